Background: an optimization exercise with open tools, aiming at small area, a short achievable clock period and few clock cycles. Do not read the settings as production practice. RTL that was checked went through simulation tests only; none was proved equivalent to the original. Runs are listed by start time; runs that overlapped did not see each other's results, and the first one shown may already differ from the original design. The series may have gaps, and a smaller design here may also do less where the tests do not look. No functional check of the RTL was part of runs 4 to 11 and 13. Power figures rest on the tool's default switching activity, not on a simulated workload.

===== flow/config.mk =====
export PLATFORM = sky130hd
export DESIGN_NAME = sap1
export DESIGN_NICKNAME = sap1
export VERILOG_FILES = /design/flow/design.v
export SDC_FILE = /design/flow/constraint.sdc
export NUM_CORES = 4
export LEC_CHECK = 0
export CAP_MARGIN = 20
export CORE_MARGIN = 2
export CORE_UTILIZATION = 40
export SLEW_MARGIN = 20

===== flow/design.v =====
module register (
    input           clk,
    input           rst,
    input           load,
    input   [7:0]   bus,
    output  [7:0]   out
);
    reg     [7:0]   register;
    always @(posedge clk or posedge rst) begin
        if (rst) register <= 8'b0; 
        else if (load) register <= bus;
    end
    assign out = register;
endmodule
module ir (
    input           clk,
    input           rst,
    input           load,
    input   [7:0]   bus,
    output  [3:0]   instr_out,
    output  [3:0]   addr_out
);
    reg     [7:0]   register;
    always @(posedge clk or posedge rst) begin
        if (rst) register <= 8'b0; 
        else if (load) register <= bus;
    end
    assign instr_out = register[7:4];
    assign addr_out = register[3:0];
endmodule
module flags(
    input           clk,
    input           rst,
    input           load,
    input           cf_in,
    input           zf_in,
    output          cf_out,
    output          zf_out
);
    reg     [1:0]   flags;
    always @(posedge clk or posedge rst) begin
        if (rst) flags <= 2'b0;
        else if (load) flags <= {cf_in, zf_in};
    end
    assign {cf_out, zf_out} = flags;
endmodule
module adder(
    input   [7:0]   a,
    input   [7:0]   b,
    input           sub,
    output  [7:0]   out,
    output          cf,
    output          zf
);
    assign {cf, out} = sub ? {1'b0, a} - {1'b0, b} : {1'b0, a} + {1'b0, b};
    assign zf = (out == 8'b0);
endmodule
module pc(
    input           clk,
    input           rst,
    input           inc,
    input           load,
    input   [7:0]   bus,
    output  [7:0]   out
);
    reg     [3:0]   counter;
    always @(posedge clk or posedge rst) begin
        if (rst) counter <= 4'b0; 
        else if (inc) counter <= counter + 1;
        else if (load) counter <= bus[3:0];
    end
    assign out = counter;
endmodule
module memory(
    input           clk,
    input           rst,
    input           load,
    input           store,
    input   [7:0]   bus,
    input           prog_we,
    input   [3:0]   prog_addr,
    input   [7:0]   prog_data,
    output  [7:0]   out,
    output  [7:0]   prog_out
);
    reg     [3:0]   mar;
    reg     [7:0]   ram [0:15];
    always @(posedge clk or posedge rst) begin
        if (rst) mar <= 4'b0;
        else if (load) mar <= bus[3:0];
    end
    always @(posedge clk) begin
        if (rst) begin
            if (prog_we) ram[prog_addr] <= prog_data;
        end
        else if (!load && store) ram[mar] <= bus;
    end
    assign out = ram[mar];
    assign prog_out = ram[prog_addr];
endmodule
module controller(
    input           clk,
    input           rst,
    input   [1:0]   flags,
    input   [3:0]   opcode,
    output  [15:0]  out
);
    localparam OP_NOP = 4'b0000;
    localparam OP_LDA = 4'b0001;
    localparam OP_ADD = 4'b0010;
    localparam OP_SUB = 4'b0011;
    localparam OP_STA = 4'b0100;
    localparam OP_LDI = 4'b0101;
    localparam OP_JMP = 4'b0110;
    localparam OP_JC  = 4'b0111;
    localparam OP_JZ  = 4'b1000;
    localparam OP_OUT = 4'b1110;
    localparam OP_HLT = 4'b1111;
    reg [2:0] stage;
    reg hlt, pc_inc, pc_load, pc_en, mar_load, mem_st, mem_en, ir_load, ir_en, 
        a_load, a_en, b_load, adder_sub, adder_en, flags_load, out_load;
    always @(posedge clk or posedge rst) begin
        if (rst)
            stage <= 3'b0;
        else if (!hlt) begin
            if (stage >= 5) 
                stage <= 0;
            else 
                stage <= stage + 1;
        end
    end
    always @(*) begin
        {hlt, pc_inc, pc_load, pc_en, mar_load, mem_st, mem_en, ir_load, ir_en, 
         a_load, a_en, b_load, adder_sub, adder_en, flags_load, out_load} = 15'b0;
        case (stage)
            0: begin
                pc_en = 1;
                mar_load = 1;
            end
            1: begin
                pc_inc = 1;
            end
            2: begin
                mem_en = 1;
                ir_load = 1;
            end
            3: begin
                case (opcode)
                    OP_LDA, OP_ADD, OP_SUB, OP_STA: begin
                        ir_en = 1;
                        mar_load = 1;
                    end
                    OP_LDI: begin
                        ir_en = 1;
                        a_load = 1;
                    end
                    OP_JMP: begin
                        ir_en = 1;
                        pc_load = 1;
                    end
                    OP_JC: begin
                        if (flags[1]) begin
                            ir_en = 1;
                            pc_load = 1;
                        end
                    end
                    OP_JZ: begin
                        if (flags[0]) begin
                            ir_en = 1;
                            pc_load = 1;
                        end
                    end
                    OP_OUT: begin
                        a_en = 1;
                        out_load = 1;
                    end
                    OP_HLT: begin
                        hlt = 1;
                    end
                endcase
            end
            4: begin
                case (opcode)
                    OP_LDA: begin
                        mem_en = 1;
                        a_load = 1;
                    end
                    OP_ADD, OP_SUB: begin
                        mem_en = 1;
                        b_load = 1;
                    end
                    OP_STA: begin
                        a_en = 1;
                        mem_st = 1;
                    end
                endcase
            end
            5: begin
                case (opcode)
                    OP_ADD: begin
                        adder_en = 1;
                        a_load = 1;
                        flags_load = 1;
                    end
                    OP_SUB: begin
                        adder_sub = 1;
                        adder_en = 1;
                        a_load = 1;
                        flags_load = 1;
                    end
                endcase
            end
        endcase
    end
    assign out = {
        hlt,
        pc_inc,
        pc_load,
        pc_en,
        mar_load,
        mem_st,
        mem_en,
        ir_load,
        ir_en,
        a_load,
        a_en,
        b_load,
        adder_sub,
        adder_en,
        flags_load,
        out_load
    };
endmodule
module sap1(
    input           clk,
    input           rst,
    input           mem_we,
    input   [3:0]   mem_addr,
    input   [7:0]   mem_wdata,
    output  [7:0]   mem_rdata,
    output  [7:0]   out,
    output          cf,
    output          zf,
    output          halted
);
    wire hlt;
    assign {cf, zf} = {flags_cf, flags_zf};
    assign halted = hlt;
    assign out = out_out;
    reg		[7:0]	bus;
    always @(*) begin
        if (ir_en) begin
            bus = {4'b0, ir_addr_out};
        end else if (adder_en) begin
            bus = adder_out;
        end else if (a_en) begin
            bus = a_out;
        end else if (mem_en) begin
            bus = mem_out;
        end else if (pc_en) begin
            bus = pc_out;
        end else begin
            bus = 8'b0;
        end
    end
    wire pc_inc;
    wire pc_load;
    wire pc_en;
    wire    [7:0]   pc_out;
    pc pc(
        .clk(clk),
        .rst(rst),
        .inc(pc_inc),
        .load(pc_load),
        .bus(bus),
        .out(pc_out)
    );
    wire mar_load;
    wire mem_st;
    wire mem_en;
    wire    [7:0]   mem_out;
    memory mem(
        .clk(clk),
        .rst(rst),
        .load(mar_load),
        .store(mem_st),
        .bus(bus),
        .prog_we(mem_we),
        .prog_addr(mem_addr),
        .prog_data(mem_wdata),
        .out(mem_out),
        .prog_out(mem_rdata)
    );
    wire a_load;
    wire a_en;
    wire    [7:0]   a_out;
    register reg_a(
        .clk(clk),
        .rst(rst),
        .load(a_load),
        .bus(bus),
        .out(a_out)
    );
    wire b_load;
    wire    [7:0]   b_out;
    register reg_b(
        .clk(clk),
        .rst(rst),
        .load(b_load),
        .bus(bus),
        .out(b_out)
    );
    wire adder_sub;
    wire adder_en;
    wire adder_cf;
    wire adder_zf;
    wire    [7:0]   adder_out;
    adder adder(
        .a(a_out),
        .b(b_out),
        .sub(adder_sub),
        .out(adder_out),
        .cf(adder_cf),
        .zf(adder_zf)
    );
    wire ir_load;
    wire ir_en;
    wire    [3:0]   ir_instr_out;
    wire    [3:0]   ir_addr_out;
    ir ir (
        .clk(clk),
        .rst(rst),
        .load(ir_load),
        .bus(bus),
        .instr_out(ir_instr_out),
        .addr_out(ir_addr_out)
    );
    wire out_load;
    wire    [7:0]   out_out;
    register out_reg(
        .clk(clk),
        .rst(rst),
        .load(out_load),
        .bus(bus),
        .out(out_out)
    );
    wire flags_load;
    wire flags_cf;
    wire flags_zf;
    flags flags(
        .clk(clk),
        .rst(rst),
        .load(flags_load),
        .cf_in(adder_cf),
        .zf_in(adder_zf),
        .cf_out(flags_cf),
        .zf_out(flags_zf)
    );
    controller controller(
        .clk(clk),
        .rst(rst),
        .flags({flags_cf, flags_zf}),
        .opcode(ir_instr_out),
        .out(
        {
            hlt,
            pc_inc,
            pc_load,
            pc_en,
            mar_load,
            mem_st,
            mem_en,
            ir_load,
            ir_en,
            a_load,
            a_en,
            b_load,
            adder_sub,
            adder_en,
            flags_load,
            out_load
        })
    );
endmodule

===== flow/constraint.sdc =====
create_clock -name core_clock -period 6.5 [get_ports {clk}]
set_input_delay 1.3000 -clock core_clock [delete_from_list [all_inputs] [get_ports {clk}]]
set_output_delay 1.3000 -clock core_clock [all_outputs]
set_load 0.01 [all_outputs]

===== flow/run.sh =====
#!/bin/bash
# synth_recipe.tcl (not shown) runs the flow's synth.tcl, then flattens the netlist and writes it again
# the make line also repeats each setting of config.mk as NAME=value (left out here)
make -C /OpenROAD-flow-scripts/flow DESIGN_CONFIG=/design/flow/config.mk WORK_HOME=/design/flow/orfs CLKGATE_MAP_FILE= SYNTH_SCRIPT=/design/flow/synth_recipe.tcl finish

==> impl_metrics.yaml, run 1 <==
synth:
  synth_area_sq_mm: 0.00889
  synth.largest_area_cell: "edfxtp_1"
  ys_ff_latch: 173
  synthTopCellsByArea: "edfxtp_1 (43%), mux4_2 (17%), dfrtp_1 (13%)"
  ys_async_sr_fraction_pct: 26.0
  synth.top_cell.area_share_pct: 43.2
  synth_edf_count: 128
  ys_seq_area_share_pct: 55.9
  syn_inst: 604
  ys.flop_type: "edfxtp_1"
  syn_nets: 635
  ys_warn_count: 7
  syn_area_per_cell_sq_um: 14.7
  synth_cell_types: 64
timing:
  setup_viol: 0
  holdWs_ns: 0.490
  slew_headroom_pct: 21.7
  tns_ns: 0
  max_freq_mhz: 193
  period_needed_ns: 5.17
  timing.final.crit_share_pct: 79.5
  tightest_slew_ns: 1.17
  rsz0062_at_grt: "false"
  final_hold_viol_count: 0
  report.final.slew_viol_count: 0
  clock_skew_ns: 0.0178
die:
  fp-row-count: 54
  dieArea_sq_mm: 0.0234
  start_util_pct: 40.8
  die_h_microns: 153
  coreArea_sq_mm: 0.0218
  boundaryPins: 34
  die_x_microns: 153
worst_setup_path:
  crit_family: "buffers and inverters"
  reg2regPathDepth: 8
  rrSetupSlack_ns: 1.74
  critPathBufInv: 3
  r2r-end: "mem.ram[15][4]"
  cp-start-kind: "primary input"
  reg2reg_from: "controller.stage[2]"
  end_kind: "output port"
  critPathArrivalTime_ns: 3.87
  criticalPathCategory: "in -> out"
  cp.depth: 5
  critPathMaxStageDelay_ns: 0.67
  crit_top_cell: "mux4_2"
  required_ns: 5.20
  path_cells: "buf_2 -> buf_4 -> mux4_2 -> mux4_2 -> clkdlybuf4s50_1"
  crit_slowest_cell: "buf_2"
  critPathMaxFanout: 26
routing:
  drt-wirelength-per-cell_microns: 24.4
  drt-vias-per-instance: 5.98
  dr.pass1.iters: 5
  wl_microns: 22700
  drc: 0
  drtIter0Drc: 613
  vias: 5572
  final_antenna_net_count: 0
clock_network:
  h-tree-depth: 4
  cts.sinks: 173
  cts_resized: 0
  cts_tree: "yes"
  clk_pin_slew_worst_paths_ns: 0.06
  cts_hold_buf: 0
  cts-root-buf: "clkbuf_16"
  clock_path_buffers: 2
  numCtsBuffers: 17
  post_cts_buffers: 0
  insertion_delay_ns: 0.43
layout:
  layout.nets: 668
  layout_commonest_cell: "edfxtp_1"
  layout_common_cells: "edfxtp_1 (128), mux4_2 (68), nand2_1 (62)"
  drive_above_1_share_pct: 23.2
  fillers: 1895
  syn2layout_area_growth_pct: 14.0
place:
  routabilityCongestion: 0.885
  io_buffers: 33
  dpl.hpwl_microns: 14700
run:
  maxCapViolations: 0
global_routing:
  grt_overflow_total: 0
  grt.met1_usage_pct: 26.1
  grt_antenna_before_repair: 1
  grt_use_met2_pct: 32.9
  track_usage_pct: 19.7
  grt_pass1_vias: 5665
  grt_first_pass_wirelength_microns: 34300
  busiest_layer: "met2"
  grt_max_degree: 46
  met3_usage_pct: 4.25
power_and_ir_drop:
  peakVddDrop_mv: 0.219
  leakage_uw: 0.00353
  p_per_area_mw_per_mm2: 380
run_status:
  status: "no timing/DRC/antenna violations"
worst_hold_path:
  hp-start: "out_reg.register[6]"
  min_to: "out_reg.register[6]"
  hold_path_class: "reg -> reg"
  whs_path_depth: 2
[synthesized netlist by cell type, types with 4 or more instances]
library cell / n
ha_1: 15
mux4_2: 68
edfxtp_1: 128
mux2_2: 14
a21oi_1: 15
nand2_1: 62
a31oi_1: 7
xor2_1: 6
clkbuf_1: 22
nor2_1: 47
nand3_1: 8
dfrtp_1: 45
nor3b_1: 4
o21ai_1: 5
o31ai_1: 10
o21ai_0: 29
xnor2_1: 4
nor3_1: 12
buf_2: 4
nor2b_1: 6
inv_1: 15
mux4_1: 11
nand2b_1: 9
buf_1: 5
[power breakdown]
part	total, uW	switching [uW]	internal [uW]
clock	1000	489	511
combinational	1430	795	639
sequential	1420	137	1280
total	3850	1420	2430
[metal layers]
layer / vias to the layer above / part of all wire, %
li1: 2455 / -
met1: 2858 / 40
met2: 234 / 51
met3: 25 / 7.6
met4: 0 / 1.1
met5: - / 0
[per-stage QoR]
| step | total power, uW | util (%) | setup WS, ns | cells | area [sq um] |
|---|---|---|---|---|---|
| finish | 3850 | 46.5 | 1.33 | 931 | 10100 |
| global route | 4060 | 46.4 | 1.16 | 930 | 10100 |
| CTS | 3850 | 46.3 | 1.26 | 927 | 10100 |
| detailed placement | 2850 | 43.6 | 1.26 | 895 | 9510 |
| global placement | 2820 | 43.5 | 1.28 | 894 | 9490 |
| floorplan | 2500 | - | 1.93 | 604 | 8890 |
[cells by family after synthesis]
kind of cell	after synthesis	share of synthesized area [%]
flip-flops	173	55.9
adder cells (fa/ha/maj)	16	2.34
multiplexers	96	22.6
AND/OR/NAND/NOR	165	8.53
buffers and inverters	50	2.48
XOR/XNOR	10	0.985
AO/OA/AOI/OAI	94	7.22
[worst max path at each step]
stage	start	endpoint	slack [ns]
6_report	mem_addr[0]	mem_rdata[2]	1.33
5_1_grt	mem_addr[0]	mem_rdata[2]	1.16
4_1_cts	mem_addr[0]	mem_rdata[2]	1.26
3_5_place_dp	mem_addr[0]	mem_rdata[2]	1.26
3_3_place_gp	mem_addr[0]	mem_rdata[2]	1.28
2_1_floorplan	mem_addr[0]	mem_rdata[7]	1.93
[sequential cells by signal, indices dropped and copies added (netlist names)]
register,cells
reg_a.register,8
pc.counter,4
mem.mar,4
mem.ram,128
controller.stage,3
out_reg.register,8
ir.register,8
reg_b.register,8
flags.flags,2
[worst register-to-register path: stages, from the launching register on]
cell and delay, ns:
dfrtp_1 0.56, inv_1 0.18, ha_1 0.29, nor4bb_1 0.15, a21oi_1 0.66, nand3_1 0.82, inv_1 0.53, a31oi_1 0.26
nor2_1 0.93
[final cells by class]
type	count	area [sq um]	share of cell area, %
Clock buffer	17	425	4.20
Clock inverter	15	158	1.55
Timing Repair Buffer	48	449	4.43
Inverter	16	60.1	0.592
Multi-Input combinational cell	381	3720	36.7
Sequential cell	173	4970	49.0
Tap cell	280	350	3.46
Antenna cell	1	2.50	0.0247
Testbench counts, summed over its fixed seeds: cycles 82,848.
==> run 2, diff against run 1 <==
==> flow/design.v (replaced) <==
module sap1(
    input           clk,
    input           rst,
    input           mem_we,
    input   [3:0]   mem_addr,
    input   [7:0]   mem_wdata,
    output  [7:0]   mem_rdata,
    output  [7:0]   out,
    output          cf,
    output          zf,
    output          halted
);
    reg     [3:0]   pc;
    reg     [7:0]   a;
    reg             c, z;
    reg     [7:0]   o;
    reg             h;
    reg     [7:0]   ram [0:15];
    assign out = o;
    assign cf = c;
    assign zf = z;
    assign halted = h;
    wire    [3:0]   raddr = (rst | h) ? mem_addr : pc;
    wire    [7:0]   ins = ram[raddr];
    assign mem_rdata = ins;
    wire    [3:0]   op = ins[7:4];
    wire    [3:0]   x = ins[3:0];
    wire    [7:0]   m = ram[x];
    wire            s = op[0];
    wire    [8:0]   t = {1'b0, a} + {1'b0, m ^ {8{s}}} + {8'b0, s};
    wire            jump = (op == 4'h6) | (op == 4'h7 & c) | (op == 4'h8 & z);
    always @(posedge clk or posedge rst) begin
        if (rst) begin
            pc <= 4'b0;
            a <= 8'b0;
            c <= 1'b0;
            z <= 1'b0;
            o <= 8'b0;
            h <= 1'b0;
        end else if (!h) begin
            pc <= jump ? x : pc + 4'b1;
            case (op)
                4'h1: a <= m;
                4'h2, 4'h3: begin
                    a <= t[7:0];
                    c <= t[8] ^ s;
                    z <= (t[7:0] == 8'b0);
                end
                4'h5: a <= {4'b0, x};
                4'he: o <= a;
                4'hf: h <= 1'b1;
                default: ;
            endcase
        end
    end
    wire            we = rst ? mem_we : (!h && op == 4'h4);
    wire    [3:0]   wa = rst ? mem_addr : x;
    wire    [7:0]   wd = rst ? mem_wdata : a;
    always @(posedge clk) begin
        if (we) ram[wa] <= wd;
    end
endmodule
==> run 2 against run 1 <==
- highest routed layer unchanged
- largest power group unchanged
- first-iteration DRC count down 23%
- non-clock buffer count grew 90
- largest cell class unchanged
- utilization rose by 3.1 points
- clock power barely moved
- cell area increased by 2.1%
- worst hold slack gained 0.00060 ns
- synthesized cell count rose by 18%
- global-route usage up 2.8 points
- critical endpoint is now z
- sequential cell count down 22
- still clean
- via count grew 14%
- power is 36% higher
- setup slack got worse by 0.91 ns
==> impl_metrics.yaml, run 2 <==
run_status:
  status: "no timing/DRC/antenna violations"
timing:
  clock_skew_ns: 0.0134
  report.final.slew_viol_count: 0
  timing.final.crit_share_pct: 93.6
  slew_headroom_pct: 40.6
  max_freq_mhz: 164
  final_hold_viol_count: 0
  tightest_slew_ns: 0.881
  setup_viol: 0
  rsz0062_at_grt: "false"
  tns_ns: 0
  period_needed_ns: 6.08
layout:
  largest_reg_flops: 128
  top_register: "ram"
  layout_commonest_cell: "edfxtp_1"
  antenna_cells: 0
  syn2layout_area_growth_pct: 22.3
  layout.nets: 849
  drive_above_1_share_pct: 26.4
  register_area_sq_mm: 0.00442
  fillers: 1831
  top_regs: "ram x128, a x8, o x8"
  multi_input_comb_area_sq_mm: 0.00376
  layout_common_cells: "edfxtp_1 (128), buf_4 (100), nand2_1 (69)"
synth:
  syn_nets: 740
  syn_inst: 715
  synth.largest_area_cell: "edfxtp_1"
  synth_area_sq_mm: 0.00846
  synth.most_common_cell: "edfxtp_1"
  ys_seq_area_share_pct: 52.2
  ys_warn_count: 1
  synth_top_family_by_area: "multiplexers"
  ys_async_sr_fraction_pct: 15.2
  synthTopCellsByArea: "edfxtp_1 (45%), dfrtp_1 (6.8%), mux2_2 (6.5%)"
  synthAdderAreaFrac_pct: 1.57
  synth.top_cell.area_share_pct: 45.4
  synth_edf_count: 128
  ys_ff_latch: 151
  ys.flop_type: "edfxtp_1"
  syn_area_per_cell_sq_um: 11.8
  synth_cell_types: 75
  synth_simple_gate_area_share_pct: 12.2
  synthMuxAreaShare_pct: 16.3
  synth_compound_area_share_pct: 12.3
  synth_common_cells: "edfxtp_1 (128), nand2_1 (69), mux2i_1 (54)"
  synth_xor_area_share_pct: 1.55
die:
  coreArea_sq_mm: 0.0209
  start_util_pct: 40.5
  die_x_microns: 149
  fp-row-count: 53
  dieArea_sq_mm: 0.0223
  boundaryPins: 34
  die_h_microns: 149
global_routing:
  grt_max_degree: 28
  grt_overflow_total: 0
  track_usage_pct: 22.4
  grt_antenna_before_repair: 0
  grt_first_pass_wirelength_microns: 37200
  grt_pass1_vias: 6401
clock_network:
  insertion_delay_ns: 0.43
  cts_resized: 0
  clk_pin_slew_worst_paths_ns: 0.07
  h-tree-depth: 4
  cts-root-buf: "clkbuf_16"
  clock_path_buffers: 2
  cts_tree: "yes"
  cts.sinks: 151
  cts_hold_buf: 0
  numCtsBuffers: 17
  post_cts_buffers: 0
power_and_ir_drop:
  leakage_uw: 0.00389
  p_total_uw: 5240
  p_per_area_mw_per_mm2: 507
  peakVddDrop_mv: 0.261
worst_setup_path:
  critPathBufInv: 3
  path_cells: "clkdlybuf4s50_1 -> o21ai_0 -> o21ai_0 -> buf_4 -> nand3_1 -> o32a_1 -> nand4_1 -> buf_4 -> mux2_2 -> nor2_1 -> a211oi_1 -> a211oi_1 -> a21oi_2 -> xnor2_1 -> fa_1 -> a21o_1 -> a21oi_1 -> o21ai_0 -> xor2_1 -> nor4b_1 -> o211ai_1 -> nor2_1 -> o311ai_1 -> o32ai_2"
  cp-start-kind: "primary input"
  crit_top_cell: "o21ai_0"
  crit_slowest_cell: "clkdlybuf4s50_1"
  required_ns: 6.85
  end_kind: "flip-flop"
  critPathMaxStageDelay_ns: 0.59
  criticalPathCategory: "in -> reg"
  critPathMaxFanout: 13
  critPathArrivalTime_ns: 6.43
  crit_family: "compound AO/OA/AOI/OAI gates"
routing:
  vias: 6340
  drtIter0Drc: 473
  drt-wirelength-per-cell_microns: 21.6
  drt-vias-per-instance: 5.70
  wl_microns: 24000
  dr.pass1.iters: 6
  drc: 0
  final_antenna_net_count: 0
place:
  dpl.hpwl_microns: 17900
  io_buffers: 33
  routabilityCongestion: 0.956
worst_hold_path:
  hold_path_class: "reg -> reg"
run:
  maxCapViolations: 0
-- run 2: cell types whose count changed in the layout (fill, tap and decap cells not counted), moves of 21 or more --
cell	change
a211oi_1	+22
a21oi_1	+31
buf_4	+88
dfrtp_1	-21
mux2_2	+35
mux2i_1	+50
mux4_2	-58
nand3_1	+27
-- run 2: area by class of cell --
class / count / area share (%)
tap: 275 / 3.33
sequential: 151 / 42.7
clock inverter: 14 / 1.57
clock buffer: 18 / 4.15
multi-input combinational: 502 / 36.3
timing repair buffer: 138 / 11.4
inverter: 14 / 0.508
-- run 2: stage by stage --
| stage | area, sq um | instances | hold slack, ns | util (%) | setup WS (ns) |
|---|---|---|---|---|---|
| floorplan | 8460 | 715 | 0.488 | - | 0.374 |
| global placement | 9750 | 1080 | 0.475 | 46.7 | -0.182 |
| detailed placement | 9750 | 1080 | 0.485 | 46.7 | -0.280 |
| CTS | 10300 | 1112 | 0.500 | 49.5 | 0.162 |
| global route | 10300 | 1112 | 0.515 | 49.5 | 0.152 |
| finish | 10300 | 1112 | 0.491 | 49.5 | 0.415 |
-- run 2: cells by family after synthesis --
family                     count (synthesis)
muxes                                    118
DFF                                      151
buffers and inverters                     62
xor gates and xnor gates                  15
and+or+nand+nor                          216
adders and majority gates                 10
AOI/OAI and AO/OA                        143
-- run 2: path summary, 6_finish.rpt --
| kind | cells past startpoint | slack (ns) | endpoint | startpoint |
|---|---|---|---|---|
| hold / removal | 1 | 0.49 | o[6] | o[6] |
| setup / recovery | 24 | 0.42 | z | mem_addr[3] |
| max in group asynchronous | 3 | 4.81 | a[1] | rst |
| setup reg to reg | 23 | 0.87 | z | h |
| min in group asynchronous | 3 | 1.31 | o[7] | rst |
| hold reg to reg | 1 | 0.49 | o[6] | o[6] |
-- run 2: power breakdown --
| group | internal (uW) | switching, uW |
|---|---|---|
| Combinational | 1390 | 1550 |
| Clock | 576 | 422 |
| Sequential | 1200 | 98.5 |
-- run 2: layer usage --
layer | routed length [microns] | track usage [%] | vias to the layer above
li1 | - | - | 2944
met1 | 10400 | 30.0 | 3134
met4 | 581 | 8.00 | 0
met2 | 11400 | 36.4 | 227
met5 | 0 | 0 | -
met3 | 1580 | 4.42 | 35
-- run 2: worst reg2reg max path: stages, from the launching register on --
cell and delay [ns]:
dfrtp_1 0.62, or3b_4 0.52, nand2_4 0.20, buf_4 0.19, nand2_1 0.05, a311o_1 0.36
nand4_1 0.13, buf_4 0.23, mux2_2 0.36, nor2_1 0.10, a211oi_1 0.06, a211oi_1 0.38
a21oi_2 0.11, xnor2_1 0.18, fa_1 0.43, a21o_1 0.18, a21oi_1 0.19, o21ai_0 0.16
xor2_1 0.18, nor4b_1 0.32, o211ai_1 0.13, nor2_1 0.10, o311ai_1 0.13, o32ai_2 0.25
Testbench counts for the RTL of run 2, summed over its fixed seeds: cycles 19,184.
==> run 3, diff against run 2 <==
--- a/flow/config.mk
+++ b/flow/config.mk
@@ -5,7 +5,9 @@
 export SDC_FILE = /design/flow/constraint.sdc
 export NUM_CORES = 4
 export LEC_CHECK = 0
+export ABC_CLOCK_PERIOD_IN_PS = 3500
 export CAP_MARGIN = 20
 export CORE_MARGIN = 2
 export CORE_UTILIZATION = 40
+export SETUP_SLACK_MARGIN = 2.5
 export SLEW_MARGIN = 20
==> run 3 against run 2 <==
- maximum frequency increased by 4.3%
- clock power about the same
- highest routed layer unchanged
- via count increased by 15%
- still clean on timing, DRC and antenna
- sequential share of layout area decreased by 7.6 points
- synthesized cell count unchanged
- sequential power about the same
- count of clock-buffer cells in the layout increased by 1
==> impl_metrics.yaml, run 3 <==
synth:
  synth.largest_area_cell: "edfxtp_1"
  syn_nets: 740
  ys_async_sr_fraction_pct: 15.2
  synth_cell_types: 75
  ys_ff_latch: 151
  syn_area_per_cell_sq_um: 11.8
  synth_area_sq_mm: 0.00846
  ys.flop_type: "edfxtp_1"
  synth_edf_count: 128
  synthTopCellsByArea: "edfxtp_1 (45%), dfrtp_1 (6.8%), mux2_2 (6.5%)"
  synth.most_common_cell: "edfxtp_1"
  synth.top_cell.area_share_pct: 45.4
  ys_warn_count: 1
  synth_common_cells: "edfxtp_1 (128), nand2_1 (69), mux2i_1 (54)"
  ys_seq_area_share_pct: 52.2
  syn_inst: 715
die:
  boundaryPins: 34
  fp-row-count: 53
  die_h_microns: 149
  start_util_pct: 40.5
  dieArea_sq_mm: 0.0223
  die_x_microns: 149
  coreArea_sq_mm: 0.0209
routing:
  dr.pass1.iters: 5
  drc: 0
  drt-wirelength-per-cell_microns: 24.4
  vias: 7272
  final_antenna_net_count: 0
  drtIter0Drc: 628
  wl_microns: 29700
  drt-vias-per-instance: 5.97
global_routing:
  grt_max_degree: 27
  grt_first_pass_wirelength_microns: 43900
  grt_overflow_total: 0
  track_usage_pct: 26.8
  grt_antenna_before_repair: 0
  grt_pass1_vias: 7265
power_and_ir_drop:
  switching_share_pct: 40.1
  power.switching_uw: 2790
  p_seq_share_pct: 18.6
  power.internal_uw: 4180
  p_comb_share_pct: 66.6
  p_per_area_mw_per_mm2: 553
  peakVddDrop_mv: 0.428
  clockPowerShare_pct: 14.7
  leakage_uw: 0.00485
  p_total_uw: 6970
worst_setup_path:
  crit_end: "z"
  crit_slowest_cell: "or3b_4"
  crit_family: "compound AO/OA/AOI/OAI gates"
  critPathBufInv: 7
  end_kind: "flip-flop"
  criticalPathCategory: "in -> reg"
  crit_start: "rst"
  cp-start-kind: "primary input"
  cp.depth: 27
  reg2reg_from: "h"
  critPathMaxStageDelay_ns: 0.49
  r2r-end: "z"
  rrSetupSlack_ns: 1.09
  critPathMaxFanout: 8
  required_ns: 6.84
  reg2regPathDepth: 26
  critPathArrivalTime_ns: 6.18
worst_hold_path:
  hold_path_class: "reg -> reg"
clock_network:
  clock_path_buffers: 2
  cts_tree: "yes"
  insertion_delay_ns: 0.44
  cts.sinks: 151
  clk_pin_slew_worst_paths_ns: 0.06
  numCtsBuffers: 17
  cts-root-buf: "clkbuf_16"
  h-tree-depth: 4
timing:
  timing.final.crit_share_pct: 89.8
  tightest_slew_ns: 1.21
  period_needed_ns: 5.83
  clock_skew_ns: 0.0113
  final_hold_viol_count: 0
  rsz0062_at_grt: "true"
  max_freq_mhz: 171
  setup_ws_ns: 0.666
  holdWs_ns: 0.489
  setup_viol: 0
  slew_headroom_pct: 19.0
  report.final.slew_viol_count: 0
layout:
  drive_above_1_share_pct: 49.1
  fillers: 1568
  register_area_sq_mm: 0.00442
  layout_commonest_cell: "edfxtp_1"
  antenna_cells: 0
  top_regs: "ram x128, a x8, o x8"
  layout_common_cells: "edfxtp_1 (128), buf_4 (118), buf_6 (61)"
  syn2layout_area_growth_pct: 48.9
  fin_util_pct: 60.3
  layout.nets: 955
  multi_input_comb_area_sq_mm: 0.00469
  postLayoutCellArea_sq_mm: 0.0126
  largest_reg_flops: 128
  top_register: "ram"
place:
  dpl.hpwl_microns: 18500
  routabilityCongestion: 0.897
  post_dp_cell_area_sq_mm: 0.00989
  io_buffers: 33
  dp_slack_ns: -0.229
run_status:
  status: "no timing/DRC/antenna violations"
run:
  maxCapViolations: 0
-- run 3: changes by cell type in the layout (fill, tap and decap cells not counted), moves of 12 or more --
cell	previous run	this run
a21oi_1	46	31
buf_12	5	20
buf_4	100	118
buf_6	0	61
clkdlybuf4s50_1	32	20
nand2_1	69	54
nand2_2	0	14
nand3_1	35	18
nand3_2	1	17
-- run 3: cell type report --
class | count | area share [%]
multi-input combinational | 506 | 37.2
inverter | 14 | 0.457
clock inverter | 13 | 1.34
tap | 275 | 2.73
sequential | 151 | 35.1
timing repair buffer | 240 | 19.8
clock buffer | 19 | 3.44
-- run 3: cell families (layout without fill, tap and decap cells) --
kind of cell | Yosys count | count (layout) | synth area share (%)
multiplexers | 118 | 119 | 16.3
AO/OA/AOI/OAI | 143 | 143 | 12.3
buffers and inverters | 62 | 286 | 3.84
AND/OR/NAND/NOR | 216 | 219 | 12.2
XOR/XNOR | 15 | 15 | 1.55
flip-flops | 151 | 151 | 52.2
adder cells (fa/ha/maj) | 10 | 10 | 1.57
-- run 3: stage by stage --
step                cells  TNS [ns]
global route         1218         0
finish               1218         0
detailed placement   1070    -0.547
floorplan             715         0
CTS                  1196         0
global placement     1070    -0.447
-- run 3: how the worst min path moves through the flow --
stage | startpoint | end | cells past startpoint
after floorplan | a[2] | a[2] | 2
after global placement | o[7] | o[7] | 1
after detailed placement | o[7] | o[7] | 1
after CTS | o[7] | o[7] | 1
after global routing | o[7] | o[7] | 1
final | o[7] | o[7] | 1
-- run 3: power groups by stage --
stage | Combinational [uW] | Sequential [uW] | Clock [uW]
2_1_floorplan | 2030 | 1280 | 0
3_3_place_gp | 3070 | 1300 | 0
3_5_place_dp | 3100 | 1310 | 0
4_1_cts | 4120 | 1290 | 1030
5_1_grt | 4900 | 1310 | 1080
6_report | 4640 | 1300 | 1030
-- run 3: repair_timing --
item,4_1_cts,5_1_grt
hold buffers,0,0
pin swaps,57,48
endpoints found under the setup margin,158,158
buffers inserted,86,21
hold endpoints to repair,0,0
gates cloned,8,1
gates resized for setup,186,84
-- run 3: per-layer routing --
layer / vias up / GRT usage (%) / share of wire [%]
li1: 3173 / - / -
met1: 3650 / 33.8 / 40
met2: 344 / 45.3 / 49
met3: 105 / 4.82 / 6.8
met4: 0 / 11.8 / 4.4
met5: - / 0 / 0
==> run 4, diff against run 3 <==
==> flow/design.v (replaced) <==
module sap1(
    input           clk,
    input           rst,
    input           mem_we,
    input   [3:0]   mem_addr,
    input   [7:0]   mem_wdata,
    output  [7:0]   mem_rdata,
    output  [7:0]   out,
    output          cf,
    output          zf,
    output          halted
);
    reg     [7:0]   ir;          
    reg     [3:0]   pc;          
    reg     [7:0]   a;
    reg             c, z;
    reg     [7:0]   o;
    reg             h;           
    reg     [7:0]   ram [0:15];
    wire    [3:0]   op = ir[7:4];
    wire    [3:0]   x = ir[3:0];
    wire            hlt = (op == 4'hf);
    assign out = o;
    assign cf = c;
    assign zf = z;
    assign halted = h | (!rst & hlt);
    wire    [7:0]   m = ram[x];
    wire            s = op[0];
    wire    [8:0]   t = {1'b0, a} + {1'b0, m ^ {8{s}}} + {8'b0, s};
    wire            jump = (op == 4'h6) | (op == 4'h7 & c) | (op == 4'h8 & z);
    wire    [3:0]   fa = jump ? x : pc;
    wire    [3:0]   raddr = (rst | h | hlt) ? mem_addr : fa;
    wire    [7:0]   rd = ram[raddr];
    assign mem_rdata = rd;
    wire            sta = (op == 4'h4);
    wire    [7:0]   nxt = (sta && x == fa) ? a : rd;
    wire            we = rst ? mem_we : (!h & sta);
    wire    [3:0]   wa = rst ? mem_addr : x;
    wire    [7:0]   wd = rst ? mem_wdata : a;
    always @(posedge clk) begin
        if (we) ram[wa] <= wd;
    end
    wire    [7:0]   ram0_next = (mem_we && mem_addr == 4'h0) ? mem_wdata : ram[0];
    always @(posedge clk) begin
        ir <= rst ? ram0_next : nxt;
    end
    always @(posedge clk or posedge rst) begin
        if (rst) begin
            pc <= 4'h1;
            a <= 8'b0;
            c <= 1'b0;
            z <= 1'b0;
            o <= 8'b0;
            h <= 1'b0;
        end else if (!h) begin
            pc <= fa + 4'h1;
            case (op)
                4'h1: a <= m;
                4'h2, 4'h3: begin
                    a <= t[7:0];
                    c <= t[8] ^ s;
                    z <= (t[7:0] == 8'b0);
                end
                4'h5: a <= {4'b0, x};
                4'he: o <= a;
                4'hf: h <= 1'b1;
                default: ;
            endcase
        end
    end
endmodule
==> run 4 against run 3 <==
- still clean on timing, DRC and antenna
- maximum frequency increased by 32%
- first-iteration DRC count up 28%
- clock skew up 0.0015 ns
- final cell count decreased by 10%
- setup slack better by 1.4 ns
- cell area is 12% lower
- count of clock-buffer cells in the layout shrank 1
- largest power group unchanged
==> impl_metrics.yaml, run 4 <==
timing:
  final_hold_viol_count: 0
  max_freq_mhz: 227
  timing.final.crit_share_pct: 67.8
  report.final.slew_viol_count: 0
  clock_skew_ns: 0.0128
  tightest_slew_ns: 1.23
  setup_viol: 0
  tns_ns: 0
  period_needed_ns: 4.41
  rsz0062_at_grt: "true"
  slew_headroom_pct: 17.7
  holdWs_ns: 0.490
worst_setup_path:
  reg2reg_from: "ir[4]"
  required_ns: 5.20
  criticalPathCategory: "in -> out"
  end_kind: "output port"
  crit_start: "rst"
  cp-start-kind: "primary input"
  critPathArrivalTime_ns: 3.11
  critPathMaxFanout: 8
layout:
  postLayoutCellArea_sq_mm: 0.0110
  layout_common_cells: "edfxtp_1 (128), buf_4 (52), nor2_1 (49)"
  fin_cells: 1094
  drive_above_1_share_pct: 28.8
  syn2layout_area_growth_pct: 27.8
  top_register: "ram"
  largest_reg_flops: 128
  antenna_cells: 0
  layout_commonest_cell: "edfxtp_1"
  layout.nets: 831
place:
  io_buffers: 33
  dpl.hpwl_microns: 17000
  dp.cells: 992
  routabilityCongestion: 0.880
  post_dp_cell_area_sq_mm: 0.00933
power_and_ir_drop:
  power.switching_uw: 1840
  p_comb_share_pct: 51.8
  peakVddDrop_mv: 0.222
  p_per_area_mw_per_mm2: 435
  clockPowerShare_pct: 19.7
  leakage_uw: 0.00409
  p_total_uw: 4810
  switching_share_pct: 38.2
  power.internal_uw: 2970
  p_seq_share_pct: 28.5
routing:
  wl_met1_microns: 11200
  final_antenna_net_count: 0
  vias: 7089
  wl_microns: 29400
  dr.pass1.iters: 5
  highest_layer: "met4"
  drc: 0
  drt-vias-per-instance: 6.48
  drtIter0Drc: 806
  dr_wl_met3_microns: 3470
  dr_wl_met2_microns: 13200
  drt-wirelength-per-cell_microns: 26.9
synth:
  ys.flop_type: "edfxtp_1"
  synth.largest_area_cell: "edfxtp_1"
  ys_warn_count: 1
  ys_ff_latch: 159
  synth_cell_types: 69
  synth_area_sq_mm: 0.00864
  syn_nets: 732
  synthTopCellsByArea: "edfxtp_1 (44%), mux4_2 (10%), dfrtp_1 (6.4%)"
  syn_area_per_cell_sq_um: 12.2
  synth.top_cell.area_share_pct: 44.5
  syn_inst: 708
  ys_async_sr_fraction_pct: 14.5
  synth.most_common_cell: "edfxtp_1"
  synth_edf_count: 128
  ys_seq_area_share_pct: 53.0
  synth_common_cells: "edfxtp_1 (128), nor2_1 (55), nand2_1 (49)"
die:
  start_util_pct: 41.0
  die_x_microns: 151
  coreArea_sq_mm: 0.0211
  dieArea_sq_mm: 0.0228
  fp-row-count: 53
  boundaryPins: 34
  die_h_microns: 151
clock_network:
  cts-root-buf: "clkbuf_16"
  h-tree-depth: 4
  cts_tree: "yes"
  insertion_delay_ns: 0.44
  cts.sinks: 159
  clock_path_buffers: 2
  numCtsBuffers: 17
  clk_pin_slew_worst_paths_ns: 0.06
run:
  maxCapViolations: 0
worst_hold_path:
  hold_path_class: "reg -> reg"
  hp-start: "o[1]"
global_routing:
  track_usage_pct: 26.0
  grt_overflow_total: 0
  grt_antenna_before_repair: 0
  grt_first_pass_wirelength_microns: 42600
  grt_max_degree: 41
  grt_pass1_vias: 6910
run_status:
  status: "no timing/DRC/antenna violations"
## run 4: metrics by stage
stage	worst slack [ns]	utilization, %
floorplan	2.48	-
global placement	0.685	44.3
detailed placement	0.611	44.3
CTS	2.16	50.9
global route	2.05	52.4
finish	2.09	52.4
## run 4: worst paths after layout
check,endpoint,slack (ns),cells past startpoint
worst max-delay path,mem_rdata[6],2.09,10
worst min-delay path,o[1],0.49,2
worst max register to register,ir[3],2.45,23
worst min register to register,o[1],0.49,2
max in group asynchronous,pc[0],5.11,4
min in group asynchronous,a[0],1.10,4
## run 4: final cells by class
class                           count  area, sq um
Timing Repair Buffer              129         1460
Sequential cell                   159         4600
Tap cell                          275          344
Multi-Input combinational cell    470         3970
Inverter                           30          119
Clock inverter                     13          115
Clock buffer                       18          429
Fill cell                        1731        10000
## run 4: logic make-up (layout without fill, tap and decap cells)
| kind of cell | Yosys count | count (layout) | share of synthesized area [%] |
|---|---|---|---|
| buf+inv | 79 | 190 | 3.69 |
| mux | 68 | 68 | 13.8 |
| compound gates | 203 | 203 | 16.8 |
| flops | 159 | 159 | 53.0 |
| simple gates | 175 | 175 | 9.75 |
| fa+ha+maj | 9 | 9 | 1.39 |
| xor+xnor | 15 | 15 | 1.52 |
## run 4: timing repair
action	in CTS	in global routing
hold buffers	0	0
resized for setup	125	36
gates cloned	7	1
endpoints found under the setup margin	15	11
pin swaps	24	22
buffers inserted	43	19
## run 4: metal layers
layer,vias to the layer above,GRT usage (%)
li1,2983,-
met1,3503,33.6
met2,494,40.0
met3,109,8.52
met4,0,11.9
met5,-,0
## run 4: power by group through the flow
stage	Sequential, uW	Combinational (uW)	Clock [uW]
after floorplan	1330	1360	0
after CTS	1380	2250	951
after global placement	1410	1830	0
final	1370	2490	947
after detailed placement	1410	1870	0
after global routing	1390	2640	994
## run 4: critical path: stages
cell and delay [ns]:
buf_12 0.12, nor2_4 0.21, o211ai_1 0.27, buf_4 0.22
o211ai_1 0.08, buf_4 0.26, a31oi_1 0.07, a22oi_1 0.19
o211ai_1 0.19, buf_2 0.19
==> run 5, diff against run 4 <==
--- a/flow/design.v
+++ b/flow/design.v
@@ -29,9 +29,8 @@
     wire    [8:0]   t = {1'b0, a} + {1'b0, m ^ {8{s}}} + {8'b0, s};
     wire            jump = (op == 4'h6) | (op == 4'h7 & c) | (op == 4'h8 & z);
     wire    [3:0]   fa = jump ? x : pc;
-    wire    [3:0]   raddr = (rst | h | hlt) ? mem_addr : fa;
-    wire    [7:0]   rd = ram[raddr];
-    assign mem_rdata = rd;
+    wire    [7:0]   rd = ram[fa];
+    assign mem_rdata = ram[mem_addr];
     wire            sta = (op == 4'h4);
     wire    [7:0]   nxt = (sta && x == fa) ? a : rd;
     wire            we = rst ? mem_we : (!h & sta);
==> flow/config.mk (replaced) <==
export PLATFORM = sky130hd
export DESIGN_NAME = sap1
export DESIGN_NICKNAME = sap1
export VERILOG_FILES = /design/flow/design.v
export SDC_FILE = /design/flow/constraint.sdc
export NUM_CORES = 4
export LEC_CHECK = 0
export CAP_MARGIN = 20
export CORE_MARGIN = 2
export CORE_UTILIZATION = 40
export SLEW_MARGIN = 20
==> run 5 against run 4 <==
- still clean
- critical path depth down 5
- register-to-register slack worse by 0.68 ns
- clock power increased by 4.9%
- setup slack got worse by 0.67 ns
- combinational power is 6% higher
- worst hold slack worse by 0.0083 ns
- final cell count fell by 6.4%
- global-route usage decreased by 3.8 points
- wire length shrank 11%
- count of clock-buffer cells in the layout fell by 1
- die area rose by 5.6%
- clock skew fell by 0.0011 ns
==> impl_metrics.yaml, run 5 <==
run_status:
  status: "no timing/DRC/antenna violations"
global_routing:
  grt_first_pass_wirelength_microns: 39300
  track_usage_pct: 22.3
  grt_max_degree: 55
  grt_overflow_total: 0
  grt_pass1_vias: 6409
  grt_antenna_before_repair: 0
layout:
  antenna_cells: 0
  layout.nets: 750
  layout_common_cells: "nand2_1 (130), edfxtp_1 (128), mux4_2 (80)"
  fillers: 1951
  drive_above_1_share_pct: 22.3
  syn2layout_area_growth_pct: 13.4
  top_register: "ram"
  layout_commonest_cell: "nand2_1"
  largest_reg_flops: 128
die:
  start_util_pct: 40.6
  boundaryPins: 34
  die_h_microns: 155
  coreArea_sq_mm: 0.0225
  die_x_microns: 155
  fp-row-count: 55
  dieArea_sq_mm: 0.0241
worst_setup_path:
  cp-start-kind: "primary input"
  reg2regPathDepth: 10
  r2r-end: "ir[2]"
  rrSetupSlack_ns: 1.77
  end_kind: "output port"
  critPathMaxFanout: 23
  required_ns: 5.20
  critPathArrivalTime_ns: 3.78
  criticalPathCategory: "in -> out"
  reg2reg_from: "ir[4]"
timing:
  setup_viol: 0
  tns_ns: 0
  report.final.slew_viol_count: 0
  slew_headroom_pct: 17.3
  tightest_slew_ns: 1.23
  clock_skew_ns: 0.0117
  final_hold_viol_count: 0
  max_freq_mhz: 197
  rsz0062_at_grt: "false"
  timing.final.crit_share_pct: 78.1
  period_needed_ns: 5.08
synth:
  syn_inst: 704
  ys_async_sr_fraction_pct: 14.5
  synthTopCellsByArea: "edfxtp_1 (42%), mux4_2 (20%), dfrtp_1 (6.0%)"
  synth_area_sq_mm: 0.00913
  ys_warn_count: 1
  syn_area_per_cell_sq_um: 13.0
  ys.flop_type: "edfxtp_1"
  syn_nets: 728
  synth.largest_area_cell: "edfxtp_1"
  synth_cell_types: 57
  ys_seq_area_share_pct: 50.2
  synth.top_cell.area_share_pct: 42.1
  synth_edf_count: 128
  synth.most_common_cell: "nand2_1"
  ys_ff_latch: 159
  synth_common_cells: "nand2_1 (130), edfxtp_1 (128), mux4_2 (80)"
power_and_ir_drop:
  leakage_uw: 0.00364
  p_total_uw: 5100
  peakVddDrop_mv: 0.287
  p_per_area_mw_per_mm2: 492
clock_network:
  cts-root-buf: "clkbuf_16"
  clock_path_buffers: 2
  cts.sinks: 159
  cts_tree: "yes"
  cts_resized: 0
  post_cts_buffers: 0
  insertion_delay_ns: 0.44
  numCtsBuffers: 17
  clk_pin_slew_worst_paths_ns: 0.07
  cts_hold_buf: 0
  h-tree-depth: 4
routing:
  drc: 0
  drt-vias-per-instance: 6.41
  drt-wirelength-per-cell_microns: 25.5
  drtIter0Drc: 754
  dr.pass1.iters: 6
  vias: 6566
  wl_microns: 26200
  final_antenna_net_count: 0
worst_hold_path:
  hp-start: "o[5]"
  whs_path_depth: 2
  min_to: "o[5]"
  hold_path_class: "reg -> reg"
place:
  routabilityCongestion: 0.942
  dpl.hpwl_microns: 17600
  io_buffers: 33
run:
  maxCapViolations: 0
run 5: cell types whose count changed in the layout (fill, tap and decap cells not counted), sizes merged, moves of 14 or more:
cell | previous run | this run
buf | 101 | 20
nand2 | 49 | 130
mux4 | 39 | 80
o21ai | 40 | 18
nor2 | 56 | 35
o211ai | 19 | 0
a21oi | 30 | 15
inv | 32 | 18
run 5: layer usage:
layer | global-route usage [%] | part of all wire (%) | vias to the layer above
li1 | - | - | 2800
met1 | 29.9 | 39 | 3247
met2 | 34.4 | 46 | 448
met3 | 6.49 | 12 | 71
met4 | 8.60 | 3.2 | 0
met5 | 0 | 0 | -
run 5: how the worst max path moves through the flow:
stage                     cells after the start   startpoint           end
final                                         5  mem_addr[0]  mem_rdata[1]
after global routing                          5  mem_addr[0]  mem_rdata[3]
after CTS                                     5  mem_addr[0]  mem_rdata[1]
after detailed placement                      5  mem_addr[0]  mem_rdata[1]
after global placement                        5  mem_addr[0]  mem_rdata[3]
after floorplan                               4  mem_addr[0]  mem_rdata[0]
run 5: stage by stage:
stage / cell area, sq um / util [%] / worst slack (ns) / cells / hold WS (ns)
final: 10400 / 46.0 / 1.42 / 1024 / 0.482
after global routing: 10400 / 46.0 / 1.25 / 1024 / 0.515
after CTS: 10400 / 46.0 / 1.37 / 1024 / 0.492
after detailed placement: 9770 / 43.4 / 1.38 / 992 / 0.476
after global placement: 9760 / 43.4 / 1.45 / 992 / 0.469
after floorplan: 9130 / - / 1.97 / 704 / 0.484
run 5: final cells by class:
type	count	area, sq um	area share [%]
inverters	15	58.8	0.568
multi-input cells	481	4310	41.6
clock buffers	17	425	4.11
repair buffers	52	468	4.52
clock inverters	15	158	1.52
flip-flops and latches	159	4580	44.2
well taps	285	357	3.44
run 5: critical path, stage by stage:
cell,delay [ns]
buf_2,0.39
buf_4,0.48
mux4_2,0.56
mux4_2,0.50
clkdlybuf4s50_1,0.50
run 5: report_power, final:
group          leakage, uW  internal, uW  total [uW]  switching, uW
Sequential         0.00151          1280        1480            199
Clock             0.000280           568         993            424
Combinational      0.00186          1100        2630           1530
Total              0.00364          2940        5100           2160
run 5: cell families after synthesis:
family	after synthesis	synth area share [%]
simple gates	229	11.2
flops	159	50.2
mux	129	25.4
compound gates	96	7.26
buf+inv	64	2.95
xor+xnor	18	1.73
fa+ha+maj	9	1.32
==> run 6, diff against run 5 <==
--- a/flow/config.mk
+++ b/flow/config.mk
@@ -5,7 +5,9 @@
 export SDC_FILE = /design/flow/constraint.sdc
 export NUM_CORES = 4
 export LEC_CHECK = 0
+export ABC_CLOCK_PERIOD_IN_PS = 3500
 export CAP_MARGIN = 20
 export CORE_MARGIN = 2
 export CORE_UTILIZATION = 40
+export SETUP_SLACK_MARGIN = 2.5
 export SLEW_MARGIN = 20
==> run 6 against run 5 <==
- synthesized cell count unchanged
- global-route usage increased by 1.0 points
- clock skew decreased by 0.0013 ns
- critical path depth increased by 1
- power increased by 3.4%
- via count increased by 2.2%
- final cell count increased by 1.6%
- maximum frequency increased by 24%
- sequential cell count unchanged
- largest power group unchanged
==> impl_metrics.yaml, run 6 <==
die:
  boundaryPins: 34
  start_util_pct: 40.6
  dieArea_sq_mm: 0.0241
  fp-row-count: 55
  coreArea_sq_mm: 0.0225
  die_h_microns: 155
  die_x_microns: 155
layout:
  layout.nets: 766
  postLayoutCellArea_sq_mm: 0.0108
  drive_above_1_share_pct: 25.6
  top_register: "ram"
  fillers: 1880
  fin_util_pct: 48.0
  largest_reg_flops: 128
  layout_commonest_cell: "nand2_1"
  syn2layout_area_growth_pct: 18.2
  antenna_cells: 0
  layout_common_cells: "nand2_1 (130), edfxtp_1 (128), mux4_2 (80)"
synth:
  syn_inst: 704
  synth_common_cells: "nand2_1 (130), edfxtp_1 (128), mux4_2 (80)"
  synth_area_sq_mm: 0.00913
  syn_nets: 728
  synth.largest_area_cell: "edfxtp_1"
  ys_warn_count: 1
  synth_xor_area_share_pct: 1.73
  ys_ff_latch: 159
  ys_seq_area_share_pct: 50.2
  synth.most_common_cell: "nand2_1"
  synth_cell_types: 57
  synthAdderAreaFrac_pct: 1.32
  synth_top_family_by_area: "multiplexers"
  synth.top_cell.area_share_pct: 42.1
  syn_area_per_cell_sq_um: 13.0
  ys_async_sr_fraction_pct: 14.5
  synthTopCellsByArea: "edfxtp_1 (42%), mux4_2 (20%), dfrtp_1 (6.0%)"
  synth_compound_area_share_pct: 7.26
  ys.flop_type: "edfxtp_1"
  synth_simple_gate_area_share_pct: 11.2
  synth_edf_count: 128
  synthMuxAreaShare_pct: 25.4
run:
  maxCapViolations: 0
place:
  io_buffers: 33
  dpl.hpwl_microns: 17600
  post_dp_cell_area_sq_mm: 0.00976
  routabilityCongestion: 0.926
  dp_slack_ns: 1.40
worst_setup_path:
  critPathMaxStageDelay_ns: 0.49
  criticalPathCategory: "in -> out"
  crit_end: "mem_rdata[6]"
  cp-start-kind: "primary input"
  r2r-end: "ir[5]"
  crit_slowest_cell: "mux4_2"
  reg2regPathDepth: 11
  required_ns: 5.20
  critPathArrivalTime_ns: 2.80
  end_kind: "output port"
  reg2reg_from: "ir[4]"
  path_cells: "buf_16 -> buf_12 -> clkbuf_16 -> mux4_2 -> mux4_2 -> buf_6"
  crit_top_cell: "mux4_2"
  critPathMaxFanout: 5
  crit_start: "mem_addr[0]"
  rrSetupSlack_ns: 2.65
clock_network:
  insertion_delay_ns: 0.44
  numCtsBuffers: 17
  clk_pin_slew_worst_paths_ns: 0.07
  h-tree-depth: 4
  cts-root-buf: "clkbuf_16"
  clock_path_buffers: 2
  cts_tree: "yes"
  cts_hold_buf: 0
  cts.sinks: 159
routing:
  final_antenna_net_count: 0
  vias: 6709
  dr.pass1.iters: 7
  drc: 0
  drt-vias-per-instance: 6.45
  wl_microns: 27400
  drt-wirelength-per-cell_microns: 26.3
  drtIter0Drc: 884
power_and_ir_drop:
  power.switching_uw: 2230
  leakage_uw: 0.00387
  p_comb_share_pct: 52.5
  p_per_area_mw_per_mm2: 489
  clockPowerShare_pct: 19.9
  peakVddDrop_mv: 0.262
  switching_share_pct: 42.3
  p_seq_share_pct: 27.6
  power.internal_uw: 3050
timing:
  period_needed_ns: 4.10
  setup_viol: 0
  max_freq_mhz: 244
  timing.final.crit_share_pct: 63.0
  holdWs_ns: 0.489
  tightest_slew_ns: 1.17
  final_hold_viol_count: 0
  tns_ns: 0
  rsz0062_at_grt: "true"
  setup_ws_ns: 2.40
  clock_skew_ns: 0.0104
  slew_headroom_pct: 21.2
  report.final.slew_viol_count: 0
global_routing:
  grt_first_pass_wirelength_microns: 41200
  track_usage_pct: 23.3
  grt_pass1_vias: 6724
  grt_overflow_total: 0
  grt_antenna_before_repair: 0
  grt_max_degree: 55
worst_hold_path:
  hold_path_class: "reg -> reg"
  hp-start: "o[5]"
run_status:
  status: "no timing/DRC/antenna violations"
run 6: cell counts after synthesis:
Identical to the previous run, type by type.
run 6: area by class of cell:
class / count / area, sq um / share of cell area (%)
Inverter: 15 / 58.8 / 0.545
Timing Repair Buffer: 68 / 870 / 8.06
Multi-Input combinational cell: 481 / 4300 / 39.9
Sequential cell: 159 / 4590 / 42.5
Tap cell: 285 / 357 / 3.30
Clock inverter: 15 / 191 / 1.77
Clock buffer: 17 / 425 / 3.94
run 6: repair_timing:
action,CTS,global route
buffers inserted,5,4
gates cloned,5,1
setup endpoints to repair,15,16
gates resized for setup,73,7
run 6: per-layer routing:
metal  global-route usage, %  routed length (microns)  vias to the layer above
met5                       0                        0                        -
li1                        -                        -                     2824
met4                    11.1                     1070                        0
met1                    29.9                    10700                     3402
met2                    37.4                    13100                      419
met3                    5.74                     2540                       64
run 6: worst min-delay path by stage:
stage               endpoint  slack, ns  cells after the start
floorplan              pc[0]       0.48                      2
global placement        o[5]       0.47                      2
detailed placement      o[5]       0.49                      2
CTS                     o[5]       0.50                      2
global route            o[7]       0.54                      1
finish                  o[5]       0.49                      2
run 6: logic make-up (layout without fill, tap and decap cells):
logic type,after synthesis,after routing
AND/OR/NAND/NOR,229,229
flip-flops,159,159
multiplexers,129,129
AO/OA/AOI/OAI,96,96
buffers and inverters,64,115
XOR/XNOR,18,18
adder cells (fa/ha/maj),9,9
run 6: critical path: cells and delay by family:
family | cells | cell delay (ns)
muxes | 2 | 0.97
buffers and inverters | 4 | 0.52
run 6: power groups by stage:
stage / Combinational, uW / Clock (uW) / Sequential [uW]
after global placement: 2510 / 0 / 1500
final: 2770 / 1050 / 1460
after detailed placement: 2560 / 0 / 1510
after global routing: 2970 / 1100 / 1480
after floorplan: 1960 / 0 / 1370
after CTS: 2630 / 1060 / 1470
run 6: per-stage QoR:
step / power (uW) / std cells
3_3_place_gp: 4010 / 992
5_1_grt: 5550 / 1040
6_report: 5280 / 1040
4_1_cts: 5160 / 1034
2_1_floorplan: 3330 / 704
3_5_place_dp: 4060 / 992
==> run 7, diff against run 6 <==
--- a/flow/design.v
+++ b/flow/design.v
@@ -28,20 +28,17 @@
     wire            s = op[0];
     wire    [8:0]   t = {1'b0, a} + {1'b0, m ^ {8{s}}} + {8'b0, s};
     wire            jump = (op == 4'h6) | (op == 4'h7 & c) | (op == 4'h8 & z);
-    wire    [3:0]   fa = jump ? x : pc;
+    wire    [3:0]   fa = rst ? 4'h0 : jump ? x : pc;
     wire    [7:0]   rd = ram[fa];
     assign mem_rdata = ram[mem_addr];
-    wire            sta = (op == 4'h4);
-    wire    [7:0]   nxt = (sta && x == fa) ? a : rd;
-    wire            we = rst ? mem_we : (!h & sta);
+    wire            we = rst ? mem_we : (!h & op == 4'h4);
     wire    [3:0]   wa = rst ? mem_addr : x;
     wire    [7:0]   wd = rst ? mem_wdata : a;
     always @(posedge clk) begin
         if (we) ram[wa] <= wd;
     end
-    wire    [7:0]   ram0_next = (mem_we && mem_addr == 4'h0) ? mem_wdata : ram[0];
     always @(posedge clk) begin
-        ir <= rst ? ram0_next : nxt;
+        ir <= (we && wa == fa) ? wd : rd;
     end
     always @(posedge clk or posedge rst) begin
         if (rst) begin
--- a/flow/config.mk
+++ b/flow/config.mk
@@ -5,7 +5,6 @@
 export SDC_FILE = /design/flow/constraint.sdc
 export NUM_CORES = 4
 export LEC_CHECK = 0
-export ABC_CLOCK_PERIOD_IN_PS = 3500
 export CAP_MARGIN = 20
 export CORE_MARGIN = 2
 export CORE_UTILIZATION = 40
==> run 7 against run 6 <==
- still clean
- clock power is 8% lower
- register-to-register slack worse by 0.68 ns
- sequential share of layout area is 2.0 points lower
- sequential cell count is 4 lower
- maximum frequency is 9.6% lower
- power is 17% higher
- worst hold slack better by 0.0076 ns
- critical endpoint is now c
==> impl_metrics.yaml, run 7 <==
routing:
  drt-wirelength-per-cell_microns: 27.3
  dr.pass1.iters: 7
  vias: 6386
  final_antenna_net_count: 0
  drt-vias-per-instance: 6.34
  drtIter0Drc: 682
  drc: 0
  wl_microns: 27500
power_and_ir_drop:
  peakVddDrop_mv: 0.396
  leakage_uw: 0.00388
  p_per_area_mw_per_mm2: 555
worst_setup_path:
  cp-start-kind: "flip-flop"
  rrSetupSlack_ns: 1.97
  required_ns: 6.82
  criticalPathCategory: "reg -> reg"
  crit_family: "multiplexers"
  reg2reg_from: "ram[10][1]"
  critPathBufInv: 1
  end_kind: "flip-flop"
  critPathArrivalTime_ns: 4.85
  critPathMaxStageDelay_ns: 0.73
  crit_slowest_cell: "mux4_4"
  path_cells: "mux4_2 -> mux4_4 -> and2b_1 -> a22oi_1 -> a31oi_1 -> or2_4 -> mux2_4 -> fa_2 -> a21oi_2 -> nor2_1 -> nor2_2 -> buf_4 -> o21bai_1 -> a21oi_2 -> o21ai_1 -> a21oi_1 -> xnor2_1 -> o21ai_1"
  crit_start: "ram[10][1]"
  critPathMaxFanout: 7
global_routing:
  grt_overflow_total: 0
  grt_antenna_before_repair: 0
  track_usage_pct: 23.5
  grt_pass1_vias: 6388
  grt_first_pass_wirelength_microns: 40700
  grt_max_degree: 33
timing:
  holdWs_ns: 0.496
  max_freq_mhz: 221
  report.final.slew_viol_count: 0
  final_hold_viol_count: 0
  clock_skew_ns: 0.0130
  setup_ws_ns: 1.97
  period_needed_ns: 4.53
  rsz0062_at_grt: "true"
  slew_headroom_pct: 43.9
  setup_viol: 0
  timing.final.crit_share_pct: 69.7
  tightest_slew_ns: 0.841
  tns_ns: 0
worst_hold_path:
  hold_path_class: "reg -> reg"
  hp-start: "pc[3]"
clock_network:
  clock_path_buffers: 2
  clk_pin_slew_worst_paths_ns: 0.07
  insertion_delay_ns: 0.43
  cts-root-buf: "clkbuf_16"
  numCtsBuffers: 17
  cts.sinks: 155
  h-tree-depth: 4
  cts_tree: "yes"
layout:
  layout_common_cells: "edfxtp_1 (128), mux4_2 (75), buf_4 (64)"
  drive_above_1_share_pct: 38.7
  layout_commonest_cell: "edfxtp_1"
  antenna_cells: 0
  top_register: "ram"
  fillers: 1801
  layout.nets: 738
  fin_cells: 1007
  top_regs: "ram x128, a x8, o x8"
  largest_reg_flops: 128
  syn2layout_area_growth_pct: 25.4
die:
  coreArea_sq_mm: 0.0218
  start_util_pct: 40.7
  dieArea_sq_mm: 0.0234
  fp-row-count: 54
  die_x_microns: 153
  boundaryPins: 34
  die_h_microns: 153
synth:
  synth_edf_count: 128
  synth_cell_types: 49
  synth.most_common_cell: "edfxtp_1"
  ys_ff_latch: 155
  synth_common_cells: "edfxtp_1 (128), mux4_2 (71), a211oi_1 (50)"
  ys_seq_area_share_pct: 50.6
  syn_inst: 620
  syn_nets: 644
  syn_area_per_cell_sq_um: 14.3
  synth_area_sq_mm: 0.00889
  synth.largest_area_cell: "edfxtp_1"
  ys.flop_type: "edfxtp_1"
  ys_warn_count: 1
  synthTopCellsByArea: "edfxtp_1 (43%), mux4_2 (18%), dfrtp_1 (6.2%)"
  ys_async_sr_fraction_pct: 14.8
  synth.top_cell.area_share_pct: 43.3
place:
  routabilityCongestion: 0.905
  dp.cells: 912
  dpl.hpwl_microns: 16400
  dp_slack_ns: 0.974
  io_buffers: 33
run_status:
  status: "no timing/DRC/antenna violations"
run:
  maxCapViolations: 0
-- run 7: path summary, 6_finish.rpt --
| check | end | depth (start not counted) |
|---|---|---|
| worst max-delay path | c | 18 |
| worst min-delay path | pc[3] | 2 |
| worst max register to register | c | 18 |
| worst min register to register | pc[3] | 2 |
| max in group asynchronous | a[1] | 3 |
| min in group asynchronous | pc[1] | 3 |
-- run 7: cells by family (layout without fill, tap and decap cells) --
| kind of cell | count (synthesis) | count (layout) | synth area share, % |
|---|---|---|---|
| buffers and inverters | 58 | 162 | 2.91 |
| adders and majority gates | 9 | 9 | 1.35 |
| AOI/OAI and AO/OA | 121 | 121 | 9.08 |
| muxes | 145 | 148 | 27.9 |
| DFF | 155 | 155 | 50.6 |
| xor gates and xnor gates | 18 | 18 | 1.77 |
| and+or+nand+nor | 114 | 114 | 6.35 |
-- run 7: stage by stage --
stage / power [uW] / area (sq um) / util (%)
detailed placement: 4340 / 9620 / 44.1
finish: 6180 / 11100 / 51.1
CTS: 6020 / 10900 / 50.0
global route: 6520 / 11100 / 51.1
global placement: 4250 / 9590 / 43.9
floorplan: 3670 / 9010 / -
-- run 7: worst reg2reg max path, stage by stage (launching register included) --
cell	delay, ns
edfxtp_1	0.45
mux4_2	0.56
mux4_4	0.73
and2b_1	0.29
a22oi_1	0.10
a31oi_1	0.21
or2_4	0.18
mux2_4	0.31
fa_2	0.41
a21oi_2	0.14
nor2_1	0.06
nor2_2	0.12
buf_4	0.12
o21bai_1	0.07
a21oi_2	0.21
o21ai_1	0.08
a21oi_1	0.17
xnor2_1	0.14
o21ai_1	0.07
-- run 7: per-layer routing --
| metal | up-vias | GRT usage [%] | wire length, microns |
|---|---|---|---|
| met5 | - | 0 | 0 |
| met4 | 0 | 9.57 | 1120 |
| met3 | 77 | 6.12 | 2430 |
| met2 | 361 | 37.5 | 13200 |
| met1 | 3240 | 30.8 | 10800 |
| li1 | 2708 | - | - |
-- run 7: power by group --
group	switching [uW]	internal, uW
clock network	431	537
registers	117	1260
logic	2060	1780
-- run 7: timing repair --
item / in CTS / in global routing
cloned: 8 / 0
hold buffers: 0 / 0
pin swaps: 32 / 17
setup endpoints to repair: 82 / 87
setup buffers: 37 / 18
resized for setup: 115 / 28
endpoints found under the hold margin: 0 / 0
-- run 7: cell type report --
type	count	area [sq um]	area share [%]
multi-input combinational	410	4460	40.0
sequential	155	4510	40.5
clock inverter	14	138	1.24
tap	280	350	3.14
clock buffer	18	429	3.85
inverter	12	48.8	0.438
timing repair buffer	118	1210	10.8
==> run 8, diff against run 7 <==
--- a/flow/config.mk
+++ b/flow/config.mk
@@ -7,6 +7,7 @@
 export LEC_CHECK = 0
 export CAP_MARGIN = 20
 export CORE_MARGIN = 2
-export CORE_UTILIZATION = 40
+export CORE_UTILIZATION = 65
+export CTS_BUF_LIST = sky130_fd_sc_hd__clkbuf_4 sky130_fd_sc_hd__clkbuf_8
 export SETUP_SLACK_MARGIN = 2.5
 export SLEW_MARGIN = 20
==> run 8 against run 7 <==
- first-iteration DRC count up 59%
- worst hold slack better by 0.0045 ns
- combinational power shrank 3%
- setup slack worse by 0.096 ns
- critical path type unchanged
- clock power shrank 23%
- cell area decreased by 2.5%
- area after synthesis is the same
- still clean
==> impl_metrics.yaml, run 8 <==
run_status:
  status: "no timing/DRC/antenna violations"
die:
  dieArea_sq_mm: 0.0146
  boundaryPins: 34
  die_h_microns: 121
  start_util_pct: 66.8
  coreArea_sq_mm: 0.0133
  die_x_microns: 121
  fp-row-count: 42
synth:
  synth_cell_types: 49
  synth.most_common_cell: "edfxtp_1"
  syn_nets: 644
  syn_inst: 620
  synth_common_cells: "edfxtp_1 (128), mux4_2 (71), a211oi_1 (50)"
  synth.largest_area_cell: "edfxtp_1"
  syn_area_per_cell_sq_um: 14.3
  ys_warn_count: 1
  synth_edf_count: 128
  synth.top_cell.area_share_pct: 43.3
  ys.flop_type: "edfxtp_1"
  synth_area_sq_mm: 0.00889
  ys_ff_latch: 155
  ys_seq_area_share_pct: 50.6
  synthTopCellsByArea: "edfxtp_1 (43%), mux4_2 (18%), dfrtp_1 (6.2%)"
  ys_async_sr_fraction_pct: 14.8
routing:
  drt-vias-per-instance: 7.47
  dr.pass1.iters: 6
  drtIter0Drc: 1081
  final_antenna_net_count: 0
  wl_microns: 27300
  vias: 6687
  drt-wirelength-per-cell_microns: 30.5
  drc: 0
clock_network:
  cts.sinks: 155
  insertion_delay_ns: 0.47
  clk_pin_slew_worst_paths_ns: 0.09
  cts_tree: "yes"
  clock_path_buffers: 2
  h-tree-depth: 4
  numCtsBuffers: 17
  cts-root-buf: "clkbuf_8"
run:
  maxCapViolations: 0
place:
  io_buffers: 33
  dpl.hpwl_microns: 15300
  routabilityCongestion: 0.951
worst_setup_path:
  criticalPathCategory: "reg -> reg"
  critPathBufInv: 2
  r2r-end: "z"
  reg2reg_from: "ram[10][1]"
  critPathMaxFanout: 30
  cp.depth: 17
  crit_slowest_cell: "mux4_4"
  reg2regPathDepth: 17
  critPathMaxStageDelay_ns: 0.73
  critPathArrivalTime_ns: 5.03
  crit_start: "ram[10][1]"
  path_cells: "mux4_2 -> mux4_4 -> buf_8 -> nor2b_1 -> a211oi_1 -> a211oi_1 -> a21oi_1 -> a21oi_2 -> xnor2_1 -> ha_1 -> inv_1 -> nor2_1 -> nor2_2 -> xnor2_1 -> or4_1 -> nor4_2 -> a41o_1"
  crit_end: "z"
  rrSetupSlack_ns: 1.87
  end_kind: "flip-flop"
  cp-start-kind: "flip-flop"
  crit_family: "multiplexers"
  required_ns: 6.91
timing:
  period_needed_ns: 4.63
  tightest_slew_ns: 0.922
  clock_skew_ns: 0.0137
  report.final.slew_viol_count: 0
  max_freq_mhz: 216
  rsz0062_at_grt: "true"
  tns_ns: 0
  timing.final.crit_share_pct: 71.2
  setup_viol: 0
  holdWs_ns: 0.501
  slew_headroom_pct: 37.3
  final_hold_viol_count: 0
global_routing:
  grt_overflow_total: 0
  grt_max_degree: 35
  grt_antenna_before_repair: 0
  grt_pass1_vias: 6525
  track_usage_pct: 38.2
  grt_first_pass_wirelength_microns: 39200
layout:
  top_regs: "ram x128, a x8, o x8"
  syn2layout_area_growth_pct: 22.2
  layout_commonest_cell: "edfxtp_1"
  largest_reg_flops: 128
  layout_common_cells: "edfxtp_1 (128), mux4_2 (79), buf_4 (46)"
  drive_above_1_share_pct: 38.2
  fin_util_pct: 81.7
  antenna_cells: 0
  top_register: "ram"
  layout.nets: 731
power_and_ir_drop:
  leakage_uw: 0.00376
  peakVddDrop_mv: 0.335
  p_per_area_mw_per_mm2: 538
  p_total_uw: 5840
worst_hold_path:
  hold_path_class: "reg -> reg"
[run 8: worst min-delay path by stage]
| stage | startpoint | endpoint | slack (ns) | depth (start not counted) |
|---|---|---|---|---|
| finish | pc[2] | pc[2] | 0.50 | 2 |
| global route | o[7] | o[7] | 0.54 | 1 |
| CTS | pc[2] | pc[2] | 0.51 | 2 |
| detailed placement | pc[2] | pc[2] | 0.49 | 2 |
| global placement | pc[2] | pc[2] | 0.48 | 2 |
| floorplan | pc[2] | pc[2] | 0.45 | 2 |
[run 8: worst min-delay path, cell delays in order, from the launching register on]
cell,delay (ns)
dfrtp_1,0.36
nand2_1,0.05
o21ai_0,0.06
[run 8: power breakdown]
group          total, uW  internal (uW)  switching (uW)
combinational       3740           1650            2090
clock                748            390             358
sequential          1360           1250             103
total               5840           3290            2550
[run 8: cells by family after synthesis]
logic type | Yosys count | synth area share, %
AND/OR/NAND/NOR | 114 | 6.35
buffers and inverters | 58 | 2.91
multiplexers | 145 | 27.9
AO/OA/AOI/OAI | 121 | 9.08
XOR/XNOR | 18 | 1.77
flip-flops | 155 | 50.6
adder cells (fa/ha/maj) | 9 | 1.35
[run 8: layout make-up]
cell class	count	area, sq um
clock inverters	11	146
inverters	12	48.8
clock buffers	20	256
repair buffers	109	1210
multi-input cells	412	4470
flip-flops and latches	155	4510
well taps	176	220
fillers	679	2430
[run 8: layer usage]
layer / up-vias / track usage, % / routed length [microns]
li1: 2689 / - / -
met5: - / 0 / 0
met4: 0 / 20.6 / 1590
met2: 573 / 57.2 / 12600
met1: 3273 / 50.1 / 9110
met3: 152 / 12.3 / 3940
[run 8: repair_timing]
action	4_1_cts	5_1_grt
setup endpoints to repair	132	84
pin swaps	11	4
cloned	8	0
resized for setup	116	35
hold buffers	0	0
buffers inserted	41	10
[run 8: per-stage QoR]
stage | instances | worst slack [ns] | area, sq um
floorplan | 620 | 2.08 | 9010
global placement | 805 | 1.30 | 9450
detailed placement | 805 | 1.12 | 9460
CTS | 885 | 2.03 | 10600
global route | 895 | 1.78 | 10900
finish | 895 | 1.87 | 10900
==> run 9, diff against run 8 <==
==> flow/design.v (replaced) <==
module adder(
    input   [7:0]   a,
    input   [7:0]   b,
    input           ci,
    output  [7:0]   s,
    output          co
);
    wire    [7:0]   g0 = a & b;
    wire    [7:0]   p0 = a ^ b;
    wire    [7:0]   g1, p1;
    wire    [7:0]   g2, p2;
    wire    [7:0]   g3, p3;
    genvar i;
    generate
        for (i = 0; i < 8; i = i + 1) begin : l1
            if (i % 2 == 1) begin : c
                assign g1[i] = g0[i] | (p0[i] & g0[i - 1]);
                assign p1[i] = p0[i] & p0[i - 1];
            end else begin : k
                assign g1[i] = g0[i];
                assign p1[i] = p0[i];
            end
        end
        for (i = 0; i < 8; i = i + 1) begin : l2
            if (i % 4 >= 2) begin : c
                assign g2[i] = g1[i] | (p1[i] & g1[i - (i % 4) + 1]);
                assign p2[i] = p1[i] & p1[i - (i % 4) + 1];
            end else begin : k
                assign g2[i] = g1[i];
                assign p2[i] = p1[i];
            end
        end
        for (i = 0; i < 8; i = i + 1) begin : l3
            if (i >= 4) begin : c
                assign g3[i] = g2[i] | (p2[i] & g2[3]);
                assign p3[i] = p2[i] & p2[3];
            end else begin : k
                assign g3[i] = g2[i];
                assign p3[i] = p2[i];
            end
        end
    endgenerate
    wire    [7:0]   c = g3 | (p3 & {8{ci}});
    assign s = p0 ^ {c[6:0], ci};
    assign co = c[7];
endmodule
module dec16(
    input   [3:0]   a,
    output  [15:0]  y
);
    wire    [3:0]   l, h;
    dec4n ul(.a(a[1:0]), .y(l));
    dec4n uh(.a(a[3:2]), .y(h));
    genvar i;
    generate
        for (i = 0; i < 16; i = i + 1) begin : g
            nor2m u(.a(l[i % 4]), .b(h[i / 4]), .y(y[i]));
        end
    endgenerate
endmodule
module dec4n(
    input   [1:0]   a,
    output  [3:0]   y
);
    assign y = ~{a[1] & a[0], a[1] & ~a[0], ~a[1] & a[0], ~a[1] & ~a[0]};
endmodule
module nor2m(
    input           a,
    input           b,
    output          y
);
    assign y = ~(a | b);
endmodule
module ao222n(
    input           a0, b0, a1, b1, a2, b2,
    output          y
);
    assign y = ~((a0 & b0) | (a1 & b1) | (a2 & b2));
endmodule
module ao22n(
    input           a0, b0, a1, b1,
    output          y
);
    assign y = ~((a0 & b0) | (a1 & b1));
endmodule
module nand6(
    input   [5:0]   a,
    output          y
);
    assign y = ~(&a);
endmodule
module rbit(
    input   [15:0]  d,
    input   [15:0]  e,
    output          y
);
    wire    [5:0]   n;
    ao222n u0(d[0], e[0], d[1], e[1], d[2], e[2], n[0]);
    ao222n u1(d[3], e[3], d[4], e[4], d[5], e[5], n[1]);
    ao222n u2(d[6], e[6], d[7], e[7], d[8], e[8], n[2]);
    ao222n u3(d[9], e[9], d[10], e[10], d[11], e[11], n[3]);
    ao22n  u4(d[12], e[12], d[13], e[13], n[4]);
    ao22n  u5(d[14], e[14], d[15], e[15], n[5]);
    nand6  u6(n, y);
endmodule
module rport(
    input   [127:0] q,
    input   [15:0]  e,
    output  [7:0]   y
);
    genvar b, i;
    generate
        for (b = 0; b < 8; b = b + 1) begin : gb
            wire    [15:0]  col;
            for (i = 0; i < 16; i = i + 1) begin : gi
                assign col[i] = q[8 * i + b];
            end
            rbit u(.d(col), .e(e), .y(y[b]));
        end
    endgenerate
endmodule
module sap1(
    input           clk,
    input           rst,
    input           mem_we,
    input   [3:0]   mem_addr,
    input   [7:0]   mem_wdata,
    output  [7:0]   mem_rdata,
    output  [7:0]   out,
    output          cf,
    output          zf,
    output          halted
);
    reg     [7:0]   ir;          
    reg     [3:0]   pc;          
    reg     [7:0]   a;
    reg             c, z;
    reg     [7:0]   o;
    reg             h;           
    reg             hs;          
    reg     [7:0]   ram [0:15];
    wire    [3:0]   op = ir[7:4];
    wire    [3:0]   x = ir[3:0];
    wire            hlt = (op == 4'hf);
    assign out = o;
    assign cf = c;
    assign zf = z;
    assign halted = h | (!rst & hlt);
    wire    [127:0] q;
    genvar i;
    generate
        for (i = 0; i < 16; i = i + 1) begin : gq
            assign q[8 * i + 7 : 8 * i] = ram[i];
        end
    endgenerate
    wire    [3:0]   ma = (rst | hs) ? mem_addr : x;
    wire    [15:0]  me;
    wire    [7:0]   m;
    dec16 u_mdec(.a(ma), .y(me));
    rport u_mport(.q(q), .e(me), .y(m));
    assign mem_rdata = m;
    wire            jump = (op == 4'h6) | (op == 4'h7 & c) | (op == 4'h8 & z);
    wire    [3:0]   fa = rst ? 4'h0 : jump ? x : pc;
    wire    [15:0]  fe;
    wire    [7:0]   rd;
    dec16 u_fdec(.a(fa), .y(fe));
    rport u_fport(.q(q), .e(fe), .y(rd));
    wire            we = rst ? mem_we : (!h & op == 4'h4);
    wire    [7:0]   wd = rst ? mem_wdata : a;
    generate
        for (i = 0; i < 16; i = i + 1) begin : gw
            always @(posedge clk) begin
                if (we & me[i]) ram[i] <= wd;
            end
        end
    endgenerate
    wire    [7:0]   nxt = (we && ma == fa) ? wd : rd;
    always @(posedge clk) begin
        ir <= nxt;
        hs <= (!rst & (h | hlt)) | (nxt[7:4] == 4'hf);
    end
    wire            s = op[0];
    wire    [7:0]   t;
    wire            co;
    adder u_add(.a(a), .b(m ^ {8{s}}), .ci(s), .s(t), .co(co));
    wire    [7:0]   za = s ? a : (~a + 8'd1);
    always @(posedge clk or posedge rst) begin
        if (rst) begin
            pc <= 4'h1;
            a <= 8'b0;
            c <= 1'b0;
            z <= 1'b0;
            o <= 8'b0;
            h <= 1'b0;
        end else if (!h) begin
            pc <= fa + 4'h1;
            case (op)
                4'h1: a <= m;
                4'h2, 4'h3: begin
                    a <= t;
                    c <= co ^ s;
                    z <= (m == za);
                end
                4'h5: a <= {4'b0, x};
                4'he: o <= a;
                4'hf: h <= 1'b1;
                default: ;
            endcase
        end
    end
endmodule
--- a/flow/config.mk
+++ b/flow/config.mk
@@ -7,7 +7,8 @@
 export LEC_CHECK = 0
 export CAP_MARGIN = 20
 export CORE_MARGIN = 2
-export CORE_UTILIZATION = 65
-export CTS_BUF_LIST = sky130_fd_sc_hd__clkbuf_4 sky130_fd_sc_hd__clkbuf_8
+export CORE_UTILIZATION = 55
+export CTS_BUF_LIST = sky130_fd_sc_hd__clkbuf_8
 export SETUP_SLACK_MARGIN = 2.5
 export SLEW_MARGIN = 20
+export SYNTH_HIERARCHICAL = 1
==> run 9 against run 8 <==
- critical path depth fell by 6
- wire length fell by 15%
- sequential cell count rose by 5
- utilization fell by 14 points
- clock skew fell by 0.0018 ns
- sequential share of layout area rose by 7.7 points
- still clean on timing, DRC and antenna
- largest cell class unchanged
==> impl_metrics.yaml, run 9 <==
clock_network:
  clk_pin_slew_worst_paths_ns: 0.09
  cts_hold_buf: 0
  insertion_delay_ns: 0.48
  numCtsBuffers: 17
  cts_tree: "yes"
  cts-root-buf: "clkbuf_8"
  h-tree-depth: 4
  cts.sinks: 160
  clock_path_buffers: 2
routing:
  wl_microns: 23200
  drt-wirelength-per-cell_microns: 27.6
  dr.pass1.iters: 11
  final_antenna_net_count: 0
  drtIter0Drc: 1147
  vias: 5893
  drt-vias-per-instance: 7.01
  drc: 0
global_routing:
  grt_pass1_vias: 5476
  grt_first_pass_wirelength_microns: 34900
  grt_max_degree: 27
  track_usage_pct: 32.5
  grt_antenna_before_repair: 0
  grt_overflow_total: 0
worst_setup_path:
  end_kind: "output port"
  reg2reg_from: "hs"
  rrSetupSlack_ns: 2.41
  cp-start-kind: "primary input"
  r2r-end: "c"
  reg2regPathDepth: 19
  criticalPathCategory: "in -> out"
  required_ns: 5.20
  critPathMaxFanout: 6
  critPathArrivalTime_ns: 3.41
synth:
  synth_common_cells: "edfxtp_1 (128), a222oi_1 (64), nor2_1 (47)"
  synth.largest_area_cell: "edfxtp_1"
  ys_async_sr_fraction_pct: 14.4
  syn_nets: 593
  synthTopCellsByArea: "edfxtp_1 (50%), a222oi_1 (8.3%), dfrtp_1 (7.1%)"
  synth.top_cell.area_share_pct: 49.8
  syn_area_per_cell_sq_um: 13.6
  ys.flop_type: "edfxtp_1"
  syn_inst: 567
  synth_edf_count: 128
  ys_ff_latch: 160
  synth_area_sq_mm: 0.00771
  synth.most_common_cell: "edfxtp_1"
  synth_cell_types: 46
  ys_warn_count: 8
  ys_seq_area_share_pct: 59.6
worst_hold_path:
  whs_path_depth: 2
  min_to: "o[1]"
  hp-start: "o[1]"
  hold_path_class: "reg -> reg"
timing:
  rsz0062_at_grt: "true"
  timing.final.crit_share_pct: 72.4
  setup_ws_ns: 1.79
  report.final.slew_viol_count: 0
  tns_ns: 0
  clock_skew_ns: 0.0119
  tightest_slew_ns: 1.04
  slew_headroom_pct: 30.7
  final_hold_viol_count: 0
  max_freq_mhz: 212
  setup_viol: 0
  period_needed_ns: 4.71
die:
  boundaryPins: 34
  fp-row-count: 43
  die_h_microns: 122
  dieArea_sq_mm: 0.0150
  coreArea_sq_mm: 0.0138
  die_x_microns: 122
  start_util_pct: 56.0
place:
  io_buffers: 33
  routabilityCongestion: 1.01
  dp.cells: 775
  dpl.hpwl_microns: 15700
  dp_slack_ns: 0.972
layout:
  layout_commonest_cell: "edfxtp_1"
  fillers: 991
  layout_common_cells: "edfxtp_1 (128), a222oi_1 (64), a22oi_2 (32)"
  top_register: "ram"
  largest_reg_flops: 128
  antenna_cells: 0
  register_area_sq_mm: 0.00460
  multi_input_comb_area_sq_mm: 0.00346
  fin_cells: 841
  drive_above_1_share_pct: 30.9
  layout.nets: 674
  syn2layout_area_growth_pct: 21.2
power_and_ir_drop:
  peakVddDrop_mv: 0.227
  p_total_uw: 4530
  leakage_uw: 0.00320
  p_per_area_mw_per_mm2: 484
run:
  maxCapViolations: 0
run_status:
  status: "no timing/DRC/antenna violations"
[run 9: cell families (layout without fill, tap and decap cells)]
kind of cell | Yosys count | in the layout | share of synthesized area (%)
adder cells (fa/ha/maj) | 11 | 11 | 1.88
AND/OR/NAND/NOR | 164 | 166 | 11.2
flip-flops | 160 | 160 | 59.6
multiplexers | 32 | 32 | 4.62
buffers and inverters | 19 | 111 | 0.924
AO/OA/AOI/OAI | 148 | 148 | 18.0
XOR/XNOR | 33 | 33 | 3.75
[run 9: worst max path at each step]
stage          startpoint      endpoint  slack (ns)  cells past startpoint
2_1_floorplan         rst             c        2.14                     16
3_3_place_gp          rst  mem_rdata[7]        0.95                      8
3_5_place_dp          rst  mem_rdata[7]        0.97                      8
4_1_cts               rst  mem_rdata[0]        1.87                      9
5_1_grt               rst  mem_rdata[0]        1.73                      9
6_report              rst  mem_rdata[3]        1.79                     11
[run 9: repair_timing]
item	CTS	global route
gates resized for setup	90	18
buffers inserted	21	10
pin swaps	36	12
endpoints found under the setup margin	28	25
cloned	2	0
[run 9: critical path, stage by stage]
cell and delay [ns]:
buf_8 0.10, nor2_4 0.16, mux2_4 0.37, nand2b_4 0.14
buf_4 0.13, buf_6 0.09, nor2_4 0.04, a222oi_1 0.46
and4_4 0.33, nand3_4 0.10, buf_6 0.16
[run 9: modules after synthesis, one instance, submodules excluded, excerpt]
| module | times used | area [sq um] | flip-flops and latches |
|---|---|---|---|
| sap1 | 1 | 5920 | 160 |
| dec4n | 4 | 22.5 | 0 |
| ao222n | 64 | 10.0 | 0 |
| nand6 | 16 | 13.8 | 0 |
| ao22n | 32 | 12.5 | 0 |
| adder | 1 | 320 | 0 |
| nor2m | 32 | 3.75 | 0 |
[run 9: area by class of cell]
type	instances	share of cell area [%]
sequential	160	49.2
multi-input combinational	390	37.0
timing repair buffer	68	6.81
clock buffer	17	2.50
tap	180	2.41
clock inverter	15	1.61
inverter	11	0.455
[run 9: layer usage]
metal	wire, microns	part of all wire, %	GRT usage [%]
met5	0	0	0
met4	704	3.0	11.8
met3	2500	11	7.06
met2	10200	44	47.3
met1	9830	42	48.0
[run 9: metrics by stage]
stage | utilization, % | instance area [sq um] | hold WS [ns]
3_3_place_gp | 61.4 | 8450 | 0.462
5_1_grt | 67.9 | 9350 | 0.505
2_1_floorplan | - | 7900 | 0.453
6_report | 67.9 | 9350 | 0.491
4_1_cts | 66.7 | 9180 | 0.496
3_5_place_dp | 61.4 | 8450 | 0.476
[run 9: report_power, final]
group / leakage, uW / switching (uW) / internal (uW)
clock: 0.000199 / 412 / 315
sequential: 0.00152 / 135 / 1290
combinational: 0.00148 / 1310 / 1060
total: 0.00320 / 1860 / 2670
==> run 10, diff against run 9 <==
--- a/flow/config.mk
+++ b/flow/config.mk
@@ -7,8 +7,7 @@
 export LEC_CHECK = 0
 export CAP_MARGIN = 20
 export CORE_MARGIN = 2
-export CORE_UTILIZATION = 55
-export CTS_BUF_LIST = sky130_fd_sc_hd__clkbuf_8
+export CORE_UTILIZATION = 40
 export SETUP_SLACK_MARGIN = 2.5
 export SLEW_MARGIN = 20
 export SYNTH_HIERARCHICAL = 1
==> run 10 against run 9 <==
- still clean
- synthesized cell count did not move
- sequential share of layout area fell by 2.2 points
- power rose by 8.9%
- utilization fell by 16 points
- largest cell class unchanged
- highest routed layer unchanged
==> impl_metrics.yaml, run 10 <==
layout:
  fin_util_pct: 51.9
  drive_above_1_share_pct: 31.4
  syn2layout_area_growth_pct: 26.7
  top_register: "ram"
  layout.nets: 682
  layout_commonest_cell: "edfxtp_1"
  fin_cells: 930
  fillers: 1580
  largest_reg_flops: 128
  layout_common_cells: "edfxtp_1 (128), a222oi_1 (64), buf_4 (35)"
timing:
  timing.final.crit_share_pct: 72.4
  setup_viol: 0
  slew_headroom_pct: 34.9
  rsz0062_at_grt: "true"
  final_hold_viol_count: 0
  max_freq_mhz: 213
  clock_skew_ns: 0.00883
  period_needed_ns: 4.71
  setup_ws_ns: 1.79
  report.final.slew_viol_count: 0
  tightest_slew_ns: 0.976
  tns_ns: 0
power_and_ir_drop:
  p_per_area_mw_per_mm2: 504
  peakVddDrop_mv: 0.212
  p_total_uw: 4930
  leakage_uw: 0.00337
worst_setup_path:
  critPathArrivalTime_ns: 3.41
  end_kind: "output port"
  critPathMaxFanout: 5
  cp-start-kind: "primary input"
  criticalPathCategory: "in -> out"
  r2r-end: "c"
  rrSetupSlack_ns: 2.51
  crit_slowest_cell: "a222oi_1"
  reg2regPathDepth: 17
  critPathMaxStageDelay_ns: 0.54
  required_ns: 5.20
  reg2reg_from: "hs"
  path_cells: "buf_8 -> nor2_4 -> mux2_4 -> nand2b_4 -> nor2_4 -> buf_6 -> a222oi_1 -> and4_4 -> nand3_4 -> buf_6"
worst_hold_path:
  hold_path_class: "reg -> reg"
  min_to: "pc[0]"
  whs_path_depth: 2
  hp-start: "pc[0]"
place:
  dp.cells: 855
  io_buffers: 33
  routabilityCongestion: 1.02
  dpl.hpwl_microns: 15400
  dp_slack_ns: 0.968
routing:
  drc: 0
  drtIter0Drc: 1068
  vias: 5802
  final_antenna_net_count: 0
  wl_microns: 22500
  dr.pass1.iters: 14
  drt-wirelength-per-cell_microns: 24.2
  drt-vias-per-instance: 6.24
synth:
  synth_cell_types: 46
  synth_common_cells: "edfxtp_1 (128), a222oi_1 (64), nor2_1 (47)"
  ys_warn_count: 8
  ys_async_sr_fraction_pct: 14.4
  synth.most_common_cell: "edfxtp_1"
  ys.flop_type: "edfxtp_1"
  synthTopCellsByArea: "edfxtp_1 (50%), a222oi_1 (8.3%), dfrtp_1 (7.1%)"
  ys_ff_latch: 160
  syn_inst: 567
  syn_area_per_cell_sq_um: 13.6
  synth_area_sq_mm: 0.00771
  synth_edf_count: 128
  ys_seq_area_share_pct: 59.6
  syn_nets: 593
  synth.largest_area_cell: "edfxtp_1"
  synth.top_cell.area_share_pct: 49.8
global_routing:
  grt_pass1_vias: 5562
  track_usage_pct: 22.8
  grt_overflow_total: 0
  grt_antenna_before_repair: 0
  grt_first_pass_wirelength_microns: 34000
  grt_max_degree: 27
die:
  die_x_microns: 143
  die_h_microns: 143
  fp-row-count: 50
  start_util_pct: 41.0
  boundaryPins: 34
  dieArea_sq_mm: 0.0204
  coreArea_sq_mm: 0.0188
clock_network:
  clk_pin_slew_worst_paths_ns: 0.07
  cts-root-buf: "clkbuf_16"
  numCtsBuffers: 17
  cts.sinks: 160
  cts_hold_buf: 0
  h-tree-depth: 4
  cts_tree: "yes"
  insertion_delay_ns: 0.43
  clock_path_buffers: 2
run:
  maxCapViolations: 0
run_status:
  status: "no timing/DRC/antenna violations"
==> run 10: worst max-delay path, delay by kind of cell <==
family                 cells  cell delay (ns)
buffers and inverters      3             0.38
AND/OR/NAND/NOR            5             0.81
multiplexers               1             0.36
AO/OA/AOI/OAI              1             0.54
==> run 10: what timing repair did <==
action	CTS	global route
setup endpoints to repair	28	21
buffers inserted	25	14
pin swaps	28	34
endpoints found under the hold margin	0	0
gates cloned	1	1
resized for setup	94	16
==> run 10: power by group <==
part / total (uW) / internal [uW] / switching (uW)
Combinational: 2410 / 1130 / 1280
Clock: 1100 / 687 / 413
Sequential: 1430 / 1290 / 132
==> run 10: worst max path at each step <==
stage / slack (ns) / start / endpoint / cells after the start
6_report: 1.79 / rst / mem_rdata[3] / 10
5_1_grt: 1.80 / rst / mem_rdata[7] / 10
4_1_cts: 1.87 / rst / mem_rdata[3] / 10
3_5_place_dp: 0.97 / rst / mem_rdata[0] / 8
3_3_place_gp: 0.98 / rst / mem_rdata[1] / 8
2_1_floorplan: 2.14 / rst / c / 16
==> run 10: metrics by stage <==
step	hold slack [ns]	area [sq um]
floorplan	0.453	7900
global placement	0.461	8550
detailed placement	0.479	8550
CTS	0.486	9600
global route	0.520	9780
finish	0.483	9780
==> run 10: routing by layer <==
layer | part of all wire [%] | track usage (%)
met1 | 42 | 31.9
met5 | 0 | 0
met2 | 46 | 35.0
met4 | 3.0 | 7.97
met3 | 9.4 | 5.40
==> run 10: Yosys stat by module, one instance, submodules excluded, excerpt <==
| module | times used | cell area [sq um] | cells inside |
|---|---|---|---|
| sap1 | 1 | 5920 | 351 |
| adder | 1 | 320 | 40 |
| dec4n | 4 | 22.5 | 4 |
| nand6 | 16 | 13.8 | 2 |
| ao22n | 32 | 12.5 | 1 |
| ao222n | 64 | 10.0 | 1 |
| nor2m | 32 | 3.75 | 1 |
==> run 10: logic make-up (layout without fill, tap and decap cells) <==
kind of cell / Yosys count / after routing / share of synthesized area [%]
fa+ha+maj: 11 / 11 / 1.88
other cells: 0 / 1 / 0
mux: 32 / 32 / 4.62
xor+xnor: 33 / 33 / 3.75
flops: 160 / 160 / 59.6
simple gates: 164 / 166 / 11.2
compound gates: 148 / 148 / 18.0
buf+inv: 19 / 119 / 0.924
==> run 10: cell type report <==
type | instances | area [sq um] | share of cell area (%)
Sequential cell | 160 | 4600 | 47.1
Multi-Input combinational cell | 390 | 3440 | 35.1
Timing Repair Buffer | 76 | 711 | 7.27
Clock buffer | 17 | 425 | 4.35
Tap cell | 260 | 325 | 3.33
Clock inverter | 15 | 231 | 2.37
Inverter | 11 | 46.3 | 0.473
Antenna cell | 1 | 2.50 | 0.0256
==> run 11, diff against run 10 <==
--- a/flow/design.v
+++ b/flow/design.v
@@ -99,8 +99,8 @@
     ao222n u1(d[3], e[3], d[4], e[4], d[5], e[5], n[1]);
     ao222n u2(d[6], e[6], d[7], e[7], d[8], e[8], n[2]);
     ao222n u3(d[9], e[9], d[10], e[10], d[11], e[11], n[3]);
-    ao22n  u4(d[12], e[12], d[13], e[13], n[4]);
-    ao22n  u5(d[14], e[14], d[15], e[15], n[5]);
+    ao222n u4(d[12], e[12], d[13], e[13], d[14], e[14], n[4]);
+    nand2m u5(.a(d[15]), .b(e[15]), .y(n[5]));
     nand6  u6(n, y);
 endmodule
 module rport(
@@ -118,6 +118,44 @@
             rbit u(.d(col), .e(e), .y(y[b]));
         end
     endgenerate
+endmodule
+module ao32n(
+    input           a1, a2, a3, b1, b2,
+    output          y
+);
+    assign y = ~((a1 & a2 & a3) | (b1 & b2));
+endmodule
+module seldec16(
+    input           sel,
+    input           en,
+    input   [3:0]   p,
+    input   [3:0]   xl,
+    input   [3:0]   xh,
+    output  [15:0]  y
+);
+    wire    [3:0]   ln, hn;
+    wire    [3:0]   pn = ~p;
+    ao32n l0(sel, pn[1], pn[0], en, xl[0], ln[0]);
+    ao32n l1(sel, pn[1], p[0],  en, xl[1], ln[1]);
+    ao32n l2(sel, p[1],  pn[0], en, xl[2], ln[2]);
+    ao32n l3(sel, p[1],  p[0],  en, xl[3], ln[3]);
+    ao32n h0(sel, pn[3], pn[2], en, xh[0], hn[0]);
+    ao32n h1(sel, pn[3], p[2],  en, xh[1], hn[1]);
+    ao32n h2(sel, p[3],  pn[2], en, xh[2], hn[2]);
+    ao32n h3(sel, p[3],  p[2],  en, xh[3], hn[3]);
+    genvar i;
+    generate
+        for (i = 0; i < 16; i = i + 1) begin : g
+            nor2m u(.a(ln[i % 4]), .b(hn[i / 4]), .y(y[i]));
+        end
+    endgenerate
+endmodule
+module nand2m(
+    input           a,
+    input           b,
+    output          y
+);
+    assign y = ~(a & b);
 endmodule
 module sap1(
     input           clk,
@@ -153,10 +191,12 @@
             assign q[8 * i + 7 : 8 * i] = ram[i];
         end
     endgenerate
-    wire    [3:0]   ma = (rst | hs) ? mem_addr : x;
     wire    [15:0]  me;
     wire    [7:0]   m;
-    dec16 u_mdec(.a(ma), .y(me));
+    wire    [3:0]   xl = {x[1:0] == 2'd3, x[1:0] == 2'd2, x[1:0] == 2'd1, x[1:0] == 2'd0};
+    wire    [3:0]   xh = {x[3:2] == 2'd3, x[3:2] == 2'd2, x[3:2] == 2'd1, x[3:2] == 2'd0};
+    seldec16 u_mdec(.sel(rst | hs), .en(!rst), .p(mem_addr),
+                    .xl(xl & {4{!hs}}), .xh(xh & {4{!hs}}), .y(me));
     rport u_mport(.q(q), .e(me), .y(m));
     assign mem_rdata = m;
     wire            jump = (op == 4'h6) | (op == 4'h7 & c) | (op == 4'h8 & z);
@@ -174,7 +214,8 @@
             end
         end
     endgenerate
-    wire    [7:0]   nxt = (we && ma == fa) ? wd : rd;
+    wire            fwd = rst ? mem_we & (mem_addr == 4'h0) : we & (x == fa);
+    wire    [7:0]   nxt = fwd ? wd : rd;
     always @(posedge clk) begin
         ir <= nxt;
         hs <= (!rst & (h | hlt)) | (nxt[7:4] == 4'hf);
--- a/flow/config.mk
+++ b/flow/config.mk
@@ -7,7 +7,8 @@
 export LEC_CHECK = 0
 export CAP_MARGIN = 20
 export CORE_MARGIN = 2
-export CORE_UTILIZATION = 40
+export CORE_UTILIZATION = 55
+export CTS_BUF_LIST = sky130_fd_sc_hd__clkbuf_8
 export SETUP_SLACK_MARGIN = 2.5
 export SLEW_MARGIN = 20
 export SYNTH_HIERARCHICAL = 1
==> run 11 against run 10 <==
- first-iteration DRC count is 36% higher
- non-clock buffer count is 8 lower
- combinational power is 5% lower
- power is 9.6% lower
- synthesized cell count is 3.0% higher
- critical path type unchanged
- largest cell class unchanged
==> impl_metrics.yaml, run 11 <==
layout:
  layout.nets: 686
  antenna_cells: 0
  syn2layout_area_growth_pct: 21.3
  layout_common_cells: "edfxtp_1 (128), a222oi_1 (80), nor2_1 (39)"
  drive_above_1_share_pct: 24.7
  fin_util_pct: 67.5
  layout_commonest_cell: "edfxtp_1"
  largest_reg_flops: 128
  top_register: "ram"
  fin_cells: 853
worst_setup_path:
  end_kind: "output port"
  criticalPathCategory: "in -> out"
  critPathMaxStageDelay_ns: 0.64
  crit_slowest_cell: "a222oi_1"
  rrSetupSlack_ns: 2.29
  path_cells: "buf_8 -> buf_4 -> clkinvlp_4 -> buf_4 -> a32oi_4 -> nor2_4 -> a222oi_1 -> and4_2 -> nand3_4 -> buf_6"
  cp-start-kind: "primary input"
  critPathMaxFanout: 9
  required_ns: 5.20
  critPathArrivalTime_ns: 3.48
  crit_top_cell: "buf_4"
synth:
  syn_area_per_cell_sq_um: 13.1
  synth_edf_count: 128
  ys.flop_type: "edfxtp_1"
  synthTopCellsByArea: "edfxtp_1 (50%), a222oi_1 (10%), dfrtp_1 (7.2%)"
  synth.most_common_cell: "edfxtp_1"
  ys_async_sr_fraction_pct: 14.4
  synth_common_cells: "edfxtp_1 (128), a222oi_1 (80), nor2_1 (51)"
  ys_warn_count: 8
  ys_ff_latch: 160
  syn_inst: 584
  ys_seq_area_share_pct: 60.3
  synth.largest_area_cell: "edfxtp_1"
  synth.top_cell.area_share_pct: 50.3
  syn_nets: 610
  synth_area_sq_mm: 0.00763
  synth_cell_types: 53
clock_network:
  h-tree-depth: 4
  clk_pin_slew_worst_paths_ns: 0.08
  cts_tree: "yes"
  cts-root-buf: "clkbuf_8"
  clock_path_buffers: 2
  cts.sinks: 160
  insertion_delay_ns: 0.48
  numCtsBuffers: 17
  cts_hold_buf: 0
timing:
  report.final.slew_viol_count: 0
  period_needed_ns: 4.78
  clock_skew_ns: 0.0186
  tightest_slew_ns: 1.17
  max_freq_mhz: 209
  final_hold_viol_count: 0
  tns_ns: 0
  holdWs_ns: 0.492
  setup_viol: 0
  slew_headroom_pct: 21.6
  rsz0062_at_grt: "true"
  timing.final.crit_share_pct: 73.6
global_routing:
  grt_max_degree: 26
  grt_first_pass_wirelength_microns: 33800
  grt_overflow_total: 0
  grt_antenna_before_repair: 0
  track_usage_pct: 31.7
  grt_pass1_vias: 5497
power_and_ir_drop:
  switching_share_pct: 41.7
  p_seq_share_pct: 32.3
  power.switching_uw: 1860
  peakVddDrop_mv: 0.208
  leakage_uw: 0.00318
  p_comb_share_pct: 51.5
  p_total_uw: 4460
  power.internal_uw: 2600
  p_per_area_mw_per_mm2: 482
  clockPowerShare_pct: 16.2
die:
  start_util_pct: 55.6
  boundaryPins: 34
  dieArea_sq_mm: 0.0148
  fp-row-count: 43
  die_h_microns: 122
  coreArea_sq_mm: 0.0137
  die_x_microns: 122
place:
  dp.cells: 790
  routabilityCongestion: 0.917
  io_buffers: 33
  dpl.hpwl_microns: 15300
run:
  maxCapViolations: 0
routing:
  drtIter0Drc: 1450
  vias: 6139
  final_antenna_net_count: 0
  drt-vias-per-instance: 7.20
  wl_microns: 23200
  drt-wirelength-per-cell_microns: 27.2
  drc: 0
  dr.pass1.iters: 10
run_status:
  status: "no timing/DRC/antenna violations"
worst_hold_path:
  hold_path_class: "reg -> reg"
-- run 11: per-layer routing --
metal	GRT usage, %	wire length [microns]
met1	47.5	9810
met2	44.7	10200
met3	9.36	2730
met4	9.99	514
met5	0	0
-- run 11: critical path, delay by kind of cell --
kind | cells | cell delay, ns
AND/OR/NAND/NOR | 3 | 0.64
AO/OA/AOI/OAI | 2 | 0.89
buffers and inverters | 5 | 0.65
-- run 11: layout make-up --
class / instances / area (sq um)
sequential: 160 / 4600
tap: 180 / 225
multi-input combinational: 394 / 3320
timing repair buffer: 68 / 641
clock inverter: 15 / 159
fill: 1004 / 4460
inverter: 19 / 75.1
clock buffer: 17 / 234
-- run 11: what timing repair did --
item / CTS / global route
pin swaps: 38 / 22
setup endpoints to repair: 19 / 19
resized for setup: 97 / 16
setup buffers: 26 / 5
-- run 11: per-module statistics from Yosys, one instance, submodules excluded, a selection --
module / cells / copies in the design / flops+latches
seldec16: 4 / 1 / 0
nand2m: 1 / 16 / 0
sap1: 364 / 1 / 160
nor2m: 1 / 32 / 0
ao32n: 1 / 8 / 0
dec4n: 4 / 2 / 0
ao222n: 1 / 80 / 0
adder: 40 / 1 / 0
nand6: 2 / 16 / 0
-- run 11: worst paths after layout --
| check | start | to | cells after the start |
|---|---|---|---|
| worst max-delay path | rst | mem_rdata[7] | 10 |
| worst min-delay path | o[1] | o[1] | 2 |
| worst max register to register | ir[2] | a[7] | 16 |
| worst min register to register | o[1] | o[1] | 2 |
| max in group asynchronous | rst | pc[0] | 5 |
| min in group asynchronous | rst | a[2] | 5 |
-- run 11: power by group through the flow --
stage / clock network, uW / registers, uW / logic (uW)
6_report: 721 / 1440 / 2300
5_1_grt: 769 / 1460 / 2450
4_1_cts: 726 / 1430 / 2140
3_5_place_dp: 0 / 1460 / 1910
3_3_place_gp: 0 / 1450 / 1860
2_1_floorplan: 0 / 1410 / 1380
-- run 11: through the flow --
stage	cell area, sq um	worst slack (ns)
2_1_floorplan	7880	1.66
6_report	9260	1.72
5_1_grt	9260	1.72
3_5_place_dp	8400	0.658
3_3_place_gp	8400	0.684
4_1_cts	9170	1.78
-- run 11: cells by family after synthesis --
| kind of cell | Yosys count | synth area share, % |
|---|---|---|
| adders and majority gates | 11 | 1.90 |
| DFF | 160 | 60.3 |
| AOI/OAI and AO/OA | 156 | 17.6 |
| muxes | 27 | 3.88 |
| and+or+nand+nor | 172 | 11.5 |
| buffers and inverters | 30 | 1.61 |
| xor gates and xnor gates | 28 | 3.21 |
==> run 12, diff against run 11 <==
--- a/flow/design.v
+++ b/flow/design.v
@@ -99,8 +99,8 @@
     ao222n u1(d[3], e[3], d[4], e[4], d[5], e[5], n[1]);
     ao222n u2(d[6], e[6], d[7], e[7], d[8], e[8], n[2]);
     ao222n u3(d[9], e[9], d[10], e[10], d[11], e[11], n[3]);
-    ao222n u4(d[12], e[12], d[13], e[13], d[14], e[14], n[4]);
-    nand2m u5(.a(d[15]), .b(e[15]), .y(n[5]));
+    ao22n  u4(d[12], e[12], d[13], e[13], n[4]);
+    ao22n  u5(d[14], e[14], d[15], e[15], n[5]);
     nand6  u6(n, y);
 endmodule
 module rport(
@@ -118,44 +118,6 @@
             rbit u(.d(col), .e(e), .y(y[b]));
         end
     endgenerate
-endmodule
-module ao32n(
-    input           a1, a2, a3, b1, b2,
-    output          y
-);
-    assign y = ~((a1 & a2 & a3) | (b1 & b2));
-endmodule
-module seldec16(
-    input           sel,
-    input           en,
-    input   [3:0]   p,
-    input   [3:0]   xl,
-    input   [3:0]   xh,
-    output  [15:0]  y
-);
-    wire    [3:0]   ln, hn;
-    wire    [3:0]   pn = ~p;
-    ao32n l0(sel, pn[1], pn[0], en, xl[0], ln[0]);
-    ao32n l1(sel, pn[1], p[0],  en, xl[1], ln[1]);
-    ao32n l2(sel, p[1],  pn[0], en, xl[2], ln[2]);
-    ao32n l3(sel, p[1],  p[0],  en, xl[3], ln[3]);
-    ao32n h0(sel, pn[3], pn[2], en, xh[0], hn[0]);
-    ao32n h1(sel, pn[3], p[2],  en, xh[1], hn[1]);
-    ao32n h2(sel, p[3],  pn[2], en, xh[2], hn[2]);
-    ao32n h3(sel, p[3],  p[2],  en, xh[3], hn[3]);
-    genvar i;
-    generate
-        for (i = 0; i < 16; i = i + 1) begin : g
-            nor2m u(.a(ln[i % 4]), .b(hn[i / 4]), .y(y[i]));
-        end
-    endgenerate
-endmodule
-module nand2m(
-    input           a,
-    input           b,
-    output          y
-);
-    assign y = ~(a & b);
 endmodule
 module sap1(
     input           clk,
@@ -175,7 +137,6 @@
     reg             c, z;
     reg     [7:0]   o;
     reg             h;           
-    reg             hs;          
     reg     [7:0]   ram [0:15];
     wire    [3:0]   op = ir[7:4];
     wire    [3:0]   x = ir[3:0];
@@ -193,37 +154,36 @@
     endgenerate
     wire    [15:0]  me;
     wire    [7:0]   m;
-    wire    [3:0]   xl = {x[1:0] == 2'd3, x[1:0] == 2'd2, x[1:0] == 2'd1, x[1:0] == 2'd0};
-    wire    [3:0]   xh = {x[3:2] == 2'd3, x[3:2] == 2'd2, x[3:2] == 2'd1, x[3:2] == 2'd0};
-    seldec16 u_mdec(.sel(rst | hs), .en(!rst), .p(mem_addr),
-                    .xl(xl & {4{!hs}}), .xh(xh & {4{!hs}}), .y(me));
+    dec16 u_mdec(.a(x), .y(me));
     rport u_mport(.q(q), .e(me), .y(m));
-    assign mem_rdata = m;
+    wire    [15:0]  pe;
+    dec16 u_pdec(.a(mem_addr), .y(pe));
+    rport u_pport(.q(q), .e(pe), .y(mem_rdata));
     wire            jump = (op == 4'h6) | (op == 4'h7 & c) | (op == 4'h8 & z);
     wire    [3:0]   fa = rst ? 4'h0 : jump ? x : pc;
     wire    [15:0]  fe;
     wire    [7:0]   rd;
     dec16 u_fdec(.a(fa), .y(fe));
     rport u_fport(.q(q), .e(fe), .y(rd));
-    wire            we = rst ? mem_we : (!h & op == 4'h4);
+    wire            sta = !h & (op == 4'h4);
     wire    [7:0]   wd = rst ? mem_wdata : a;
     generate
         for (i = 0; i < 16; i = i + 1) begin : gw
             always @(posedge clk) begin
-                if (we & me[i]) ram[i] <= wd;
-            end
-        end
-    endgenerate
-    wire            fwd = rst ? mem_we & (mem_addr == 4'h0) : we & (x == fa);
+                if (rst ? mem_we & pe[i] : sta & me[i]) ram[i] <= wd;
+            end
+        end
+    endgenerate
+    wire            fwd = rst ? mem_we & (mem_addr == 4'h0) : sta & (x == fa);
     wire    [7:0]   nxt = fwd ? wd : rd;
     always @(posedge clk) begin
         ir <= nxt;
-        hs <= (!rst & (h | hlt)) | (nxt[7:4] == 4'hf);
     end
     wire            s = op[0];
     wire    [7:0]   t;
     wire            co;
     adder u_add(.a(a), .b(m ^ {8{s}}), .ci(s), .s(t), .co(co));
+    wire    [7:0]   ca = s ? a : ~a;
     wire    [7:0]   za = s ? a : (~a + 8'd1);
     always @(posedge clk or posedge rst) begin
         if (rst) begin
@@ -239,7 +199,7 @@
                 4'h1: a <= m;
                 4'h2, 4'h3: begin
                     a <= t;
-                    c <= co ^ s;
+                    c <= (m > ca);
                     z <= (m == za);
                 end
                 4'h5: a <= {4'b0, x};
==> run 12 against run 11 <==
- count of clock-buffer cells in the layout is the same
- non-clock buffer count fell by 10
- cell area up 9.6%
- maximum frequency is 14% higher
- final cell count is 15% higher
- sequential power hardly changed
- critical path type unchanged
==> impl_metrics.yaml, run 12 <==
run_status:
  status: "no timing/DRC/antenna violations"
global_routing:
  grt_max_degree: 34
  grt_pass1_vias: 7019
  grt_overflow_total: 0
  grt_antenna_before_repair: 1
  grt_first_pass_wirelength_microns: 43900
  track_usage_pct: 36.2
die:
  boundaryPins: 34
  dieArea_sq_mm: 0.0170
  coreArea_sq_mm: 0.0157
  die_x_microns: 130
  fp-row-count: 46
  start_util_pct: 55.8
  die_h_microns: 130
routing:
  dr.pass1.iters: 15
  drtIter0Drc: 1880
  drc: 0
  drt-wirelength-per-cell_microns: 31.0
  vias: 7447
  final_antenna_net_count: 0
  wl_microns: 30500
  drt-vias-per-instance: 7.58
layout:
  largest_reg_flops: 128
  drive_above_1_share_pct: 25.6
  syn2layout_area_growth_pct: 15.8
  postLayoutCellArea_sq_mm: 0.0101
  fin_util_pct: 64.6
  layout.nets: 788
  fillers: 1176
  top_register: "ram"
  antenna_cells: 0
  layout_commonest_cell: "edfxtp_1"
  layout_common_cells: "edfxtp_1 (128), a222oi_1 (96), nor2_1 (49)"
clock_network:
  h-tree-depth: 4
  cts.sinks: 159
  insertion_delay_ns: 0.48
  clk_pin_slew_worst_paths_ns: 0.09
  cts_hold_buf: 0
  clock_path_buffers: 2
  numCtsBuffers: 17
  cts-root-buf: "clkbuf_8"
  cts_tree: "yes"
worst_setup_path:
  critPathMaxStageDelay_ns: 0.57
  crit_slowest_cell: "a222oi_1"
  criticalPathCategory: "in -> out"
  critPathMaxFanout: 4
  end_kind: "output port"
  required_ns: 5.20
  crit_family: "simple AND/OR/NAND/NOR gates"
  path_cells: "buf_8 -> nand2b_4 -> buf_6 -> nor2_4 -> a222oi_1 -> and4_1 -> nand3_1 -> buf_2"
  critPathBufInv: 3
  critPathArrivalTime_ns: 2.91
  cp-start-kind: "primary input"
timing:
  setup_ws_ns: 2.29
  report.final.slew_viol_count: 0
  slew_headroom_pct: 19.3
  max_freq_mhz: 238
  rsz0062_at_grt: "true"
  tightest_slew_ns: 1.21
  setup_viol: 0
  holdWs_ns: 0.521
  period_needed_ns: 4.21
  tns_ns: 0
  final_hold_viol_count: 0
  timing.final.crit_share_pct: 64.7
  clock_skew_ns: 0.0176
power_and_ir_drop:
  p_per_area_mw_per_mm2: 467
  leakage_uw: 0.00343
  peakVddDrop_mv: 0.330
place:
  post_dp_cell_area_sq_mm: 0.00932
  dp_slack_ns: 1.30
  routabilityCongestion: 1.02
  io_buffers: 33
  dpl.hpwl_microns: 21200
synth:
  syn_nets: 727
  synth_area_sq_mm: 0.00877
  syn_area_per_cell_sq_um: 12.6
  ys_warn_count: 8
  syn_inst: 693
run:
  maxCapViolations: 0
worst_hold_path:
  hold_path_class: "reg -> reg"
run 12: changes by cell type in the layout (fill, tap and decap cells not counted), sizes merged, moves of 9 or more:
cell / previous run / this run
a222oi: 80 / 96
and4: 16 / 25
a22o: 5 / 17
nand2b: 5 / 14
a22oi: 7 / 53
nand2: 32 / 22
nor2b: 17 / 2
nor2: 51 / 72
run 12: timing repair:
action                     4_1_cts  5_1_grt
cloned                           1        1
gates resized for setup        114       29
setup endpoints to repair       22       13
pin swaps                       23       18
buffers inserted                14        6
run 12: per-stage QoR:
stage                     cells  total power, uW
final                       983             4740
after global placement      929             3750
after detailed placement    929             3850
after CTS                   976             4620
after floorplan             693             3150
after global routing        983             4990
run 12: worst paths after layout:
kind	from	slack, ns	depth (start not counted)	end
setup / recovery	mem_addr[3]	2.29	8	mem_rdata[3]
hold / removal	o[1]	0.52	1	o[1]
setup reg to reg	ir[4]	2.55	11	ir[7]
hold reg to reg	o[1]	0.52	1	o[1]
max in group asynchronous	rst	4.93	3	pc[0]
min in group asynchronous	rst	1.27	3	pc[2]
run 12: power by group:
group	internal, uW	switching, uW	leakage [uW]	total (uW)
Sequential	1260	183	0.00151	1450
Clock	290	444	0.000198	734
Combinational	1040	1520	0.00172	2560
Total	2590	2150	0.00343	4740
run 12: area by class of cell:
cell class              instances  area [sq um]  area share, %
repair buffers                 58           548           5.40
clock inverters                15           163           1.60
inverters                      16          60.1          0.592
flip-flops and latches        159          4590           45.3
well taps                     216           270           2.66
multi-input cells             502          4280           42.2
clock buffers                  17           234           2.31
run 12: layer usage:
metal  up-vias  GRT usage [%]  wire length [microns]
li1       3095              -                      -
met1      3621           49.9                  11700
met2       606           56.5                  13800
met3       123           7.54                   3560
met4         2           14.6                   1370
met5         -              0                     11
Testbench counts for the RTL of run 12, summed over its fixed seeds: cycles 18,992.
==> run 13, diff against run 12 <==
--- a/flow/design.v
+++ b/flow/design.v
@@ -99,8 +99,8 @@
     ao222n u1(d[3], e[3], d[4], e[4], d[5], e[5], n[1]);
     ao222n u2(d[6], e[6], d[7], e[7], d[8], e[8], n[2]);
     ao222n u3(d[9], e[9], d[10], e[10], d[11], e[11], n[3]);
-    ao22n  u4(d[12], e[12], d[13], e[13], n[4]);
-    ao22n  u5(d[14], e[14], d[15], e[15], n[5]);
+    ao222n u4(d[12], e[12], d[13], e[13], d[14], e[14], n[4]);
+    nand2m u5(.a(d[15]), .b(e[15]), .y(n[5]));
     nand6  u6(n, y);
 endmodule
 module rport(
@@ -116,6 +116,44 @@
                 assign col[i] = q[8 * i + b];
             end
             rbit u(.d(col), .e(e), .y(y[b]));
+        end
+    endgenerate
+endmodule
+module nand2m(
+    input           a,
+    input           b,
+    output          y
+);
+    assign y = ~(a & b);
+endmodule
+module ao32n(
+    input           a1, a2, a3, b1, b2,
+    output          y
+);
+    assign y = ~((a1 & a2 & a3) | (b1 & b2));
+endmodule
+module seldec16(
+    input           sel,
+    input           en,
+    input   [3:0]   p,
+    input   [3:0]   xl,
+    input   [3:0]   xh,
+    output  [15:0]  y
+);
+    wire    [3:0]   ln, hn;
+    wire    [3:0]   pn = ~p;
+    ao32n l0(sel, pn[1], pn[0], en, xl[0], ln[0]);
+    ao32n l1(sel, pn[1], p[0],  en, xl[1], ln[1]);
+    ao32n l2(sel, p[1],  pn[0], en, xl[2], ln[2]);
+    ao32n l3(sel, p[1],  p[0],  en, xl[3], ln[3]);
+    ao32n h0(sel, pn[3], pn[2], en, xh[0], hn[0]);
+    ao32n h1(sel, pn[3], p[2],  en, xh[1], hn[1]);
+    ao32n h2(sel, p[3],  pn[2], en, xh[2], hn[2]);
+    ao32n h3(sel, p[3],  p[2],  en, xh[3], hn[3]);
+    genvar i;
+    generate
+        for (i = 0; i < 16; i = i + 1) begin : g
+            nor2m u(.a(ln[i % 4]), .b(hn[i / 4]), .y(y[i]));
         end
     endgenerate
 endmodule
@@ -137,6 +175,7 @@
     reg             c, z;
     reg     [7:0]   o;
     reg             h;           
+    reg             hs;          
     reg     [7:0]   ram [0:15];
     wire    [3:0]   op = ir[7:4];
     wire    [3:0]   x = ir[3:0];
@@ -156,35 +195,35 @@
     wire    [7:0]   m;
     dec16 u_mdec(.a(x), .y(me));
     rport u_mport(.q(q), .e(me), .y(m));
-    wire    [15:0]  pe;
-    dec16 u_pdec(.a(mem_addr), .y(pe));
-    rport u_pport(.q(q), .e(pe), .y(mem_rdata));
     wire            jump = (op == 4'h6) | (op == 4'h7 & c) | (op == 4'h8 & z);
-    wire    [3:0]   fa = rst ? 4'h0 : jump ? x : pc;
+    wire    [3:0]   fa = jump ? x : pc;
+    wire    [3:0]   fl = {fa[1:0] == 2'd3, fa[1:0] == 2'd2, fa[1:0] == 2'd1, fa[1:0] == 2'd0};
+    wire    [3:0]   fh = {fa[3:2] == 2'd3, fa[3:2] == 2'd2, fa[3:2] == 2'd1, fa[3:2] == 2'd0};
     wire    [15:0]  fe;
     wire    [7:0]   rd;
-    dec16 u_fdec(.a(fa), .y(fe));
+    seldec16 u_fdec(.sel(rst | hs), .en(!rst), .p(mem_addr),
+                    .xl(fl & {4{!hs}}), .xh(fh & {4{!hs}}), .y(fe));
     rport u_fport(.q(q), .e(fe), .y(rd));
+    assign mem_rdata = rd;
     wire            sta = !h & (op == 4'h4);
     wire    [7:0]   wd = rst ? mem_wdata : a;
     generate
         for (i = 0; i < 16; i = i + 1) begin : gw
             always @(posedge clk) begin
-                if (rst ? mem_we & pe[i] : sta & me[i]) ram[i] <= wd;
+                if (rst ? mem_we & fe[i] : sta & me[i]) ram[i] <= wd;
             end
         end
     endgenerate
     wire            fwd = rst ? mem_we & (mem_addr == 4'h0) : sta & (x == fa);
-    wire    [7:0]   nxt = fwd ? wd : rd;
+    wire    [7:0]   nxt = fwd ? wd : rst ? ram[0] : rd;
     always @(posedge clk) begin
         ir <= nxt;
+        hs <= (!rst & (h | hlt)) | (nxt[7:4] == 4'hf);
     end
     wire            s = op[0];
     wire    [7:0]   t;
     wire            co;
     adder u_add(.a(a), .b(m ^ {8{s}}), .ci(s), .s(t), .co(co));
-    wire    [7:0]   ca = s ? a : ~a;
-    wire    [7:0]   za = s ? a : (~a + 8'd1);
     always @(posedge clk or posedge rst) begin
         if (rst) begin
             pc <= 4'h1;
@@ -199,8 +238,8 @@
                 4'h1: a <= m;
                 4'h2, 4'h3: begin
                     a <= t;
-                    c <= (m > ca);
-                    z <= (m == za);
+                    c <= co ^ s;
+                    z <= (t == 8'b0);
                 end
                 4'h5: a <= {4'b0, x};
                 4'he: o <= a;
==> run 13 against run 12 <==
- first-iteration DRC count is 29% lower
- global-route usage is 4.2 points lower
- critical path depth is 1 higher
- still clean
- cell area is 8.5% lower
- sequential cell count is 1 higher
- area after synthesis is 12% lower
- clock skew is 0.0033 ns lower
- wire length is 23% lower
==> impl_metrics.yaml, run 13 <==
worst_setup_path:
  critPathArrivalTime_ns: 3.71
  path_cells: "dlygate4sd2_1 -> or2_4 -> a32oi_4 -> buf_4 -> nor2_4 -> a222oi_1 -> and4_1 -> nand3_2 -> buf_6"
  required_ns: 5.20
  crit_end: "mem_rdata[5]"
  cp-start-kind: "primary input"
  reg2regPathDepth: 14
  rrSetupSlack_ns: 2.63
  end_kind: "output port"
  crit_start: "rst"
  critPathMaxFanout: 9
  criticalPathCategory: "in -> out"
  r2r-end: "z"
  crit_slowest_cell: "a222oi_1"
  critPathMaxStageDelay_ns: 0.47
  reg2reg_from: "ir[0]"
layout:
  antenna_cells: 0
  top_register: "ram"
  fillers: 986
  syn2layout_area_growth_pct: 21.0
  layout_commonest_cell: "edfxtp_1"
  postLayoutCellArea_sq_mm: 0.00928
  drive_above_1_share_pct: 25.9
  layout.nets: 674
  largest_reg_flops: 128
  layout_common_cells: "edfxtp_1 (128), a222oi_1 (80), nand2_1 (30)"
clock_network:
  cts-root-buf: "clkbuf_8"
  clock_path_buffers: 2
  h-tree-depth: 4
  clk_pin_slew_worst_paths_ns: 0.09
  cts_tree: "yes"
  insertion_delay_ns: 0.46
  cts.sinks: 160
  numCtsBuffers: 17
synth:
  synth_common_cells: "edfxtp_1 (128), a222oi_1 (80), nor2_1 (46)"
  ys_warn_count: 8
  synth.most_common_cell: "edfxtp_1"
  syn_nets: 602
  ys.flop_type: "edfxtp_1"
  syn_area_per_cell_sq_um: 13.4
  ys_async_sr_fraction_pct: 14.4
  syn_inst: 574
  ys_ff_latch: 160
  synth_edf_count: 128
  ys_seq_area_share_pct: 60.0
  synth_cell_types: 55
  synth.top_cell.area_share_pct: 50.1
  synthTopCellsByArea: "edfxtp_1 (50%), a222oi_1 (10%), dfrtp_1 (7.2%)"
  synth_area_sq_mm: 0.00767
  synth.largest_area_cell: "edfxtp_1"
timing:
  tns_ns: 0
  final_hold_viol_count: 0
  slew_headroom_pct: 46.6
  timing.final.crit_share_pct: 77.1
  setup_viol: 0
  period_needed_ns: 5.01
  holdWs_ns: 0.510
  rsz0062_at_grt: "true"
  clock_skew_ns: 0.0144
  report.final.slew_viol_count: 0
  setup_ws_ns: 1.49
  tightest_slew_ns: 0.799
  max_freq_mhz: 200
routing:
  drc: 0
  drt-vias-per-instance: 7.23
  wl_microns: 23500
  final_antenna_net_count: 0
  dr.pass1.iters: 13
  vias: 6068
  drt-wirelength-per-cell_microns: 28.0
  drtIter0Drc: 1333
place:
  io_buffers: 33
  dp_slack_ns: 0.865
  post_dp_cell_area_sq_mm: 0.00823
  dpl.hpwl_microns: 15600
  routabilityCongestion: 0.943
global_routing:
  track_usage_pct: 32.1
  grt_overflow_total: 0
  grt_pass1_vias: 5735
  grt_max_degree: 26
  grt_antenna_before_repair: 0
  grt_first_pass_wirelength_microns: 34700
die:
  boundaryPins: 34
  dieArea_sq_mm: 0.0149
  start_util_pct: 55.7
  die_h_microns: 122
  fp-row-count: 43
  die_x_microns: 122
  coreArea_sq_mm: 0.0138
worst_hold_path:
  hold_path_class: "reg -> reg"
power_and_ir_drop:
  switching_share_pct: 40.4
  power.internal_uw: 2460
  clockPowerShare_pct: 19.1
  leakage_uw: 0.00321
  p_per_area_mw_per_mm2: 445
  p_seq_share_pct: 34.3
  peakVddDrop_mv: 0.306
  p_comb_share_pct: 46.5
  power.switching_uw: 1670
run:
  maxCapViolations: 0
run_status:
  status: "no timing/DRC/antenna violations"
run 13: timing repair:
action                                  CTS  global route
hold buffers                              0             0
buffers inserted                         28             2
gates resized for setup                 117            12
pin swaps                                36            12
cloned                                    3             0
endpoints found under the setup margin   18            11
run 13: worst min path at each step:
stage	start	to	slack [ns]	cells past startpoint
4_1_cts	pc[0]	pc[0]	0.51	2
3_3_place_gp	o[0]	o[0]	0.49	1
5_1_grt	o[0]	o[0]	0.54	1
3_5_place_dp	pc[0]	pc[0]	0.50	2
6_report	pc[0]	pc[0]	0.51	2
2_1_floorplan	pc[0]	pc[0]	0.48	2
run 13: area by class of cell:
type                       count  area, sq um  share of cell area (%)
clock inverter                15          191                    2.06
sequential                   160         4620                    49.7
timing repair buffer          66          637                    6.86
inverter                      22         86.3                   0.930
clock buffer                  17          234                    2.52
multi-input combinational    379         3290                    35.5
tap                          180          225                    2.43
run 13: per-module statistics from Yosys (local to each module, per instance), excerpt:
module | times used | flops+latches | cells inside
ao222n | 80 | 0 | 1
sap1 | 1 | 160 | 354
adder | 1 | 0 | 40
nand6 | 16 | 0 | 2
dec4n | 2 | 0 | 4
ao32n | 8 | 0 | 1
seldec16 | 1 | 0 | 4
run 13: critical path: cells and delay by family:
family,cells,cell delay (ns)
AOI/OAI and AO/OA,2,0.92
and+or+nand+nor,4,0.84
buffers and inverters,3,0.63
run 13: per-stage QoR:
stage               std cells  total power [uW]  util [%]
global route              839              4320      67.4
finish                    839              4130      67.4
global placement          774              3010      59.7
floorplan                 574              2510         -
CTS                       837              4050      67.1
detailed placement        774              3050      59.7
run 13: power by group through the flow:
stage / combinational, uW / clock (uW) / sequential, uW
after floorplan: 1140 / 0 / 1370
after detailed placement: 1630 / 0 / 1430
final: 1920 / 791 / 1420
after CTS: 1850 / 793 / 1410
after global routing: 2040 / 843 / 1440
after global placement: 1590 / 0 / 1420
run 13: logic make-up (layout without fill, tap and decap cells):
family	after synthesis	after routing	synth area share [%]
buffers and inverters	38	120	2.25
flip-flops	160	160	60.0
multiplexers	37	37	5.41
AO/OA/AOI/OAI	155	155	17.6
AND/OR/NAND/NOR	151	154	10.3
adder cells (fa/ha/maj)	13	13	2.22
XOR/XNOR	20	20	2.28
run 13: per-layer routing:
metal  vias to the layer above  wire (microns)  global-route usage (%)
li1                       2570               -                       -
met1                      2967            9340                    46.4
met2                       474           10600                    46.9
met3                        57            2620                    6.74
met4                         0             913                    14.2
met5                         -               0                       0
==> run 14, diff against run 13 <==
--- a/flow/design.v
+++ b/flow/design.v
@@ -99,8 +99,8 @@
     ao222n u1(d[3], e[3], d[4], e[4], d[5], e[5], n[1]);
     ao222n u2(d[6], e[6], d[7], e[7], d[8], e[8], n[2]);
     ao222n u3(d[9], e[9], d[10], e[10], d[11], e[11], n[3]);
-    ao222n u4(d[12], e[12], d[13], e[13], d[14], e[14], n[4]);
-    nand2m u5(.a(d[15]), .b(e[15]), .y(n[5]));
+    ao22n  u4(d[12], e[12], d[13], e[13], n[4]);
+    ao22n  u5(d[14], e[14], d[15], e[15], n[5]);
     nand6  u6(n, y);
 endmodule
 module rport(
@@ -116,44 +116,6 @@
                 assign col[i] = q[8 * i + b];
             end
             rbit u(.d(col), .e(e), .y(y[b]));
-        end
-    endgenerate
-endmodule
-module nand2m(
-    input           a,
-    input           b,
-    output          y
-);
-    assign y = ~(a & b);
-endmodule
-module ao32n(
-    input           a1, a2, a3, b1, b2,
-    output          y
-);
-    assign y = ~((a1 & a2 & a3) | (b1 & b2));
-endmodule
-module seldec16(
-    input           sel,
-    input           en,
-    input   [3:0]   p,
-    input   [3:0]   xl,
-    input   [3:0]   xh,
-    output  [15:0]  y
-);
-    wire    [3:0]   ln, hn;
-    wire    [3:0]   pn = ~p;
-    ao32n l0(sel, pn[1], pn[0], en, xl[0], ln[0]);
-    ao32n l1(sel, pn[1], p[0],  en, xl[1], ln[1]);
-    ao32n l2(sel, p[1],  pn[0], en, xl[2], ln[2]);
-    ao32n l3(sel, p[1],  p[0],  en, xl[3], ln[3]);
-    ao32n h0(sel, pn[3], pn[2], en, xh[0], hn[0]);
-    ao32n h1(sel, pn[3], p[2],  en, xh[1], hn[1]);
-    ao32n h2(sel, p[3],  pn[2], en, xh[2], hn[2]);
-    ao32n h3(sel, p[3],  p[2],  en, xh[3], hn[3]);
-    genvar i;
-    generate
-        for (i = 0; i < 16; i = i + 1) begin : g
-            nor2m u(.a(ln[i % 4]), .b(hn[i / 4]), .y(y[i]));
         end
     endgenerate
 endmodule
@@ -175,7 +137,6 @@
     reg             c, z;
     reg     [7:0]   o;
     reg             h;           
-    reg             hs;          
     reg     [7:0]   ram [0:15];
     wire    [3:0]   op = ir[7:4];
     wire    [3:0]   x = ir[3:0];
@@ -195,30 +156,28 @@
     wire    [7:0]   m;
     dec16 u_mdec(.a(x), .y(me));
     rport u_mport(.q(q), .e(me), .y(m));
+    wire    [15:0]  pe;
+    dec16 u_pdec(.a(mem_addr), .y(pe));
+    rport u_pport(.q(q), .e(pe), .y(mem_rdata));
     wire            jump = (op == 4'h6) | (op == 4'h7 & c) | (op == 4'h8 & z);
-    wire    [3:0]   fa = jump ? x : pc;
-    wire    [3:0]   fl = {fa[1:0] == 2'd3, fa[1:0] == 2'd2, fa[1:0] == 2'd1, fa[1:0] == 2'd0};
-    wire    [3:0]   fh = {fa[3:2] == 2'd3, fa[3:2] == 2'd2, fa[3:2] == 2'd1, fa[3:2] == 2'd0};
+    wire    [3:0]   fa = rst ? 4'h0 : jump ? x : pc;
     wire    [15:0]  fe;
     wire    [7:0]   rd;
-    seldec16 u_fdec(.sel(rst | hs), .en(!rst), .p(mem_addr),
-                    .xl(fl & {4{!hs}}), .xh(fh & {4{!hs}}), .y(fe));
+    dec16 u_fdec(.a(fa), .y(fe));
     rport u_fport(.q(q), .e(fe), .y(rd));
-    assign mem_rdata = rd;
     wire            sta = !h & (op == 4'h4);
     wire    [7:0]   wd = rst ? mem_wdata : a;
     generate
         for (i = 0; i < 16; i = i + 1) begin : gw
             always @(posedge clk) begin
-                if (rst ? mem_we & fe[i] : sta & me[i]) ram[i] <= wd;
+                if (rst ? mem_we & pe[i] : sta & me[i]) ram[i] <= wd;
             end
         end
     endgenerate
     wire            fwd = rst ? mem_we & (mem_addr == 4'h0) : sta & (x == fa);
-    wire    [7:0]   nxt = fwd ? wd : rst ? ram[0] : rd;
+    wire    [7:0]   nxt = fwd ? wd : rd;
     always @(posedge clk) begin
         ir <= nxt;
-        hs <= (!rst & (h | hlt)) | (nxt[7:4] == 4'hf);
     end
     wire            s = op[0];
     wire    [7:0]   t;
==> run 14 against run 13 <==
- critical path type unchanged
- still clean on timing, DRC and antenna
- wire length is 19% higher
- global-route usage up 2.4 points
- maximum frequency is 21% higher
- power rose by 4.8%
- utilization shrank 1.5 points
- critical endpoint is now mem_rdata[4]
- cell area grew 4.0%
==> impl_metrics.yaml, run 14 <==
run_status:
  status: "no timing/DRC/antenna violations"
routing:
  final_antenna_net_count: 0
  drtIter0Drc: 1597
  drc: 0
  wl_microns: 27900
  drt-wirelength-per-cell_microns: 31.6
  drt-vias-per-instance: 8.02
  dr.pass1.iters: 14
  vias: 7079
place:
  routabilityCongestion: 1.04
  dpl.hpwl_microns: 19400
  post_dp_cell_area_sq_mm: 0.00884
  dp.cells: 828
  io_buffers: 33
synth:
  ys_ff_latch: 159
  synth.top_cell.area_share_pct: 46.1
  ys_warn_count: 8
  synthTopCellsByArea: "edfxtp_1 (46%), a222oi_1 (12%), a22oi_2 (7.2%)"
  syn_area_per_cell_sq_um: 13.4
  synth.largest_area_cell: "edfxtp_1"
  synth_cell_types: 61
  syn_inst: 622
  synth_edf_count: 128
  ys.flop_type: "edfxtp_1"
  ys_seq_area_share_pct: 55.0
  ys_async_sr_fraction_pct: 14.5
  synth.most_common_cell: "edfxtp_1"
  synth_area_sq_mm: 0.00833
  syn_nets: 647
  synth_common_cells: "edfxtp_1 (128), a222oi_1 (96), nor2_1 (64)"
run:
  maxCapViolations: 0
clock_network:
  cts_tree: "yes"
  numCtsBuffers: 17
  insertion_delay_ns: 0.47
  cts-root-buf: "clkbuf_8"
  clock_path_buffers: 2
  clk_pin_slew_worst_paths_ns: 0.08
  h-tree-depth: 4
  cts.sinks: 159
layout:
  drive_above_1_share_pct: 28.9
  antenna_cells: 0
  fin_cells: 883
  top_register: "ram"
  postLayoutCellArea_sq_mm: 0.00966
  layout_commonest_cell: "edfxtp_1"
  layout_common_cells: "edfxtp_1 (128), a222oi_1 (96), a22oi_2 (48)"
  fin_util_pct: 65.9
  largest_reg_flops: 128
  layout.nets: 711
  syn2layout_area_growth_pct: 15.9
timing:
  final_hold_viol_count: 0
  report.final.slew_viol_count: 0
  tightest_slew_ns: 1.04
  period_needed_ns: 4.13
  timing.final.crit_share_pct: 63.5
  setup_viol: 0
  clock_skew_ns: 0.0153
  rsz0062_at_grt: "true"
  max_freq_mhz: 242
  slew_headroom_pct: 30.5
  tns_ns: 0
worst_setup_path:
  end_kind: "output port"
  crit_slowest_cell: "a222oi_1"
  critPathMaxFanout: 5
  required_ns: 5.20
  crit_end: "mem_rdata[4]"
  criticalPathCategory: "in -> out"
  cp-start-kind: "primary input"
  path_cells: "buf_8 -> nand2b_4 -> nor2_4 -> a222oi_1 -> and4_1 -> nand3_1 -> buf_2"
  r2r-end: "z"
  reg2reg_from: "ir[1]"
  crit_start: "mem_addr[2]"
  reg2regPathDepth: 14
  rrSetupSlack_ns: 2.53
  critPathMaxStageDelay_ns: 0.53
  critPathArrivalTime_ns: 2.83
power_and_ir_drop:
  power.switching_uw: 1920
  peakVddDrop_mv: 0.245
  clockPowerShare_pct: 15.3
  power.internal_uw: 2410
  p_comb_share_pct: 51.7
  switching_share_pct: 44.3
  p_seq_share_pct: 33.0
  leakage_uw: 0.00317
  p_per_area_mw_per_mm2: 449
die:
  coreArea_sq_mm: 0.0146
  die_x_microns: 127
  die_h_microns: 127
  dieArea_sq_mm: 0.0161
  boundaryPins: 34
  fp-row-count: 44
  start_util_pct: 56.9
global_routing:
  grt_antenna_before_repair: 0
  track_usage_pct: 34.4
  grt_first_pass_wirelength_microns: 41100
  grt_max_degree: 25
  grt_overflow_total: 0
  grt_pass1_vias: 6571
worst_hold_path:
  hold_path_class: "reg -> reg"
-- run 14: cell types whose count changed after synthesis, moves of 10 or more --
cell | before | now
nor2_1 | 46 | 64
a222oi_1 | 80 | 96
inv_1 | 22 | 11
mux2i_1 | 13 | 3
a22oi_2 | 0 | 48
nand2_1 | 30 | 17
-- run 14: metrics by stage --
step	setup WS (ns)	total power [uW]	hold WS [ns]
after floorplan	2.55	2800	0.484
after global placement	1.38	3390	0.489
after detailed placement	1.36	3470	0.493
after CTS	2.48	4140	0.512
after global routing	2.44	4500	0.525
final	2.37	4330	0.509
-- run 14: power groups by stage --
stage,sequential (uW),combinational [uW],clock [uW]
after floorplan,1370,1430,0
after global placement,1430,1960,0
after detailed placement,1440,2020,0
after CTS,1420,2050,669
after global routing,1450,2340,713
final,1430,2240,663
-- run 14: per-layer routing --
| metal | vias up | GRT usage, % | routed length (microns) | part of all wire [%] |
|---|---|---|---|---|
| met5 | - | 0 | 0 | 0 |
| met4 | 0 | 15.2 | 1510 | 5.4 |
| met3 | 120 | 8.92 | 3700 | 13 |
| met2 | 669 | 54.8 | 12700 | 45 |
| met1 | 3433 | 44.9 | 10000 | 36 |
| li1 | 2857 | - | - | - |
-- run 14: Yosys stat by module, one instance, submodules excluded, a selection --
module | cell area [sq um] | times used
sap1 | 5800 | 1
nor2m | 3.75 | 48
nand6 | 13.8 | 24
ao22n | 12.5 | 48
adder | 320 | 1
ao222n | 10.0 | 96
-- run 14: cells by family (layout without fill, tap and decap cells) --
| logic type | count (synthesis) | after routing | synth area share, % |
|---|---|---|---|
| xor+xnor | 18 | 18 | 1.89 |
| buf+inv | 24 | 99 | 1.29 |
| fa+ha+maj | 10 | 10 | 1.59 |
| mux | 28 | 28 | 4.10 |
| flops | 159 | 159 | 55.0 |
| compound gates | 210 | 210 | 24.8 |
| simple gates | 173 | 175 | 11.3 |
-- run 14: final cells by class --
type / count / area [sq um]
fill: 1026 / 4990
sequential: 159 / 4590
multi-input combinational: 441 / 3890
timing repair buffer: 56 / 558
clock buffer: 17 / 234
tap: 184 / 230
clock inverter: 15 / 111
inverter: 11 / 41.3
-- run 14: worst min-delay path by stage --
stage | cells past startpoint | to | start | slack (ns)
4_1_cts | 1 | o[2] | o[2] | 0.51
3_5_place_dp | 1 | o[2] | o[2] | 0.49
6_report | 1 | o[2] | o[2] | 0.51
2_1_floorplan | 2 | pc[0] | pc[0] | 0.48
3_3_place_gp | 1 | o[5] | o[5] | 0.49
5_1_grt | 1 | o[2] | o[2] | 0.52
-- run 14: timing repair --
action,4_1_cts,5_1_grt
setup buffers,10,10
endpoints found under the hold margin,0,0
hold buffers,0,0
setup endpoints to repair,17,14
pin swaps,24,24
resized for setup,110,28
gates cloned,0,3
-- run 14: critical path, delay by kind of cell --
kind,cells,cell delay (ns)
AO/OA/AOI/OAI,1,0.53
AND/OR/NAND/NOR,4,0.74
buffers and inverters,2,0.26
Testbench counts for the RTL of run 14, summed over its fixed seeds: cycles 18,992.
==> run 15, diff against run 14 <==
--- a/flow/design.v
+++ b/flow/design.v
@@ -99,8 +99,8 @@
     ao222n u1(d[3], e[3], d[4], e[4], d[5], e[5], n[1]);
     ao222n u2(d[6], e[6], d[7], e[7], d[8], e[8], n[2]);
     ao222n u3(d[9], e[9], d[10], e[10], d[11], e[11], n[3]);
-    ao22n  u4(d[12], e[12], d[13], e[13], n[4]);
-    ao22n  u5(d[14], e[14], d[15], e[15], n[5]);
+    ao222n u4(d[12], e[12], d[13], e[13], d[14], e[14], n[4]);
+    nand2m u5(.a(d[15]), .b(e[15]), .y(n[5]));
     nand6  u6(n, y);
 endmodule
 module rport(
@@ -118,6 +118,13 @@
             rbit u(.d(col), .e(e), .y(y[b]));
         end
     endgenerate
+endmodule
+module nand2m(
+    input           a,
+    input           b,
+    output          y
+);
+    assign y = ~(a & b);
 endmodule
 module sap1(
     input           clk,
==> flow/flow/run.sh (new file) <==
#!/bin/bash
# The standard layout (standard.sh), with the port buffers that ORFS inserts
# before global placement made from sky130_fd_sc_hd__buf_1 instead of the
# cell buffer_ports picks by itself; repair resizes them where timing needs.
set -euo pipefail
export BUFFER_PORTS_ARGS="-buffer_cell sky130_fd_sc_hd__buf_1"
bash standard.sh > standard.log 2>&1
==> flow/standard.sh (new file) <==
#!/bin/bash
# synth_recipe.tcl (not shown) runs the flow's synth.tcl, then flattens the netlist and writes it again
# the make line also repeats each setting of config.mk as NAME=value (left out here)
make -C /OpenROAD-flow-scripts/flow DESIGN_CONFIG=/design/flow/config.mk WORK_HOME=/design/flow/orfs CLKGATE_MAP_FILE= SYNTH_SCRIPT=/design/flow/synth_recipe.tcl "${@:-finish}"
--- a/flow/config.mk
+++ b/flow/config.mk
@@ -6,6 +6,7 @@
 export NUM_CORES = 4
 export LEC_CHECK = 0
 export CAP_MARGIN = 20
+export CELL_PAD_IN_SITES_DETAIL_PLACEMENT = 1
 export CORE_MARGIN = 2
 export CORE_UTILIZATION = 55
 export CTS_BUF_LIST = sky130_fd_sc_hd__clkbuf_8
removed: flow/run.sh
==> run 15 against run 14 <==
- die area shrank 3.1%
- utilization shrank 0.73 points
- critical endpoint is now mem_rdata[1]
- sequential cell count is the same
- maximum frequency shrank 2.6%
- critical path depth grew 1
- count of clock-buffer cells in the layout is the same
- largest cell class unchanged
- via count grew 5.8%
- power grew 6.9%
- wire length grew 22%
- setup slack lost 0.11 ns
- global-route usage grew 4.5 points
- sequential share of layout area grew 1.3 points
==> impl_metrics.yaml, run 15 <==
run_status:
  status: "no timing/DRC/antenna violations"
die:
  dieArea_sq_mm: 0.0156
  start_util_pct: 55.9
  fp-row-count: 44
  die_h_microns: 125
  die_x_microns: 125
  boundaryPins: 34
  coreArea_sq_mm: 0.0144
routing:
  drtIter0Drc: 1916
  dr.pass1.iters: 12
  wl_microns: 34100
  drt-wirelength-per-cell_microns: 38.1
  drc: 0
  vias: 7491
  drt-vias-per-instance: 8.38
  final_antenna_net_count: 0
global_routing:
  grt_first_pass_wirelength_microns: 45100
  grt_max_degree: 20
  grt_pass1_vias: 6970
  track_usage_pct: 38.9
  grt_overflow_total: 0
  grt_antenna_before_repair: 2
worst_hold_path:
  whs_path_depth: 1
  hp-start: "o[3]"
  hold_path_class: "reg -> reg"
  min_to: "o[3]"
layout:
  layout.nets: 721
  largest_reg_flops: 128
  multi_input_comb_area_sq_mm: 0.00363
  top_register: "ram"
  layout_common_cells: "edfxtp_1 (128), a222oi_1 (120), nor2_1 (40)"
  register_area_sq_mm: 0.00459
  layout_commonest_cell: "edfxtp_1"
  fillers: 1362
  drive_above_1_share_pct: 24.0
  syn2layout_area_growth_pct: 16.7
synth:
  synthTopCellsByArea: "edfxtp_1 (48%), a222oi_1 (15%), dfrtp_1 (6.8%)"
  syn_nets: 647
  ys_warn_count: 8
  synth_common_cells: "edfxtp_1 (128), a222oi_1 (120), nor2_1 (64)"
  synth_cell_types: 60
  synth.top_cell.area_share_pct: 47.7
  ys_ff_latch: 159
  synth.largest_area_cell: "edfxtp_1"
  syn_area_per_cell_sq_um: 13.0
  synth_edf_count: 128
  ys.flop_type: "edfxtp_1"
  synth.most_common_cell: "edfxtp_1"
  ys_async_sr_fraction_pct: 14.5
  ys_seq_area_share_pct: 56.8
  synth_area_sq_mm: 0.00806
  syn_inst: 622
timing:
  report.final.slew_viol_count: 0
  slew_headroom_pct: 39.1
  setup_viol: 0
  clock_skew_ns: 0.0287
  max_freq_mhz: 236
  tightest_slew_ns: 0.911
  tns_ns: 0
  period_needed_ns: 4.24
  timing.final.crit_share_pct: 65.2
  final_hold_viol_count: 0
  rsz0062_at_grt: "true"
clock_network:
  insertion_delay_ns: 0.50
  cts-root-buf: "clkbuf_8"
  numCtsBuffers: 17
  cts_hold_buf: 0
  clock_path_buffers: 2
  cts_tree: "yes"
  h-tree-depth: 4
  cts.sinks: 159
  clk_pin_slew_worst_paths_ns: 0.11
worst_setup_path:
  rrSetupSlack_ns: 2.30
  cp-start-kind: "primary input"
  end_kind: "output port"
  reg2regPathDepth: 13
  required_ns: 5.20
  criticalPathCategory: "in -> out"
  critPathMaxFanout: 5
  r2r-end: "ir[7]"
  reg2reg_from: "ir[6]"
  critPathArrivalTime_ns: 2.94
power_and_ir_drop:
  power.internal_uw: 2460
  switching_share_pct: 46.9
  clockPowerShare_pct: 17.3
  p_comb_share_pct: 50.9
  p_per_area_mw_per_mm2: 492
  p_total_uw: 4630
  peakVddDrop_mv: 0.218
  power.switching_uw: 2170
  p_seq_share_pct: 31.8
  leakage_uw: 0.00317
place:
  dpl.hpwl_microns: 20100
  routabilityCongestion: 0.989
  io_buffers: 33
run:
  maxCapViolations: 0
## run 15: kinds of logic (layout without fill, tap and decap cells)
family	Yosys count	after routing	share of synthesized area, %
other cells	0	1	0
simple gates	197	199	12.8
flops	159	159	56.8
buf+inv	24	109	1.34
compound gates	186	186	21.1
xor+xnor	18	18	1.96
fa+ha+maj	10	10	1.65
mux	28	28	4.24
## run 15: modules after synthesis, one instance, submodules excluded, a selection
module	copies in the design	area, sq um	cells inside
ao222n	120	10.0	1
nor2m	48	3.75	1
adder	1	320	40
nand6	24	13.8	2
dec4n	6	22.5	4
nand2m	24	3.75	1
sap1	1	5800	318
## run 15: critical path, cell delays in order
cell and delay (ns):
buf_12 0.09, nand2b_4 0.19, nor2_4 0.07, buf_4 0.14
a222oi_1 0.51, and4_4 0.38, nand3_4 0.09, buf_6 0.16
## run 15: repair_timing
item | in CTS | in global routing
gates cloned | 2 | 1
pin swaps | 15 | 14
buffers inserted | 11 | 21
endpoints found under the setup margin | 15 | 22
gates resized for setup | 79 | 36
## run 15: power by group through the flow
stage / Combinational [uW] / Sequential [uW] / Clock (uW)
after CTS: 2020 / 1430 / 769
final: 2360 / 1470 / 799
after global routing: 2450 / 1480 / 834
after floorplan: 1420 / 1370 / 0
after detailed placement: 1950 / 1450 / 0
after global placement: 1840 / 1430 / 0
## run 15: worst max path at each step
stage / from / end / slack, ns / cells past startpoint
2_1_floorplan: rst / halted / 2.55 / 4
3_3_place_gp: rst / halted / 2.10 / 4
3_5_place_dp: rst / halted / 1.94 / 4
4_1_cts: mem_addr[2] / mem_rdata[3] / 2.40 / 7
5_1_grt: mem_addr[2] / mem_rdata[2] / 2.31 / 7
6_report: mem_addr[0] / mem_rdata[1] / 2.26 / 8
## run 15: routing by layer
layer | up-vias | share of wire [%] | GRT usage, % | wire length [microns]
li1 | 2878 | - | - | -
met1 | 3613 | 35 | 54.8 | 12100
met2 | 815 | 43 | 58.9 | 14700
met3 | 185 | 15 | 11.0 | 5250
met4 | 0 | 5.8 | 13.0 | 1990
met5 | - | 0 | 0 | 0
## run 15: area by class of cell
class / instances / area share [%]
sequential: 159 / 48.8
inverter: 11 / 0.479
clock inverter: 15 / 1.77
timing repair buffer: 65 / 5.24
multi-input combinational: 441 / 38.6
clock buffer: 17 / 2.49
timing repair inverter: 1 / 0.0532
tap: 184 / 2.45
antenna: 1 / 0.0266
## run 15: through the flow
step	utilization (%)	hold slack [ns]	instances	area (sq um)	worst slack, ns
final	65.2	0.517	894	9410	2.26
after global routing	65.2	0.541	893	9400	2.31
after CTS	63.1	0.514	871	9110	2.40
after global placement	57.9	0.487	826	8350	2.10
after floorplan	-	0.484	622	8060	2.55
after detailed placement	57.9	0.492	826	8350	1.94
Testbench counts for the RTL of run 15, summed over its fixed seeds: cycles 18,992.
==> run 16, diff against run 15 <==
--- a/flow/design.v
+++ b/flow/design.v
@@ -71,37 +71,23 @@
 );
     assign y = ~(a | b);
 endmodule
-module ao222n(
-    input           a0, b0, a1, b1, a2, b2,
-    output          y
-);
-    assign y = ~((a0 & b0) | (a1 & b1) | (a2 & b2));
-endmodule
-module ao22n(
-    input           a0, b0, a1, b1,
-    output          y
-);
-    assign y = ~((a0 & b0) | (a1 & b1));
-endmodule
-module nand6(
-    input   [5:0]   a,
-    output          y
-);
-    assign y = ~(&a);
-endmodule
 module rbit(
     input   [15:0]  d,
     input   [15:0]  e,
     output          y
 );
-    wire    [5:0]   n;
-    ao222n u0(d[0], e[0], d[1], e[1], d[2], e[2], n[0]);
-    ao222n u1(d[3], e[3], d[4], e[4], d[5], e[5], n[1]);
-    ao222n u2(d[6], e[6], d[7], e[7], d[8], e[8], n[2]);
-    ao222n u3(d[9], e[9], d[10], e[10], d[11], e[11], n[3]);
-    ao222n u4(d[12], e[12], d[13], e[13], d[14], e[14], n[4]);
-    nand2m u5(.a(d[15]), .b(e[15]), .y(n[5]));
-    nand6  u6(n, y);
+    wire    [15:0]  t;
+    wire    [3:0]   u;
+    genvar i;
+    generate
+        for (i = 0; i < 16; i = i + 1) begin : g
+            nand2m ut(.a(d[i]), .b(e[i]), .y(t[i]));
+        end
+        for (i = 0; i < 4; i = i + 1) begin : h
+            nand4m uu(.a(t[4 * i + 3 : 4 * i]), .y(u[i]));
+        end
+    endgenerate
+    or4m uy(.a(u), .y(y));
 endmodule
 module rport(
     input   [127:0] q,
@@ -125,6 +111,18 @@
     output          y
 );
     assign y = ~(a & b);
+endmodule
+module nand4m(
+    input   [3:0]   a,
+    output          y
+);
+    assign y = ~(&a);
+endmodule
+module or4m(
+    input   [3:0]   a,
+    output          y
+);
+    assign y = |a;
 endmodule
 module sap1(
     input           clk,
==> flow/run.sh (new file) <==
#!/bin/bash
# synth_recipe.tcl (not shown) runs the flow's synth.tcl, then flattens the netlist and writes it again
# the make line also repeats each setting of config.mk as NAME=value (left out here)
make -C /OpenROAD-flow-scripts/flow DESIGN_CONFIG=/design/flow/config.mk WORK_HOME=/design/flow/orfs CLKGATE_MAP_FILE= SYNTH_SCRIPT=/design/flow/synth_recipe.tcl finish
--- a/flow/config.mk
+++ b/flow/config.mk
@@ -6,7 +6,6 @@
 export NUM_CORES = 4
 export LEC_CHECK = 0
 export CAP_MARGIN = 20
-export CELL_PAD_IN_SITES_DETAIL_PLACEMENT = 1
 export CORE_MARGIN = 2
 export CORE_UTILIZATION = 55
 export CTS_BUF_LIST = sky130_fd_sc_hd__clkbuf_8
removed: flow/flow/run.sh
removed: flow/standard.sh
==> run 16 against run 15 <==
- still clean on timing, DRC and antenna
- first-iteration DRC count decreased by 32%
- critical path depth unchanged
- global-route usage decreased by 0.19 points
- clock skew decreased by 0.011 ns
- sequential cell count unchanged
- utilization increased by 0.15 points
- critical endpoint unchanged
- highest routed layer unchanged
==> impl_metrics.yaml, run 16 <==
synth:
  syn_area_per_cell_sq_um: 9.27
  ys_seq_area_share_pct: 52.9
  synth.largest_area_cell: "edfxtp_1"
  synth.most_common_cell: "nand2_1"
  synth_xor_area_share_pct: 1.82
  synthMuxAreaShare_pct: 3.94
  synth_simple_gate_area_share_pct: 32.8
  ys_warn_count: 8
  synth_common_cells: "nand2_1 (401), edfxtp_1 (128), nand4_1 (97)"
  syn_nets: 959
  synth_cell_types: 59
  synth_area_sq_mm: 0.00866
  ys_ff_latch: 159
  ys_async_sr_fraction_pct: 14.5
  synth_edf_count: 128
  synthTopCellsByArea: "edfxtp_1 (44%), nand2_1 (17%), nand4_1 (7.0%)"
  synth.top_cell.area_share_pct: 44.4
  synthAdderAreaFrac_pct: 1.53
  synth_top_family_by_area: "simple AND/OR/NAND/NOR gates"
  synth_compound_area_share_pct: 5.81
  ys.flop_type: "edfxtp_1"
  syn_inst: 934
clock_network:
  h-tree-depth: 4
  clk_pin_slew_worst_paths_ns: 0.09
  cts_tree: "yes"
  clock_path_buffers: 2
  insertion_delay_ns: 0.48
  cts_hold_buf: 0
  numCtsBuffers: 17
  cts-root-buf: "clkbuf_8"
  cts.sinks: 159
die:
  die_h_microns: 129
  die_x_microns: 129
  start_util_pct: 56.5
  coreArea_sq_mm: 0.0153
  boundaryPins: 34
  fp-row-count: 45
  dieArea_sq_mm: 0.0168
timing:
  rsz0062_at_grt: "true"
  tightest_slew_ns: 0.929
  clock_skew_ns: 0.0173
  final_hold_viol_count: 0
  slew_headroom_pct: 38.1
  timing.final.crit_share_pct: 62.3
  tns_ns: 0
  period_needed_ns: 4.05
  max_freq_mhz: 247
  report.final.slew_viol_count: 0
  setup_viol: 0
  setup_ws_ns: 2.45
global_routing:
  met3_usage_pct: 8.71
  track_usage_pct: 38.8
  grt_first_pass_wirelength_microns: 46300
  grt_pass1_vias: 7302
  grt_overflow_total: 0
  grt_max_degree: 26
  grt_antenna_before_repair: 0
  grt.met1_usage_pct: 50.8
  grt_use_met2_pct: 61.9
  busiest_layer: "met2"
layout:
  syn2layout_area_growth_pct: 15.6
  antenna_cells: 0
  layout.nets: 1020
  fillers: 1231
  drive_above_1_share_pct: 15.8
  layout_commonest_cell: "nand2_1"
  layout_common_cells: "nand2_1 (393), edfxtp_1 (128), nand4_1 (97)"
  largest_reg_flops: 128
  top_register: "ram"
power_and_ir_drop:
  peakVddDrop_mv: 0.241
  leakage_uw: 0.00362
  p_per_area_mw_per_mm2: 432
worst_setup_path:
  criticalPathCategory: "in -> out"
  required_ns: 5.20
  cp-start-kind: "primary input"
  critPathArrivalTime_ns: 2.75
  critPathMaxFanout: 7
  end_kind: "output port"
place:
  dp_slack_ns: 1.36
  routabilityCongestion: 1.07
  dpl.hpwl_microns: 22300
  io_buffers: 33
routing:
  wl_microns: 32200
  vias: 8193
  drt-vias-per-instance: 6.72
  drt-wirelength-per-cell_microns: 26.5
  drtIter0Drc: 1294
  final_antenna_net_count: 0
  drc: 0
  dr.pass1.iters: 6
run_status:
  status: "no timing/DRC/antenna violations"
worst_hold_path:
  hold_path_class: "reg -> reg"
run:
  maxCapViolations: 0
-- run 16: cell count changes after synthesis --
| cell | delta |
|---|---|
| and4_1 | -24 |
| nand3_1 | -24 |
| or4_1 | +24 |
| a222oi_1 | -120 |
| nand4_1 | +96 |
| nand2_1 | +360 |
-- run 16: repair_timing --
action | 4_1_cts | 5_1_grt
gates resized for setup | 105 | 43
gates cloned | 1 | 3
setup buffers | 4 | 13
hold endpoints to repair | 0 | 0
setup endpoints to repair | 9 | 21
pin swaps | 26 | 23
-- run 16: per-module statistics from Yosys, one instance, submodules excluded, a selection --
module / copies in the design / area (sq um) / flip-flops and latches
sap1: 1 / 5800 / 159
adder: 1 / 320 / 0
dec4n: 6 / 22.5 / 0
or4m: 24 / 7.51 / 0
nand4m: 96 / 6.26 / 0
nand2m: 384 / 3.75 / 0
nor2m: 48 / 3.75 / 0
-- run 16: critical path, cell delays in order --
cell and delay, ns:
buf_6 0.10, nand2b_4 0.20, nor2_4 0.09, buf_4 0.15, nand2_1 0.06, nand4_1 0.21
or4_1 0.47, buf_2 0.15
-- run 16: cell families after synthesis --
kind of cell | Yosys count
multiplexers | 28
buffers and inverters | 24
adder cells (fa/ha/maj) | 10
XOR/XNOR | 18
AO/OA/AOI/OAI | 66
AND/OR/NAND/NOR | 629
flip-flops | 159
-- run 16: layout make-up --
| cell class | instances | area, sq um | share of cell area, % |
|---|---|---|---|
| inverter | 11 | 41.3 | 0.413 |
| multi-input combinational | 755 | 4220 | 42.1 |
| clock inverter | 15 | 181 | 1.81 |
| tap | 211 | 264 | 2.64 |
| clock buffer | 17 | 234 | 2.34 |
| sequential | 159 | 4590 | 45.8 |
| timing repair buffer | 51 | 487 | 4.86 |
-- run 16: worst paths after layout --
path                                   from           end  slack (ns)  cells after the start
worst min-delay path                   o[6]          o[6]        0.52                      1
min in group asynchronous               rst         pc[1]        1.04                      3
worst min register to register         o[6]          o[6]        0.52                      1
worst max-delay path            mem_addr[0]  mem_rdata[1]        2.45                      8
worst max register to register        ir[1]             z        2.64                     14
max in group asynchronous               rst         pc[0]        5.21                      3
-- run 16: layer usage --
| layer | wire (microns) | up-vias | part of all wire (%) |
|---|---|---|---|
| met5 | 0 | - | 0 |
| met4 | 1820 | 0 | 5.7 |
| met3 | 3460 | 151 | 11 |
| met2 | 14800 | 650 | 46 |
| met1 | 12200 | 3903 | 38 |
| li1 | - | 3489 | - |
-- run 16: where the power goes --
group | total (uW) | internal, uW | leakage (uW) | switching (uW)
Combinational | 2140 | 818 | 0.00190 | 1320
Clock | 750 | 297 | 0.000202 | 452
Sequential | 1430 | 1270 | 0.00152 | 167
-- run 16: stage by stage --
stage               hold slack, ns  util (%)  instance area (sq um)  std cells  power [uW]
global route                 0.537      65.4                  10000       1219        4510
detailed placement           0.498      60.0                   9200       1166        3420
finish                       0.519      65.4                  10000       1219        4320
floorplan                    0.484         -                   8660        934        2770
global placement             0.487      60.0                   9200       1166        3350
CTS                          0.519      63.8                   9770       1203        4190
Testbench counts for the RTL of run 16, summed over its fixed seeds: cycles 18,992.
==> run 17, diff against run 16 <==
--- a/flow/design.v
+++ b/flow/design.v
@@ -87,7 +87,10 @@
             nand4m uu(.a(t[4 * i + 3 : 4 * i]), .y(u[i]));
         end
     endgenerate
-    or4m uy(.a(u), .y(y));
+    wire    [1:0]   w;
+    nor2m uw0(.a(u[0]), .b(u[1]), .y(w[0]));
+    nor2m uw1(.a(u[2]), .b(u[3]), .y(w[1]));
+    nand2m uy(.a(w[0]), .b(w[1]), .y(y));
 endmodule
 module rport(
     input   [127:0] q,
@@ -117,12 +120,6 @@
     output          y
 );
     assign y = ~(&a);
-endmodule
-module or4m(
-    input   [3:0]   a,
-    output          y
-);
-    assign y = |a;
 endmodule
 module sap1(
     input           clk,
--- a/flow/config.mk
+++ b/flow/config.mk
@@ -9,6 +9,6 @@
 export CORE_MARGIN = 2
 export CORE_UTILIZATION = 55
 export CTS_BUF_LIST = sky130_fd_sc_hd__clkbuf_8
-export SETUP_SLACK_MARGIN = 2.5
+export SETUP_SLACK_MARGIN = 2.8
 export SLEW_MARGIN = 20
 export SYNTH_HIERARCHICAL = 1
==> run 17 against run 16 <==
- via count up 3.1%
- wire length decreased by 4.7%
- die area is 1.0% higher
- critical path type unchanged
- cell area up 7.5%
- sequential cell count unchanged
- power grew 1.2%
==> impl_metrics.yaml, run 17 <==
run_status:
  status: "no timing/DRC/antenna violations"
synth:
  ys.flop_type: "edfxtp_1"
  synth.top_cell.area_share_pct: 43.9
  ys_warn_count: 8
  ys_ff_latch: 159
  synth_edf_count: 128
  synth.largest_area_cell: "edfxtp_1"
  syn_area_per_cell_sq_um: 8.91
  ys_seq_area_share_pct: 52.4
  synth.most_common_cell: "nand2_1"
  synth_common_cells: "nand2_1 (425), edfxtp_1 (128), nor2_1 (112)"
  syn_nets: 1007
  synth_cell_types: 58
  synthTopCellsByArea: "edfxtp_1 (44%), nand2_1 (18%), nand4_1 (6.9%)"
  ys_async_sr_fraction_pct: 14.5
  synth_area_sq_mm: 0.00875
  syn_inst: 982
layout:
  drive_above_1_share_pct: 19.9
  top_register: "ram"
  antenna_cells: 0
  layout.nets: 1126
  largest_reg_flops: 128
  layout_common_cells: "nand2_1 (419), edfxtp_1 (128), nand4_1 (97)"
  syn2layout_area_growth_pct: 22.9
  layout_commonest_cell: "nand2_1"
worst_setup_path:
  required_ns: 5.20
  critPathMaxFanout: 6
  critPathMaxStageDelay_ns: 0.33
  crit_top_cell: "buf_6"
  path_cells: "buf_12 -> or2_4 -> buf_6 -> nor2_4 -> buf_6 -> nand2_2 -> nand4_1 -> nor2_1 -> nand2_1 -> buf_2"
  cp-start-kind: "primary input"
  critPathArrivalTime_ns: 2.57
  crit_slowest_cell: "or2_4"
  criticalPathCategory: "in -> out"
  end_kind: "output port"
timing:
  setup_viol: 0
  holdWs_ns: 0.510
  tightest_slew_ns: 0.848
  report.final.slew_viol_count: 0
  period_needed_ns: 3.87
  clock_skew_ns: 0.0145
  slew_headroom_pct: 43.5
  setup_ws_ns: 2.63
  final_hold_viol_count: 0
  rsz0062_at_grt: "true"
  max_freq_mhz: 258
  tns_ns: 0
  timing.final.crit_share_pct: 59.6
power_and_ir_drop:
  power.switching_uw: 1900
  power.internal_uw: 2480
  clockPowerShare_pct: 18.5
  leakage_uw: 0.00400
  peakVddDrop_mv: 0.219
  p_comb_share_pct: 49.1
  p_seq_share_pct: 32.4
  p_per_area_mw_per_mm2: 407
  switching_share_pct: 43.4
clock_network:
  cts_tree: "yes"
  numCtsBuffers: 17
  cts-root-buf: "clkbuf_8"
  insertion_delay_ns: 0.49
  h-tree-depth: 4
  clk_pin_slew_worst_paths_ns: 0.09
  cts.sinks: 159
  clock_path_buffers: 2
die:
  boundaryPins: 34
  dieArea_sq_mm: 0.0169
  die_h_microns: 130
  coreArea_sq_mm: 0.0157
  start_util_pct: 55.7
  fp-row-count: 46
  die_x_microns: 130
place:
  io_buffers: 33
  dp_slack_ns: 1.53
  routabilityCongestion: 0.992
  dpl.hpwl_microns: 19400
global_routing:
  grt_antenna_before_repair: 0
  grt_overflow_total: 0
  track_usage_pct: 36.6
  grt_pass1_vias: 7502
  grt_max_degree: 19
  grt_first_pass_wirelength_microns: 44600
routing:
  final_antenna_net_count: 0
  drc: 0
  drt-vias-per-instance: 6.35
  drtIter0Drc: 1390
  vias: 8451
  wl_microns: 30700
  dr.pass1.iters: 6
  drt-wirelength-per-cell_microns: 23.1
run:
  maxCapViolations: 0
worst_hold_path:
  hold_path_class: "reg -> reg"
[run 17: cell types whose count changed after synthesis]
cell,delta
nor2_1,+48
nand2_1,+24
or4_1,-24
[run 17: worst max-delay path, delay by kind of cell]
| kind | cells | cell delay [ns] |
|---|---|---|
| buffers and inverters | 4 | 0.53 |
| and+or+nand+nor | 6 | 0.73 |
[run 17: cells by family after synthesis]
kind of cell	after synthesis	share of synthesized area, %
xor gates and xnor gates	18	1.80
muxes	28	3.90
buffers and inverters	24	1.23
and+or+nand+nor	677	33.4
AOI/OAI and AO/OA	66	5.75
adders and majority gates	10	1.52
DFF	159	52.4
[run 17: worst paths after layout]
check	slack [ns]	to	startpoint	cells past startpoint
max	2.63	mem_rdata[7]	mem_addr[1]	10
min	0.51	o[5]	o[5]	1
max reg2reg	2.89	z	ir[0]	15
min reg2reg	0.51	o[5]	o[5]	1
max in group asynchronous	4.83	o[1]	rst	4
min in group asynchronous	1.15	pc[2]	rst	4
[run 17: final cells by class]
cell class | count | area, sq um
clock buffer | 17 | 234
clock inverter | 15 | 195
fill | 1238 | 4960
inverter | 11 | 45.0
multi-input combinational | 810 | 4480
sequential | 159 | 4580
tap | 216 | 270
timing repair buffer | 101 | 941
timing repair inverter | 1 | 5.00
[run 17: power groups by stage]
stage / combinational [uW] / sequential (uW) / clock [uW]
4_1_cts: 2030 / 1410 / 821
2_1_floorplan: 1440 / 1370 / 0
5_1_grt: 2320 / 1440 / 853
3_3_place_gp: 1950 / 1430 / 0
3_5_place_dp: 1970 / 1430 / 0
6_report: 2150 / 1420 / 809
[run 17: per-module statistics from Yosys, one instance, submodules excluded, excerpt]
module / cells inside / cell area, sq um
nor2m: 1 / 3.75
dec4n: 4 / 22.5
adder: 40 / 320
nand4m: 1 / 6.26
sap1: 318 / 5800
nand2m: 1 / 3.75
[run 17: through the flow]
stage / utilization (%) / total power (uW) / std cells / cell area [sq um]
after detailed placement: 59.2 / 3400 / 1219 / 9300
after global routing: 68.5 / 4610 / 1330 / 10800
final: 68.5 / 4380 / 1330 / 10800
after floorplan: - / 2810 / 982 / 8760
after CTS: 67.4 / 4260 / 1321 / 10600
after global placement: 59.2 / 3380 / 1219 / 9300
[run 17: what timing repair did]
item,CTS,global route
setup endpoints to repair,10,23
buffers inserted,58,9
hold buffers,0,0
resized for setup,156,33
gates cloned,12,0
pin swaps,50,18
[run 17: per-layer routing]
layer | track usage (%) | vias up | wire length, microns
met1 | 48.4 | 3888 | 11900
met2 | 53.8 | 688 | 13000
met4 | 21.1 | 0 | 2050
li1 | - | 3716 | -
met3 | 11.0 | 159 | 3790
met5 | 0 | - | 0
Testbench counts for the RTL of run 17, summed over its fixed seeds: cycles 18,992.
==> run 18, diff against run 17 <==
--- a/flow/config.mk
+++ b/flow/config.mk
@@ -9,6 +9,6 @@
 export CORE_MARGIN = 2
 export CORE_UTILIZATION = 55
 export CTS_BUF_LIST = sky130_fd_sc_hd__clkbuf_8
-export SETUP_SLACK_MARGIN = 2.8
+export SETUP_SLACK_MARGIN = 2.5
 export SLEW_MARGIN = 20
 export SYNTH_HIERARCHICAL = 1
==> run 18 against run 17 <==
- global-route usage shrank 2.1 points
- sequential power about the same
- combinational power shrank 4%
- register-to-register slack got worse by 0.18 ns
- worst hold slack got worse by 0.0015 ns
- setup slack worse by 0.11 ns
- first-iteration DRC count decreased by 16%
- wire length down 7.2%
- power is 4.3% lower
- utilization fell by 3.6 points
- critical path depth is 1 lower
- non-clock buffer count decreased by 44
- largest cell class unchanged
- largest power group unchanged
- highest routed layer is now met5
==> impl_metrics.yaml, run 18 <==
run_status:
  status: "no timing/DRC/antenna violations"
layout:
  fillers: 1310
  syn2layout_area_growth_pct: 16.4
  top_register: "ram"
  drive_above_1_share_pct: 14.1
  largest_reg_flops: 128
  antenna_cells: 0
  layout_commonest_cell: "nand2_1"
  layout.nets: 1077
  layout_common_cells: "nand2_1 (423), edfxtp_1 (128), nand4_1 (97)"
worst_setup_path:
  criticalPathCategory: "in -> out"
  crit_slowest_cell: "or2_4"
  r2r-end: "z"
  path_cells: "clkbuf_4 -> or2_4 -> nor2_4 -> buf_6 -> nand2_1 -> nand4_1 -> nor2_1 -> nand2_1 -> clkdlybuf4s15_2"
  critPathMaxStageDelay_ns: 0.32
  critPathArrivalTime_ns: 2.68
  crit_end: "mem_rdata[7]"
  reg2regPathDepth: 15
  crit_top_cell: "nand2_1"
  rrSetupSlack_ns: 2.71
  required_ns: 5.20
  cp-start-kind: "primary input"
  reg2reg_from: "ir[3]"
  crit_start: "mem_addr[0]"
  critPathMaxFanout: 6
  end_kind: "output port"
synth:
  synth_cell_types: 58
  ys.flop_type: "edfxtp_1"
  ys_async_sr_fraction_pct: 14.5
  synthTopCellsByArea: "edfxtp_1 (44%), nand2_1 (18%), nand4_1 (6.9%)"
  synth_common_cells: "nand2_1 (425), edfxtp_1 (128), nor2_1 (112)"
  ys_warn_count: 8
  synth.top_cell.area_share_pct: 43.9
  ys_ff_latch: 159
  syn_nets: 1007
  synth.most_common_cell: "nand2_1"
  syn_inst: 982
  ys_seq_area_share_pct: 52.4
  synth_area_sq_mm: 0.00875
  synth.largest_area_cell: "edfxtp_1"
  synth_edf_count: 128
  syn_area_per_cell_sq_um: 8.91
die:
  die_x_microns: 130
  dieArea_sq_mm: 0.0169
  start_util_pct: 55.7
  coreArea_sq_mm: 0.0157
  fp-row-count: 46
  boundaryPins: 34
  die_h_microns: 130
routing:
  wl_microns: 28500
  vias: 7984
  drt-wirelength-per-cell_microns: 22.3
  dr.pass1.iters: 8
  drtIter0Drc: 1161
  drt-vias-per-instance: 6.24
  final_antenna_net_count: 0
  drc: 0
power_and_ir_drop:
  leakage_uw: 0.00370
  p_total_uw: 4190
  p_per_area_mw_per_mm2: 411
  peakVddDrop_mv: 0.271
timing:
  period_needed_ns: 3.98
  final_hold_viol_count: 0
  tightest_slew_ns: 0.859
  timing.final.crit_share_pct: 61.3
  holdWs_ns: 0.509
  rsz0062_at_grt: "true"
  report.final.slew_viol_count: 0
  tns_ns: 0
  clock_skew_ns: 0.0212
  max_freq_mhz: 251
  slew_headroom_pct: 42.7
  setup_viol: 0
global_routing:
  track_usage_pct: 34.5
  grt_max_degree: 25
  grt_overflow_total: 0
  grt_first_pass_wirelength_microns: 42400
  grt_antenna_before_repair: 1
  grt_pass1_vias: 7100
clock_network:
  cts.sinks: 159
  numCtsBuffers: 17
  h-tree-depth: 4
  clock_path_buffers: 2
  clk_pin_slew_worst_paths_ns: 0.09
  cts_tree: "yes"
  cts-root-buf: "clkbuf_8"
  insertion_delay_ns: 0.48
run:
  maxCapViolations: 0
place:
  io_buffers: 33
  dpl.hpwl_microns: 18900
  routabilityCongestion: 0.970
worst_hold_path:
  hold_path_class: "reg -> reg"
  whs_path_depth: 1
[run 18: cell counts after synthesis]
No cell type changed its count.
[run 18: repair_timing]
| item | CTS | global route |
|---|---|---|
| resized for setup | 89 | 30 |
| endpoints found under the setup margin | 9 | 13 |
| cloned | 7 | 0 |
| pin swaps | 22 | 11 |
| setup buffers | 16 | 6 |
| hold buffers | 0 | 0 |
[run 18: routing by layer]
layer / track usage (%) / part of all wire, % / vias to the layer above
met5: 0 / 0.042 / -
met2: 52.5 / 44 / 549
met4: 13.9 / 4.2 / 2
met1: 46.9 / 40 / 3742
met3: 9.92 / 11 / 91
li1: - / - / 3600
[run 18: kinds of logic after synthesis]
kind of cell,Yosys count,synth area share [%]
AND/OR/NAND/NOR,677,33.4
AO/OA/AOI/OAI,66,5.75
multiplexers,28,3.90
XOR/XNOR,18,1.80
adder cells (fa/ha/maj),10,1.52
flip-flops,159,52.4
buffers and inverters,24,1.23
[run 18: metrics by stage]
stage	setup WS [ns]	utilization [%]	std cells	instance area (sq um)
floorplan	2.55	-	982	8750
global placement	1.55	59.2	1220	9300
detailed placement	1.52	59.2	1220	9300
CTS	2.51	64.0	1274	10100
global route	2.46	64.8	1280	10200
finish	2.52	64.8	1280	10200
[run 18: how the worst min path moves through the flow]
stage | startpoint | endpoint | slack [ns]
after floorplan | pc[0] | pc[0] | 0.48
after global placement | o[2] | o[2] | 0.49
after detailed placement | o[3] | o[3] | 0.49
after CTS | o[0] | o[0] | 0.51
after global routing | o[3] | o[3] | 0.53
final | o[5] | o[5] | 0.51
[run 18: power by group]
group	switching, uW	internal (uW)
Combinational	1270	795
Sequential	150	1260
Clock	399	306
[run 18: area by class of cell]
type / count / area (sq um) / area share (%)
timing repair buffer: 57 / 576 / 5.65
multi-input combinational: 806 / 4350 / 42.7
tap: 216 / 270 / 2.65
inverter: 11 / 41.3 / 0.405
clock buffer: 17 / 234 / 2.30
sequential: 159 / 4580 / 45.0
clock inverter: 14 / 134 / 1.31
[run 18: critical path: cells and delay by family]
family                 cells  cell delay (ns)
buffers and inverters      3             0.54
AND/OR/NAND/NOR            6             0.84
[run 18: modules after synthesis (local to each module, per instance), excerpt]
module	flops+latches	area [sq um]
sap1	159	5800
nand2m	0	3.75
adder	0	320
dec4n	0	22.5
nor2m	0	3.75
nand4m	0	6.26
==> run 19, diff against run 18 <==
--- a/flow/design.v
+++ b/flow/design.v
@@ -184,7 +184,10 @@
     wire            s = op[0];
     wire    [7:0]   t;
     wire            co;
-    adder u_add(.a(a), .b(m ^ {8{s}}), .ci(s), .s(t), .co(co));
+    wire    [7:0]   b = m ^ {8{s}};
+    adder u_add(.a(a), .b(b), .ci(s), .s(t), .co(co));
+    wire    [7:0]   p = a ^ b;
+    wire            zr = &(p ~^ {a[6:0] | b[6:0], s});
     always @(posedge clk or posedge rst) begin
         if (rst) begin
             pc <= 4'h1;
@@ -200,7 +203,7 @@
                 4'h2, 4'h3: begin
                     a <= t;
                     c <= co ^ s;
-                    z <= (t == 8'b0);
+                    z <= zr;
                 end
                 4'h5: a <= {4'b0, x};
                 4'he: o <= a;
==> run 19 against run 18 <==
- global-route usage is 1.4 points higher
- synthesized cell count increased by 8.0%
- largest power group unchanged
- utilization about the same
- power increased by 8.6%
- first-iteration DRC count rose by 14%
- critical path type unchanged
- worst hold slack worse by 0.028 ns
- highest routed layer is now met4
- count of clock-buffer cells in the layout unchanged
- still clean on timing, DRC and antenna
- register-to-register slack lost 0.05 ns
==> impl_metrics.yaml, run 19 <==
run_status:
  status: "no timing/DRC/antenna violations"
power_and_ir_drop:
  power.internal_uw: 2480
  power.switching_uw: 2070
  p_per_area_mw_per_mm2: 427
  clockPowerShare_pct: 16.1
  p_seq_share_pct: 31.0
  p_comb_share_pct: 52.9
  leakage_uw: 0.00393
  peakVddDrop_mv: 0.251
  switching_share_pct: 45.5
worst_setup_path:
  crit_start: "mem_addr[2]"
  critPathArrivalTime_ns: 2.68
  required_ns: 5.20
  criticalPathCategory: "in -> out"
  crit_end: "mem_rdata[4]"
  r2r-end: "c"
  rrSetupSlack_ns: 2.66
  cp-start-kind: "primary input"
  reg2regPathDepth: 14
  critPathMaxFanout: 6
  end_kind: "output port"
  reg2reg_from: "ir[0]"
layout:
  syn2layout_area_growth_pct: 16.7
  largest_reg_flops: 128
  layout.nets: 1172
  top_register: "ram"
  fillers: 1347
  antenna_cells: 0
  register_area_sq_mm: 0.00458
  layout_commonest_cell: "nand2_1"
  layout_common_cells: "nand2_1 (423), edfxtp_1 (128), nand4_1 (99)"
  drive_above_1_share_pct: 12.3
  multi_input_comb_area_sq_mm: 0.00468
  fin_cells: 1373
place:
  routabilityCongestion: 1.03
  dpl.hpwl_microns: 21100
  dp.cells: 1298
  io_buffers: 33
die:
  fp-row-count: 47
  boundaryPins: 34
  coreArea_sq_mm: 0.0164
  die_x_microns: 133
  dieArea_sq_mm: 0.0176
  start_util_pct: 55.5
  die_h_microns: 133
timing:
  period_needed_ns: 3.98
  setup_viol: 0
  clock_skew_ns: 0.0171
  final_hold_viol_count: 0
  slew_headroom_pct: 35.3
  rsz0062_at_grt: "true"
  report.final.slew_viol_count: 0
  timing.final.crit_share_pct: 61.2
  tightest_slew_ns: 0.970
  max_freq_mhz: 251
  tns_ns: 0
run:
  maxCapViolations: 0
synth:
  synth_common_cells: "nand2_1 (426), edfxtp_1 (128), nor2_1 (110)"
  ys.flop_type: "edfxtp_1"
  synth.largest_area_cell: "edfxtp_1"
  syn_nets: 1093
  synth_area_sq_mm: 0.00911
  synth_compound_area_share_pct: 6.70
  syn_area_per_cell_sq_um: 8.59
  synth_simple_gate_area_share_pct: 34.1
  ys_async_sr_fraction_pct: 14.5
  ys_warn_count: 8
  synth_xor_area_share_pct: 2.31
  ys_seq_area_share_pct: 50.3
  synth.top_cell.area_share_pct: 42.2
  synthMuxAreaShare_pct: 1.89
  ys_ff_latch: 159
  synth_cell_types: 56
  synthAdderAreaFrac_pct: 2.42
  synth.most_common_cell: "nand2_1"
  synthTopCellsByArea: "edfxtp_1 (42%), nand2_1 (18%), nand4_1 (6.8%)"
  synth_edf_count: 128
  syn_inst: 1061
  synth_top_family_by_area: "simple AND/OR/NAND/NOR gates"
routing:
  wl_microns: 31700
  vias: 8817
  final_antenna_net_count: 0
  drc: 0
  drt-wirelength-per-cell_microns: 23.1
  drtIter0Drc: 1324
  drt-vias-per-instance: 6.42
  dr.pass1.iters: 8
global_routing:
  track_usage_pct: 36.0
  grt_first_pass_wirelength_microns: 47100
  grt_overflow_total: 0
  grt_antenna_before_repair: 0
  grt_pass1_vias: 7895
  grt_max_degree: 25
worst_hold_path:
  hp-start: "o[4]"
  hold_path_class: "reg -> reg"
clock_network:
  h-tree-depth: 4
  cts.sinks: 159
  numCtsBuffers: 17
  clk_pin_slew_worst_paths_ns: 0.09
  clock_path_buffers: 2
  insertion_delay_ns: 0.49
  cts-root-buf: "clkbuf_8"
  cts_tree: "yes"
-- run 19: cell count changes after synthesis, sizes merged, moves of 4 or more --
cell and change:
a211oi +4, a31oi +8, clkbuf +8, ha +7
inv +19, mux2 -23, mux2i +12, nand2b +10
nand3 +6, nor3 +9, o2111ai +8, or4 +9
xnor2 +6
-- run 19: Yosys stat by module, one instance, submodules excluded, excerpt --
module / area (sq um) / copies in the design
adder: 320 / 1
dec4n: 22.5 / 6
nand2m: 3.75 / 408
nand4m: 6.26 / 96
nor2m: 3.75 / 96
sap1: 6170 / 1
-- run 19: per-layer routing --
layer	vias up	global-route usage, %	routed length (microns)
li1	3908	-	-
met1	4133	49.6	12400
met2	663	53.9	13800
met3	113	8.47	3790
met4	0	17.0	1710
met5	-	0	0
-- run 19: worst min-delay path by stage --
stage          endpoint  slack [ns]  cells after the start
3_3_place_gp       o[4]        0.46                      2
5_1_grt            o[5]        0.53                      2
3_5_place_dp       o[3]        0.47                      2
4_1_cts            o[3]        0.49                      2
6_report           o[4]        0.48                      2
2_1_floorplan      o[0]        0.52                      2
-- run 19: cells by family (layout without fill, tap and decap cells) --
logic type | Yosys count | in the layout
xor gates and xnor gates | 24 | 24
DFF | 159 | 159
muxes | 17 | 17
AOI/OAI and AO/OA | 82 | 82
and+or+nand+nor | 711 | 723
buffers and inverters | 51 | 131
adders and majority gates | 17 | 17
-- run 19: per-stage QoR --
step                instance area (sq um)  util, %  setup slack, ns  power (uW)  hold WS [ns]
global placement                     9670     58.9             1.57        3680         0.461
detailed placement                   9670     58.9             1.56        3710         0.469
floorplan                            9110        -             2.93        3060         0.516
finish                              10600     64.8             2.52        4550         0.481
global route                        10600     64.8             2.49        4810         0.530
CTS                                 10600     64.7             2.48        4460         0.490
-- run 19: power by group through the flow --
| stage | sequential [uW] | combinational, uW | clock [uW] |
|---|---|---|---|
| after floorplan | 1360 | 1700 | 0 |
| after CTS | 1410 | 2320 | 737 |
| after detailed placement | 1430 | 2280 | 0 |
| final | 1410 | 2410 | 730 |
| after global placement | 1430 | 2250 | 0 |
| after global routing | 1420 | 2610 | 779 |
-- run 19: repair_timing --
| action | CTS | global route |
|---|---|---|
| resized for setup | 93 | 23 |
| hold buffers | 0 | 0 |
| pin swaps | 27 | 6 |
| endpoints found under the setup margin | 9 | 14 |
| buffers inserted | 30 | 1 |
| gates cloned | 12 | 0 |
-- run 19: cell type report --
cell class	instances	area share, %
repair buffers	69	5.52
clock buffers	17	2.20
clock inverters	15	1.55
flip-flops and latches	159	43.1
inverters	30	1.06
well taps	220	2.59
multi-input cells	863	44.0
-- run 19: worst max-delay path, stage by stage --
cell and delay, ns:
buf_2 0.15, or2_4 0.33, buf_4 0.16, nor2_4 0.12, buf_4 0.15, nand2_1 0.05, nand4_1 0.12, nor2_1 0.08
nand2_1 0.09, buf_2 0.13
Testbench counts for the RTL of run 19, summed over its fixed seeds: cycles 18,992.
==> run 20, diff against run 19 <==
--- a/flow/design.v
+++ b/flow/design.v
@@ -71,26 +71,37 @@
 );
     assign y = ~(a | b);
 endmodule
+module ao222n(
+    input           a0, b0, a1, b1, a2, b2,
+    output          y
+);
+    assign y = ~((a0 & b0) | (a1 & b1) | (a2 & b2));
+endmodule
+module ao22n(
+    input           a0, b0, a1, b1,
+    output          y
+);
+    assign y = ~((a0 & b0) | (a1 & b1));
+endmodule
+module nand6(
+    input   [5:0]   a,
+    output          y
+);
+    assign y = ~(&a);
+endmodule
 module rbit(
     input   [15:0]  d,
     input   [15:0]  e,
     output          y
 );
-    wire    [15:0]  t;
-    wire    [3:0]   u;
-    genvar i;
-    generate
-        for (i = 0; i < 16; i = i + 1) begin : g
-            nand2m ut(.a(d[i]), .b(e[i]), .y(t[i]));
-        end
-        for (i = 0; i < 4; i = i + 1) begin : h
-            nand4m uu(.a(t[4 * i + 3 : 4 * i]), .y(u[i]));
-        end
-    endgenerate
-    wire    [1:0]   w;
-    nor2m uw0(.a(u[0]), .b(u[1]), .y(w[0]));
-    nor2m uw1(.a(u[2]), .b(u[3]), .y(w[1]));
-    nand2m uy(.a(w[0]), .b(w[1]), .y(y));
+    wire    [5:0]   n;
+    ao222n u0(d[0], e[0], d[1], e[1], d[2], e[2], n[0]);
+    ao222n u1(d[3], e[3], d[4], e[4], d[5], e[5], n[1]);
+    ao222n u2(d[6], e[6], d[7], e[7], d[8], e[8], n[2]);
+    ao222n u3(d[9], e[9], d[10], e[10], d[11], e[11], n[3]);
+    ao222n u4(d[12], e[12], d[13], e[13], d[14], e[14], n[4]);
+    nand2m u5(.a(d[15]), .b(e[15]), .y(n[5]));
+    nand6  u6(n, y);
 endmodule
 module rport(
     input   [127:0] q,
@@ -114,12 +125,6 @@
     output          y
 );
     assign y = ~(a & b);
-endmodule
-module nand4m(
-    input   [3:0]   a,
-    output          y
-);
-    assign y = ~(&a);
 endmodule
 module sap1(
     input           clk,
@@ -184,10 +189,7 @@
     wire            s = op[0];
     wire    [7:0]   t;
     wire            co;
-    wire    [7:0]   b = m ^ {8{s}};
-    adder u_add(.a(a), .b(b), .ci(s), .s(t), .co(co));
-    wire    [7:0]   p = a ^ b;
-    wire            zr = &(p ~^ {a[6:0] | b[6:0], s});
+    adder u_add(.a(a), .b(m ^ {8{s}}), .ci(s), .s(t), .co(co));
     always @(posedge clk or posedge rst) begin
         if (rst) begin
             pc <= 4'h1;
@@ -203,7 +205,7 @@
                 4'h2, 4'h3: begin
                     a <= t;
                     c <= co ^ s;
-                    z <= zr;
+                    z <= (t == 8'b0);
                 end
                 4'h5: a <= {4'b0, x};
                 4'he: o <= a;
--- a/flow/config.mk
+++ b/flow/config.mk
@@ -9,6 +9,6 @@
 export CORE_MARGIN = 2
 export CORE_UTILIZATION = 55
 export CTS_BUF_LIST = sky130_fd_sc_hd__clkbuf_8
-export SETUP_SLACK_MARGIN = 2.5
+export SETUP_SLACK_MARGIN = 2.2
 export SLEW_MARGIN = 20
 export SYNTH_HIERARCHICAL = 1
==> run 20 against run 19 <==
- global-route usage decreased by 1.4 points
- setup slack got worse by 0.35 ns
- via count decreased by 25%
- clock power about the same
- still clean on timing, DRC and antenna
- synthesized cell count decreased by 41%
- sequential cell count unchanged
- cell area decreased by 14%
- maximum frequency decreased by 8.2%
- wire length decreased by 14%
- non-clock buffer count decreased by 31
- final cell count decreased by 37%
- largest cell class is now sequential cells
- critical path type unchanged
==> impl_metrics.yaml, run 20 <==
power_and_ir_drop:
  power.switching_uw: 1780
  clockPowerShare_pct: 17.3
  peakVddDrop_mv: 0.253
  p_per_area_mw_per_mm2: 462
  p_comb_share_pct: 48.7
  switching_share_pct: 42.2
  leakage_uw: 0.00304
  p_seq_share_pct: 33.9
  power.internal_uw: 2430
place:
  routabilityCongestion: 1.07
  dpl.hpwl_microns: 18800
  io_buffers: 33
  dp_slack_ns: 1.30
worst_setup_path:
  critPathMaxFanout: 9
  critPathArrivalTime_ns: 3.03
  criticalPathCategory: "in -> out"
  crit_start: "mem_addr[3]"
  crit_end: "mem_rdata[7]"
  required_ns: 5.20
  end_kind: "output port"
  reg2reg_from: "ir[3]"
  reg2regPathDepth: 14
  r2r-end: "z"
  cp-start-kind: "primary input"
  rrSetupSlack_ns: 2.31
synth:
  syn_inst: 622
  synth_area_sq_mm: 0.00806
  ys_seq_area_share_pct: 56.8
  synth.top_cell.area_share_pct: 47.7
  synth_cell_types: 60
  ys.flop_type: "edfxtp_1"
  synth.most_common_cell: "edfxtp_1"
  syn_area_per_cell_sq_um: 13.0
  synth_common_cells: "edfxtp_1 (128), a222oi_1 (120), nor2_1 (64)"
  ys_warn_count: 8
  ys_async_sr_fraction_pct: 14.5
  synth_edf_count: 128
  synth.largest_area_cell: "edfxtp_1"
  synthTopCellsByArea: "edfxtp_1 (48%), a222oi_1 (15%), dfrtp_1 (6.8%)"
  ys_ff_latch: 159
  syn_nets: 647
clock_network:
  cts.sinks: 159
  insertion_delay_ns: 0.46
  cts_hold_buf: 0
  clock_path_buffers: 2
  cts_tree: "yes"
  h-tree-depth: 4
  cts-root-buf: "clkbuf_8"
  numCtsBuffers: 17
  clk_pin_slew_worst_paths_ns: 0.08
global_routing:
  grt_overflow_total: 0
  grt_max_degree: 25
  grt_pass1_vias: 6203
  grt_antenna_before_repair: 2
  grt_first_pass_wirelength_microns: 39700
  track_usage_pct: 34.5
layout:
  layout.nets: 691
  syn2layout_area_growth_pct: 13.0
  layout_common_cells: "edfxtp_1 (128), a222oi_1 (120), nor2_1 (48)"
  layout_commonest_cell: "edfxtp_1"
  largest_reg_flops: 128
  top_register: "ram"
  drive_above_1_share_pct: 16.2
die:
  boundaryPins: 34
  dieArea_sq_mm: 0.0156
  start_util_pct: 55.9
  fp-row-count: 44
  coreArea_sq_mm: 0.0144
  die_x_microns: 125
  die_h_microns: 125
routing:
  drc: 0
  wl_met1_microns: 10400
  wl_microns: 27200
  drt-wirelength-per-cell_microns: 31.4
  highest_layer: "met5"
  final_antenna_net_count: 0
  dr_wl_met2_microns: 12000
  dr_wl_met3_microns: 3550
  drt-vias-per-instance: 7.66
  vias: 6618
  drtIter0Drc: 1945
  dr.pass1.iters: 17
timing:
  slew_headroom_pct: 41.3
  final_hold_viol_count: 0
  rsz0062_at_grt: "true"
  setup_ws_ns: 2.17
  setup_viol: 0
  report.final.slew_viol_count: 0
  clock_skew_ns: 0.0158
  timing.final.crit_share_pct: 66.6
  tns_ns: 0
  max_freq_mhz: 231
  period_needed_ns: 4.33
  tightest_slew_ns: 0.879
run_status:
  status: "no timing/DRC/antenna violations"
worst_hold_path:
  hold_path_class: "reg -> reg"
run:
  maxCapViolations: 0
==> run 20: final cells by class <==
type | instances | area (sq um)
inverters | 11 | 41.3
clock buffers | 17 | 234
flip-flops and latches | 159 | 4590
fillers | 1138 | 5320
diodes | 1 | 2.50
repair buffers | 38 | 333
well taps | 184 | 230
clock inverters | 15 | 159
multi-input cells | 439 | 3520
==> run 20: worst min path at each step <==
stage	start	end	slack, ns	cells past startpoint
2_1_floorplan	pc[0]	pc[0]	0.48	2
3_3_place_gp	o[5]	o[5]	0.49	1
3_5_place_dp	o[6]	o[6]	0.50	1
4_1_cts	o[1]	o[1]	0.52	1
5_1_grt	o[1]	o[1]	0.52	1
6_report	o[1]	o[1]	0.51	1
==> run 20: critical path, stage by stage <==
cell and delay (ns):
clkbuf_4 0.15, nand2b_4 0.18, nor2_4 0.08, a222oi_1 0.60, and4_1 0.36, nand3_1 0.10
clkdlybuf4s15_1 0.26
==> run 20: logic make-up after synthesis <==
| group | count (synthesis) | share of synthesized area, % |
|---|---|---|
| and+or+nand+nor | 197 | 12.8 |
| muxes | 28 | 4.24 |
| xor gates and xnor gates | 18 | 1.96 |
| DFF | 159 | 56.8 |
| AOI/OAI and AO/OA | 186 | 21.1 |
| adders and majority gates | 10 | 1.65 |
| buffers and inverters | 24 | 1.34 |
==> run 20: metal layers <==
layer,global-route usage [%],vias to the layer above
met5,0,-
met4,15.5,2
met3,8.90,87
met2,50.8,548
met1,48.6,3165
li1,-,2816
==> run 20: Yosys stat by module (local to each module, per instance), excerpt <==
module,area [sq um],times used,cells inside
adder,320,1,40
ao222n,10.0,120,1
dec4n,22.5,6,4
nand2m,3.75,24,1
nand6,13.8,24,2
nor2m,3.75,48,1
sap1,5800,1,318
==> run 20: what timing repair did <==
action                                  in CTS  in global routing
buffers inserted                             4                  0
endpoints found under the setup margin       9                 11
resized for setup                           72                 14
gates cloned                                 0                  0
hold endpoints to repair                     0                  0
pin swaps                                   16                 13
==> run 20: metrics by stage <==
stage               utilization (%)  total power, uW  instances  instance area (sq um)  hold slack [ns]
floorplan                         -             2790        622                   8060            0.484
finish                         63.1             4210        864                   9100            0.513
detailed placement             59.4             3390        827                   8560            0.496
CTS                            63.0             4120        863                   9090            0.517
global placement               59.4             3350        827                   8560            0.489
global route                   63.1             4410        863                   9100            0.524
==> run 20: power by group through the flow <==
stage                     Sequential, uW  Combinational (uW)  Clock [uW]
after floorplan                     1370                1420           0
after global placement              1440                1910           0
after detailed placement            1450                1950           0
after CTS                           1420                1960         739
after global routing                1450                2180         783
final                               1430                2050         730
Testbench counts for the RTL of run 20, summed over its fixed seeds: cycles 18,992.
==> run 21, diff against run 20 <==
--- a/flow/config.mk
+++ b/flow/config.mk
@@ -9,6 +9,6 @@
 export CORE_MARGIN = 2
 export CORE_UTILIZATION = 55
 export CTS_BUF_LIST = sky130_fd_sc_hd__clkbuf_8
-export SETUP_SLACK_MARGIN = 2.2
+export SETUP_SLACK_MARGIN = 2.5
 export SLEW_MARGIN = 20
 export SYNTH_HIERARCHICAL = 1
==> run 21 against run 20 <==
- still clean on timing, DRC and antenna
- sequential power about the same
- final cell count is 1.6% higher
- global-route usage increased by 0.31 points
- via count is 3.9% higher
- clock skew rose by 0.0022 ns
- maximum frequency increased by 2.1%
- non-clock buffer count is 9 higher
- first-iteration DRC count is 4.0% higher
- wire length rose by 1.9%
- power up 2.7%
- clock power about the same
- critical path type unchanged
==> impl_metrics.yaml, run 21 <==
clock_network:
  insertion_delay_ns: 0.46
  numCtsBuffers: 17
  cts-root-buf: "clkbuf_8"
  cts.sinks: 159
  cts_tree: "yes"
  clock_path_buffers: 2
  cts_hold_buf: 0
  clk_pin_slew_worst_paths_ns: 0.09
  h-tree-depth: 4
die:
  die_x_microns: 125
  die_h_microns: 125
  start_util_pct: 55.9
  coreArea_sq_mm: 0.0144
  boundaryPins: 34
  fp-row-count: 44
  dieArea_sq_mm: 0.0156
routing:
  drc: 0
  dr.pass1.iters: 17
  drt-vias-per-instance: 7.83
  final_antenna_net_count: 0
  drt-wirelength-per-cell_microns: 31.5
  vias: 6874
  wl_microns: 27700
  drtIter0Drc: 2023
synth:
  ys_ff_latch: 159
  syn_area_per_cell_sq_um: 13.0
  synth_area_sq_mm: 0.00806
  ys_async_sr_fraction_pct: 14.5
  synth_cell_types: 60
  syn_inst: 622
  synth.top_cell.area_share_pct: 47.7
  synth_common_cells: "edfxtp_1 (128), a222oi_1 (120), nor2_1 (64)"
  synth.most_common_cell: "edfxtp_1"
  ys_warn_count: 8
  synth.largest_area_cell: "edfxtp_1"
  ys.flop_type: "edfxtp_1"
  syn_nets: 647
  synthTopCellsByArea: "edfxtp_1 (48%), a222oi_1 (15%), dfrtp_1 (6.8%)"
  synth_edf_count: 128
  ys_seq_area_share_pct: 56.8
timing:
  period_needed_ns: 4.24
  setup_viol: 0
  tightest_slew_ns: 0.969
  timing.final.crit_share_pct: 65.3
  slew_headroom_pct: 35.4
  tns_ns: 0
  max_freq_mhz: 236
  clock_skew_ns: 0.0180
  report.final.slew_viol_count: 0
  rsz0062_at_grt: "true"
  final_hold_viol_count: 0
layout:
  layout_commonest_cell: "edfxtp_1"
  syn2layout_area_growth_pct: 16.0
  postLayoutCellArea_sq_mm: 0.00935
  top_register: "ram"
  fillers: 1115
  largest_reg_flops: 128
  layout_common_cells: "edfxtp_1 (128), a222oi_1 (120), nor2_1 (45)"
  multi_input_comb_area_sq_mm: 0.00361
  register_area_sq_mm: 0.00459
  drive_above_1_share_pct: 20.4
  layout.nets: 702
  fin_cells: 878
global_routing:
  track_usage_pct: 34.8
  busiest_layer: "met2"
  grt_antenna_before_repair: 3
  grt_max_degree: 25
  grt_overflow_total: 0
  grt_pass1_vias: 6229
  grt_use_met2_pct: 51.1
  grt.met1_usage_pct: 49.0
  met3_usage_pct: 9.46
  grt_first_pass_wirelength_microns: 40000
place:
  post_dp_cell_area_sq_mm: 0.00856
  dp.cells: 827
  io_buffers: 33
  dpl.hpwl_microns: 18800
  routabilityCongestion: 1.07
worst_hold_path:
  hold_path_class: "reg -> reg"
worst_setup_path:
  end_kind: "output port"
  cp-start-kind: "primary input"
  required_ns: 5.20
  critPathMaxFanout: 5
  criticalPathCategory: "in -> out"
  critPathArrivalTime_ns: 2.94
run:
  maxCapViolations: 0
run_status:
  status: "no timing/DRC/antenna violations"
power_and_ir_drop:
  peakVddDrop_mv: 0.274
  p_total_uw: 4320
  p_per_area_mw_per_mm2: 462
  leakage_uw: 0.00314
[run 21: cell counts after synthesis]
Identical to the previous run, type by type.
[run 21: worst paths after layout]
kind	startpoint	endpoint	slack (ns)	depth (start not counted)
worst max-delay path	mem_addr[3]	mem_rdata[2]	2.26	7
worst min-delay path	o[1]	o[1]	0.51	1
min in group asynchronous	rst	o[7]	1.30	3
worst min register to register	o[1]	o[1]	0.51	1
worst max register to register	ir[0]	a[7]	2.59	13
max in group asynchronous	rst	pc[0]	4.90	3
[run 21: final cells by class]
cell class | count | share of cell area, %
clock buffers | 17 | 2.50
diodes | 4 | 0.107
repair buffers | 47 | 5.07
flip-flops and latches | 159 | 49.1
clock inverters | 15 | 1.70
inverters | 11 | 0.442
well taps | 184 | 2.46
multi-input cells | 441 | 38.6
[run 21: per-module statistics from Yosys, one instance, submodules excluded, a selection]
module | flip-flops and latches | cell area (sq um) | cells
sap1 | 159 | 5800 | 318
adder | 0 | 320 | 40
dec4n | 0 | 22.5 | 4
nand6 | 0 | 13.8 | 2
ao222n | 0 | 10.0 | 1
nand2m | 0 | 3.75 | 1
nor2m | 0 | 3.75 | 1
[run 21: critical path, stage by stage]
cell and delay [ns]:
buf_8 0.09, nand2b_4 0.19, nor2_4 0.08, a222oi_1 0.66
and4_1 0.36, nand3_2 0.11, buf_6 0.15
[run 21: repair_timing]
action | CTS | global route
resized for setup | 111 | 30
buffers inserted | 7 | 6
endpoints found under the setup margin | 12 | 15
cloned | 1 | 1
pin swaps | 22 | 27
[run 21: cells by family after synthesis]
group                    count (synthesis)  synth area share (%)
AND/OR/NAND/NOR                        197                  12.8
multiplexers                            28                  4.24
flip-flops                             159                  56.8
buffers and inverters                   24                  1.34
AO/OA/AOI/OAI                          186                  21.1
adder cells (fa/ha/maj)                 10                  1.65
XOR/XNOR                                18                  1.96
[run 21: report_power, final]
| part | switching, uW | internal [uW] |
|---|---|---|
| clock | 387 | 346 |
| sequential | 168 | 1270 |
| combinational | 1280 | 868 |
[run 21: per-stage QoR]
step	util, %	hold slack (ns)	worst slack [ns]
4_1_cts	63.5	0.517	2.36
3_5_place_dp	59.4	0.496	1.30
6_report	64.8	0.512	2.26
2_1_floorplan	-	0.484	2.55
5_1_grt	64.8	0.524	2.33
3_3_place_gp	59.4	0.489	1.34
[run 21: per-layer routing]
layer  up-vias  routed length (microns)
li1       2845                        -
met1      3306                    10600
met2       604                    12100
met3       117                     3640
met4         2                     1350
met5         -                       13

## separate check: timing with driven ports
How much do the figures lean on ideal ports? The routed layouts below were timed once more, with nothing changed but the port constraints. Step 1 assumes that a clkbuf_16 drives the clock port and a buf_2 every other input. Step 2, shift: input delay + t, output delay - t, t = (earliest + latest rising clock arrival at the registers) / 2. This alone moves slack from input paths to output paths. a / b / c = ideal ports / drivers / drivers and shift; a / b = the first two.
run | t (ns) | setup WS [ns] | clock arrival spread, ns | worst register clock-pin slew, ns
run 1 | 0.470 | 1.330 / 1.300 / 1.300 | 0.018 / 0.017 | 0.07 / 0.07
run 2 | 0.471 | 0.415 / 0.417 / -0.053 | 0.013 / 0.013 | 0.07 / 0.07
run 3 | 0.473 | 0.666 / 0.662 / 0.189 | 0.011 / 0.012 | 0.07 / 0.07
run 4 | 0.483 | 2.092 / 2.043 / 1.862 | 0.013 / 0.013 | 0.07 / 0.07
run 5 | 0.478 | 1.420 / 1.389 / 1.389 | 0.012 / 0.011 | 0.07 / 0.07
run 6 | 0.483 | 2.402 / 2.316 / 2.316 | 0.010 / 0.011 | 0.07 / 0.07
run 7 | 0.468 | 1.968 / 1.968 / 1.968 | 0.013 / 0.013 | 0.07 / 0.07
run 8 | 0.505 | 1.872 / 1.872 / 1.872 | 0.013 / 0.014 | 0.09 / 0.09
run 9 | 0.508 | 1.792 / 1.740 / 1.325 | 0.014 / 0.013 | 0.10 / 0.10
run 10 | 0.469 | 1.795 / 1.752 / 1.422 | 0.009 / 0.009 | 0.07 / 0.07
run 11 | 0.512 | 1.719 / 1.665 / 1.288 | 0.019 / 0.019 | 0.10 / 0.10
run 12 | 0.508 | 2.294 / 2.243 / 2.206 | 0.017 / 0.017 | 0.11 / 0.11
run 13 | 0.494 | 1.489 / 1.460 / 1.469 | 0.015 / 0.016 | 0.10 / 0.10
run 14 | 0.499 | 2.373 / 2.320 / 2.268 | 0.016 / 0.016 | 0.10 / 0.10
run 15 | 0.530 | 2.263 / 2.191 / 1.944 | 0.031 / 0.031 | 0.12 / 0.12
run 16 | 0.510 | 2.449 / 2.366 / 2.366 | 0.018 / 0.018 | 0.11 / 0.11
run 17 | 0.518 | 2.629 / 2.579 / 2.539 | 0.015 / 0.015 | 0.10 / 0.10
run 18 | 0.510 | 2.519 / 2.499 / 2.499 | 0.021 / 0.022 | 0.10 / 0.10
run 19 | 0.522 | 2.522 / 2.502 / 2.502 | 0.019 / 0.019 | 0.10 / 0.10
run 20 | 0.489 | 2.168 / 2.145 / 2.145 | 0.016 / 0.016 | 0.09 / 0.09
run 21 | 0.491 | 2.257 / 2.206 / 2.206 | 0.018 / 0.018 | 0.10 / 0.10
Met with ideal ports but missed after step 2: setup timing in run 2. For run 3, which loses most, drivers alone change the setup slack by -0.004 ns; drivers and shift together by -0.477 ns.
